From an optimization exercise on the open Yosys and OpenROAD flow, aimed at small area; shortcuts taken in it are not production practice.
Only simulation tests tie the RTL to the original design; equivalence was not proved.
Order is by start time. A run may have started before the one above it ended, and the first run may already hold edits.
Some runs may be left out. An edit can pass the tests and still lose a function that they never use.
Power is estimated from default activity; no workload was simulated.

==> design/flow/design.v <==
module updown ( din, ncs, nrd, nwr, a0, a1, clk, start, reset, cout, err, dir, ec, dout, dout_en ) ;
input wire [7:0]din ;
input wire ncs ;
input wire nrd ;
input wire nwr ;
input wire a0 ;
input wire a1 ;
input wire clk ;
input wire start ;
input wire reset ;
output reg [7:0]cout ;
output reg dir ;
output reg err ;
output reg ec ;
output wire [7:0]dout ;
output wire dout_en ;
reg [7:0]PLR ;
reg [7:0]ULR ;
reg [7:0]LLR ;
reg [7:0]CCR ;
reg [7:0]dataout ;
reg [7:0]cycle_count ;
reg posedge_start ;
reg stop_downcount ;
reg stop_upcount;
reg start_upcount ;
reg stop_load_plr ;
assign dout_en = (!nrd && !ncs && nwr ) ;   
assign dout = dout_en ? dataout : 8'h0 ;
always @(*)
   begin
     if (nrd == 1'b0 && nwr == 1'b0 && ncs == 1'b0) 
         dataout <= 8'h0 ;
     else if ( a0 == 1'b0 && a1 == 1'b0 && nrd == 1'b0 && ncs == 1'b0 && nwr)
          dataout <= PLR ;
     else if ( a0 == 1'b1 && a1 == 1'b0 && nrd == 1'b0 && ncs == 1'b0 && nwr)
          dataout <= ULR  ;
     else if ( a0 == 1'b0 && a1 == 1'b1 && nrd == 1'b0 && ncs == 1'b0 && nwr)
          dataout <= LLR;
     else if ( a0 == 1'b1 && a1 == 1'b1 && nrd == 1'b0 && ncs == 1'b0 && nwr)
          dataout <= CCR ;
     else
         dataout <= 8'h0 ;
   end
always @ (posedge clk)        
   begin
     if (reset)
         posedge_start <= 1'b0 ;
     else
       begin
         if ( nwr == 1'b0 && nrd == 1'b0 )
             posedge_start <= 1'b0 ;
         else if ( start == 1'b1 )
             posedge_start <= 1'b1 ;  
         else if ( cycle_count == 8'b0 )
             posedge_start <= 1'b0 ;
         else if ( PLR < LLR || PLR > ULR )
             posedge_start <= 1'b0 ;
         else
             posedge_start <= posedge_start ;
       end
   end
always @ (posedge clk)    
   begin
      if (reset) 
          PLR <= 8'h0 ;
      else if ( !nwr && !ncs && !a0 && !a1 && !posedge_start && nrd)
          PLR <= din ;
      else 
          PLR <= PLR ;
   end
always @ (posedge clk)  
   begin
      if (reset) 
          ULR <= 8'hff ;
      else if ( !nwr && !ncs && a0 && !a1 && !posedge_start && nrd)
          ULR <= din ;
      else 
          ULR <= ULR ;
   end
always @ (posedge clk)   
   begin
      if (reset) 
          LLR <= 8'h0 ;
      else if ( !nwr && !ncs && !a0 && a1 && !posedge_start && nrd)
          LLR <= din ;
      else 
          LLR <= LLR ;
   end
always @ (posedge clk)  
   begin
      if (reset) 
          CCR <= 8'h0 ;
      else if ( !nwr && !ncs  && a0 && a1 && !posedge_start && nrd)
          CCR <= din ;
      else 
          CCR <= CCR ;
   end
always @ (posedge clk)  
   begin
      if (reset)
          err <= 1'b0 ;
      else if ( start && (PLR < LLR || PLR > ULR) )
          err <= 1'b1 ;
      else if (start && PLR >= LLR && PLR <= ULR)
          err <= 1'b0 ;
      else 
          err <= err ;
   end
always @ (posedge clk)  
   begin
      if (reset)
           ec <= 1'b0 ;
      else if(!ncs&&!nwr&&!nrd&&start)
   	   ec<= ec;
      else if ( posedge_start && (PLR < LLR || PLR > ULR))
          ec <= 1'd0 ;
      else if ( cycle_count == 8'd0 && !start && posedge_start && ( nwr | nrd))
           ec <= 1'b1 ;
      else if ( start && !posedge_start )
           ec <= 1'b0 ;
      else 
           ec <= ec ;
   end
always @ (posedge clk)  
   begin
      if (reset)
          cout <= 8'h0 ;
      else if ( start && (PLR < LLR || PLR > ULR))
          cout <= 8'd0 ;
      else if (start && stop_load_plr == 1'b0 && ( nwr | nrd ))
          cout <= PLR ;
      else if ( (PLR == ULR) && (PLR == LLR) && cycle_count != 8'h0 && posedge_start)
            cout <= cout ;
      else if ( posedge_start && (PLR > LLR) && (PLR < ULR) && (cout < ULR) && cycle_count != 8'h0 && stop_upcount == 1'b0 && start_upcount == 1'b0 && (PLR >= (LLR + 8'h02)) && (PLR <= (ULR - 8'h02)) )
          cout <= cout + 8'h01 ;
      else if ( posedge_start  && (PLR > LLR) && (PLR < ULR) && ( cout > LLR ) && stop_downcount == 1'b0 && cycle_count != 8'h0  && (PLR >= (LLR + 8'h02)) && (PLR <= (ULR - 8'h02)))
          cout <= cout - 8'h01 ;
      else if ( posedge_start &&  (PLR > LLR) && (PLR < ULR) && (cout < PLR) && cycle_count != 8'h0  && (PLR >= (LLR + 8'h02)) && (PLR <= (ULR - 8'h02)))
          cout <= cout + 8'h01 ;
      else if ( posedge_start && (PLR > LLR) && (PLR < ULR) && (cout < ULR) && cycle_count != 8'h0 && stop_upcount == 1'b0 && (PLR == (LLR + 8'h01)) && (PLR == (ULR - 8'h01)) )
          cout <= cout + 8'h01 ;
      else if ( posedge_start && (PLR > LLR) && (PLR < ULR) && ( cout > LLR ) && stop_downcount == 1'b0 && cycle_count != 8'h0  && (PLR == (LLR + 8'h01)) && (PLR == (ULR - 8'h01)))
          cout <= cout - 8'h01 ;
      else if ( posedge_start && (PLR > LLR) && (PLR < ULR) && (cout < PLR) && cycle_count != 8'h0  && (PLR == (LLR + 8'h01)) && (PLR == (ULR - 8'h01)))
          cout <= cout + 8'h01 ;
      else if ( posedge_start && (PLR == LLR) && (PLR < ULR) && (cout < ULR) && cycle_count != 8'h0 && !(stop_upcount) && ( ULR >= PLR + 8'h02)) 
          cout <= cout + 8'h01 ;
      else if ( posedge_start  && (PLR == LLR) && (PLR < ULR) && (cout < ULR) && cycle_count != 8'h0 && ( PLR == ULR - 8'h01)) 
          cout <= cout + 8'h01 ;
      else if ( posedge_start  && (PLR == LLR) && (PLR < ULR) && (cout > LLR) && cycle_count != 8'h0 )
          cout <= cout - 8'h01 ;
      else if ( posedge_start && (PLR == ULR) && (PLR > LLR) && (cout > LLR) && cycle_count != 8'h0 && !(stop_downcount) && ( LLR <= PLR - 8'h02) ) 
          cout <= cout - 8'h01 ;
      else if ( posedge_start && (PLR == ULR) && (PLR > LLR) && (cout > LLR) && cycle_count != 8'h0 && ( LLR == PLR - 8'h01) ) 
          cout <= cout - 8'h01 ;
      else if ( posedge_start && (PLR == ULR) && (PLR > LLR) && (cout < ULR) && cycle_count != 8'h0 )
          cout <= cout + 8'h01 ;
      else 
          cout <= cout ;
   end
always @ (posedge clk)  
   begin
     if ( reset )
         stop_load_plr <= 1'b0 ;
     else if ( start )
         stop_load_plr <= 1'b1 ;
     else if ( ec == 1'b1 || (nwr == 1'b0 && posedge_start != 1'b1) || err == 1'b1)
         stop_load_plr <= 1'b0 ;
    else 
        stop_load_plr <= stop_load_plr ;
   end
always @ (posedge clk)   
   begin
      if (reset)
           cycle_count <= 8'h0 ;
      else if (start && stop_load_plr == 1'b0)
           cycle_count <= CCR ;
      else if ( (PLR == ULR) && (PLR == LLR) && cycle_count != 8'h0 && posedge_start)
           cycle_count <= cycle_count - 8'h01;
      else if ( PLR >= (LLR + 8'h02) && PLR <= (ULR - 8'h02) )
        begin
          if ((cout == (PLR - 8'h01)) && cycle_count != 8'h0 && stop_downcount == 1'b1)
              cycle_count <= cycle_count - 8'h01;
        end
      else if ( (PLR == ( LLR + 8'h01 )) && ( PLR == ( ULR - 8'h01)) )
        begin
          if ( cout == LLR && cycle_count != 8'h0 && stop_upcount == 1'b1 )
              cycle_count <= cycle_count - 8'h01 ;
        end
      else if ( (PLR == LLR) && (PLR <= ULR - 8'h02 ) && cycle_count != 8'h0 && stop_upcount == 1'b1 && cout== (PLR + 8'h01) ) 
           cycle_count <= cycle_count - 8'h01 ;
      else if ( (PLR == LLR) && (PLR == ULR - 8'h01 ) && cycle_count != 8'h0 && cout == ULR ) 
           cycle_count <= cycle_count - 8'h01 ;
      else if ( (PLR == ULR) && (PLR >= LLR + 8'h02 ) && cycle_count != 8'h0 && stop_downcount == 1'b1 && cout== (PLR - 8'h01) ) 
           cycle_count <= cycle_count - 8'h01 ;
      else if ( (PLR == ULR) && (PLR == LLR + 8'h01 ) && cycle_count != 8'h0 && cout == LLR ) 
           cycle_count <= cycle_count - 8'h01 ;
      else 
           cycle_count <= cycle_count ;
   end
always @ (posedge clk)   
   begin
      if (reset || CCR == 8'd0)
           dir <= 1'b0 ;
      else if ( (PLR == ULR) && (PLR == LLR) && cycle_count != 8'h0 && posedge_start)
           dir <= dir ;
      else if ( ((PLR == LLR) && (ULR == PLR + 8'h01)) && cout < ULR && posedge_start && cycle_count != 8'h0)
           dir <= 1'b1 ;
      else if ( ((PLR == LLR) && (ULR == PLR + 8'h01)) && cout > LLR && posedge_start)
           dir <= 1'b0 ;
      else if ( cout > LLR && (PLR == ULR) && (LLR == PLR - 8'h01) && posedge_start && cycle_count != 8'h0)
           dir <= 1'b0 ;
      else if ( cout < ULR && (PLR == ULR) && (LLR == PLR - 8'h01) && posedge_start)
           dir <= 1'b1 ;
      else if (start && !posedge_start && (PLR != ULR) && (PLR >= LLR) && (PLR <= ULR))
           dir <= 1'b1 ;
      else if ( posedge_start && (PLR >= LLR) && (PLR <= ULR) && (cout < ULR) && !stop_upcount && !start_upcount && cycle_count != 8'h0 )
           dir <= 1'b1 ;
      else if ( posedge_start && (PLR >= LLR) && (PLR <= ULR) && ( cout > LLR ) && !stop_downcount && cycle_count != 8'h0)
           dir <= 1'b0 ;
      else if ( posedge_start && (PLR >= LLR) && (PLR <= ULR) && (cout < PLR) && cycle_count != 8'h0)
           dir <= 1'b1 ;
      else 
           dir <= dir ;
   end
always @ (posedge clk)   
   begin
     if (reset)
         start_upcount <= 1'b0 ;
     else if ( PLR >= (LLR + 8'h02) && PLR <= (ULR - 8'h02) )
       begin
         if ((cout == LLR) && posedge_start )
             start_upcount <= 1'b1 ;
         else if ((cout == (PLR - 8'h01)) && posedge_start)
             start_upcount <= 1'b0 ;
         else 
             start_upcount <= start_upcount ;
       end
    else if ( (PLR == ( LLR + 8'h01 )) && ( PLR == ( ULR - 8'h01)) )
      begin
        if ((cout == PLR) && posedge_start )
            start_upcount <= 1'b0 ;
        else if ((cout == LLR) && posedge_start)
            start_upcount <= 1'b1 ;
         else 
             start_upcount <= start_upcount ;
     end
     else 
         start_upcount <= start_upcount ;
   end
always @ (posedge clk)   
   begin
     if (reset)
         stop_upcount <= 1'b0 ;
     else if ( PLR == LLR && PLR < ULR && cout == PLR + 8'h01 && PLR == ULR - 8'h02 )
         stop_upcount <= 1'b0 ;
     else if ((cout == ULR) && posedge_start )
         stop_upcount <= 1'b1 ;
     else if (cout == LLR && posedge_start)
         stop_upcount <= 1'b0 ;
     else if (ec ) 
         stop_upcount <= 1'b0 ;
     else 
         stop_upcount <= stop_upcount ;
   end
always @ (posedge clk)   
   begin
     if (reset)
         stop_downcount <= 1'b0 ;
     else if ( (PLR == LLR) && ( PLR < ULR) )
       begin
           stop_downcount <= 1'b0 ;
       end
     else if ( PLR == ULR && LLR < PLR && posedge_start && cout == PLR - 8'h01 && stop_upcount == 1'b0)
         stop_downcount <= 1'b0 ;
     else if ((cout == LLR) && posedge_start )
         stop_downcount <= 1'b1 ;
     else if (posedge_start && cout == PLR)
         stop_downcount <= 1'b0 ;
     else if (ec ) 
         stop_downcount <= 1'b0 ;
     else 
         stop_downcount <= stop_downcount ;
   end
endmodule
==> design/flow/run.sh <==
#!/bin/bash
# synth_recipe.tcl (not shown) runs the flow's synth.tcl, then flattens the netlist and writes it again
# the make line also repeats each setting of config.mk as NAME=value (left out here)
make -C /OpenROAD-flow-scripts/flow DESIGN_CONFIG=/design/flow/config.mk WORK_HOME=/design/flow/orfs CLKGATE_MAP_FILE= SYNTH_SCRIPT=/design/flow/synth_recipe.tcl finish
==> design/flow/config.mk <==
export PLATFORM = sky130hd
export DESIGN_NAME = updown
export DESIGN_NICKNAME = updown
export VERILOG_FILES = /design/flow/design.v
export SDC_FILE = /design/flow/constraint.sdc
export NUM_CORES = 4
export LEC_CHECK = 0
export CAP_MARGIN = 20
export CORE_MARGIN = 2
export CORE_UTILIZATION = 40
export SLEW_MARGIN = 20
==> design/flow/constraint.sdc <==
create_clock -name core_clock -period 8.0 [get_ports {clk}]
set_input_delay 1.6000 -clock core_clock [delete_from_list [all_inputs] [get_ports {clk}]]
set_output_delay 1.6000 -clock core_clock [all_outputs]
set_load 0.01 [all_outputs]
==> flow_metrics.env, run 1 <==
export IMPL_cp_startpoint="a1"
export IMPL_netlist_area_um2=6380
export IMPL_drt_iter0_markers=504
export IMPL_die_x_um=130
export IMPL_p_switching_mw=0.247
export IMPL_power_share_switching=0.339
export IMPL_timing_rr_start="ULR[2]$_SDFFE_PP1P_"
export IMPL_async_flop_share=0
export IMPL_fin_crit_sh=0.666
export IMPL_postSynthAreaPerCell_um2=8.03
export IMPL_yosys_area_share_simple=0.252
export IMPL_clockBufferDepth=2
export IMPL_grt_max_degree=50
export IMPL_gp_congestion=0.873
export IMPL_syn2layout_area_growth_pct=10.3
export IMPL_pwr_share_comb=0.263
export IMPL_cap_violations=0
export IMPL_cts_buffers=5
export IMPL_vdd_drop_max_mv=0.0833
export IMPL_cts_setup_buffers=0
export IMPL_worstMarginPinSlew_ns=0.982
export IMPL_dieHeight_um=130
export IMPL_power_frac_clock=0.320
export IMPL_hp_class="flop to flop"
export IMPL_via_per_inst=5.87
export IMPL_antenna_cells=0
export IMPL_arrival_ns=3.72
export IMPL_cts_clk_slew_worst_paths_ns=0.07
export IMPL_synth_compound_area_share=0.196
export IMPL_final_common_cell="ha_1"
export IMPL_power_mw=0.729
export IMPL_htreeDepth=2
export IMPL_clkLatencyLatePin_ns=0.31
export IMPL_drive_gt1_frac=0.0607
export IMPL_pin_count=36
export IMPL_synthCells=795
export IMPL_fin_tns_setup_ns=0
export IMPL_die_area_um2=17000
export IMPL_critPathMaxFanout=12
export IMPL_critPathKind="input pin to primary output"
export IMPL_grt_pass1_vias=5691
export IMPL_synth_nets=893
export IMPL_required_ns=6.40
export IMPL_status="no timing/DRC/antenna violations"
export IMPL_ys_flop_type="dfxtp_1"
export IMPL_rsz0062_at_grt="no"
export IMPL_seqPwrFrac=0.417
export IMPL_powerDensity_nw_per_um2=104
export IMPL_grt_use_total=0.246
export IMPL_postCtsResizedCells=0
export IMPL_drv_slew=0
export IMPL_final_cell_mix="ha_1, nor2_1, dfxtp_1"
export IMPL_grt_pass1_wl_um=32100
export IMPL_wl_per_cell_um=19.9
export IMPL_fin_crit_ns=5.32
export IMPL_slew_headroom=0.345
export IMPL_grt_antenna_before_repair=0
export IMPL_cts_root_buf="clkbuf_16"
export IMPL_hold_path_startpoint="stop_load_plr$_SDFFE_PP0P_"
export IMPL_dr_pass1_iters=5
export IMPL_dr_total_vias=6003
export IMPL_yosys_area_share_adder=0.161
export IMPL_ctsHoldBuffers=0
export IMPL_hold_violations=0
export IMPL_drt_total_wl_um=20300
export IMPL_fin_skew_ns=0.00813
export IMPL_core_area_um2=15700
export IMPL_yosys_register_bits=56
export IMPL_rows=46
export IMPL_setup_viol=0
export IMPL_grt_ovfl_total=0
export IMPL_synth_xor_area_frac=0.0941
export IMPL_endpoint_kind="primary output"
export IMPL_cts_sinks=56
export IMPL_cts_tree="yes"
export IMPL_cellLeakagePower_nw=2.96
export IMPL_floorplan_initialDensity=0.406
export IMPL_ys_warn_count=1
export IMPL_critPathLaunchType="input pin"
export IMPL_synth_edf_count=0
export IMPL_seq_area_frac_synth=0.176
export IMPL_post_route_drc_count=0
export IMPL_synth_mux_area_frac=0.0712
export IMPL_fin_nets=904
export IMPL_postRouteAntennaNets=0
export IMPL_max_clock_freq_mhz=188
export IMPL_intPower_mw=0.482
export IMPL_synth_cell_types=84
export IMPL_synth_top_family_by_area="simple AND/OR/NAND/NOR gates"
export IMPL_dpl_hpwl_um=14900
export IMPL_port_buffers=35
-- cell type report --
class	instances	area (µm²)
Sequential cell	56	1120
Clock inverter	3	22.5
Inverter	39	146
Multi-Input combinational cell	660	4940
Clock buffer	5	125
Fill cell	1623	8670
Timing Repair Buffer	44	413
Tap cell	216	270
-- logic make-up (layout without fill, tap and decap cells) --
family	Yosys count	count (layout)
buffers and inverters	79	91
adders and majority gates	82	82
AOI/OAI and AO/OA	171	171
xor gates and xnor gates	67	67
DFF	56	56
and+or+nand+nor	305	305
muxes	35	35
-- power groups by stage --
stage | combinational (mW) | clock (mW) | sequential, mW
final | 0.191 | 0.233 | 0.304
after floorplan | 0.132 | 0 | 0.303
after global routing | 0.210 | 0.249 | 0.306
after global placement | 0.188 | 0 | 0.311
after detailed placement | 0.188 | 0 | 0.311
after CTS | 0.189 | 0.240 | 0.304
-- metal layers --
metal,track usage,wire [µm],vias up
met5,0,0,-
met4,0.108,884,0
met3,0.0369,1320,44
met2,0.385,8810,243
met1,0.337,9320,2747
li1,-,-,2969
-- Yosys cell counts (all sizes together) (4+ instances only) --
cell type,n,area share
nor2b,17,0.017
nand3b,5,0.0059
nor3b,7,0.0082
o211ai,11,0.015
nor4b,4,0.0075
buf,16,0.013
mux4,8,0.029
xnor2,44,0.060
mux2i,27,0.042
a211o,11,0.015
nand3,28,0.022
or4,5,0.0059
nand2,55,0.034
or2,5,0.0049
a31oi,10,0.011
xor2,22,0.030
o21bai,5,0.0059
a211oi,14,0.016
o2111ai,4,0.0055
and3,17,0.017
inv,38,0.022
nor4,16,0.018
a21oi,39,0.031
or3b,4,0.0055
ha,82,0.16
or3,4,0.0039
nor2,80,0.047
clkbuf,24,0.014
nand4,18,0.018
nor3,21,0.016
a21o,9,0.012
o21ai,25,0.020
a41oi,5,0.0080
dfxtp,56,0.18
nand2b,7,0.0069
-- metrics by stage --
| stage | worst slack (ns) | utilization | hold WS [ns] | instance area (µm²) | cells |
|---|---|---|---|---|---|
| finish | 2.68 | 0.448 | 0.485 | 7040 | 1023 |
| global route | 2.54 | 0.448 | 0.508 | 7040 | 1023 |
| CTS | 2.65 | 0.448 | 0.490 | 7030 | 1022 |
| detailed placement | 2.65 | 0.438 | 0.471 | 6890 | 1014 |
| global placement | 2.67 | 0.438 | 0.469 | 6890 | 1014 |
| floorplan | 3.66 | - | 0.448 | 6380 | 795 |
-- final timing paths --
path,endpoint,slack (ns),cells after the start
min,stop_load_plr$_SDFFE_PP0P_,0.49,2
max,dout[3],2.68,4
max reg2reg,cout[6]$_SDFFE_PP0P_,3.44,15
min reg2reg,stop_load_plr$_SDFFE_PP0P_,0.49,2
-- flip-flops by register name, indices dropped and copies added, names as in the netlist --
register	count
cout	8
stop_load_plr	1
dir	1
PLR	8
CCR	8
cycle_count	8
LLR	8
start_upcount	1
stop_downcount	1
posedge_start	1
ec	1
err	1
ULR	8
stop_upcount	1
-- critical path: stages --
cell and delay, ns:
clkdlybuf4s50_1 0.85, mux4_1 0.63, nor2b_1 0.15, clkdlybuf4s50_1 0.49
==> run 2, diff against run 1 <==
==> design/flow/design.v (replaced) <==
module updown ( din, ncs, nrd, nwr, a0, a1, clk, start, reset, cout, err, dir, ec, dout, dout_en ) ;
input wire [7:0]din ;
input wire ncs ;
input wire nrd ;
input wire nwr ;
input wire a0 ;
input wire a1 ;
input wire clk ;
input wire start ;
input wire reset ;
output reg [7:0]cout ;
output reg dir ;
output reg err ;
output reg ec ;
output wire [7:0]dout ;
output wire dout_en ;
reg [7:0]PLR ;
reg [7:0]ULR ;
reg [7:0]LLR ;
reg [7:0]CCR ;
reg [7:0]cycle_count ;
reg posedge_start ;
reg stop_downcount ;
reg stop_upcount;
reg start_upcount ;
reg stop_load_plr ;
function [8:0] sub9;
  input [7:0] a;
  input [7:0] b;
  integer i;
  reg br;
  begin
    br = 1'b0;
    for (i = 0; i < 8; i = i + 1) begin
      sub9[i] = a[i] ^ b[i] ^ br;
      br = (~a[i] & b[i]) | (~(a[i] ^ b[i]) & br);
    end
    sub9[8] = br;
  end
endfunction
function lt8;
  input [7:0] a;
  input [7:0] b;
  integer i;
  reg r;
  begin
    r = 1'b0;
    for (i = 0; i < 8; i = i + 1)
      r = (~a[i] & b[i]) | (~(a[i] ^ b[i]) & r);
    lt8 = r;
  end
endfunction
function [7:0] inc8;
  input [7:0] a;
  integer i;
  reg c;
  begin
    c = 1'b1;
    for (i = 0; i < 8; i = i + 1) begin
      inc8[i] = a[i] ^ c;
      c = a[i] & c;
    end
  end
endfunction
function [7:0] dec8;
  input [7:0] a;
  integer i;
  reg b;
  begin
    b = 1'b1;
    for (i = 0; i < 8; i = i + 1) begin
      dec8[i] = a[i] ^ b;
      b = ~a[i] & b;
    end
  end
endfunction
wire bothlow = ~nwr & ~nrd ;
wire wr      = ~nwr & ~ncs & nrd & ~posedge_start ;
assign dout_en = ~nrd & ~ncs & nwr ;
assign dout = ~dout_en ? 8'h0 :
              a1 ? (a0 ? CCR : LLR) : (a0 ? ULR : PLR) ;
wire [8:0] dpl = sub9(PLR, LLR) ;    
wire [8:0] dup = sub9(ULR, PLR) ;    
wire pl_hi0 = ~|dpl[7:1] ;
wire up_hi0 = ~|dup[7:1] ;
wire p_lt_l = dpl[8] ;
wire p_eq_l = pl_hi0 & ~dpl[0] ;
wire pl_one = pl_hi0 & dpl[0] ;           
wire pl_ge2 = ~dpl[8] & ~pl_hi0 ;         
wire p_gt_l = ~dpl[8] & ~p_eq_l ;
wire p_gt_u = dup[8] ;
wire p_eq_u = up_hi0 & ~dup[0] ;
wire up_one = up_hi0 & dup[0] ;           
wire up_ge2 = ~dup[8] & ~up_hi0 ;         
wire up_two = dup[7:0] == 8'd2 ;           
wire p_lt_u = ~dup[8] & ~p_eq_u ;
wire p_out  = p_lt_l | p_gt_u ;
wire l_hi = &LLR[7:1] ;
wire u_lo = ~|ULR[7:1] ;
wire p_hi = &PLR[7:1] ;
wire p_lo = ~|PLR[7:1] ;
wire p_ge_l2w = pl_ge2 | (l_hi & (~LLR[0] | |PLR)) ;    
wire p_le_u2w = up_ge2 | (u_lo & (ULR[0] | ~&PLR)) ;    
wire u_ge_p2w = up_ge2 | (p_hi & (~PLR[0] | |ULR)) ;    
wire l_le_p2w = pl_ge2 | (p_lo & (PLR[0] | ~&LLR)) ;    
wire [7:0] c_inc = inc8(cout) ;
wire [7:0] c_dec = dec8(cout) ;
wire c_lt_u = lt8(cout, ULR) ;
wire c_eq_u = cout == ULR ;
wire c_gt_l = lt8(LLR, cout) ;
wire c_eq_l = cout == LLR ;
wire c_lt_p = lt8(cout, PLR) ;
wire c_eq_p = cout == PLR ;
wire c_eq_pm1 = c_inc == PLR ;           
wire c_eq_pp1 = c_dec == PLR ;           
wire nz = |cycle_count ;
wire ccr0 = ~|CCR ;
wire mA = p_ge_l2w & p_le_u2w ;          
wire mB = pl_one & up_one ;
wire nA = p_gt_l & p_lt_u & pl_ge2 & up_ge2 ;
wire nB = p_gt_l & p_lt_u & pl_one & up_one ;
always @ (posedge clk)
  if (reset)
    posedge_start <= 1'b0 ;
  else if (bothlow)
    posedge_start <= 1'b0 ;
  else if (start)
    posedge_start <= 1'b1 ;
  else if (~nz | p_out)
    posedge_start <= 1'b0 ;
always @ (posedge clk)
  if (reset) PLR <= 8'h0 ;
  else if (wr & ~a0 & ~a1) PLR <= din ;
always @ (posedge clk)
  if (reset) ULR <= 8'hff ;
  else if (wr & a0 & ~a1) ULR <= din ;
always @ (posedge clk)
  if (reset) LLR <= 8'h0 ;
  else if (wr & ~a0 & a1) LLR <= din ;
always @ (posedge clk)
  if (reset) CCR <= 8'h0 ;
  else if (wr & a0 & a1) CCR <= din ;
always @ (posedge clk)
  if (reset) err <= 1'b0 ;
  else if (start) err <= p_out ;
always @ (posedge clk)
  if (reset)
    ec <= 1'b0 ;
  else if (~ncs & bothlow & start)
    ec <= ec ;
  else if (posedge_start & p_out)
    ec <= 1'b0 ;
  else if (~nz & ~start & posedge_start & ~bothlow)
    ec <= 1'b1 ;
  else if (start & ~posedge_start)
    ec <= 1'b0 ;
wire g = posedge_start & nz ;
always @ (posedge clk)
  if (reset)
    cout <= 8'h0 ;
  else if (start & p_out)
    cout <= 8'd0 ;
  else if (start & ~stop_load_plr & ~bothlow)
    cout <= PLR ;
  else if (p_eq_u & p_eq_l & g)
    cout <= cout ;
  else if (g & nA & c_lt_u & ~stop_upcount & ~start_upcount)
    cout <= c_inc ;
  else if (g & nA & c_gt_l & ~stop_downcount)
    cout <= c_dec ;
  else if (g & nA & c_lt_p)
    cout <= c_inc ;
  else if (g & nB & c_lt_u & ~stop_upcount)
    cout <= c_inc ;
  else if (g & nB & c_gt_l & ~stop_downcount)
    cout <= c_dec ;
  else if (g & nB & c_lt_p)
    cout <= c_inc ;
  else if (g & p_eq_l & p_lt_u & c_lt_u & ~stop_upcount & u_ge_p2w)
    cout <= c_inc ;
  else if (g & p_eq_l & p_lt_u & c_lt_u & up_one)
    cout <= c_inc ;
  else if (g & p_eq_l & p_lt_u & c_gt_l)
    cout <= c_dec ;
  else if (g & p_eq_u & p_gt_l & c_gt_l & ~stop_downcount & l_le_p2w)
    cout <= c_dec ;
  else if (g & p_eq_u & p_gt_l & c_gt_l & pl_one)
    cout <= c_dec ;
  else if (g & p_eq_u & p_gt_l & c_lt_u)
    cout <= c_inc ;
always @ (posedge clk)
  if (reset)
    stop_load_plr <= 1'b0 ;
  else if (start)
    stop_load_plr <= 1'b1 ;
  else if (ec | (~nwr & ~posedge_start) | err)
    stop_load_plr <= 1'b0 ;
wire [7:0] n_dec = dec8(cycle_count) ;
always @ (posedge clk)
  if (reset)
    cycle_count <= 8'h0 ;
  else if (start & ~stop_load_plr)
    cycle_count <= CCR ;
  else if (p_eq_u & p_eq_l & nz & posedge_start)
    cycle_count <= n_dec ;
  else if (mA) begin
    if (c_eq_pm1 & nz & stop_downcount)
      cycle_count <= n_dec ;
  end
  else if (mB) begin
    if (c_eq_l & nz & stop_upcount)
      cycle_count <= n_dec ;
  end
  else if (p_eq_l & p_le_u2w & nz & stop_upcount & c_eq_pp1)
    cycle_count <= n_dec ;
  else if (p_eq_l & up_one & nz & c_eq_u)
    cycle_count <= n_dec ;
  else if (p_eq_u & p_ge_l2w & nz & stop_downcount & c_eq_pm1)
    cycle_count <= n_dec ;
  else if (p_eq_u & pl_one & nz & c_eq_l)
    cycle_count <= n_dec ;
always @ (posedge clk)
  if (reset | ccr0)
    dir <= 1'b0 ;
  else if (p_eq_u & p_eq_l & nz & posedge_start)
    dir <= dir ;
  else if (p_eq_l & up_one & c_lt_u & g)
    dir <= 1'b1 ;
  else if (p_eq_l & up_one & c_gt_l & posedge_start)
    dir <= 1'b0 ;
  else if (c_gt_l & p_eq_u & pl_one & g)
    dir <= 1'b0 ;
  else if (c_lt_u & p_eq_u & pl_one & posedge_start)
    dir <= 1'b1 ;
  else if (start & ~posedge_start & ~p_eq_u & ~p_out)
    dir <= 1'b1 ;
  else if (g & ~p_out & c_lt_u & ~stop_upcount & ~start_upcount)
    dir <= 1'b1 ;
  else if (g & ~p_out & c_gt_l & ~stop_downcount)
    dir <= 1'b0 ;
  else if (g & ~p_out & c_lt_p)
    dir <= 1'b1 ;
always @ (posedge clk)
  if (reset)
    start_upcount <= 1'b0 ;
  else if (mA) begin
    if (c_eq_l & posedge_start)
      start_upcount <= 1'b1 ;
    else if (c_eq_pm1 & posedge_start)
      start_upcount <= 1'b0 ;
  end
  else if (mB) begin
    if (c_eq_p & posedge_start)
      start_upcount <= 1'b0 ;
    else if (c_eq_l & posedge_start)
      start_upcount <= 1'b1 ;
  end
always @ (posedge clk)
  if (reset)
    stop_upcount <= 1'b0 ;
  else if (p_eq_l & p_lt_u & c_eq_pp1 & up_two)
    stop_upcount <= 1'b0 ;
  else if (c_eq_u & posedge_start)
    stop_upcount <= 1'b1 ;
  else if (c_eq_l & posedge_start)
    stop_upcount <= 1'b0 ;
  else if (ec)
    stop_upcount <= 1'b0 ;
always @ (posedge clk)
  if (reset)
    stop_downcount <= 1'b0 ;
  else if (p_eq_l & p_lt_u)
    stop_downcount <= 1'b0 ;
  else if (p_eq_u & p_gt_l & posedge_start & c_eq_pm1 & ~stop_upcount)
    stop_downcount <= 1'b0 ;
  else if (c_eq_l & posedge_start)
    stop_downcount <= 1'b1 ;
  else if (posedge_start & c_eq_p)
    stop_downcount <= 1'b0 ;
  else if (ec)
    stop_downcount <= 1'b0 ;
endmodule
==> run 2 against run 1 <==
Clock-buffer cell count unchanged; setup slack worse by 0.67 ns; hold slack better by 0.024 ns; sequential share of layout area up 5.1 points; sequential power down 4%; clock power up 14%; cell area down 24%; clock skew up 0.0016 ns; power down 7.6%.
==> flow_metrics.env, run 2 <==
export IMPL_holdPathEnd="err$_SDFFE_PP0P_"
export IMPL_yosys_register_bits=56
export IMPL_dr_pass1_iters=5
export IMPL_antenna_cells=0
export IMPL_powerDensity_nw_per_um2=126
export IMPL_met2_length_um=6510
export IMPL_synth_most_common_cell="dfxtp_1"
export IMPL_rsz0062_at_grt="no"
export IMPL_max_stage_delay_ns=0.71
export IMPL_final_cell_mix="dfxtp_1, inv_1, nor2_1"
export IMPL_instances_no_fill=704
export IMPL_postRouteAntennaNets=0
export IMPL_port_buffers=35
export IMPL_drt_met1_wl_um=6560
export IMPL_fin_crit_ns=5.99
export IMPL_crit_family="adder cells"
export IMPL_synth_edf_count=0
export IMPL_final_common_cell="dfxtp_1"
export IMPL_timing_rr_start="PLR[0]$_SDFFE_PP0P_"
export IMPL_synth_nets=611
export IMPL_setup_viol=0
export IMPL_cts_tree="yes"
export IMPL_cts_clk_slew_worst_paths_ns=0.08
export IMPL_critPathMaxFanout=7
export IMPL_cts_buffers=5
export IMPL_ctsHoldBuffers=0
export IMPL_wl_per_cell_um=20.2
export IMPL_drive_gt1_frac=0.0535
export IMPL_cts_setup_buffers=0
export IMPL_netlist_top_cells_area="dfxtp_1, ha_1, mux2i_1"
export IMPL_ys_warn_count=1
export IMPL_clkLatencyLatePin_ns=0.31
export IMPL_max_clock_freq_mhz=167
export IMPL_worstMarginPinSlew_ns=0.824
export IMPL_cp_startpoint="PLR[0]$_SDFFE_PP0P_"
export IMPL_die_area_um2=12700
export IMPL_critPathLaunchType="flop"
export IMPL_post_route_drc_count=0
export IMPL_n_fill_cell=1135
export IMPL_synth_common_cells="dfxtp_1, inv_1, nor2_1"
export IMPL_status="no timing/DRC/antenna violations"
export IMPL_cp_slowest_cell="a2111oi_0"
export IMPL_hold_violations=0
export IMPL_dr_total_vias=4246
export IMPL_cts_root_buf="clkbuf_16"
export IMPL_htreeDepth=2
export IMPL_grt_antenna_before_repair=0
export IMPL_via_per_inst=6.03
export IMPL_fin_area_um2=5340
export IMPL_wl_met3_um=889
export IMPL_power_mw=0.674
export IMPL_arrival_ns=6.25
export IMPL_worstPathCellList="inv_1 > ha_1 > inv_1 > fa_1 > inv_1 > fa_1 > fa_1 > fa_1 > fa_1 > fa_1 > inv_1 > fa_1 > nand4b_1 > a2111oi_0 > a41oi_1 > nor2_1 > a211oi_1 > and2_1 > nor2b_1 > a31o_1"
export IMPL_seq_area_frac_synth=0.237
export IMPL_endpoint_kind="flop"
export IMPL_vdd_drop_max_mv=0.0974
export IMPL_cellLeakagePower_nw=2.28
export IMPL_cap_violations=0
export IMPL_synth_cell_types=70
export IMPL_top_layer="met4"
export IMPL_netlist_area_um2=4730
export IMPL_path_buf_inv=4
export IMPL_synth_top_area_cell="dfxtp_1"
export IMPL_slew_headroom=0.449
export IMPL_syn2layout_area_growth_pct=12.8
export IMPL_grt_pass1_wl_um=23000
export IMPL_core_area_um2=11500
export IMPL_drt_iter0_markers=281
export IMPL_fin_crit_sh=0.749
export IMPL_hold_depth=2
export IMPL_pin_count=36
export IMPL_crit_top_cell="fa_1"
export IMPL_synthCells=537
export IMPL_grt_max_degree=44
export IMPL_ys_flop_type="dfxtp_1"
export IMPL_placed_area_um2=5160
export IMPL_r2r_cells=20
export IMPL_grt_pass1_vias=4179
export IMPL_dpl_hpwl_um=11100
export IMPL_synth_top_area_share=0.237
export IMPL_dp_cells=696
export IMPL_critPathKind="flop to flop"
export IMPL_fin_nets=634
export IMPL_dieHeight_um=113
export IMPL_die_x_um=113
export IMPL_rrSetupSlack_ns=2.01
export IMPL_cts_sinks=56
export IMPL_floorplan_initialDensity=0.413
export IMPL_fin_tns_setup_ns=0
export IMPL_postSynthAreaPerCell_um2=8.82
export IMPL_hp_class="flop to flop"
export IMPL_fin_util=0.466
export IMPL_rows=39
export IMPL_clockBufferDepth=2
export IMPL_hold_path_startpoint="err$_SDFFE_PP0P_"
export IMPL_rr_endpoint="cout[4]$_SDFFE_PP0P_"
export IMPL_drt_total_wl_um=14200
export IMPL_drv_slew=0
export IMPL_grt_ovfl_total=0
export IMPL_async_flop_share=0
export IMPL_gp_congestion=0.941
export IMPL_required_ns=8.25
export IMPL_grt_use_total=0.230
export IMPL_fin_skew_ns=0.00969
export IMPL_postCtsResizedCells=0
==> run 2: changes by cell type in the layout (fill, tap and decap cells not counted), sizes merged, moves of 12 or more <==
cell   change
a21oi     -21
a22o      +15
fa        +14
ha        -38
inv       +14
nand2     -27
nand3     -15
nor2      -35
nor2b     -15
o21ai     -12
xnor2     -33
xor2      -16
==> run 2: cell type report <==
class | instances | area (µm²) | share of cell area
clock inverter | 3 | 46.3 | 0.00867
multi-input combinational | 407 | 3300 | 0.618
tap | 143 | 179 | 0.0335
clock buffer | 5 | 125 | 0.0234
inverter | 52 | 195 | 0.0366
timing repair buffer | 38 | 373 | 0.0698
sequential | 56 | 1120 | 0.210
==> run 2: how the worst max path moves through the flow <==
| stage | end | slack [ns] | cells past startpoint |
|---|---|---|---|
| after global placement | cycle_count[7]$_SDFFE_PP0P_ | 2.31 | 20 |
| after CTS | cout[4]$_SDFFE_PP0P_ | 2.13 | 20 |
| after detailed placement | cout[2]$_SDFFE_PP0P_ | 2.18 | 20 |
| final | cout[4]$_SDFFE_PP0P_ | 2.01 | 20 |
| after global routing | cout[4]$_SDFFE_PP0P_ | 1.66 | 20 |
| after floorplan | cycle_count[7]$_SDFFE_PP0P_ | 2.85 | 20 |
==> run 2: metal layers <==
layer,global-route usage,up-vias
li1,-,2022
met1,0.319,2065
met2,0.370,140
met3,0.0380,19
met4,0.0667,0
met5,0,-
==> run 2: worst min-delay path: stages, from the launching register on <==
cell	delay [ns]
dfxtp_1	0.33
nor2_1	0.09
a211oi_1	0.05
==> run 2: where the power goes <==
part           switching (mW)  internal [mW]
sequential            0.00875          0.283
clock                   0.116          0.150
combinational          0.0690         0.0468
total                   0.194          0.480
==> run 2: cells by family after synthesis <==
kind of cell             share of synthesized area
adder cells (fa/ha/maj)                      0.175
AND/OR/NAND/NOR                              0.212
XOR/XNOR                                    0.0314
buffers and inverters                       0.0671
AO/OA/AOI/OAI                                0.164
flip-flops                                   0.237
multiplexers                                 0.113
==> run 2: through the flow <==
step	hold slack [ns]	setup WS, ns
after global routing	0.532	1.66
after floorplan	0.460	2.85
after detailed placement	0.503	2.18
after global placement	0.500	2.31
after CTS	0.513	2.13
final	0.510	2.01
==> run 3, diff against run 2 <==
==> design/flow/flow/run.sh (new file) <==
#!/bin/bash
# Own layout flow: the standard ORFS flow, with
#  - an area-oriented ABC script in synthesis (deepsyn, then area mapping) and no adder
#    extraction, so ABC sees all the combinational logic; registers are untouched;
#  - small buf_1 cells as the port buffers.
# Each tool's full output goes to a log file in this folder (make_*.log) and under orfs/logs.
set -euo pipefail
W=$(pwd)
F=$W/flow
cat > $W/area_synth.tcl <<EOT
set ::env(ADDER_MAP_FILE) ""
proc abc {args} {
  set i [lsearch -exact \$args -script]
  if {\$i >= 0} { set args [lreplace \$args [expr {\$i + 1}] [expr {\$i + 1}] $F/abc_area.script] }
  yosys abc {*}\$args
}
source $W/synth_recipe.tcl
EOT
bash $W/standard.sh SYNTH_SCRIPT=$W/area_synth.tcl \
  "BUFFER_PORTS_ARGS=-buffer_cell sky130_fd_sc_hd__buf_1" finish > $W/make_finish.log 2>&1
==> design/flow/flow/abc_area.script (new file) <==
&get -n
&st
&deepsyn -T 20
&put
dch -f
map -a -B 0
topo
==> design/flow/standard.sh (new file) <==
#!/bin/bash
# synth_recipe.tcl (not shown) runs the flow's synth.tcl, then flattens the netlist and writes it again
# the make line also repeats each setting of config.mk as NAME=value (left out here)
make -C /OpenROAD-flow-scripts/flow DESIGN_CONFIG=/design/flow/config.mk WORK_HOME=/design/flow/orfs CLKGATE_MAP_FILE= SYNTH_SCRIPT=/design/flow/synth_recipe.tcl "${@:-finish}"
--- a/design/flow/config.mk
+++ b/design/flow/config.mk
@@ -9,3 +9,4 @@
 export CORE_MARGIN = 2
 export CORE_UTILIZATION = 40
+export CTS_BUF_LIST = sky130_fd_sc_hd__clkbuf_8
 export SLEW_MARGIN = 20
removed: design/flow/run.sh
==> run 3 against run 2 <==
Highest routed layer unchanged; critical path type unchanged; first-iteration DRC count grew 41%; setup slack improved by 1.2 ns; sequential power about the same; still clean on timing, DRC and antenna; global-route usage grew 4.5 points.
==> flow_metrics.env, run 3 <==
export IMPL_power_mw=0.558
export IMPL_antenna_cells=0
export IMPL_ys_flop_type="dfxtp_1"
export IMPL_dpl_hpwl_um=10500
export IMPL_floorplan_initialDensity=0.412
export IMPL_endpoint_kind="flop"
export IMPL_arrival_ns=4.97
export IMPL_fin_crit_ns=4.75
export IMPL_cp_slowest_cell="a2111oi_0"
export IMPL_powerDensity_nw_per_um2=141
export IMPL_clockBufferDepth=2
export IMPL_required_ns=8.22
export IMPL_instances_no_fill=725
export IMPL_status="no timing/DRC/antenna violations"
export IMPL_postSynthAreaPerCell_um2=6.27
export IMPL_clkLatencyLatePin_ns=0.32
export IMPL_fin_area_um2=3970
export IMPL_postCtsResizedCells=0
export IMPL_cts_setup_buffers=0
export IMPL_final_cell_mix="clkinv_1, nor2_1, nand2_1"
export IMPL_drive_gt1_frac=0.0194
export IMPL_path_buf_inv=2
export IMPL_synth_top_area_cell="dfxtp_1"
export IMPL_netlist_top_cells_area="dfxtp_1, clkinv_1, nor2_1"
export IMPL_setup_viol=0
export IMPL_die_area_um2=9760
export IMPL_synth_most_common_cell="clkinv_1"
export IMPL_crit_top_cell="nand2_1"
export IMPL_setup_ws_ns=3.25
export IMPL_drt_total_wl_um=13400
export IMPL_max_clock_freq_mhz=211
export IMPL_pin_count=36
export IMPL_fin_nets=632
export IMPL_core_area_um2=8720
export IMPL_cts_root_buf="clkbuf_8"
export IMPL_drt_iter0_markers=396
export IMPL_cts_buffers=5
export IMPL_seq_area_frac_synth=0.312
export IMPL_critPathLaunchType="flop"
export IMPL_grt_antenna_before_repair=0
export IMPL_hold_slack_ns=0.492
export IMPL_cap_violations=0
export IMPL_rsz0062_at_grt="no"
export IMPL_post_route_drc_count=0
export IMPL_ys_warn_count=1
export IMPL_cts_tree="yes"
export IMPL_worstPathCellList="clkinv_1 > nand2_1 > nand2_1 > a21oi_1 > a31oi_1 > nor4_1 > nand2_1 > nor2_1 > clkinv_1 > a2111oi_0 > a41oi_1 > o21ai_0 > nand2_1 > nor2_1 > nand2_1 > nor2_1 > nand2_1 > a21oi_1 > o22ai_1"
export IMPL_fin_crit_sh=0.594
export IMPL_critPathKind="flop to flop"
export IMPL_synth_cell_types=25
export IMPL_hp_class="flop to flop"
export IMPL_grt_max_degree=20
export IMPL_htreeDepth=2
export IMPL_crit_family="simple AND/OR/NAND/NOR gates"
export IMPL_netlist_area_um2=3590
export IMPL_final_common_cell="clkinv_1"
export IMPL_place_ws_ns=3.06
export IMPL_syn2layout_area_growth_pct=10.4
export IMPL_dieHeight_um=98.8
export IMPL_ctsHoldBuffers=0
export IMPL_grt_ovfl_total=0
export IMPL_placed_area_um2=3870
export IMPL_grt_pass1_wl_um=21600
export IMPL_vdd_drop_max_mv=0.0925
export IMPL_n_fill_cell=926
export IMPL_dr_total_vias=4359
export IMPL_synth_common_cells="clkinv_1, nor2_1, nand2_1"
export IMPL_cts_clk_slew_worst_paths_ns=0.12
export IMPL_synth_edf_count=0
export IMPL_yosys_register_bits=56
export IMPL_synth_nets=589
export IMPL_gp_congestion=0.984
export IMPL_worstMarginPinSlew_ns=0.958
export IMPL_synth_top_area_share=0.312
export IMPL_dp_cells=717
export IMPL_fin_tns_setup_ns=0
export IMPL_cts_sinks=56
export IMPL_postRouteAntennaNets=0
export IMPL_drv_slew=0
export IMPL_fin_skew_ns=0.00477
export IMPL_die_x_um=98.8
export IMPL_critPathMaxFanout=6
export IMPL_wl_per_cell_um=18.5
export IMPL_grt_pass1_vias=4138
export IMPL_port_buffers=35
export IMPL_slew_headroom=0.345
export IMPL_grt_use_total=0.275
export IMPL_hold_violations=0
export IMPL_dr_pass1_iters=5
export IMPL_synthCells=573
export IMPL_fin_util=0.455
export IMPL_rows=34
export IMPL_max_stage_delay_ns=0.87
export IMPL_cellLeakagePower_nw=1.34
export IMPL_async_flop_share=0
export IMPL_via_per_inst=6.01
[run 3: final timing paths]
check	from	end	slack [ns]	depth (start not counted)
hold reg to reg	err$_SDFFE_PP0P_	err$_SDFFE_PP0P_	0.49	2
setup / recovery	PLR[7]$_SDFFE_PP0P_	cycle_count[6]$_SDFFE_PP0P_	3.25	19
setup reg to reg	PLR[7]$_SDFFE_PP0P_	cycle_count[6]$_SDFFE_PP0P_	3.25	19
hold / removal	err$_SDFFE_PP0P_	err$_SDFFE_PP0P_	0.49	2
[run 3: area by class of cell]
type / instances / area, µm² / share of cell area
Inverter: 107 / 402 / 0.101
Timing Repair Buffer: 36 / 139 / 0.0350
Tap cell: 108 / 135 / 0.0341
Sequential cell: 56 / 1120 / 0.283
Clock buffer: 5 / 68.8 / 0.0174
Multi-Input combinational cell: 410 / 2080 / 0.523
Clock inverter: 3 / 25.0 / 0.00631
[run 3: worst reg2reg max path: cells and delay by family, from the launching register on]
family	cells	cell delay, ns
and+or+nand+nor	10	1.90
AOI/OAI and AO/OA	7	1.86
DFF	1	0.46
buffers and inverters	2	0.43
[run 3: routing by layer]
metal / GRT usage / routed length (µm) / vias up
met1: 0.386 / 6030 / 2013
li1: - / - / 2096
met3: 0.0369 / 937 / 33
met2: 0.442 / 6170 / 217
met5: 0 / 0 / -
met4: 0.0769 / 285 / 0
[run 3: logic make-up after synthesis]
group	Yosys count	share of synthesized area
flops	56	0.312
xor+xnor	6	0.0146
buf+inv	107	0.112
compound gates	182	0.307
simple gates	222	0.255
[run 3: report_power, final]
group          switching, mW  total [mW]  internal, mW
logic                 0.0645      0.0904        0.0259
registers            0.00756       0.292         0.284
clock network          0.111       0.176        0.0650
==> run 4, diff against run 3 <==
--- a/design/flow/design.v
+++ b/design/flow/design.v
@@ -78,6 +78,9 @@
 wire wr      = ~nwr & ~ncs & nrd & ~posedge_start ;
 assign dout_en = ~nrd & ~ncs & nwr ;
-assign dout = ~dout_en ? 8'h0 :
-              a1 ? (a0 ? CCR : LLR) : (a0 ? ULR : PLR) ;
+wire rd_p = dout_en & ~a1 & ~a0 ;
+wire rd_u = dout_en & ~a1 &  a0 ;
+wire rd_l = dout_en &  a1 & ~a0 ;
+wire rd_c = dout_en &  a1 &  a0 ;
+assign dout = ({8{rd_p}} & PLR) | ({8{rd_u}} & ULR) | ({8{rd_l}} & LLR) | ({8{rd_c}} & CCR) ;
 wire [8:0] dpl = sub9(PLR, LLR) ;    
 wire [8:0] dup = sub9(ULR, PLR) ;    
@@ -104,14 +107,14 @@
 wire u_ge_p2w = up_ge2 | (p_hi & (~PLR[0] | |ULR)) ;    
 wire l_le_p2w = pl_ge2 | (p_lo & (PLR[0] | ~&LLR)) ;    
-wire [7:0] c_inc = inc8(cout) ;
-wire [7:0] c_dec = dec8(cout) ;
 wire c_lt_u = lt8(cout, ULR) ;
 wire c_eq_u = cout == ULR ;
 wire c_gt_l = lt8(LLR, cout) ;
 wire c_eq_l = cout == LLR ;
-wire c_lt_p = lt8(cout, PLR) ;
-wire c_eq_p = cout == PLR ;
-wire c_eq_pm1 = c_inc == PLR ;           
-wire c_eq_pp1 = c_dec == PLR ;           
+wire [8:0] dpc = sub9(PLR, cout) ;    
+wire pc_hi0 = ~|dpc[7:1] ;
+wire c_eq_p = pc_hi0 & ~dpc[0] ;
+wire c_eq_pm1 = pc_hi0 & dpc[0] ;        
+wire c_eq_pp1 = &dpc[7:0] ;              
+wire c_lt_p = ~dpc[8] & ~c_eq_p ;
 wire nz = |cycle_count ;
 wire ccr0 = ~|CCR ;
@@ -156,4 +159,35 @@
     ec <= 1'b0 ;
 wire g = posedge_start & nz ;
+reg c_up, c_dn ;
+always @(*) begin
+  c_up = 1'b0 ; c_dn = 1'b0 ;
+  if (p_eq_u & p_eq_l & g) ;
+  else if (g & nA & c_lt_u & ~stop_upcount & ~start_upcount) c_up = 1'b1 ;
+  else if (g & nA & c_gt_l & ~stop_downcount) c_dn = 1'b1 ;
+  else if (g & nA & c_lt_p) c_up = 1'b1 ;
+  else if (g & nB & c_lt_u & ~stop_upcount) c_up = 1'b1 ;
+  else if (g & nB & c_gt_l & ~stop_downcount) c_dn = 1'b1 ;
+  else if (g & nB & c_lt_p) c_up = 1'b1 ;
+  else if (g & p_eq_l & p_lt_u & c_lt_u & ~stop_upcount & u_ge_p2w) c_up = 1'b1 ;
+  else if (g & p_eq_l & p_lt_u & c_lt_u & up_one) c_up = 1'b1 ;
+  else if (g & p_eq_l & p_lt_u & c_gt_l) c_dn = 1'b1 ;
+  else if (g & p_eq_u & p_gt_l & c_gt_l & ~stop_downcount & l_le_p2w) c_dn = 1'b1 ;
+  else if (g & p_eq_u & p_gt_l & c_gt_l & pl_one) c_dn = 1'b1 ;
+  else if (g & p_eq_u & p_gt_l & c_lt_u) c_up = 1'b1 ;
+end
+function [7:0] step8;
+  input [7:0] a;
+  input dn;
+  integer i;
+  reg t;
+  begin
+    t = 1'b1;
+    for (i = 0; i < 8; i = i + 1) begin
+      step8[i] = a[i] ^ t;
+      t = t & (a[i] ^ dn);
+    end
+  end
+endfunction
+wire [7:0] c_step = step8(cout, c_dn) ;
 always @ (posedge clk)
   if (reset)
@@ -163,30 +197,6 @@
   else if (start & ~stop_load_plr & ~bothlow)
     cout <= PLR ;
-  else if (p_eq_u & p_eq_l & g)
-    cout <= cout ;
-  else if (g & nA & c_lt_u & ~stop_upcount & ~start_upcount)
-    cout <= c_inc ;
-  else if (g & nA & c_gt_l & ~stop_downcount)
-    cout <= c_dec ;
-  else if (g & nA & c_lt_p)
-    cout <= c_inc ;
-  else if (g & nB & c_lt_u & ~stop_upcount)
-    cout <= c_inc ;
-  else if (g & nB & c_gt_l & ~stop_downcount)
-    cout <= c_dec ;
-  else if (g & nB & c_lt_p)
-    cout <= c_inc ;
-  else if (g & p_eq_l & p_lt_u & c_lt_u & ~stop_upcount & u_ge_p2w)
-    cout <= c_inc ;
-  else if (g & p_eq_l & p_lt_u & c_lt_u & up_one)
-    cout <= c_inc ;
-  else if (g & p_eq_l & p_lt_u & c_gt_l)
-    cout <= c_dec ;
-  else if (g & p_eq_u & p_gt_l & c_gt_l & ~stop_downcount & l_le_p2w)
-    cout <= c_dec ;
-  else if (g & p_eq_u & p_gt_l & c_gt_l & pl_one)
-    cout <= c_dec ;
-  else if (g & p_eq_u & p_gt_l & c_lt_u)
-    cout <= c_inc ;
+  else if (c_up | c_dn)
+    cout <= c_step ;
 always @ (posedge clk)
   if (reset)
==> design/flow/flow/run.sh (replaced) <==
#!/bin/bash
# Own layout flow: the standard ORFS flow (standard.sh), changed only in
#  - synthesis: the adder step keeps full adders only (no half adders), and the one ABC
#    mapping call runs an area script (deepsyn, then area mapping) with four seeds,
#    keeping the smallest result; registers and all other synthesis steps are untouched;
#  - port buffers: buf_1 cells.
# Each tool's full output goes to a log file in this folder (make_*.log) and under orfs/logs.
set -euo pipefail
W=$(pwd)
F=$W/flow
for s in 1 2 3 4; do
  sed "s/@SEED@/$s/" $F/abc_area.script > $W/abc_area_s$s.script
done
cat > $W/area_synth.tcl <<EOT
proc extract_fa {args} { yosys extract_fa -fa }
proc abc {args} {
  set lib [lindex \$args [expr {[lsearch -exact \$args -liberty] + 1}]]
  set i [lsearch -exact \$args -script]
  yosys design -save flow_pre_abc
  set best ""
  foreach s {1 2 3 4} {
    yosys design -load flow_pre_abc
    yosys abc {*}[lreplace \$args [expr {\$i + 1}] [expr {\$i + 1}] $W/abc_area_s\$s.script]
    set st [tee -q -s result.string stat -liberty \$lib]
    regexp {Chip area for module [^:]*: ([0-9.]+)} \$st -> area
    puts "area abc seed \$s: \$area"
    if {\$best eq "" || \$area < \$best} {
      set best \$area
      yosys design -save flow_best_abc
    }
  }
  yosys design -load flow_best_abc
  puts "area abc best: \$best"
}
source $W/synth_recipe.tcl
EOT
bash $W/standard.sh SYNTH_SCRIPT=$W/area_synth.tcl \
  "BUFFER_PORTS_ARGS=-buffer_cell sky130_fd_sc_hd__buf_1" ${FLOW_TARGET:-finish} > $W/make_finish.log 2>&1
==> design/flow/flow/abc_area.script (replaced) <==
&get -n
&st
&deepsyn -T 45 -S @SEED@
&put
dch -f
map -a -B 0
topo
==> run 4 against run 3 <==
Sequential cell count did not move; cell area fell by 2.1%; cell count fell by 14%; wire length fell by 12%; still clean; die area fell by 2.3%; hold slack got worse by 0.0057 ns; combinational power rose by 13%; setup slack got worse by 2.4 ns.
==> flow_metrics.env, run 4 <==
export IMPL_dieHeight_um=97.6
export IMPL_cellLeakagePower_nw=1.29
export IMPL_cts_sinks=56
export IMPL_yosys_register_bits=56
export IMPL_cap_violations=0
export IMPL_path_buf_inv=7
export IMPL_setup_viol=0
export IMPL_grt_antenna_before_repair=0
export IMPL_floorplan_initialDensity=0.408
export IMPL_dpl_hpwl_um=9180
export IMPL_via_per_inst=6.02
export IMPL_rows=34
export IMPL_postRouteAntennaNets=0
export IMPL_ctsHoldBuffers=0
export IMPL_cts_tree="yes"
export IMPL_synth_top_area_cell="dfxtp_1"
export IMPL_fin_crit_sh=0.894
export IMPL_cts_buffers=5
export IMPL_netlist_area_um2=3510
export IMPL_arrival_ns=7.37
export IMPL_wl_per_cell_um=19.0
export IMPL_drv_slew=0
export IMPL_instances_no_fill=623
export IMPL_critPathLaunchType="flop"
export IMPL_rrSetupSlack_ns=0.84
export IMPL_slew_headroom=0.284
export IMPL_required_ns=8.21
export IMPL_grt_pass1_wl_um=19500
export IMPL_die_x_um=97.6
export IMPL_cts_root_buf="clkbuf_8"
export IMPL_synth_cell_types=30
export IMPL_dr_pass1_iters=5
export IMPL_postSynthAreaPerCell_um2=7.45
export IMPL_max_clock_freq_mhz=140
export IMPL_status="no timing/DRC/antenna violations"
export IMPL_cp_slowest_cell="nor4_2"
export IMPL_synth_nets=508
export IMPL_drt_total_wl_um=11900
export IMPL_clockBufferDepth=2
export IMPL_grt_pass1_vias=3711
export IMPL_fin_tns_setup_ns=0
export IMPL_synth_most_common_cell="clkinv_1"
export IMPL_core_area_um2=8590
export IMPL_async_flop_share=0
export IMPL_fin_nets=551
export IMPL_rsz0062_at_grt="no"
export IMPL_hold_violations=0
export IMPL_worstMarginPinSlew_ns=1.07
export IMPL_n_fill_cell=901
export IMPL_final_cell_mix="clkinv_1, dfxtp_1, nor2_1, o22ai_1, o21ai_0"
export IMPL_pin_count=36
export IMPL_antenna_cells=0
export IMPL_cts_clk_slew_worst_paths_ns=0.11
export IMPL_vdd_drop_max_mv=0.0731
export IMPL_grt_ovfl_total=0
export IMPL_synthCells=471
export IMPL_die_area_um2=9530
export IMPL_gp_congestion=0.985
export IMPL_clkLatencyLatePin_ns=0.32
export IMPL_dr_total_vias=3752
export IMPL_netlist_top_cells_area="dfxtp_1, fa_1, clkinv_1"
export IMPL_crit_family="adder cells"
export IMPL_seq_area_frac_synth=0.320
export IMPL_critPathKind="flop to flop"
export IMPL_drive_gt1_frac=0.0233
export IMPL_fin_area_um2=3880
export IMPL_grt_use_total=0.253
export IMPL_port_buffers=35
export IMPL_htreeDepth=2
export IMPL_ys_warn_count=1
export IMPL_fin_crit_ns=7.16
export IMPL_syn2layout_area_growth_pct=10.7
export IMPL_powerDensity_nw_per_um2=145
export IMPL_max_stage_delay_ns=0.45
export IMPL_ys_flop_type="dfxtp_1"
export IMPL_grt_max_degree=19
export IMPL_synth_top_area_share=0.320
export IMPL_post_route_drc_count=0
export IMPL_synth_common_cells="clkinv_1, dfxtp_1, nor2_1, o22ai_1, o21ai_0"
export IMPL_endpoint_kind="flop"
export IMPL_final_common_cell="clkinv_1"
export IMPL_fin_skew_ns=0.0125
export IMPL_critPathMaxFanout=5
export IMPL_drt_iter0_markers=306
export IMPL_hp_class="flop to flop"
export IMPL_placed_area_um2=3780
export IMPL_dp_cells=615
export IMPL_synth_edf_count=0
-- run 4: cell count changes after synthesis, moves of 5 or more --
cell,change
fa_1,+21
o21ai_0,-14
nand2_1,-42
clkinv_1,-5
a21oi_1,-11
nor2_1,-47
a22oi_1,-6
nand4_1,+8
a31oi_1,-5
-- run 4: layout make-up --
class	count	area, µm²	share of cell area
multi-input combinational	313	2020	0.519
clock buffer	5	68.8	0.0177
sequential	56	1120	0.289
tap	108	135	0.0348
clock inverter	3	21.3	0.00548
timing repair buffer	36	139	0.0358
inverter	102	383	0.0986
-- run 4: cells by family after synthesis --
logic type                 count (synthesis)  share of synthesized area
AOI/OAI and AO/OA                        148                      0.262
and+or+nand+nor                          140                      0.179
buffers and inverters                    102                      0.109
DFF                                       56                      0.320
adders and majority gates                 21                      0.120
xor gates and xnor gates                   3                    0.00749
muxes                                      1                    0.00285
-- run 4: worst paths after layout --
kind	cells after the start	endpoint	startpoint
worst max register to register	33	cout[7]$_SDFFE_PP0P_	ULR[0]$_SDFFE_PP1P_
worst max-delay path	33	cout[7]$_SDFFE_PP0P_	ULR[0]$_SDFFE_PP1P_
worst min register to register	2	cycle_count[7]$_SDFFE_PP0P_	cycle_count[7]$_SDFFE_PP0P_
worst min-delay path	2	cycle_count[7]$_SDFFE_PP0P_	cycle_count[7]$_SDFFE_PP0P_
-- run 4: metrics by stage --
step | utilization | hold WS, ns | power [mW] | worst slack [ns]
2_1_floorplan | - | 0.458 | 0.362 | 1.72
3_3_place_gp | 0.440 | 0.478 | 0.394 | 0.912
3_5_place_dp | 0.440 | 0.471 | 0.395 | 0.817
4_1_cts | 0.450 | 0.490 | 0.563 | 0.777
5_1_grt | 0.452 | 0.516 | 0.588 | 0.224
6_report | 0.452 | 0.486 | 0.563 | 0.844
-- run 4: repair_timing --
action / 4_1_cts / 5_1_grt
setup buffers: 0 / 0
endpoints found under the setup margin: 0 / 1
gates resized for setup: 0 / 2
-- run 4: tightest hold or removal path: cells and delay by family (launching register included) --
kind	cells	cell delay, ns
and+or+nand+nor	1	0.06
DFF	1	0.33
AOI/OAI and AO/OA	1	0.06
-- run 4: layer usage --
metal / vias up / global-route usage / wire length, µm
met5: - / 0 / 0
met4: 0 / 0.0962 / 331
met3: 31 / 0.0532 / 961
met2: 197 / 0.411 / 5480
met1: 1767 / 0.331 / 5080
li1: 1757 / - / -
-- run 4: power breakdown --
part           switching (mW)  internal, mW
Clock                   0.106        0.0634
Combinational          0.0715        0.0308
Sequential            0.00698         0.284
Total                   0.185         0.378
==> run 5, diff against run 4 <==
--- a/design/flow/config.mk
+++ b/design/flow/config.mk
@@ -6,7 +6,7 @@
 export NUM_CORES = 4
 export LEC_CHECK = 0
-export CAP_MARGIN = 20
+export CAP_MARGIN = 0
 export CORE_MARGIN = 2
 export CORE_UTILIZATION = 40
 export CTS_BUF_LIST = sky130_fd_sc_hd__clkbuf_8
-export SLEW_MARGIN = 20
+export SLEW_MARGIN = 0
==> run 5 against run 4 <==
Still clean; clock-buffer cell count unchanged; cell area unchanged; setup slack unchanged; fmax unchanged; critical path type unchanged; highest routed layer unchanged.
==> flow_metrics.env, run 5 <==
export IMPL_r2r_cells=33
export IMPL_postSynthAreaPerCell_um2=7.45
export IMPL_cts_clk_slew_worst_paths_ns=0.11
export IMPL_status="no timing/DRC/antenna violations"
export IMPL_synth_nets=508
export IMPL_port_buffers=35
export IMPL_netlist_area_um2=3510
export IMPL_fin_tns_setup_ns=0
export IMPL_ctsHoldBuffers=0
export IMPL_cap_violations=0
export IMPL_drt_total_wl_um=11900
export IMPL_grt_pass1_wl_um=19500
export IMPL_worstMarginPinSlew_ns=1.07
export IMPL_die_x_um=97.6
export IMPL_postRouteAntennaNets=0
export IMPL_ys_warn_count=1
export IMPL_synth_top_area_share=0.320
export IMPL_pin_count=36
export IMPL_max_stage_delay_ns=0.45
export IMPL_max_clock_freq_mhz=140
export IMPL_rsz0062_at_grt="no"
export IMPL_htreeDepth=2
export IMPL_cts_root_buf="clkbuf_8"
export IMPL_hold_depth=2
export IMPL_ys_flop_type="dfxtp_1"
export IMPL_via_per_inst=6.02
export IMPL_antenna_cells=0
export IMPL_yosys_register_bits=56
export IMPL_hold_violations=0
export IMPL_arrival_ns=7.37
export IMPL_final_cell_mix="clkinv_1, dfxtp_1, nor2_1, o22ai_1, o21ai_0"
export IMPL_instances_no_fill=623
export IMPL_floorplan_initialDensity=0.408
export IMPL_fin_skew_ns=0.0125
export IMPL_dr_pass1_iters=5
export IMPL_seq_area_frac_synth=0.320
export IMPL_placed_area_um2=3780
export IMPL_cts_buffers=5
export IMPL_synth_most_common_cell="clkinv_1"
export IMPL_synth_common_cells="clkinv_1, dfxtp_1, nor2_1, o22ai_1, o21ai_0"
export IMPL_synth_edf_count=0
export IMPL_slew_headroom=0.284
export IMPL_post_route_drc_count=0
export IMPL_cts_sinks=56
export IMPL_final_common_cell="clkinv_1"
export IMPL_critPathKind="flop to flop"
export IMPL_core_area_um2=8590
export IMPL_synth_cell_types=30
export IMPL_hp_class="flop to flop"
export IMPL_clkLatencyLatePin_ns=0.32
export IMPL_rows=34
export IMPL_cp_slowest_cell="nor4_2"
export IMPL_synthCells=471
export IMPL_drive_gt1_frac=0.0233
export IMPL_setup_ws_ns=0.844
export IMPL_dr_total_vias=3752
export IMPL_grt_antenna_before_repair=0
export IMPL_wl_per_cell_um=19.0
export IMPL_critPathLaunchType="flop"
export IMPL_dpl_hpwl_um=9180
export IMPL_gp_congestion=0.985
export IMPL_vdd_drop_max_mv=0.0731
export IMPL_dieHeight_um=97.6
export IMPL_drt_iter0_markers=306
export IMPL_cts_tree="yes"
export IMPL_netlist_top_cells_area="dfxtp_1, fa_1, clkinv_1"
export IMPL_grt_max_degree=19
export IMPL_setup_viol=0
export IMPL_syn2layout_area_growth_pct=10.7
export IMPL_endpoint_kind="flop"
export IMPL_dp_cells=615
export IMPL_fin_crit_sh=0.894
export IMPL_cellLeakagePower_nw=1.29
export IMPL_required_ns=8.21
export IMPL_fin_area_um2=3880
export IMPL_place_ws_ns=0.817
export IMPL_fin_util=0.452
export IMPL_powerDensity_nw_per_um2=145
export IMPL_drv_slew=0
export IMPL_fin_nets=551
export IMPL_grt_ovfl_total=0
export IMPL_async_flop_share=0
export IMPL_grt_pass1_vias=3711
export IMPL_grt_use_total=0.253
export IMPL_clockBufferDepth=2
export IMPL_synth_top_area_cell="dfxtp_1"
export IMPL_fin_crit_ns=7.16
export IMPL_die_area_um2=9530
export IMPL_critPathMaxFanout=5
-- run 5: cell counts after synthesis --
Identical to the previous run, type by type.
-- run 5: final timing paths --
path | from | slack, ns | end
min | cycle_count[7]$_SDFFE_PP0P_ | 0.49 | cycle_count[7]$_SDFFE_PP0P_
min reg2reg | cycle_count[7]$_SDFFE_PP0P_ | 0.49 | cycle_count[7]$_SDFFE_PP0P_
max reg2reg | ULR[0]$_SDFFE_PP1P_ | 0.84 | cout[7]$_SDFFE_PP0P_
max | ULR[0]$_SDFFE_PP1P_ | 0.84 | cout[7]$_SDFFE_PP0P_
-- run 5: layout make-up --
cell class	count	area, µm²
repair buffers	36	139
multi-input cells	313	2020
clock inverters	3	21.3
flip-flops and latches	56	1120
well taps	108	135
fillers	901	4710
clock buffers	5	68.8
inverters	102	383
-- run 5: per-stage QoR --
step | power, mW | hold WS, ns
2_1_floorplan | 0.362 | 0.458
3_3_place_gp | 0.394 | 0.478
3_5_place_dp | 0.395 | 0.471
4_1_cts | 0.563 | 0.490
5_1_grt | 0.588 | 0.516
6_report | 0.563 | 0.486
-- run 5: kinds of logic after synthesis --
logic type | synth area share
flip-flops | 0.320
multiplexers | 0.00285
buffers and inverters | 0.109
AO/OA/AOI/OAI | 0.262
adder cells (fa/ha/maj) | 0.120
AND/OR/NAND/NOR | 0.179
XOR/XNOR | 0.00749
-- run 5: power by group --
group / internal (mW) / switching (mW) / leakage (nW)
Combinational: 0.0308 / 0.0715 / 0.785
Clock: 0.0634 / 0.106 / 0.0503
Sequential: 0.284 / 0.00698 / 0.453
Total: 0.378 / 0.185 / 1.29
-- run 5: repair_timing --
item,4_1_cts,5_1_grt
resized for setup,0,2
buffers inserted,0,0
setup endpoints to repair,0,1
hold endpoints to repair,0,0
-- run 5: per-layer routing --
metal / part of all wire / vias to the layer above / GRT usage
li1: - / 1757 / -
met1: 0.43 / 1767 / 0.331
met2: 0.46 / 197 / 0.411
met3: 0.081 / 31 / 0.0532
met4: 0.028 / 0 / 0.0962
met5: 0 / - / 0
-- run 5: critical path: cells and delay by family (launching register included) --
kind | cells | cell delay (ns)
DFF | 1 | 0.44
and+or+nand+nor | 10 | 1.79
AOI/OAI and AO/OA | 8 | 1.12
adders and majority gates | 7 | 2.60
buffers and inverters | 7 | 0.90
muxes | 1 | 0.20
==> run 6, diff against run 5 <==
--- a/design/flow/design.v
+++ b/design/flow/design.v
@@ -15,5 +15,6 @@
 output wire [7:0]dout ;
 output wire dout_en ;
-reg [7:0]PLR ;
+reg [7:0]PLR_n ;                  
+wire [7:0]PLR = ~PLR_n ;
 reg [7:0]ULR ;
 reg [7:0]LLR ;
@@ -25,4 +26,19 @@
 reg start_upcount ;
 reg stop_load_plr ;
+function [8:0] add9;
+  input [7:0] a;
+  input [7:0] b;
+  input ci;
+  integer i;
+  reg c;
+  begin
+    c = ci;
+    for (i = 0; i < 8; i = i + 1) begin
+      add9[i] = a[i] ^ b[i] ^ c;
+      c = (a[i] & b[i]) | (a[i] & c) | (b[i] & c);
+    end
+    add9[8] = c;
+  end
+endfunction
 function [8:0] sub9;
   input [7:0] a;
@@ -83,6 +99,8 @@
 wire rd_c = dout_en &  a1 &  a0 ;
 assign dout = ({8{rd_p}} & PLR) | ({8{rd_u}} & ULR) | ({8{rd_l}} & LLR) | ({8{rd_c}} & CCR) ;
-wire [8:0] dpl = sub9(PLR, LLR) ;    
-wire [8:0] dup = sub9(ULR, PLR) ;    
+wire [8:0] spl = add9(PLR_n, LLR, 1'b0) ;    
+wire [8:0] dpl = {spl[8], ~spl[7:0]} ;       
+wire [8:0] sup = add9(ULR, PLR_n, 1'b1) ;    
+wire [8:0] dup = {~sup[8], sup[7:0]} ;       
 wire pl_hi0 = ~|dpl[7:1] ;
 wire up_hi0 = ~|dup[7:1] ;
@@ -111,5 +129,6 @@
 wire c_gt_l = lt8(LLR, cout) ;
 wire c_eq_l = cout == LLR ;
-wire [8:0] dpc = sub9(PLR, cout) ;    
+wire [8:0] spc = add9(PLR_n, cout, 1'b0) ;   
+wire [8:0] dpc = {spc[8], ~spc[7:0]} ;       
 wire pc_hi0 = ~|dpc[7:1] ;
 wire c_eq_p = pc_hi0 & ~dpc[0] ;
@@ -133,6 +152,6 @@
     posedge_start <= 1'b0 ;
 always @ (posedge clk)
-  if (reset) PLR <= 8'h0 ;
-  else if (wr & ~a0 & ~a1) PLR <= din ;
+  if (reset) PLR_n <= 8'hff ;
+  else if (wr & ~a0 & ~a1) PLR_n <= ~din ;
 always @ (posedge clk)
   if (reset) ULR <= 8'hff ;
@@ -159,21 +178,13 @@
     ec <= 1'b0 ;
 wire g = posedge_start & nz ;
-reg c_up, c_dn ;
-always @(*) begin
-  c_up = 1'b0 ; c_dn = 1'b0 ;
-  if (p_eq_u & p_eq_l & g) ;
-  else if (g & nA & c_lt_u & ~stop_upcount & ~start_upcount) c_up = 1'b1 ;
-  else if (g & nA & c_gt_l & ~stop_downcount) c_dn = 1'b1 ;
-  else if (g & nA & c_lt_p) c_up = 1'b1 ;
-  else if (g & nB & c_lt_u & ~stop_upcount) c_up = 1'b1 ;
-  else if (g & nB & c_gt_l & ~stop_downcount) c_dn = 1'b1 ;
-  else if (g & nB & c_lt_p) c_up = 1'b1 ;
-  else if (g & p_eq_l & p_lt_u & c_lt_u & ~stop_upcount & u_ge_p2w) c_up = 1'b1 ;
-  else if (g & p_eq_l & p_lt_u & c_lt_u & up_one) c_up = 1'b1 ;
-  else if (g & p_eq_l & p_lt_u & c_gt_l) c_dn = 1'b1 ;
-  else if (g & p_eq_u & p_gt_l & c_gt_l & ~stop_downcount & l_le_p2w) c_dn = 1'b1 ;
-  else if (g & p_eq_u & p_gt_l & c_gt_l & pl_one) c_dn = 1'b1 ;
-  else if (g & p_eq_u & p_gt_l & c_lt_u) c_up = 1'b1 ;
-end
+wire m_ab = nA | nB ;        
+wire m_l  = p_eq_l & p_lt_u ;
+wire m_u  = p_eq_u & p_gt_l ;
+wire ab_up1 = c_lt_u & ~stop_upcount & (~start_upcount | nB) ;
+wire ab_dn  = c_gt_l & ~stop_downcount ;
+wire l_up = c_lt_u & (~stop_upcount | up_one) ;
+wire u_dn = c_gt_l & (~stop_downcount | pl_one) ;
+wire c_up = g & ((m_ab & (ab_up1 | (~ab_dn & c_lt_p))) | (m_l & l_up) | (m_u & ~u_dn & c_lt_u)) ;
+wire c_dn = g & ((m_ab & ~ab_up1 & ab_dn) | (m_l & ~l_up & c_gt_l) | (m_u & u_dn)) ;
 function [7:0] step8;
   input [7:0] a;
--- a/design/flow/flow/run.sh
+++ b/design/flow/flow/run.sh
@@ -2,12 +2,13 @@
 # Own layout flow: the standard ORFS flow (standard.sh), changed only in
 #  - synthesis: the adder step keeps full adders only (no half adders), and the one ABC
-#    mapping call runs an area script (deepsyn, then area mapping) with four seeds,
+#    mapping call runs an area script (deepsyn, then area mapping) with eight seeds,
 #    keeping the smallest result; registers and all other synthesis steps are untouched;
-#  - port buffers: buf_1 cells.
+#  - port buffers: buf_1 cells;
+#  - clock tree: clkbuf_8 buffers, without the dummy loads CTS adds for balance.
 # Each tool's full output goes to a log file in this folder (make_*.log) and under orfs/logs.
 set -euo pipefail
 W=$(pwd)
 F=$W/flow
-for s in 1 2 3 4; do
+for s in 1 2 3 4 5 6 7 8; do
   sed "s/@SEED@/$s/" $F/abc_area.script > $W/abc_area_s$s.script
 done
@@ -19,5 +20,5 @@
   yosys design -save flow_pre_abc
   set best ""
-  foreach s {1 2 3 4} {
+  foreach s {1 2 3 4 5 6 7 8} {
     yosys design -load flow_pre_abc
     yosys abc {*}[lreplace \$args [expr {\$i + 1}] [expr {\$i + 1}] $W/abc_area_s\$s.script]
@@ -36,3 +37,5 @@
 EOT
 bash $W/standard.sh SYNTH_SCRIPT=$W/area_synth.tcl \
-  "BUFFER_PORTS_ARGS=-buffer_cell sky130_fd_sc_hd__buf_1" ${FLOW_TARGET:-finish} > $W/make_finish.log 2>&1
+  "BUFFER_PORTS_ARGS=-buffer_cell sky130_fd_sc_hd__buf_1" \
+  "CTS_ARGS=-sink_clustering_enable -repair_clock_nets -buf_list sky130_fd_sc_hd__clkbuf_8 -dont_use_dummy_load" \
+  ${FLOW_TARGET:-finish} > $W/make_finish.log 2>&1
==> design/flow/flow/abc_area.script (replaced) <==
&get -n
&st
&deepsyn -T 40 -S @SEED@
&put
dch -f
map -a -B 0
topo
--- a/design/flow/config.mk
+++ b/design/flow/config.mk
@@ -6,7 +6,7 @@
 export NUM_CORES = 4
 export LEC_CHECK = 0
-export CAP_MARGIN = 0
+export CAP_MARGIN = 20
 export CORE_MARGIN = 2
 export CORE_UTILIZATION = 40
 export CTS_BUF_LIST = sky130_fd_sc_hd__clkbuf_8
-export SLEW_MARGIN = 0
+export SLEW_MARGIN = 20
==> run 6 against run 5 <==
Largest cell class unchanged; sequential share of layout area rose by 0.15 points; combinational power rose to 2.7 times the previous value; power rose by 32%; die area rose by 0.20%; critical endpoint unchanged; via count fell by 0.29%; fmax fell by 1.4%; critical path type unchanged.
==> flow_metrics.env, run 6 <==
export IMPL_status="no timing/DRC/antenna violations"
export IMPL_htreeDepth=2
export IMPL_fin_skew_ns=0.0211
export IMPL_cap_violations=0
export IMPL_rows=34
export IMPL_fin_nets=559
export IMPL_grt_antenna_before_repair=0
export IMPL_rsz0062_at_grt="no"
export IMPL_synth_top_area_share=0.319
export IMPL_cts_buffers=5
export IMPL_dr_total_vias=3741
export IMPL_setup_viol=0
export IMPL_drive_gt1_frac=0.0173
export IMPL_core_area_um2=8640
export IMPL_timing_rr_start="PLR_n[0]$_SDFFE_PP1P_"
export IMPL_cts_clk_slew_worst_paths_ns=0.10
export IMPL_wl_per_cell_um=18.6
export IMPL_cts_root_buf="clkbuf_8"
export IMPL_place_ws_ns=0.774
export IMPL_grt_use_total=0.247
export IMPL_r2r_cells=35
export IMPL_die_x_um=97.7
export IMPL_hold_depth=2
export IMPL_async_flop_share=0
export IMPL_pin_count=36
export IMPL_netlist_area_um2=3510
export IMPL_n_fill_cell=907
export IMPL_hp_class="flop to flop"
export IMPL_syn2layout_area_growth_pct=9.93
export IMPL_final_common_cell="clkinv_1"
export IMPL_synth_common_cells="clkinv_1, nor2_1, dfxtp_1"
export IMPL_crit_top_cell="nor2_1"
export IMPL_synth_nets=516
export IMPL_clockBufferDepth=2
export IMPL_ys_flop_type="dfxtp_1"
export IMPL_cp_startpoint="PLR_n[0]$_SDFFE_PP1P_"
export IMPL_setup_ws_ns=0.739
export IMPL_holdPathEnd="stop_load_plr$_SDFFE_PP0P_"
export IMPL_grt_ovfl_total=0
export IMPL_critPathKind="flop to flop"
export IMPL_instances_no_fill=628
export IMPL_dp_cells=623
export IMPL_gp_congestion=1.04
export IMPL_arrival_ns=7.50
export IMPL_powerDensity_nw_per_um2=192
export IMPL_cts_setup_buffers=0
export IMPL_required_ns=8.23
export IMPL_cts_tree="yes"
export IMPL_final_cell_mix="clkinv_1, nor2_1, dfxtp_1"
export IMPL_fin_util=0.447
export IMPL_cp_slowest_cell="fa_1"
export IMPL_dr_pass1_iters=5
export IMPL_rrSetupSlack_ns=0.74
export IMPL_synthCells=479
export IMPL_die_area_um2=9550
export IMPL_max_clock_freq_mhz=138
export IMPL_postSynthAreaPerCell_um2=7.34
export IMPL_drv_slew=0
export IMPL_cellLeakagePower_nw=1.25
export IMPL_synth_cell_types=29
export IMPL_synth_top_area_cell="dfxtp_1"
export IMPL_slew_headroom=0.475
export IMPL_critPathMaxFanout=5
export IMPL_endpoint_kind="flop"
export IMPL_fin_crit_sh=0.908
export IMPL_grt_pass1_wl_um=18800
export IMPL_hold_path_startpoint="stop_load_plr$_SDFFE_PP0P_"
export IMPL_vdd_drop_max_mv=0.178
export IMPL_seq_area_frac_synth=0.319
export IMPL_dieHeight_um=97.7
export IMPL_grt_pass1_vias=3561
export IMPL_worstMarginPinSlew_ns=0.782
export IMPL_ys_warn_count=1
export IMPL_cts_sinks=56
export IMPL_clkLatencyLatePin_ns=0.32
export IMPL_hold_slack_ns=0.474
export IMPL_synth_most_common_cell="clkinv_1"
export IMPL_drt_iter0_markers=297
export IMPL_fin_crit_ns=7.26
export IMPL_post_route_drc_count=0
export IMPL_max_stage_delay_ns=0.44
export IMPL_via_per_inst=5.96
export IMPL_antenna_cells=0
export IMPL_rr_endpoint="cout[7]$_SDFFE_PP0P_"
export IMPL_port_buffers=35
export IMPL_floorplan_initialDensity=0.407
export IMPL_ctsHoldBuffers=0
export IMPL_critPathLaunchType="flop"
export IMPL_synth_edf_count=0
export IMPL_register_area_um2=1120
export IMPL_netlist_top_cells_area="dfxtp_1, fa_1, clkinv_1"
export IMPL_fin_tns_setup_ns=0
export IMPL_postRouteAntennaNets=0
export IMPL_yosys_register_bits=56
export IMPL_grt_max_degree=19
export IMPL_postCtsResizedCells=0
export IMPL_multi_input_area_um2=2020
export IMPL_drt_total_wl_um=11700
export IMPL_hold_violations=0
export IMPL_dpl_hpwl_um=9220
-- run 6: cell count changes after synthesis, moves of 5 or more --
| cell | before | now |
|---|---|---|
| a31oi_1 | 2 | 8 |
| nor2_1 | 49 | 69 |
| nand2_1 | 34 | 41 |
| o21ai_0 | 39 | 34 |
| nand4_1 | 13 | 5 |
| o22ai_1 | 49 | 41 |
| a22oi_1 | 11 | 20 |
-- run 6: final cells by class --
class,instances,area share
Clock buffer,5,0.0178
Inverter,100,0.0972
Multi-Input combinational cell,323,0.524
Sequential cell,56,0.290
Tap cell,108,0.0350
Timing Repair Buffer,36,0.0359
-- run 6: worst max path at each step --
stage                                       to  cells past startpoint  slack [ns]
after global placement    cout[7]$_SDFFE_PP0P_                     34        1.16
final                     cout[7]$_SDFFE_PP0P_                     35        0.74
after global routing      cout[7]$_SDFFE_PP0P_                     35        0.12
after CTS                 cout[7]$_SDFFE_PP0P_                     35        0.74
after detailed placement  cout[7]$_SDFFE_PP0P_                     35        0.77
after floorplan           cout[7]$_SDFFE_PP0P_                     34        1.67
-- run 6: per-layer routing --
layer  GRT usage  part of all wire  vias up
li1            -                 -     1756
met1       0.346              0.43     1742
met2       0.382              0.45      205
met3      0.0422             0.081       38
met4       0.100             0.038        0
met5           0                 0        -
-- run 6: report_power, final --
part | total, mW | leakage, nW | switching, mW | internal, mW
Combinational | 0.271 | 0.761 | 0.177 | 0.0937
Clock | 0.147 | 0.0359 | 0.0903 | 0.0570
Sequential | 0.324 | 0.454 | 0.0214 | 0.302
-- run 6: metrics by stage --
stage | area (µm²) | power (mW)
after floorplan | 3510 | 0.527
after global placement | 3790 | 0.596
after detailed placement | 3790 | 0.594
after CTS | 3860 | 0.742
after global routing | 3860 | 0.800
final | 3860 | 0.741
-- run 6: kinds of logic (layout without fill, tap and decap cells) --
logic type               after synthesis  after routing  synth area share
XOR/XNOR                               3              3           0.00748
flip-flops                            56             56             0.319
buffers and inverters                100            141             0.107
AND/OR/NAND/NOR                      155            155             0.189
adder cells (fa/ha/maj)               21             21             0.120
AO/OA/AOI/OAI                        144            144             0.258
-- run 6: worst max-delay path, delay by kind of cell, from the launching register on --
| family | cells | cell delay, ns |
|---|---|---|
| flops | 1 | 0.41 |
| simple gates | 15 | 2.53 |
| compound gates | 5 | 0.64 |
| buf+inv | 8 | 0.99 |
| fa+ha+maj | 7 | 2.63 |
==> run 7, diff against run 6 <==
==> design/flow/design.v: back to that of run 4 <==
==> run 7 against run 6 <==
Power shrank 28%; highest routed layer unchanged; clock power is essentially flat; critical path type unchanged; critical path depth grew 1; still clean on timing, DRC and antenna.
==> flow_metrics.env, run 7 <==
export IMPL_post_route_drc_count=0
export IMPL_max_clock_freq_mhz=135
export IMPL_dieHeight_um=97.7
export IMPL_drive_gt1_frac=0.0195
export IMPL_dr_pass1_iters=5
export IMPL_synth_nets=510
export IMPL_fin_tns_setup_ns=0
export IMPL_gp_congestion=0.972
export IMPL_grt_use_total=0.238
export IMPL_status="no timing/DRC/antenna violations"
export IMPL_floorplan_initialDensity=0.407
export IMPL_dr_total_vias=3718
export IMPL_fin_nets=553
export IMPL_postSynthAreaPerCell_um2=7.42
export IMPL_die_x_um=97.7
export IMPL_seq_area_frac_synth=0.319
export IMPL_vdd_drop_max_mv=0.0679
export IMPL_netlist_top_cells_area="dfxtp_1, fa_1, clkinv_1"
export IMPL_synth_edf_count=0
export IMPL_cellLeakagePower_nw=1.30
export IMPL_postRouteAntennaNets=0
export IMPL_power_frac_clock=0.282
export IMPL_fin_crit_ns=7.42
export IMPL_fin_area_um2=3850
export IMPL_drt_total_wl_um=11200
export IMPL_wl_per_cell_um=18.0
export IMPL_critPathLaunchType="flop"
export IMPL_cp_slowest_cell="nor4_1"
export IMPL_cts_clk_slew_worst_paths_ns=0.10
export IMPL_synth_top_area_cell="dfxtp_1"
export IMPL_p_switching_mw=0.163
export IMPL_synth_cell_types=32
export IMPL_slew_headroom=0.367
export IMPL_pin_count=36
export IMPL_ys_warn_count=1
export IMPL_hold_slack_ns=0.467
export IMPL_grt_antenna_before_repair=0
export IMPL_instances_no_fill=622
export IMPL_synthCells=473
export IMPL_clockBufferDepth=2
export IMPL_fin_skew_ns=0.0178
export IMPL_setup_viol=0
export IMPL_dpl_hpwl_um=8890
export IMPL_ctsHoldBuffers=0
export IMPL_synth_common_cells="clkinv_1, nor2_1, dfxtp_1"
export IMPL_antenna_cells=0
export IMPL_cts_root_buf="clkbuf_8"
export IMPL_clkLatencyLatePin_ns=0.32
export IMPL_grt_pass1_vias=3590
export IMPL_rsz0062_at_grt="no"
export IMPL_die_area_um2=9540
export IMPL_syn2layout_area_growth_pct=9.76
export IMPL_synth_most_common_cell="clkinv_1"
export IMPL_core_area_um2=8640
export IMPL_rows=34
export IMPL_fin_crit_sh=0.928
export IMPL_yosys_register_bits=56
export IMPL_drt_iter0_markers=315
export IMPL_cap_violations=0
export IMPL_final_common_cell="clkinv_1"
export IMPL_hold_violations=0
export IMPL_required_ns=8.20
export IMPL_hp_class="flop to flop"
export IMPL_port_buffers=35
export IMPL_postCtsResizedCells=0
export IMPL_endpoint_kind="flop"
export IMPL_cts_setup_buffers=0
export IMPL_ys_flop_type="dfxtp_1"
export IMPL_powerDensity_nw_per_um2=138
export IMPL_critPathKind="flop to flop"
export IMPL_synth_top_area_share=0.319
export IMPL_async_flop_share=0
export IMPL_via_per_inst=5.98
export IMPL_grt_max_degree=20
export IMPL_arrival_ns=7.62
export IMPL_grt_pass1_wl_um=18300
export IMPL_power_share_switching=0.306
export IMPL_grt_ovfl_total=0
export IMPL_final_cell_mix="clkinv_1, nor2_1, dfxtp_1"
export IMPL_worstMarginPinSlew_ns=0.942
export IMPL_seqPwrFrac=0.547
export IMPL_critPathMaxFanout=5
export IMPL_intPower_mw=0.369
export IMPL_pwr_share_comb=0.171
export IMPL_cts_sinks=56
export IMPL_crit_top_cell="clkinv_1"
export IMPL_netlist_area_um2=3510
export IMPL_cts_buffers=5
export IMPL_cts_tree="yes"
export IMPL_placed_area_um2=3780
export IMPL_dp_cells=617
export IMPL_max_stage_delay_ns=0.73
export IMPL_drv_slew=0
export IMPL_htreeDepth=2
-- run 7: cell count changes in the layout (fill, tap and decap cells not counted), sizes merged, moves of 5 or more --
cell    before  now
a21oi       17   24
a211oi      10    2
clkinv     100   95
nand3       11   17
nor2        69   59
o22ai       41   36
a22oi       20   27
nand4        5   12
a31oi        8    2
-- run 7: worst paths after layout --
check,slack (ns),end,cells past startpoint,from
worst max register to register,0.58,cout[7]$_SDFFE_PP0P_,36,PLR[0]$_SDFFE_PP0P_
worst min register to register,0.47,err$_SDFFE_PP0P_,2,err$_SDFFE_PP0P_
worst max-delay path,0.58,cout[7]$_SDFFE_PP0P_,36,PLR[0]$_SDFFE_PP0P_
worst min-delay path,0.47,err$_SDFFE_PP0P_,2,err$_SDFFE_PP0P_
-- run 7: stage by stage --
step           setup slack (ns)  power (mW)  utilization
2_1_floorplan              1.78       0.355            -
3_3_place_gp              0.926       0.386        0.438
3_5_place_dp              0.743       0.386        0.438
4_1_cts                   0.713       0.532        0.446
5_1_grt                  0.0286       0.553        0.446
6_report                  0.580       0.532        0.446
-- run 7: kinds of logic (layout without fill, tap and decap cells) --
kind of cell	after synthesis	after routing	share of synthesized area
buffers and inverters	95	136	0.102
adder cells (fa/ha/maj)	21	21	0.120
AO/OA/AOI/OAI	143	143	0.260
AND/OR/NAND/NOR	158	158	0.199
flip-flops	56	56	0.319
-- run 7: critical path, delay by kind of cell, from the launching register on --
kind | cells | cell delay, ns
compound gates | 7 | 0.96
flops | 1 | 0.42
buf+inv | 9 | 1.08
fa+ha+maj | 7 | 2.54
simple gates | 13 | 2.32
-- run 7: layout make-up --
type	count	area [µm²]
inverter	95	357
tap	108	135
timing repair buffer	36	139
sequential	56	1120
fill	910	4780
clock buffer	5	68.8
multi-input combinational	322	2030
-- run 7: power groups by stage --
stage / Combinational [mW] / Sequential (mW) / Clock, mW
after floorplan: 0.0589 / 0.296 / 0
after global placement: 0.0890 / 0.297 / 0
after detailed placement: 0.0887 / 0.297 / 0
after CTS: 0.0891 / 0.291 / 0.152
after global routing: 0.100 / 0.292 / 0.161
final: 0.0912 / 0.291 / 0.150
-- run 7: routing by layer --
layer / GRT usage / vias to the layer above / wire length (µm)
met5: 0 / - / 0
met4: 0.0865 / 0 / 167
met3: 0.0475 / 11 / 984
met2: 0.376 / 170 / 5130
met1: 0.324 / 1769 / 4950
li1: - / 1768 / -
==> run 8, diff against run 7 <==
==> design/flow/design.v: back to that of run 6 <==
--- a/design/flow/flow/run.sh
+++ b/design/flow/flow/run.sh
@@ -2,5 +2,5 @@
 # Own layout flow: the standard ORFS flow (standard.sh), changed only in
 #  - synthesis: the adder step keeps full adders only (no half adders), and the one ABC
-#    mapping call runs an area script (deepsyn, then area mapping) with eight seeds,
+#    mapping call runs an area script (deepsyn, then area mapping) with sixteen seeds,
 #    keeping the smallest result; registers and all other synthesis steps are untouched;
 #  - port buffers: buf_1 cells;
@@ -10,5 +10,5 @@
 W=$(pwd)
 F=$W/flow
-for s in 1 2 3 4 5 6 7 8; do
+for s in $(seq 1 16); do
   sed "s/@SEED@/$s/" $F/abc_area.script > $W/abc_area_s$s.script
 done
@@ -20,5 +20,5 @@
   yosys design -save flow_pre_abc
   set best ""
-  foreach s {1 2 3 4 5 6 7 8} {
+  foreach s {1 2 3 4 5 6 7 8 9 10 11 12 13 14 15 16} {
     yosys design -load flow_pre_abc
     yosys abc {*}[lreplace \$args [expr {\$i + 1}] [expr {\$i + 1}] $W/abc_area_s\$s.script]
==> design/flow/flow/abc_area.script (replaced) <==
&get -n
&st
&deepsyn -T 30 -S @SEED@
&put
dch -f
map -a -B 0
topo
--- a/design/flow/config.mk
+++ b/design/flow/config.mk
@@ -10,3 +10,4 @@
 export CORE_UTILIZATION = 40
 export CTS_BUF_LIST = sky130_fd_sc_hd__clkbuf_8
+export GPL_TIMING_DRIVEN = 0
 export SLEW_MARGIN = 20
==> run 8 against run 7 <==
Cell area grew 0.45%; global-route usage shrank 0.25 points; area after synthesis up 0.25%; critical path type unchanged; critical endpoint unchanged; largest power group unchanged; highest routed layer unchanged.
==> flow_metrics.env, run 8 <==
export IMPL_status="no timing/DRC/antenna violations"
export IMPL_clkLatencyLatePin_ns=0.32
export IMPL_worstMarginPinSlew_ns=0.938
export IMPL_grt_use_total=0.236
export IMPL_critPathLaunchType="flop"
export IMPL_grt_ovfl_total=0
export IMPL_max_stage_delay_ns=0.45
export IMPL_endpoint_kind="flop"
export IMPL_yosys_register_bits=56
export IMPL_drive_gt1_frac=0.0213
export IMPL_port_buffers=35
export IMPL_rsz0062_at_grt="no"
export IMPL_arrival_ns=7.35
export IMPL_crit_top_cell="fa_1"
export IMPL_syn2layout_area_growth_pct=9.99
export IMPL_floorplan_initialDensity=0.408
export IMPL_holdPathEnd="stop_load_plr$_SDFFE_PP0P_"
export IMPL_drt_iter0_markers=363
export IMPL_n_fill_cell=903
export IMPL_die_area_um2=9570
export IMPL_dpl_hpwl_um=8910
export IMPL_async_flop_share=0
export IMPL_grt_pass1_vias=3454
export IMPL_synth_nets=513
export IMPL_rrSetupSlack_ns=0.84
export IMPL_rr_endpoint="cout[7]$_SDFFE_PP0P_"
export IMPL_antenna_cells=0
export IMPL_register_area_um2=1120
export IMPL_setup_viol=0
export IMPL_netlist_area_um2=3520
export IMPL_fin_nets=555
export IMPL_synth_common_cells="clkinv_1, nor2_1, dfxtp_1"
export IMPL_fin_skew_ns=0.0279
export IMPL_synth_top_area_cell="dfxtp_1"
export IMPL_hold_depth=1
export IMPL_timing_rr_start="PLR_n[0]$_SDFFE_PP1P_"
export IMPL_core_area_um2=8640
export IMPL_powerDensity_nw_per_um2=139
export IMPL_drv_slew=0
export IMPL_cellLeakagePower_nw=1.24
export IMPL_clockBufferDepth=2
export IMPL_ys_flop_type="dfxtp_1"
export IMPL_hold_violations=0
export IMPL_synth_edf_count=0
export IMPL_die_x_um=97.8
export IMPL_dr_pass1_iters=5
export IMPL_synth_top_area_share=0.319
export IMPL_grt_antenna_before_repair=0
export IMPL_postRouteAntennaNets=0
export IMPL_postSynthAreaPerCell_um2=7.39
export IMPL_hold_path_startpoint="err$_SDFFE_PP0P_"
export IMPL_power_mw=0.540
export IMPL_cap_violations=0
export IMPL_cts_root_buf="clkbuf_8"
export IMPL_post_route_drc_count=0
export IMPL_gp_congestion=0.921
export IMPL_fin_area_um2=3870
export IMPL_grt_max_degree=20
export IMPL_pin_count=36
export IMPL_final_common_cell="clkinv_1"
export IMPL_final_cell_mix="clkinv_1, nor2_1, dfxtp_1"
export IMPL_cts_sinks=56
export IMPL_wl_per_cell_um=17.8
export IMPL_slew_headroom=0.369
export IMPL_cts_tree="yes"
export IMPL_placed_area_um2=3790
export IMPL_synth_cell_types=29
export IMPL_dieHeight_um=97.8
export IMPL_seq_area_frac_synth=0.319
export IMPL_fin_crit_sh=0.894
export IMPL_fin_tns_setup_ns=0
export IMPL_cts_clk_slew_worst_paths_ns=0.10
export IMPL_grt_pass1_wl_um=18000
export IMPL_critPathMaxFanout=5
export IMPL_critPathKind="flop to flop"
export IMPL_ctsHoldBuffers=0
export IMPL_vdd_drop_max_mv=0.0802
export IMPL_multi_input_area_um2=2020
export IMPL_cp_slowest_cell="fa_1"
export IMPL_synthCells=476
export IMPL_via_per_inst=5.90
export IMPL_synth_most_common_cell="clkinv_1"
export IMPL_r2r_cells=35
export IMPL_max_clock_freq_mhz=140
export IMPL_required_ns=8.20
export IMPL_htreeDepth=2
export IMPL_hp_class="flop to flop"
export IMPL_netlist_top_cells_area="dfxtp_1, fa_1, clkinv_1"
export IMPL_dr_total_vias=3681
export IMPL_cts_buffers=5
export IMPL_drt_total_wl_um=11100
export IMPL_rows=34
export IMPL_ys_warn_count=1
export IMPL_fin_crit_ns=7.16
-- run 8: changes by cell type in the layout (fill, tap and decap cells not counted), sizes merged, moves of 3 or more --
| cell | change |
|---|---|
| a211oi | +7 |
| a21oi | -5 |
| a22oi | -6 |
| clkinv | +10 |
| nand2 | -5 |
| nand4 | -8 |
| nor2 | +4 |
| nor3 | -4 |
| nor4 | +3 |
| o22ai | +3 |
| xor2 | +6 |
-- run 8: how the worst max path moves through the flow --
stage,cells past startpoint,from,to,slack [ns]
after CTS,35,PLR_n[0]$_SDFFE_PP1P_,cout[7]$_SDFFE_PP0P_,0.25
after global routing,35,PLR_n[0]$_SDFFE_PP1P_,cout[7]$_SDFFE_PP0P_,0.16
after detailed placement,35,PLR_n[0]$_SDFFE_PP1P_,cout[7]$_SDFFE_PP0P_,0.32
after floorplan,35,PLR_n[0]$_SDFFE_PP1P_,cout[7]$_SDFFE_PP0P_,1.55
after global placement,35,PLR_n[0]$_SDFFE_PP1P_,cout[7]$_SDFFE_PP0P_,0.33
final,35,PLR_n[0]$_SDFFE_PP1P_,cout[7]$_SDFFE_PP0P_,0.84
-- run 8: power breakdown --
part           switching, mW  leakage, nW  total [mW]  internal (mW)
combinational         0.0695        0.754       0.101         0.0312
clock                 0.0917       0.0359       0.149         0.0570
sequential           0.00631        0.453       0.290          0.284
total                  0.168         1.24       0.540          0.372
-- run 8: routing by layer --
layer  GRT usage  wire length [µm]  share of wire
met1       0.332              5000           0.45
met2       0.382              5020           0.45
met3      0.0301               775          0.070
met4      0.0705               342          0.031
met5           0                 0              0
-- run 8: logic make-up (layout without fill, tap and decap cells) --
kind of cell,count (synthesis),in the layout,share of synthesized area
and+or+nand+nor,145,145,0.176
AOI/OAI and AO/OA,142,142,0.258
buffers and inverters,106,146,0.113
DFF,56,56,0.319
adders and majority gates,21,21,0.119
xor gates and xnor gates,6,6,0.0149
-- run 8: final cells by class --
cell class | instances | share of cell area
repair buffers | 35 | 0.0339
clock buffers | 5 | 0.0178
inverters | 106 | 0.103
well taps | 108 | 0.0349
multi-input cells | 314 | 0.521
flip-flops and latches | 56 | 0.290
-- run 8: stage by stage --
step	instances	utilization	setup WS [ns]	hold WS, ns
finish	624	0.448	0.845	0.480
global route	624	0.448	0.158	0.519
CTS	624	0.446	0.251	0.490
detailed placement	619	0.438	0.324	0.473
global placement	619	0.438	0.332	0.464
floorplan	476	-	1.55	0.457
-- run 8: repair_timing --
action / 4_1_cts / 5_1_grt
setup endpoints to repair: 0 / 4
gates resized for setup: 0 / 5
setup buffers: 0 / 0
-- run 8: worst max-delay path: cells and delay by family (launching register included) --
kind,cells,cell delay (ns)
AND/OR/NAND/NOR,15,2.39
XOR/XNOR,1,0.16
AO/OA/AOI/OAI,5,0.59
buffers and inverters,7,0.79
adder cells (fa/ha/maj),7,2.65
flip-flops,1,0.43
==> run 9, diff against run 8 <==
==> design/flow/design.v: back to that of run 4 <==
==> run 9 against run 8 <==
Fmax down 0.61%; area after synthesis down 0.25%; synthesized cell count down 0.63%.
==> flow_metrics.env, run 9 <==
export IMPL_grt_pass1_wl_um=17800
export IMPL_powerDensity_nw_per_um2=137
export IMPL_antenna_cells=0
export IMPL_grt_ovfl_total=0
export IMPL_drt_total_wl_um=11100
export IMPL_grt_max_degree=19
export IMPL_synth_edf_count=0
export IMPL_grt_antenna_before_repair=0
export IMPL_power_frac_clock=0.278
export IMPL_fin_nets=552
export IMPL_postRouteAntennaNets=0
export IMPL_cts_setup_buffers=0
export IMPL_core_area_um2=8640
export IMPL_synth_most_common_cell="clkinv_1"
export IMPL_cp_slowest_cell="nor4_1"
export IMPL_synth_top_area_share=0.319
export IMPL_synth_nets=510
export IMPL_htreeDepth=2
export IMPL_async_flop_share=0
export IMPL_crit_top_cell="clkinv_1"
export IMPL_status="no timing/DRC/antenna violations"
export IMPL_n_fill_cell=936
export IMPL_final_cell_mix="clkinv_1, nor2_1, dfxtp_1"
export IMPL_postSynthAreaPerCell_um2=7.42
export IMPL_cts_clk_slew_worst_paths_ns=0.09
export IMPL_clockBufferDepth=2
export IMPL_via_per_inst=5.92
export IMPL_power_share_switching=0.302
export IMPL_endpoint_kind="flop"
export IMPL_synth_common_cells="clkinv_1, nor2_1, dfxtp_1"
export IMPL_cellLeakagePower_nw=1.29
export IMPL_drive_gt1_frac=0.0195
export IMPL_clkLatencyLatePin_ns=0.32
export IMPL_cts_tree="yes"
export IMPL_synthCells=473
export IMPL_netlist_top_cells_area="dfxtp_1, fa_1, clkinv_1"
export IMPL_post_route_drc_count=0
export IMPL_die_area_um2=9540
export IMPL_ctsHoldBuffers=0
export IMPL_fin_tns_setup_ns=0
export IMPL_critPathLaunchType="flop"
export IMPL_register_area_um2=1120
export IMPL_drv_slew=0
export IMPL_dr_pass1_iters=5
export IMPL_cts_buffers=5
export IMPL_pwr_share_comb=0.171
export IMPL_cap_violations=0
export IMPL_seq_area_frac_synth=0.319
export IMPL_dr_total_vias=3677
export IMPL_pin_count=36
export IMPL_hp_class="flop to flop"
export IMPL_dpl_hpwl_um=8850
export IMPL_gp_congestion=0.921
export IMPL_worstMarginPinSlew_ns=1.03
export IMPL_dieHeight_um=97.7
export IMPL_max_stage_delay_ns=0.56
export IMPL_syn2layout_area_growth_pct=9.76
export IMPL_floorplan_initialDensity=0.407
export IMPL_netlist_area_um2=3510
export IMPL_grt_use_total=0.233
export IMPL_fin_util=0.446
export IMPL_seqPwrFrac=0.551
export IMPL_cts_sinks=56
export IMPL_p_switching_mw=0.159
export IMPL_ys_warn_count=1
export IMPL_synth_top_area_cell="dfxtp_1"
export IMPL_yosys_register_bits=56
export IMPL_vdd_drop_max_mv=0.0610
export IMPL_place_ws_ns=0.723
export IMPL_final_common_cell="clkinv_1"
export IMPL_rows=34
export IMPL_hold_violations=0
export IMPL_critPathKind="flop to flop"
export IMPL_port_buffers=35
export IMPL_arrival_ns=7.38
export IMPL_drt_iter0_markers=263
export IMPL_fin_skew_ns=0.0261
export IMPL_postCtsResizedCells=0
export IMPL_slew_headroom=0.313
export IMPL_cts_root_buf="clkbuf_8"
export IMPL_rsz0062_at_grt="no"
export IMPL_setup_ws_ns=0.801
export IMPL_critPathMaxFanout=7
export IMPL_grt_pass1_vias=3440
export IMPL_wl_per_cell_um=17.8
export IMPL_ys_flop_type="dfxtp_1"
export IMPL_intPower_mw=0.369
export IMPL_required_ns=8.19
export IMPL_synth_cell_types=32
export IMPL_max_clock_freq_mhz=139
export IMPL_die_x_um=97.7
export IMPL_fin_crit_sh=0.900
export IMPL_multi_input_area_um2=2040
export IMPL_setup_viol=0
export IMPL_fin_crit_ns=7.20
-- run 9: area by class of cell --
| type | count | share of cell area |
|---|---|---|
| Clock buffer | 5 | 0.0179 |
| Multi-Input combinational cell | 322 | 0.530 |
| Timing Repair Buffer | 35 | 0.0341 |
| Sequential cell | 56 | 0.291 |
| Tap cell | 108 | 0.0351 |
| Inverter | 95 | 0.0925 |
-- run 9: logic make-up (layout without fill, tap and decap cells) --
logic type               after synthesis  count (layout)  share of synthesized area
AO/OA/AOI/OAI                        143             143                      0.260
adder cells (fa/ha/maj)               21              21                      0.120
buffers and inverters                 95             135                      0.102
flip-flops                            56              56                      0.319
AND/OR/NAND/NOR                      158             158                      0.199
-- run 9: final timing paths --
kind / cells after the start / end / startpoint / slack (ns)
worst min-delay path: 2 / err$_SDFFE_PP0P_ / err$_SDFFE_PP0P_ / 0.47
worst max register to register: 33 / cout[7]$_SDFFE_PP0P_ / PLR[0]$_SDFFE_PP0P_ / 0.80
worst max-delay path: 33 / cout[7]$_SDFFE_PP0P_ / PLR[0]$_SDFFE_PP0P_ / 0.80
worst min register to register: 2 / err$_SDFFE_PP0P_ / err$_SDFFE_PP0P_ / 0.47
-- run 9: power groups by stage --
stage | Sequential [mW] | Combinational (mW) | Clock [mW]
after floorplan | 0.296 | 0.0589 | 0
after global placement | 0.298 | 0.0861 | 0
after detailed placement | 0.298 | 0.0870 | 0
after CTS | 0.291 | 0.0875 | 0.153
after global routing | 0.292 | 0.101 | 0.159
final | 0.291 | 0.0906 | 0.147
-- run 9: metrics by stage --
stage | area, µm² | hold WS (ns) | std cells | power [mW]
floorplan | 3510 | 0.459 | 473 | 0.355
global placement | 3780 | 0.458 | 616 | 0.384
detailed placement | 3780 | 0.461 | 616 | 0.385
CTS | 3850 | 0.476 | 621 | 0.531
global route | 3850 | 0.491 | 621 | 0.552
finish | 3850 | 0.473 | 621 | 0.529
-- run 9: critical path, delay by kind of cell, from the launching register on --
family | cells | cell delay, ns
buffers and inverters | 8 | 1.03
AO/OA/AOI/OAI | 7 | 1.02
flip-flops | 1 | 0.36
AND/OR/NAND/NOR | 11 | 2.14
adder cells (fa/ha/maj) | 7 | 2.52
-- run 9: per-layer routing --
metal,vias up,wire length (µm),global-route usage
met5,-,0,0
met4,0,272,0.0769
met3,23,720,0.0324
met2,160,5170,0.377
met1,1734,4890,0.321
li1,1760,-,-
==> run 10, diff against run 9 <==
--- a/design/flow/design.v
+++ b/design/flow/design.v
@@ -176,27 +176,23 @@
   else if (g & p_eq_u & p_gt_l & c_lt_u) c_up = 1'b1 ;
 end
-function [7:0] step8;
-  input [7:0] a;
+function [7:0] tmask8;
+  input [7:0] a;
+  input en;
   input dn;
   integer i;
   reg t;
   begin
-    t = 1'b1;
-    for (i = 0; i < 8; i = i + 1) begin
-      step8[i] = a[i] ^ t;
+    t = en;
+    for (i = 0; i < 8; i = i + 1) begin
+      tmask8[i] = t;
       t = t & (a[i] ^ dn);
     end
   end
 endfunction
-wire [7:0] c_step = step8(cout, c_dn) ;
-always @ (posedge clk)
-  if (reset)
-    cout <= 8'h0 ;
-  else if (start & p_out)
-    cout <= 8'd0 ;
-  else if (start & ~stop_load_plr & ~bothlow)
-    cout <= PLR ;
-  else if (c_up | c_dn)
-    cout <= c_step ;
+wire c_clr = reset | (start & p_out) ;
+wire c_ldp = ~c_clr & start & ~stop_load_plr & ~bothlow ;
+wire [7:0] c_cnt = cout ^ tmask8(cout, c_up | c_dn, c_dn) ;
+always @ (posedge clk)
+  cout <= c_ldp ? PLR : (c_clr ? 8'h0 : c_cnt) ;
 always @ (posedge clk)
   if (reset)
@@ -206,28 +202,26 @@
   else if (ec | (~nwr & ~posedge_start) | err)
     stop_load_plr <= 1'b0 ;
-wire [7:0] n_dec = dec8(cycle_count) ;
-always @ (posedge clk)
-  if (reset)
-    cycle_count <= 8'h0 ;
-  else if (start & ~stop_load_plr)
-    cycle_count <= CCR ;
-  else if (p_eq_u & p_eq_l & nz & posedge_start)
-    cycle_count <= n_dec ;
-  else if (mA) begin
-    if (c_eq_pm1 & nz & stop_downcount)
-      cycle_count <= n_dec ;
-  end
-  else if (mB) begin
-    if (c_eq_l & nz & stop_upcount)
-      cycle_count <= n_dec ;
-  end
+reg n_dn ;
+always @(*) begin
+  n_dn = 1'b0 ;
+  if (p_eq_u & p_eq_l & nz & posedge_start)
+    n_dn = 1'b1 ;
+  else if (mA)
+    n_dn = c_eq_pm1 & nz & stop_downcount ;
+  else if (mB)
+    n_dn = c_eq_l & nz & stop_upcount ;
   else if (p_eq_l & p_le_u2w & nz & stop_upcount & c_eq_pp1)
-    cycle_count <= n_dec ;
+    n_dn = 1'b1 ;
   else if (p_eq_l & up_one & nz & c_eq_u)
-    cycle_count <= n_dec ;
+    n_dn = 1'b1 ;
   else if (p_eq_u & p_ge_l2w & nz & stop_downcount & c_eq_pm1)
-    cycle_count <= n_dec ;
+    n_dn = 1'b1 ;
   else if (p_eq_u & pl_one & nz & c_eq_l)
-    cycle_count <= n_dec ;
+    n_dn = 1'b1 ;
+end
+wire n_ld = ~reset & start & ~stop_load_plr ;
+wire [7:0] n_cnt = cycle_count ^ tmask8(cycle_count, n_dn & ~reset, 1'b1) ;
+always @ (posedge clk)
+  cycle_count <= n_ld ? CCR : (reset ? 8'h0 : n_cnt) ;
 always @ (posedge clk)
   if (reset | ccr0)
--- a/design/flow/flow/run.sh
+++ b/design/flow/flow/run.sh
@@ -2,5 +2,5 @@
 # Own layout flow: the standard ORFS flow (standard.sh), changed only in
 #  - synthesis: the adder step keeps full adders only (no half adders), and the one ABC
-#    mapping call runs an area script (deepsyn, then area mapping) with sixteen seeds,
+#    mapping call runs an area script (deepsyn, then area mapping) with eight seeds,
 #    keeping the smallest result; registers and all other synthesis steps are untouched;
 #  - port buffers: buf_1 cells;
@@ -10,5 +10,5 @@
 W=$(pwd)
 F=$W/flow
-for s in $(seq 1 16); do
+for s in 1 2 3 4 5 6 7 8; do
   sed "s/@SEED@/$s/" $F/abc_area.script > $W/abc_area_s$s.script
 done
@@ -20,5 +20,5 @@
   yosys design -save flow_pre_abc
   set best ""
-  foreach s {1 2 3 4 5 6 7 8 9 10 11 12 13 14 15 16} {
+  foreach s {1 2 3 4 5 6 7 8} {
     yosys design -load flow_pre_abc
     yosys abc {*}[lreplace \$args [expr {\$i + 1}] [expr {\$i + 1}] $W/abc_area_s\$s.script]
==> design/flow/flow/abc_area.script (replaced) <==
&get -n
&st
&deepsyn -T 40 -S @SEED@
&put
dch -f
map -a -B 0
topo
--- a/design/flow/config.mk
+++ b/design/flow/config.mk
@@ -10,4 +10,3 @@
 export CORE_UTILIZATION = 40
 export CTS_BUF_LIST = sky130_fd_sc_hd__clkbuf_8
-export GPL_TIMING_DRIVEN = 0
 export SLEW_MARGIN = 20
==> run 10 against run 9 <==
Combinational power increased by 110%; global-route usage increased by 1.6 points; clock power increased by 3%; sequential cell count unchanged; sequential share of layout area increased by 0.16 points; highest routed layer unchanged; die area decreased by 0.58%; critical path type unchanged; area after synthesis decreased by 0.61%; sequential power increased by 4%; setup slack improved by 0.036 ns; hold slack improved by 0.022 ns; synthesized cell count decreased by 0.85%.
==> flow_metrics.env, run 10 <==
export IMPL_status="no timing/DRC/antenna violations"
export IMPL_holdPathEnd="cycle_count[7]$_DFF_P_"
export IMPL_rrSetupSlack_ns=0.84
export IMPL_vdd_drop_max_mv=0.0842
export IMPL_drt_total_wl_um=11400
export IMPL_postSynthAreaPerCell_um2=7.44
export IMPL_max_stage_delay_ns=0.59
export IMPL_placed_area_um2=3760
export IMPL_crit_top_cell="clkinv_1"
export IMPL_pin_count=36
export IMPL_fin_tns_setup_ns=0
export IMPL_seq_area_frac_synth=0.321
export IMPL_yosys_register_bits=56
export IMPL_dr_pass1_iters=5
export IMPL_hp_class="flop to flop"
export IMPL_critPathKind="flop to flop"
export IMPL_via_per_inst=5.80
export IMPL_slew_headroom=0.522
export IMPL_synth_top_area_share=0.321
export IMPL_cts_sinks=56
export IMPL_fin_skew_ns=0.0220
export IMPL_netlist_top_cells_area="dfxtp_1, fa_1, clkinv_1"
export IMPL_n_fill_cell=901
export IMPL_grt_pass1_wl_um=19000
export IMPL_grt_use_total=0.249
export IMPL_fin_crit_sh=0.895
export IMPL_fin_area_um2=3830
export IMPL_worstMarginPinSlew_ns=0.710
export IMPL_grt_pass1_vias=3561
export IMPL_cellLeakagePower_nw=1.27
export IMPL_post_route_drc_count=0
export IMPL_arrival_ns=7.37
export IMPL_fin_util=0.446
export IMPL_rr_endpoint="cout[5]$_DFF_P_"
export IMPL_r2r_cells=32
export IMPL_clockBufferDepth=2
export IMPL_clkLatencyLatePin_ns=0.32
export IMPL_antenna_cells=0
export IMPL_powerDensity_nw_per_um2=169
export IMPL_fin_crit_ns=7.16
export IMPL_port_buffers=35
export IMPL_synth_nets=506
export IMPL_setup_viol=0
export IMPL_netlist_area_um2=3490
export IMPL_synth_most_common_cell="clkinv_1"
export IMPL_cts_root_buf="clkbuf_8"
export IMPL_floorplan_initialDensity=0.406
export IMPL_cap_violations=0
export IMPL_synth_cell_types=28
export IMPL_cp_depth=32
export IMPL_postCtsResizedCells=0
export IMPL_drt_iter0_markers=339
export IMPL_rsz0062_at_grt="no"
export IMPL_grt_ovfl_total=0
export IMPL_grt_antenna_before_repair=0
export IMPL_critPathLaunchType="flop"
export IMPL_dr_total_vias=3583
export IMPL_htreeDepth=2
export IMPL_path_buf_inv=8
export IMPL_cts_buffers=5
export IMPL_core_area_um2=8590
export IMPL_max_clock_freq_mhz=140
export IMPL_rows=34
export IMPL_final_cell_mix="clkinv_1, dfxtp_1, nor2_1"
export IMPL_drive_gt1_frac=0.0196
export IMPL_timing_rr_start="PLR[0]$_SDFFE_PP0P_"
export IMPL_cts_clk_slew_worst_paths_ns=0.10
export IMPL_hold_slack_ns=0.495
export IMPL_cts_tree="yes"
export IMPL_wl_per_cell_um=18.5
export IMPL_synthCells=469
export IMPL_synth_edf_count=0
export IMPL_ys_warn_count=1
export IMPL_dieHeight_um=97.4
export IMPL_crit_family="adder cells"
export IMPL_syn2layout_area_growth_pct=9.82
export IMPL_synth_common_cells="clkinv_1, dfxtp_1, nor2_1"
export IMPL_ys_flop_type="dfxtp_1"
export IMPL_required_ns=8.20
export IMPL_endpoint_kind="flop"
export IMPL_fin_nets=549
export IMPL_drv_slew=0
export IMPL_cts_setup_buffers=0
export IMPL_critPathMaxFanout=5
export IMPL_async_flop_share=0
export IMPL_die_area_um2=9490
export IMPL_dpl_hpwl_um=9230
export IMPL_hold_depth=2
export IMPL_ctsHoldBuffers=0
export IMPL_synth_top_area_cell="dfxtp_1"
export IMPL_hold_violations=0
export IMPL_grt_max_degree=20
export IMPL_final_common_cell="clkinv_1"
export IMPL_die_x_um=97.4
export IMPL_gp_congestion=1.01
export IMPL_hold_path_startpoint="cycle_count[7]$_DFF_P_"
export IMPL_cp_slowest_cell="nor4_1"
export IMPL_postRouteAntennaNets=0
==> run 10: cell types whose count changed after synthesis, sizes merged, moves of 4 or more <==
cell    change
nor2       -10
o221ai      +9
o21ai       -7
nand2       +6
clkinv      +5
a22oi       -4
nor3        +4
==> run 10: kinds of logic after synthesis <==
logic type | count (synthesis) | share of synthesized area
xor gates and xnor gates | 3 | 0.00753
and+or+nand+nor | 157 | 0.200
buffers and inverters | 100 | 0.108
adders and majority gates | 21 | 0.120
AOI/OAI and AO/OA | 132 | 0.243
DFF | 56 | 0.321
==> run 10: layout make-up <==
| type | instances | area, µm² | share of cell area |
|---|---|---|---|
| multi-input combinational | 313 | 1990 | 0.520 |
| clock buffer | 5 | 68.8 | 0.0180 |
| inverter | 100 | 375 | 0.0979 |
| sequential | 56 | 1120 | 0.293 |
| tap | 108 | 135 | 0.0353 |
| timing repair buffer | 36 | 139 | 0.0362 |
==> run 10: report_power, final <==
group	internal (mW)	switching [mW]	leakage [nW]
clock network	0.0570	0.0938	0.0359
registers	0.291	0.0137	0.453
logic	0.0670	0.124	0.779
total	0.415	0.231	1.27
==> run 10: worst register-to-register path, delay by kind of cell, from the launching register on <==
family	cells	cell delay, ns
AOI/OAI and AO/OA	4	0.53
xor gates and xnor gates	1	0.17
adders and majority gates	7	2.61
buffers and inverters	8	1.18
DFF	1	0.43
and+or+nand+nor	12	2.16
==> run 10: per-layer routing <==
metal | vias up | share of wire | global-route usage
li1 | 1731 | - | -
met1 | 1677 | 0.45 | 0.346
met2 | 159 | 0.46 | 0.405
met3 | 16 | 0.070 | 0.0388
met4 | 0 | 0.019 | 0.0662
met5 | - | 0 | 0
==> run 10: how the worst max path moves through the flow <==
stage / from / endpoint / slack, ns
5_1_grt: PLR[0]$_SDFFE_PP0P_ / cout[5]$_DFF_P_ / 0.24
4_1_cts: PLR[0]$_SDFFE_PP0P_ / cout[5]$_DFF_P_ / 1.01
3_3_place_gp: PLR[0]$_SDFFE_PP0P_ / cout[7]$_DFF_P_ / 0.98
6_report: PLR[0]$_SDFFE_PP0P_ / cout[5]$_DFF_P_ / 0.84
3_5_place_dp: PLR[0]$_SDFFE_PP0P_ / cout[5]$_DFF_P_ / 1.04
2_1_floorplan: PLR[0]$_SDFFE_PP0P_ / cout[5]$_DFF_P_ / 2.18
==> run 10: stage by stage <==
stage / power (mW) / setup WS [ns] / std cells
after CTS: 0.646 / 1.01 / 618
after global routing: 0.683 / 0.237 / 618
final: 0.646 / 0.837 / 618
after global placement: 0.497 / 0.978 / 613
after floorplan: 0.442 / 2.18 / 469
after detailed placement: 0.496 / 1.04 / 613
==> run 11, diff against run 10 <==
--- a/design/flow/flow/run.sh
+++ b/design/flow/flow/run.sh
@@ -2,5 +2,5 @@
 # Own layout flow: the standard ORFS flow (standard.sh), changed only in
 #  - synthesis: the adder step keeps full adders only (no half adders), and the one ABC
-#    mapping call runs an area script (deepsyn, then area mapping) with eight seeds,
+#    mapping call runs an area script (deepsyn, then area mapping) with sixteen seeds,
 #    keeping the smallest result; registers and all other synthesis steps are untouched;
 #  - port buffers: buf_1 cells;
@@ -10,5 +10,5 @@
 W=$(pwd)
 F=$W/flow
-for s in 1 2 3 4 5 6 7 8; do
+for s in $(seq 1 16); do
   sed "s/@SEED@/$s/" $F/abc_area.script > $W/abc_area_s$s.script
 done
@@ -20,5 +20,5 @@
   yosys design -save flow_pre_abc
   set best ""
-  foreach s {1 2 3 4 5 6 7 8} {
+  foreach s {1 2 3 4 5 6 7 8 9 10 11 12 13 14 15 16} {
     yosys design -load flow_pre_abc
     yosys abc {*}[lreplace \$args [expr {\$i + 1}] [expr {\$i + 1}] $W/abc_area_s\$s.script]
==> run 11 against run 10 <==
Still clean; utilization did not move; hold slack did not move; register-to-register slack barely moved; power did not move; first-iteration DRC count did not move; sequential share of layout area did not move; clock power barely moved; synthesized cell count did not move; critical endpoint unchanged.
==> flow_metrics.env, run 11 <==
export IMPL_status="no timing/DRC/antenna violations"
export IMPL_grt_ovfl_total=0
export IMPL_dr_total_vias=3583
export IMPL_grt_antenna_before_repair=0
export IMPL_synth_cell_types=28
export IMPL_worstMarginPinSlew_ns=0.710
export IMPL_cts_clk_slew_worst_paths_ns=0.10
export IMPL_timing_rr_start="PLR[0]$_SDFFE_PP0P_"
export IMPL_critPathMaxFanout=5
export IMPL_vdd_drop_max_mv=0.0842
export IMPL_via_per_inst=5.80
export IMPL_postCtsResizedCells=0
export IMPL_synth_edf_count=0
export IMPL_fin_nets=549
export IMPL_cts_buffers=5
export IMPL_dpl_hpwl_um=9230
export IMPL_final_common_cell="clkinv_1"
export IMPL_grt_max_degree=20
export IMPL_fin_crit_sh=0.895
export IMPL_die_area_um2=9490
export IMPL_gp_congestion=1.01
export IMPL_rows=34
export IMPL_clockBufferDepth=2
export IMPL_synth_most_common_cell="clkinv_1"
export IMPL_hold_violations=0
export IMPL_seq_area_frac_synth=0.321
export IMPL_netlist_top_cells_area="dfxtp_1, fa_1, clkinv_1"
export IMPL_power_mw=0.646
export IMPL_place_ws_ns=1.04
export IMPL_slew_headroom=0.522
export IMPL_setup_ws_ns=0.837
export IMPL_setup_viol=0
export IMPL_synthCells=469
export IMPL_rr_endpoint="cout[5]$_DFF_P_"
export IMPL_syn2layout_area_growth_pct=9.82
export IMPL_floorplan_initialDensity=0.406
export IMPL_cap_violations=0
export IMPL_hp_class="flop to flop"
export IMPL_netlist_area_um2=3490
export IMPL_ctsHoldBuffers=0
export IMPL_pin_count=36
export IMPL_cp_startpoint="PLR[0]$_SDFFE_PP0P_"
export IMPL_dp_cells=613
export IMPL_synth_common_cells="clkinv_1, dfxtp_1, nor2_1"
export IMPL_fin_crit_ns=7.16
export IMPL_wl_per_cell_um=18.5
export IMPL_rsz0062_at_grt="no"
export IMPL_endpoint_kind="flop"
export IMPL_powerDensity_nw_per_um2=169
export IMPL_synth_nets=506
export IMPL_synth_top_area_cell="dfxtp_1"
export IMPL_fin_skew_ns=0.0220
export IMPL_cts_setup_buffers=0
export IMPL_max_clock_freq_mhz=140
export IMPL_synth_top_area_share=0.321
export IMPL_cts_tree="yes"
export IMPL_top_layer="met4"
export IMPL_instances_no_fill=618
export IMPL_ys_warn_count=1
export IMPL_port_buffers=35
export IMPL_rrSetupSlack_ns=0.84
export IMPL_grt_pass1_vias=3561
export IMPL_drive_gt1_frac=0.0196
export IMPL_cp_slowest_cell="nor4_1"
export IMPL_fin_tns_setup_ns=0
export IMPL_postSynthAreaPerCell_um2=7.44
export IMPL_required_ns=8.20
export IMPL_drt_met1_wl_um=5110
export IMPL_yosys_register_bits=56
export IMPL_antenna_cells=0
export IMPL_clkLatencyLatePin_ns=0.32
export IMPL_met2_length_um=5310
export IMPL_drv_slew=0
export IMPL_max_stage_delay_ns=0.59
export IMPL_die_x_um=97.4
export IMPL_critPathLaunchType="flop"
export IMPL_drt_iter0_markers=339
export IMPL_post_route_drc_count=0
export IMPL_cts_sinks=56
export IMPL_final_cell_mix="clkinv_1, dfxtp_1, nor2_1"
export IMPL_r2r_cells=32
export IMPL_arrival_ns=7.37
export IMPL_drt_total_wl_um=11400
export IMPL_cellLeakagePower_nw=1.27
export IMPL_endpoint="cout[5]$_DFF_P_"
export IMPL_grt_pass1_wl_um=19000
export IMPL_ys_flop_type="dfxtp_1"
export IMPL_async_flop_share=0
export IMPL_wl_met3_um=804
export IMPL_dieHeight_um=97.4
export IMPL_core_area_um2=8590
export IMPL_htreeDepth=2
export IMPL_dr_pass1_iters=5
export IMPL_postRouteAntennaNets=0
export IMPL_hold_slack_ns=0.495
export IMPL_cts_root_buf="clkbuf_8"
export IMPL_critPathKind="flop to flop"
export IMPL_crit_top_cell="clkinv_1"
export IMPL_grt_use_total=0.249
-- run 11: cell counts in the layout (fill, tap and decap cells not counted) --
Identical to the previous run, type by type.
-- run 11: final cells by class --
class                           instances  area (µm²)
Clock buffer                            5        68.8
Fill cell                             901        4760
Inverter                              100         375
Multi-Input combinational cell        313        1990
Sequential cell                        56        1120
Tap cell                              108         135
Timing Repair Buffer                   36         139
-- run 11: kinds of logic after synthesis --
| logic type | count (synthesis) | share of synthesized area |
|---|---|---|
| buf+inv | 100 | 0.108 |
| flops | 56 | 0.321 |
| xor+xnor | 3 | 0.00753 |
| compound gates | 132 | 0.243 |
| fa+ha+maj | 21 | 0.120 |
| simple gates | 157 | 0.200 |
-- run 11: critical path, delay by kind of cell, from the launching register on --
kind	cells	cell delay, ns
AOI/OAI and AO/OA	4	0.52
xor gates and xnor gates	1	0.17
adders and majority gates	7	2.61
buffers and inverters	8	1.18
DFF	1	0.43
and+or+nand+nor	12	2.16
-- run 11: power breakdown --
group,total (mW),internal (mW),switching [mW]
Clock,0.151,0.0570,0.0938
Combinational,0.191,0.0670,0.124
Sequential,0.304,0.291,0.0137
-- run 11: routing by layer --
metal	up-vias	track usage
met5	-	0
met4	0	0.0662
met3	16	0.0388
met2	159	0.405
met1	1677	0.346
li1	1731	-
-- run 11: how the worst min path moves through the flow --
| stage | from | to | slack, ns | cells past startpoint |
|---|---|---|---|---|
| 6_report | cycle_count[7]$_DFF_P_ | cycle_count[7]$_DFF_P_ | 0.49 | 2 |
| 5_1_grt | cycle_count[7]$_DFF_P_ | cycle_count[7]$_DFF_P_ | 0.53 | 2 |
| 4_1_cts | cycle_count[7]$_DFF_P_ | cycle_count[7]$_DFF_P_ | 0.50 | 2 |
| 3_5_place_dp | cycle_count[7]$_DFF_P_ | cycle_count[7]$_DFF_P_ | 0.48 | 2 |
| 3_3_place_gp | cycle_count[7]$_DFF_P_ | cycle_count[7]$_DFF_P_ | 0.48 | 2 |
| 2_1_floorplan | cycle_count[7]$_DFF_P_ | cycle_count[7]$_DFF_P_ | 0.46 | 2 |
-- run 11: per-stage QoR --
step,instance area [µm²],util
floorplan,3490,-
global placement,3760,0.438
detailed placement,3760,0.438
CTS,3830,0.446
global route,3830,0.446
finish,3830,0.446
==> run 12, diff against run 11 <==
--- a/design/flow/design.v
+++ b/design/flow/design.v
@@ -192,5 +192,7 @@
 wire c_clr = reset | (start & p_out) ;
 wire c_ldp = ~c_clr & start & ~stop_load_plr & ~bothlow ;
-wire [7:0] c_cnt = cout ^ tmask8(cout, c_up | c_dn, c_dn) ;
+wire [7:0] c_ones  = tmask8(cout, 1'b1, 1'b0) ;    
+wire [7:0] c_zeros = tmask8(cout, 1'b1, 1'b1) ;    
+wire [7:0] c_cnt = cout ^ (({8{c_up}} & c_ones) | ({8{c_dn}} & c_zeros)) ;
 always @ (posedge clk)
   cout <= c_ldp ? PLR : (c_clr ? 8'h0 : c_cnt) ;
==> run 12 against run 11 <==
Hold slack got worse by 0.045 ns; sequential cell count unchanged; clock power about the same; global-route usage fell by 0.66 points; utilization grew 0.058 points; wire length fell by 0.84%; critical path depth up 1; area after synthesis grew 0.22%; critical endpoint is now cout[7]$_DFF_P_.
==> flow_metrics.env, run 12 <==
export IMPL_register_area_um2=1120
export IMPL_synth_edf_count=0
export IMPL_max_stage_delay_ns=0.66
export IMPL_cts_sinks=56
export IMPL_antenna_cells=0
export IMPL_final_common_cell="clkinv_1"
export IMPL_endpoint_kind="flop"
export IMPL_dp_cells=614
export IMPL_hold_path_startpoint="start_upcount$_SDFFE_PP0P_"
export IMPL_pin_count=36
export IMPL_clkLatencyLatePin_ns=0.32
export IMPL_port_buffers=35
export IMPL_vdd_drop_max_mv=0.0620
export IMPL_drive_gt1_frac=0.0176
export IMPL_fin_crit_ns=7.15
export IMPL_dpl_hpwl_um=9080
export IMPL_place_ws_ns=0.941
export IMPL_clockBufferDepth=2
export IMPL_power_frac_clock=0.282
export IMPL_synth_common_cells="clkinv_1, dfxtp_1, nor2_1"
export IMPL_ys_flop_type="dfxtp_1"
export IMPL_synth_cell_types=27
export IMPL_drt_total_wl_um=11300
export IMPL_grt_ovfl_total=0
export IMPL_dr_total_vias=3667
export IMPL_dr_pass1_iters=5
export IMPL_cts_clk_slew_worst_paths_ns=0.10
export IMPL_status="no timing/DRC/antenna violations"
export IMPL_synth_most_common_cell="clkinv_1"
export IMPL_drt_iter0_markers=265
export IMPL_rsz0062_at_grt="no"
export IMPL_power_mw=0.530
export IMPL_floorplan_initialDensity=0.407
export IMPL_core_area_um2=8590
export IMPL_yosys_register_bits=56
export IMPL_worstMarginPinSlew_ns=0.896
export IMPL_syn2layout_area_growth_pct=9.73
export IMPL_timing_rr_start="PLR[0]$_SDFFE_PP0P_"
export IMPL_powerDensity_nw_per_um2=138
export IMPL_slew_headroom=0.398
export IMPL_r2r_cells=33
export IMPL_cts_root_buf="clkbuf_8"
export IMPL_hold_slack_ns=0.450
export IMPL_post_route_drc_count=0
export IMPL_postSynthAreaPerCell_um2=7.42
export IMPL_synthCells=471
export IMPL_hold_depth=2
export IMPL_fin_tns_setup_ns=0
export IMPL_intPower_mw=0.367
export IMPL_via_per_inst=5.92
export IMPL_grt_antenna_before_repair=0
export IMPL_seq_area_frac_synth=0.321
export IMPL_ctsHoldBuffers=0
export IMPL_drv_slew=0
export IMPL_cellLeakagePower_nw=1.29
export IMPL_postRouteAntennaNets=0
export IMPL_seqPwrFrac=0.548
export IMPL_fin_util=0.447
export IMPL_grt_pass1_wl_um=18400
export IMPL_cp_slowest_cell="nor4_1"
export IMPL_max_clock_freq_mhz=140
export IMPL_postCtsResizedCells=0
export IMPL_placed_area_um2=3760
export IMPL_synth_top_area_cell="dfxtp_1"
export IMPL_htreeDepth=2
export IMPL_synth_top_area_share=0.321
export IMPL_critPathLaunchType="flop"
export IMPL_wl_per_cell_um=18.3
export IMPL_arrival_ns=7.35
export IMPL_gp_congestion=0.958
export IMPL_grt_pass1_vias=3448
export IMPL_cap_violations=0
export IMPL_setup_viol=0
export IMPL_hp_class="flop to flop"
export IMPL_cts_buffers=5
export IMPL_multi_input_area_um2=2000
export IMPL_required_ns=8.20
export IMPL_power_share_switching=0.307
export IMPL_final_cell_mix="clkinv_1, dfxtp_1, nor2_1"
export IMPL_pwr_share_comb=0.170
export IMPL_critPathMaxFanout=5
export IMPL_die_area_um2=9510
export IMPL_synth_nets=508
export IMPL_setup_ws_ns=0.849
export IMPL_grt_max_degree=18
export IMPL_dieHeight_um=97.5
export IMPL_ys_warn_count=1
export IMPL_cp_startpoint="PLR[0]$_SDFFE_PP0P_"
export IMPL_p_switching_mw=0.163
export IMPL_hold_violations=0
export IMPL_cts_tree="yes"
export IMPL_grt_use_total=0.242
export IMPL_async_flop_share=0
export IMPL_die_x_um=97.5
export IMPL_netlist_area_um2=3500
export IMPL_fin_nets=550
export IMPL_n_fill_cell=915
export IMPL_fin_area_um2=3840
export IMPL_netlist_top_cells_area="dfxtp_1, fa_1, clkinv_1"
export IMPL_cts_setup_buffers=0
export IMPL_rows=34
export IMPL_fin_skew_ns=0.0159
export IMPL_fin_crit_sh=0.894
export IMPL_instances_no_fill=619
export IMPL_critPathKind="flop to flop"
==> run 12: area by class of cell <==
class / count / share of cell area
Clock buffer: 5 / 0.0179
Tap cell: 108 / 0.0352
Inverter: 102 / 0.0998
Multi-Input combinational cell: 313 / 0.521
Timing Repair Buffer: 35 / 0.0342
Sequential cell: 56 / 0.292
==> run 12: cell families after synthesis <==
group | Yosys count | synth area share
AOI/OAI and AO/OA | 132 | 0.247
xor gates and xnor gates | 1 | 0.00250
adders and majority gates | 21 | 0.120
buffers and inverters | 102 | 0.109
DFF | 56 | 0.321
and+or+nand+nor | 159 | 0.201
==> run 12: critical path, delay by kind of cell (launching register included) <==
kind	cells	cell delay, ns
DFF	1	0.40
AOI/OAI and AO/OA	8	1.35
buffers and inverters	7	0.81
and+or+nand+nor	11	1.95
adders and majority gates	7	2.53
==> run 12: final timing paths <==
kind,endpoint,slack [ns]
worst min-delay path,start_upcount$_SDFFE_PP0P_,0.45
worst max register to register,cout[7]$_DFF_P_,0.85
worst max-delay path,cout[7]$_DFF_P_,0.85
worst min register to register,start_upcount$_SDFFE_PP0P_,0.45
==> run 12: layer usage <==
metal / share of wire / GRT usage
met1: 0.43 / 0.332
met2: 0.47 / 0.393
met3: 0.074 / 0.0317
met4: 0.028 / 0.0865
met5: 0 / 0
==> run 12: power groups by stage <==
| stage | clock network, mW | logic, mW | registers, mW |
|---|---|---|---|
| floorplan | 0 | 0.0599 | 0.295 |
| global placement | 0 | 0.0866 | 0.297 |
| detailed placement | 0 | 0.0874 | 0.297 |
| CTS | 0.154 | 0.0876 | 0.290 |
| global route | 0.163 | 0.101 | 0.291 |
| finish | 0.150 | 0.0902 | 0.290 |
==> run 13, diff against run 12 <==
--- a/design/flow/design.v
+++ b/design/flow/design.v
@@ -192,7 +192,5 @@
 wire c_clr = reset | (start & p_out) ;
 wire c_ldp = ~c_clr & start & ~stop_load_plr & ~bothlow ;
-wire [7:0] c_ones  = tmask8(cout, 1'b1, 1'b0) ;    
-wire [7:0] c_zeros = tmask8(cout, 1'b1, 1'b1) ;    
-wire [7:0] c_cnt = cout ^ (({8{c_up}} & c_ones) | ({8{c_dn}} & c_zeros)) ;
+wire [7:0] c_cnt = cout ^ tmask8(cout, c_up | c_dn, c_dn) ;
 always @ (posedge clk)
   cout <= c_ldp ? PLR : (c_clr ? 8'h0 : c_cnt) ;
--- a/design/flow/flow/run.sh
+++ b/design/flow/flow/run.sh
@@ -2,5 +2,5 @@
 # Own layout flow: the standard ORFS flow (standard.sh), changed only in
 #  - synthesis: the adder step keeps full adders only (no half adders), and the one ABC
-#    mapping call runs an area script (deepsyn, then area mapping) with sixteen seeds,
+#    mapping call runs an area script (deepsyn, then area mapping) with eight seeds,
 #    keeping the smallest result; registers and all other synthesis steps are untouched;
 #  - port buffers: buf_1 cells;
@@ -10,5 +10,5 @@
 W=$(pwd)
 F=$W/flow
-for s in $(seq 1 16); do
+for s in 1 2 3 4 5 6 7 8; do
   sed "s/@SEED@/$s/" $F/abc_area.script > $W/abc_area_s$s.script
 done
@@ -20,5 +20,5 @@
   yosys design -save flow_pre_abc
   set best ""
-  foreach s {1 2 3 4 5 6 7 8 9 10 11 12 13 14 15 16} {
+  foreach s {1 2 3 4 5 6 7 8} {
     yosys design -load flow_pre_abc
     yosys abc {*}[lreplace \$args [expr {\$i + 1}] [expr {\$i + 1}] $W/abc_area_s\$s.script]
==> design/flow/flow/abc_area.script (replaced) <==
&get -n
&st
&deepsyn -T 100 -S @SEED@
&put
dch -f
map -a -B 0
topo
==> run 13 against run 12 <==
Hold slack better by 0.045 ns; clock skew increased by 0.0061 ns; sequential share of layout area is essentially flat; synthesized cell count shrank 0.42%; critical path type unchanged; critical endpoint is now cout[5]$_DFF_P_; largest cell class unchanged.
==> flow_metrics.env, run 13 <==
export IMPL_synth_most_common_cell="clkinv_1"
export IMPL_timing_rr_start="PLR[0]$_SDFFE_PP0P_"
export IMPL_htreeDepth=2
export IMPL_cts_setup_buffers=0
export IMPL_floorplan_initialDensity=0.406
export IMPL_fin_area_um2=3830
export IMPL_crit_top_cell="clkinv_1"
export IMPL_cts_root_buf="clkbuf_8"
export IMPL_final_common_cell="clkinv_1"
export IMPL_hp_class="flop to flop"
export IMPL_wl_per_cell_um=18.5
export IMPL_cts_sinks=56
export IMPL_hold_slack_ns=0.495
export IMPL_pin_count=36
export IMPL_hold_depth=2
export IMPL_port_buffers=35
export IMPL_fin_nets=549
export IMPL_cp_slowest_cell="nor4_1"
export IMPL_r2r_cells=32
export IMPL_clkLatencyLatePin_ns=0.32
export IMPL_required_ns=8.20
export IMPL_setup_viol=0
export IMPL_grt_use_total=0.249
export IMPL_netlist_top_cells_area="dfxtp_1, fa_1, clkinv_1"
export IMPL_final_cell_mix="clkinv_1, dfxtp_1, nor2_1"
export IMPL_status="no timing/DRC/antenna violations"
export IMPL_dr_pass1_iters=5
export IMPL_rsz0062_at_grt="no"
export IMPL_yosys_register_bits=56
export IMPL_drt_iter0_markers=339
export IMPL_synth_cell_types=28
export IMPL_drv_slew=0
export IMPL_rr_endpoint="cout[5]$_DFF_P_"
export IMPL_drt_total_wl_um=11400
export IMPL_rows=34
export IMPL_max_stage_delay_ns=0.59
export IMPL_fin_crit_ns=7.16
export IMPL_synth_top_area_cell="dfxtp_1"
export IMPL_synth_common_cells="clkinv_1, dfxtp_1, nor2_1"
export IMPL_seq_area_frac_synth=0.321
export IMPL_synth_top_area_share=0.321
export IMPL_ctsHoldBuffers=0
export IMPL_ys_warn_count=1
export IMPL_dpl_hpwl_um=9230
export IMPL_cap_violations=0
export IMPL_dieHeight_um=97.4
export IMPL_worstMarginPinSlew_ns=0.710
export IMPL_post_route_drc_count=0
export IMPL_die_x_um=97.4
export IMPL_grt_pass1_wl_um=19000
export IMPL_placed_area_um2=3760
export IMPL_fin_tns_setup_ns=0
export IMPL_grt_max_degree=20
export IMPL_ys_flop_type="dfxtp_1"
export IMPL_powerDensity_nw_per_um2=169
export IMPL_arrival_ns=7.37
export IMPL_netlist_area_um2=3490
export IMPL_endpoint_kind="flop"
export IMPL_critPathKind="flop to flop"
export IMPL_synthCells=469
export IMPL_drive_gt1_frac=0.0196
export IMPL_postSynthAreaPerCell_um2=7.44
export IMPL_die_area_um2=9490
export IMPL_hold_violations=0
export IMPL_slew_headroom=0.522
export IMPL_grt_ovfl_total=0
export IMPL_grt_pass1_vias=3561
export IMPL_clockBufferDepth=2
export IMPL_critPathLaunchType="flop"
export IMPL_synth_edf_count=0
export IMPL_vdd_drop_max_mv=0.0842
export IMPL_cts_clk_slew_worst_paths_ns=0.10
export IMPL_postRouteAntennaNets=0
export IMPL_rrSetupSlack_ns=0.84
export IMPL_antenna_cells=0
export IMPL_critPathMaxFanout=5
export IMPL_postCtsResizedCells=0
export IMPL_gp_congestion=1.01
export IMPL_cts_buffers=5
export IMPL_dr_total_vias=3583
export IMPL_holdPathEnd="cycle_count[7]$_DFF_P_"
export IMPL_core_area_um2=8590
export IMPL_fin_crit_sh=0.895
export IMPL_fin_skew_ns=0.0220
export IMPL_fin_util=0.446
export IMPL_cts_tree="yes"
export IMPL_hold_path_startpoint="cycle_count[7]$_DFF_P_"
export IMPL_max_clock_freq_mhz=140
export IMPL_grt_antenna_before_repair=0
export IMPL_synth_nets=506
export IMPL_syn2layout_area_growth_pct=9.82
export IMPL_async_flop_share=0
export IMPL_via_per_inst=5.80
export IMPL_cellLeakagePower_nw=1.27
-- run 13: cell types whose count changed after synthesis, moves of 4 or more --
| cell | previous run | this run |
|---|---|---|
| nor2_1 | 56 | 49 |
| a221oi_1 | 5 | 1 |
| a22oi_1 | 18 | 23 |
| nor4_1 | 10 | 5 |
| o32ai_1 | 5 | 0 |
| a21oi_1 | 18 | 23 |
-- run 13: final cells by class --
cell class                 instances  area [µm²]
inverter                         100         375
multi-input combinational        313        1990
tap                              108         135
sequential                        56        1120
timing repair buffer              36         139
clock buffer                       5        68.8
fill                             901        4760
-- run 13: worst max-delay path by stage --
stage,to,startpoint,cells after the start,slack (ns)
floorplan,cout[5]$_DFF_P_,PLR[0]$_SDFFE_PP0P_,32,2.18
global placement,cout[7]$_DFF_P_,PLR[0]$_SDFFE_PP0P_,33,0.98
detailed placement,cout[5]$_DFF_P_,PLR[0]$_SDFFE_PP0P_,32,1.04
CTS,cout[5]$_DFF_P_,PLR[0]$_SDFFE_PP0P_,32,1.01
global route,cout[5]$_DFF_P_,PLR[0]$_SDFFE_PP0P_,32,0.24
finish,cout[5]$_DFF_P_,PLR[0]$_SDFFE_PP0P_,32,0.84
-- run 13: through the flow --
stage / power (mW) / worst slack, ns / cells
2_1_floorplan: 0.442 / 2.18 / 469
3_3_place_gp: 0.497 / 0.978 / 613
3_5_place_dp: 0.496 / 1.04 / 613
4_1_cts: 0.646 / 1.01 / 618
5_1_grt: 0.683 / 0.237 / 618
6_report: 0.646 / 0.837 / 618
-- run 13: kinds of logic (layout without fill, tap and decap cells) --
family	Yosys count	after routing	share of synthesized area
DFF	56	56	0.321
adders and majority gates	21	21	0.120
xor gates and xnor gates	3	3	0.00753
AOI/OAI and AO/OA	132	132	0.243
and+or+nand+nor	157	157	0.200
buffers and inverters	100	141	0.108
-- run 13: worst max-delay path, delay by kind of cell (launching register included) --
kind                     cells  cell delay (ns)
buffers and inverters        8             1.18
adder cells (fa/ha/maj)      7             2.61
AO/OA/AOI/OAI                4             0.52
AND/OR/NAND/NOR             12             2.16
flip-flops                   1             0.43
XOR/XNOR                     1             0.17
-- run 13: where the power goes --
group / switching, mW / internal (mW)
Sequential: 0.0137 / 0.291
Clock: 0.0938 / 0.0570
Combinational: 0.124 / 0.0670
Total: 0.231 / 0.415
-- run 13: layer usage --
metal / wire, µm / track usage / up-vias / part of all wire
li1: - / - / 1731 / -
met1: 5110 / 0.346 / 1677 / 0.45
met2: 5310 / 0.405 / 159 / 0.46
met3: 804 / 0.0388 / 16 / 0.070
met4: 212 / 0.0662 / 0 / 0.019
met5: 0 / 0 / - / 0
==> run 14, diff against run 13 <==
--- a/design/flow/design.v
+++ b/design/flow/design.v
@@ -192,5 +192,7 @@
 wire c_clr = reset | (start & p_out) ;
 wire c_ldp = ~c_clr & start & ~stop_load_plr & ~bothlow ;
-wire [7:0] c_cnt = cout ^ tmask8(cout, c_up | c_dn, c_dn) ;
+wire [7:0] c_ones  = tmask8(cout, 1'b1, 1'b0) ;    
+wire [7:0] c_zeros = tmask8(cout, 1'b1, 1'b1) ;    
+wire [7:0] c_cnt = cout ^ (({8{c_up}} & c_ones) | ({8{c_dn}} & c_zeros)) ;
 always @ (posedge clk)
   cout <= c_ldp ? PLR : (c_clr ? 8'h0 : c_cnt) ;
==> run 14 against run 13 <==
Clock power hardly changed; via count rose by 5.3%; hold slack got worse by 0.0094 ns; power shrank 16%; global-route usage is 0.25 points lower; sequential power decreased by 4%; wire length increased by 2.9%; register-to-register slack gained 0.03 ns; die area up 0.97%; largest power group unchanged.
==> flow_metrics.env, run 14 <==
export IMPL_status="no timing/DRC/antenna violations"
export IMPL_postRouteAntennaNets=0
export IMPL_hold_slack_ns=0.485
export IMPL_grt_use_total=0.246
export IMPL_htreeDepth=2
export IMPL_synth_common_cells="clkinv_1, dfxtp_1, nor2_1"
export IMPL_port_buffers=35
export IMPL_final_cell_mix="clkinv_1, dfxtp_1, nor2_1"
export IMPL_cap_violations=0
export IMPL_synthCells=482
export IMPL_synth_most_common_cell="clkinv_1"
export IMPL_cts_sinks=56
export IMPL_critPathKind="flop to flop"
export IMPL_post_route_drc_count=0
export IMPL_cts_tree="yes"
export IMPL_postSynthAreaPerCell_um2=7.31
export IMPL_endpoint_kind="flop"
export IMPL_cts_buffers=5
export IMPL_hp_class="flop to flop"
export IMPL_drv_slew=0
export IMPL_async_flop_share=0
export IMPL_cp_startpoint="PLR[0]$_SDFFE_PP0P_"
export IMPL_max_clock_freq_mhz=140
export IMPL_yosys_register_bits=56
export IMPL_cp_slowest_cell="fa_1"
export IMPL_cellLeakagePower_nw=1.30
export IMPL_via_per_inst=5.96
export IMPL_fin_tns_setup_ns=0
export IMPL_setup_viol=0
export IMPL_final_common_cell="clkinv_1"
export IMPL_grt_antenna_before_repair=0
export IMPL_fin_util=0.450
export IMPL_critPathMaxFanout=7
export IMPL_clockBufferDepth=2
export IMPL_powerDensity_nw_per_um2=139
export IMPL_crit_top_cell="clkinv_1"
export IMPL_grt_max_degree=20
export IMPL_drt_total_wl_um=11800
export IMPL_path_buf_inv=11
export IMPL_worstMarginPinSlew_ns=1.05
export IMPL_synth_edf_count=0
export IMPL_pin_count=36
export IMPL_hold_violations=0
export IMPL_grt_pass1_vias=3681
export IMPL_ys_flop_type="dfxtp_1"
export IMPL_ys_warn_count=1
export IMPL_rows=34
export IMPL_synth_top_area_cell="dfxtp_1"
export IMPL_synth_cell_types=26
export IMPL_syn2layout_area_growth_pct=10.3
export IMPL_core_area_um2=8640
export IMPL_cts_setup_buffers=0
export IMPL_dr_pass1_iters=5
export IMPL_clkLatencyLatePin_ns=0.32
export IMPL_grt_ovfl_total=0
export IMPL_cts_clk_slew_worst_paths_ns=0.12
export IMPL_dpl_hpwl_um=9200
export IMPL_cts_root_buf="clkbuf_8"
export IMPL_wl_per_cell_um=18.6
export IMPL_rrSetupSlack_ns=0.86
export IMPL_critPathLaunchType="flop"
export IMPL_gp_congestion=0.972
export IMPL_max_stage_delay_ns=0.40
export IMPL_crit_family="adder cells"
export IMPL_vdd_drop_max_mv=0.0774
export IMPL_die_x_um=97.9
export IMPL_register_area_um2=1120
export IMPL_fin_nets=564
export IMPL_synth_top_area_share=0.318
export IMPL_netlist_top_cells_area="dfxtp_1, fa_1, clkinv_1"
export IMPL_slew_headroom=0.293
export IMPL_rsz0062_at_grt="no"
export IMPL_floorplan_initialDensity=0.408
export IMPL_hold_path_startpoint="dir$_SDFFE_PP0P_"
export IMPL_fin_skew_ns=0.0335
export IMPL_dr_total_vias=3772
export IMPL_multi_input_area_um2=2010
export IMPL_die_area_um2=9580
export IMPL_dieHeight_um=97.9
export IMPL_timing_rr_start="PLR[0]$_SDFFE_PP0P_"
export IMPL_fin_crit_sh=0.892
export IMPL_antenna_cells=0
export IMPL_fin_crit_ns=7.14
export IMPL_drive_gt1_frac=0.0171
export IMPL_drt_iter0_markers=269
export IMPL_grt_pass1_wl_um=19000
export IMPL_required_ns=8.20
export IMPL_n_fill_cell=908
export IMPL_netlist_area_um2=3520
export IMPL_synth_nets=519
export IMPL_seq_area_frac_synth=0.318
export IMPL_arrival_ns=7.33
==> run 14: cell types whose count changed in the layout (fill, tap and decap cells not counted), moves of 4 or more <==
cell / delta
o21ai_0: +13
a211oi_1: +10
o221ai_1: -10
a22oi_1: -9
o22ai_1: +9
clkinv_1: +7
a21oi_1: -6
nor4_1: +5
nand3_1: -4
==> run 14: worst paths after layout <==
kind,end,cells past startpoint
worst max register to register,cout[7]$_DFF_P_,37
worst min register to register,dir$_SDFFE_PP0P_,2
worst min-delay path,dir$_SDFFE_PP0P_,2
worst max-delay path,cout[7]$_DFF_P_,37
==> run 14: power breakdown <==
| group | switching (mW) | internal [mW] | total, mW |
|---|---|---|---|
| combinational | 0.0671 | 0.0303 | 0.0974 |
| clock | 0.0949 | 0.0571 | 0.152 |
| sequential | 0.00671 | 0.284 | 0.291 |
==> run 14: cell families after synthesis <==
| family | Yosys count | synth area share |
|---|---|---|
| buf+inv | 107 | 0.114 |
| flops | 56 | 0.318 |
| xor+xnor | 3 | 0.00746 |
| compound gates | 143 | 0.253 |
| fa+ha+maj | 21 | 0.119 |
| simple gates | 152 | 0.189 |
==> run 14: cell type report <==
type / instances / share of cell area
Tap cell: 108 / 0.0347
Timing Repair Buffer: 38 / 0.0396
Clock buffer: 5 / 0.0177
Inverter: 107 / 0.103
Sequential cell: 56 / 0.288
Multi-Input combinational cell: 319 / 0.516
==> run 14: metrics by stage <==
step	instance area (µm²)	setup WS, ns	std cells	power, mW
after CTS	3880	0.816	633	0.538
after detailed placement	3810	0.863	628	0.391
after global placement	3810	1.01	628	0.390
after floorplan	3520	1.46	482	0.356
after global routing	3890	0.177	633	0.564
final	3890	0.865	633	0.540
==> run 14: repair_timing <==
item,CTS,global route
hold buffers,0,0
endpoints found under the hold margin,0,0
gates resized for setup,0,1
setup endpoints to repair,0,1
==> run 14: worst min-delay path, stage by stage, from the launching register on <==
cell	delay, ns
dfxtp_1	0.31
clkinv_1	0.05
a221oi_1	0.07
==> run 14: per-layer routing <==
metal,share of wire,track usage
met5,0,0
met4,0.022,0.0737
met3,0.069,0.0379
met2,0.46,0.407
met1,0.45,0.335

re-timing with driven ports:
In the flow no input, the clock included, has a driving cell. The finished layouts below were timed again as built, in two steps. Step 1 assumes that a clkbuf_16 drives the clock port and a buf_2 every other input. Step 2, shift: input delay + t, output delay - t, t = (earliest + latest rising clock arrival at the registers) / 2. This alone moves slack from input paths to output paths. Slacks: ideal / step 1 / step 2; pairs: ideal / step 1.
run	shift t [ns]	setup WS [ns]	worst setup path after step 2	latest minus earliest clock arrival (ns)	slew at the worst register clock pin (ns)
run 1	0.346	2.675 / 2.653 / 2.653	input to output	0.009 / 0.008	0.08 / 0.08
run 2	0.341	2.008 / 2.008 / 2.008	register to register	0.009 / 0.010	0.08 / 0.08
run 3	0.350	3.250 / 3.250 / 3.250	register to register	0.004 / 0.004	0.12 / 0.12
run 4	0.350	0.844 / 0.844 / 0.844	register to register	0.012 / 0.013	0.12 / 0.12
run 5	0.350	0.844 / 0.844 / 0.844	register to register	0.012 / 0.013	0.12 / 0.12
run 6	0.341	0.739 / 0.739 / 0.739	register to register	0.021 / 0.021	0.11 / 0.11
run 7	0.347	0.580 / 0.580 / 0.580	register to register	0.018 / 0.018	0.11 / 0.11
run 8	0.336	0.845 / 0.845 / 0.845	register to register	0.028 / 0.028	0.11 / 0.11
run 9	0.337	0.801 / 0.801 / 0.801	register to register	0.026 / 0.026	0.11 / 0.11
run 10	0.351	0.837 / 0.837 / 0.837	register to register	0.022 / 0.022	0.11 / 0.11
run 11	0.351	0.837 / 0.837 / 0.837	register to register	0.022 / 0.022	0.11 / 0.11
run 12	0.340	0.849 / 0.849 / 0.849	register to register	0.017 / 0.016	0.10 / 0.10
run 13	0.351	0.837 / 0.837 / 0.837	register to register	0.022 / 0.022	0.11 / 0.11
run 14	0.339	0.865 / 0.865 / 0.865	register to register	0.034 / 0.033	0.12 / 0.12
After both steps every run listed still meets setup and hold. The setup slack of run 1, which loses most, moves by -0.022 ns with the drivers and by -0.022 ns with both steps.
